Background: an optimization exercise with open tools, aiming at small area, a short achievable clock period and few clock cycles. Do not read the settings as production practice. In this exercise RTL edits were held to simulation tests only and were not proved equivalent to the original. Runs are listed by start time; runs that overlapped did not see each other's results, and the first one shown may already differ from the original design. Some runs may be left out. An edit can pass the tests and still lose a function that they never use. Power figures rest on the tool's default switching activity, not on a simulated workload.

==> flow/design.v <==
`timescale 1ns / 1ps
module adder(
    input [31:0] A,
    input [31:0] B,
    input cin,
    output ZF,
    output CF,
    output OF,
    output NF,
    output [31:0] S
);
wire [32:0] M;
assign M = {1'b0,A} + {1'b0,B} + cin;
assign ZF = M[31:0] == 32'd0;
assign CF = M[32];
assign OF = A[31]==B[31] && A[31]!=M[31];
assign NF = M[31];
assign S = M[31:0];
endmodule
`timescale 1ns / 1ps
module leadingz(
input [31:0] A,
output [4:0] res
);
wire [15:0] val16;
wire [7:0] val8;
wire [3:0] val4;
wire [1:0] val2;
assign res[4] = A[31:16] == 16'd0;
assign val16 = res[4] ? A[15:0] : A[31:16];
assign res[3] = val16[15:8] == 8'd0;
assign val8 = res[3] ? val16[7:0] : val16[15:8];
assign res[2] = val8[7:4] == 4'd0;
assign val4 = res[2] ? val8[3:0] : val8[7:4];
assign res[1] = val4[3:2] == 2'd0;
assign val2 = res[1] ? val4[1:0] : val4[3:2];
assign res[0] = val2[1] == 1'd0;
endmodule
`timescale 1ns / 1ps
module alu(
input [31:0] A,
input [31:0] B,
input [3:0] op,
output [31:0] alu_out,
output ZF_out,OF_out,LF_out
);
wire [2:0] ctrl;
wire [31:0] and32 = A & B;
wire [31:0] or32 = A | B;
wire [31:0] xor32 = A ^ B;
wire [31:0] nor32 = ~or32;
wire [31:0] A_xor_op0 = A ^{32{op[0]}};  
wire [31:0] B_xor_op0 = B ^{32{op[0]}};  
wire [31:0] se = op[0] ? {{16{B[15]}},B[15:0]}: {{24{B[7]}},B[7:0]} ;  
wire [31:0] slt;  
wire [31:0] prefix0;  
wire less_sel = !op[3] && op[2] && op[1] &&op[0];  
wire [4:0] mediate_leadingz;  
wire                                    CF;
wire                                    NF;
wire                                    OF;
wire [31:0]                             S;
wire                                    ZF;
assign ctrl[2] = !op[3]&&!op[1] || !op[3]&&op[2]&&op[0] || op[3]&&op[1];
assign ctrl[1] = !op[3]&&!op[2]&&!op[1] || op[3]&&!op[2]&&!op[0] ||
    op[2]&&op[1]&&!op[0] || op[3]&&op[1];
assign ctrl[0] = !op[2]&&!op[1] || !op[3]&&op[2]&&op[0] || op[3]&&op[2]&&op[1];
adder adder( 
    .A                          (A[31:0]                        ),
    .B                          (B_xor_op0                        ),
    .cin                        (op[0]                            ),
    .ZF                         (ZF                             ),
    .CF                         (CF                             ),
    .OF                         (OF                             ),
    .NF                         (NF                             ),
    .S                          (S[31:0]                        )
);
leadingz leadingz( 
    .A                          (A_xor_op0[31:0]                        ),
    .res                        (mediate_leadingz[4:0]                      )
);
assign LF_out = less_sel ? !CF : NF^OF;  
assign ZF_out = ZF;
assign OF_out = OF && op[3] && op[2] && op[1]; 
assign prefix0[5:0] = A_xor_op0 == 32'd0 ? 6'b100000 : {1'b0,mediate_leadingz[4:0]} ;
assign prefix0[31:6] = 26'd0;
assign slt = LF_out ? 32'd1 : 32'd0;
assign alu_out = ctrl==3'b000 ? prefix0 :
    (ctrl==3'b001 ? xor32 :
    (ctrl==3'b010 ? or32 :
    (ctrl==3'b011 ? nor32 :
    (ctrl==3'b100 ? and32 :
    (ctrl==3'b101 ? slt :
    (ctrl==3'b110 ? se : S
))))));
endmodule
`timescale 1ns / 1ps
module barrel_shifter
#(parameter lo_l = 0 , parameter lo_r = 1 , parameter al_r = 2 , parameter ci_r = 3)
(
	input [31:0] Shift_in,
	input [4:0] Shift_amount,
	input [1:0] Shift_op,
	output reg [31:0] Shift_out	
);
	reg [31:0] inter1;
	reg [31:0] inter2;
    	always@(*)
    	begin
    	   inter1 = 32'h0;
    	   inter2 = 32'h0;
    		Shift_out = Shift_in;
		case(Shift_op)
	 	lo_l: Shift_out = Shift_in << Shift_amount;
		lo_r: Shift_out = Shift_in >> Shift_amount;
		al_r: Shift_out = $signed(Shift_in) >>> Shift_amount;
		ci_r: begin 
			if(Shift_amount[4] == 1'b1) Shift_out = {Shift_out[15:0] , Shift_out[31:16]};
			if(Shift_amount[3] == 1'b1) Shift_out = {Shift_out[7:0] , Shift_out[31:8]};
			if(Shift_amount[2] == 1'b1) Shift_out = {Shift_out[3:0] , Shift_out[31:4]};
			if(Shift_amount[1] == 1'b1) Shift_out = {Shift_out[1:0] , Shift_out[31:2]};
			if(Shift_amount[0] == 1'b1) Shift_out = {Shift_out[0] , Shift_out[31:1]};
			end
		endcase
	end
endmodule
`timescale 1ns / 1ps
module control_unit(
    input clk,
    input reset,
    input mem_stall,
    input [4 :0] ifid_rs_addr,
    input [4 : 0] real_rt_addr,
    input [4 : 0] idex_rd_addr,
    input idex_mem_read,
    input [31:0] predicted_idex_pc,
    input [31:0] predicted_ifid_pc,   
    input [31:0] target_exmem_pc,
    input [31:0] mem_pc,
    input cp0_intr,
    input id_jump,
    input mem_jmp,
    input exmem_eret,
    input exmem_syscall,
    input mem_nop,
    input ex_nop,
    output reg [3 : 0]cu_pc_src,
    output reg cu_pc_stall,
    output reg cu_ifid_stall,
    output reg cu_idex_stall,
    output reg cu_exmem_stall,
    output reg cu_ifid_flush,
    output reg cu_idex_flush,
    output reg cu_exmem_flush,
    output reg cu_cp0_w_en,
    output reg [4 : 0] cu_exec_code,
    output reg [31 : 0] cu_epc,
    output reg [31 :0] cu_vector,
    output reg bpu_write_en
);
    wire load_use_hazard = idex_mem_read & (idex_rd_addr == ifid_rs_addr | idex_rd_addr == real_rt_addr);
    wire classic_branch_hazard = !(ex_nop || mem_nop) && (predicted_idex_pc != target_exmem_pc);
    wire load_use_with_wrong_prediction_hazard = ex_nop && !mem_nop && !mem_jmp && (predicted_ifid_pc != target_exmem_pc);
    wire branch_hazard = classic_branch_hazard || load_use_with_wrong_prediction_hazard;
    reg [31:0] correct_pc;   
    reg [31:0] clock_cnt;    
    reg [31:0] instr_cnt;    
    always @(posedge clk or posedge reset) begin: update_status
        if (reset) begin
            correct_pc <= 32'h00000000;
            clock_cnt <= 32'd0;
            instr_cnt <= 32'd0;
        end
        else begin
            if ( !mem_nop && !mem_stall ) begin
                correct_pc <= mem_pc;
                instr_cnt <= instr_cnt + 1;
            end
            clock_cnt <= clock_cnt + 1;
        end
    end
    always @(*) begin
        cu_pc_src = 4'b0101;
        cu_pc_stall = 1'b0;
        cu_ifid_stall = 1'b0;
        cu_idex_stall = 1'b0;
        cu_exmem_stall = 1'b0;
        cu_ifid_flush = 1'b0;
        cu_idex_flush = 1'b0;
        cu_exmem_flush = 1'b0;
        cu_cp0_w_en = 1'b0;
        cu_exec_code = 5'b00000;
        cu_epc = 32'h00000000;
        cu_vector = 32'h80000180;
        bpu_write_en = 1'b0;
        if (~branch_hazard  & load_use_hazard) begin
            cu_pc_stall = 1'b1;
            cu_ifid_stall = 1'b1;
            cu_idex_flush = 1'b1;
        end
        if (branch_hazard) begin
            cu_ifid_flush = 1'b1;
            cu_idex_flush = 1'b1;
            cu_exmem_flush = 1'b1;
            if (~cp0_intr) begin 
                cu_pc_src = 4;
            end
            bpu_write_en = 1'b1;
        end
        if (~branch_hazard & id_jump) begin
            cu_pc_src = 4'b0000;
            cu_ifid_flush = 1;
        end
        if (exmem_syscall) begin
            cu_pc_src = 4'b0010;
            cu_cp0_w_en = 1'b1;
            cu_exec_code = 8;
            cu_epc = target_exmem_pc;
        end
        if (cp0_intr) begin
            cu_pc_src = 4'b0010;
            cu_cp0_w_en = 1'b1;
            cu_exec_code = 0;
            if ( !mem_nop ) begin
                cu_epc = target_exmem_pc;   
            end
            else begin
                cu_epc = correct_pc;
            end
        end
        if (exmem_eret) begin
            cu_ifid_flush = 1'b1;
            cu_idex_flush = 1'b1;
            cu_exmem_flush = 1'b1;
            cu_pc_src = 4'b0011;
        end
        if (mem_stall) begin
            cu_pc_stall = 1'b1;
            cu_ifid_stall = 1'b1;
            cu_idex_stall = 1'b1;
            cu_exmem_stall = 1'b1;
        end
    end
endmodule
`timescale 1ns / 1ps
module cp0
(
	input Wb_cp0_w_en,
	input Cu_cp0_w_en,
	input [31:0] Epc,
	input [4:0] Id_cp0_src_addr,
	input [4:0] Wb_cp0_dst_addr,
	input [31:0] Ex_data,
	input [4:0] Cu_exec_code,
	input [7:0] Interrupt,
	input Clk,
	input Reset,
	output [31:0] Cp0_data,
	output reg [31:0] Cp0_epc,
	output Cp0_intr
);
    	reg [31:0] cp0_data_reg;
	reg cp0_intr;
	reg [31:0] status;
	reg [31:0] cause;
	reg [31:0] count;
	reg [7:0] interrupt_detect;
	integer i;
	always @(*) 
	begin
		interrupt_detect[7:0] = 8'h0;
		i = 0;
		if(status[0] == 1'b1)				 
        	begin
			interrupt_detect[7:0] = status[15:8] & cause[15:8];
			i = (interrupt_detect[0] | interrupt_detect[1] | interrupt_detect[2] | interrupt_detect[3] | interrupt_detect[4] | interrupt_detect[5] | interrupt_detect[6] | interrupt_detect[7]);
			if(i == 1)				 
				cp0_intr = 1'b1;		 
			else
				cp0_intr = 1'b0;
		end
		else						 
				cp0_intr = 1'b0;
		if(Id_cp0_src_addr == 12)			 
			cp0_data_reg = status;
		else if(Id_cp0_src_addr == 13)
			cp0_data_reg = cause;
		else if(Id_cp0_src_addr == 14)
			cp0_data_reg = Cp0_epc;
		else if(Id_cp0_src_addr == 9)
			cp0_data_reg = count;
		else
			cp0_data_reg = 32'd0;
	end
	always@(posedge Clk)
	begin
		if (Reset) begin
			status <= 32'hff01;
			cause <= 32'h0;
			Cp0_epc <= 32'h0;
			count <= 32'h0;
		end
		else begin
		count <= count + 1;
		if(Cu_cp0_w_en == 1'b1)			 
		begin
			if(status[0] == 1'b1)
			begin
				cause[6:2] <= Cu_exec_code;	 
				status[0] <= 1'b0;		 
				Cp0_epc <= Epc;			 
			end
		end
		else 
		begin
			if(Wb_cp0_w_en == 1'b1) 	 
			begin  
				if(Wb_cp0_dst_addr == 13)   	 
					cause <= Ex_data;
				else if(Wb_cp0_dst_addr == 12)	 
					status <= Ex_data;
				else if(Wb_cp0_dst_addr == 14)	 
					Cp0_epc <= Ex_data;
				else if(Wb_cp0_dst_addr == 9)	 
					count <= Ex_data;
			end
            		else
				cause[15:8] <= Interrupt;	 
		end
		end
	end
	assign Cp0_data = cp0_data_reg;
	assign Cp0_intr = cp0_intr;
endmodule
`timescale 1ns / 1ps
module decoder(
    input   [31:0] ifid_instr, output  reg idex_mem_w,
    output  reg idex_mem_r,
    output  reg idex_reg_w,
    output  reg idex_branch,
    output  reg [2:0] idex_condition,
    output  reg idex_B_sel,
    output  reg [3:0] idex_ALU_op,
    output  [4:0] idex_shamt,
    output  reg idex_shamt_sel,
    output  reg [1:0] idex_shift_op,
    output  reg [2:0] idex_load_sel,
    output  reg [2:0] idex_store_sel,
    output  reg idex_of_w_disen,
    output  [4:0] idex_cp0_dest_addr,
    output  reg idex_cp0_w_en,
    output  reg idex_syscall,
    output  reg idex_eret,
    output  reg [1:0] id_imm_ext,
    output  reg id_jr,
    output  reg id_jump,
    output  reg [1:0] id_rd_addr_sel,
    output  reg id_rt_addr_sel,  
    output  reg id_rt_data_sel,  
    output  [4:0] id_cp0_src_addr,
    output  reg [2:0] idex_exres_sel,
    output  reg idex_movn,
    output  reg idex_movz,
	output  reg [3:0] idex_div_mul 
    );
    assign idex_shamt = ifid_instr[10:6];
    assign idex_rs_addr = ifid_instr[25:21];
    assign idex_rt_addr = ifid_instr[20:16];
    assign idex_cp0_dest_addr = ifid_instr[15:11];
    assign id_cp0_src_addr = ifid_instr[15:11];
    always@(*) begin
        if(ifid_instr == 0) begin
			idex_div_mul = 0;
            idex_movn = 0; idex_movz = 0;
            idex_mem_w = 0; idex_mem_r = 0; idex_reg_w = 0;
            idex_branch = 0; idex_condition = 0;
            idex_of_w_disen = 0; idex_exres_sel = 0;
            idex_ALU_op = 0;
            idex_shamt_sel = 0;
            idex_shift_op = 0;
            idex_cp0_w_en = 0;
            idex_load_sel = 0; idex_store_sel = 0;
            idex_B_sel = 0;
            idex_eret = 0; idex_syscall = 0;
            id_imm_ext = 0;
            id_rd_addr_sel = 0;
            id_rt_addr_sel = 0;
            id_rt_data_sel = 1;
            id_jr = 0; id_jump = 0;
        end
        else if(ifid_instr[31:26] == 0 && ifid_instr[5:4] == 2'b10) begin
			idex_div_mul = 0;
            idex_movn = 0; idex_movz = 0;
            idex_branch = 0; idex_condition = 0;     
            idex_load_sel = 0; idex_store_sel = 0;   
            idex_shamt_sel = 0; idex_shift_op = 0;   
            id_imm_ext = 0;  
            idex_mem_w = 0; idex_mem_r = 0; idex_reg_w = 1;
            idex_cp0_w_en = 0;
            idex_eret = 0;
            idex_syscall = 0;
            id_rt_addr_sel = 0;
            id_rt_data_sel = 1;
            id_rd_addr_sel = 1;
            idex_B_sel = 0;
            idex_exres_sel = 0;   
            id_jr = 0; id_jump = 0;
            case(ifid_instr[3:0])
            4'b0000: begin
                idex_of_w_disen = 1;
                idex_ALU_op = 4'b1110;
            end
            4'b0001: begin
                idex_of_w_disen = 0;
                idex_ALU_op = 4'b0000;
            end
            4'b0010: begin
                idex_ALU_op = 4'b1111;
                idex_of_w_disen = 1;
            end
            4'b0011: begin
                idex_ALU_op = 4'b0001;
                idex_of_w_disen = 0;
            end
            4'b0100: begin
                idex_ALU_op = 4'b0100;
                idex_of_w_disen = 0;
            end
            4'b0101: begin
                idex_ALU_op = 4'b0110;
                idex_of_w_disen = 0;
            end
            4'b0110: begin
                idex_ALU_op = 4'b1001;
                idex_of_w_disen = 0;
            end
            4'b0111: begin
                idex_ALU_op = 4'b1000;
                idex_of_w_disen = 0;
            end
            4'b1010: begin
                idex_ALU_op = 4'b0101;
                idex_of_w_disen = 0;
            end
            4'b1011: begin
                idex_ALU_op = 4'b0111;
                idex_of_w_disen = 0;
            end
            default: begin
                idex_ALU_op = 4'b0111;
                idex_of_w_disen = 0;
            end
            endcase
        end
        else if(ifid_instr[31:26] == 0 && ifid_instr[5:3] == 3'b000) begin
			idex_div_mul = 0;
            idex_movn = 0; idex_movz = 0;
            idex_mem_w = 0; idex_mem_r = 0; idex_reg_w = 1;
            idex_branch = 0; idex_condition = 0;  
            idex_load_sel = 0; idex_store_sel = 0;  
            idex_ALU_op = 0; idex_B_sel = 0;  
            idex_eret = 0; idex_syscall = 0;
            idex_of_w_disen = 0;
            idex_exres_sel = 1;
            idex_cp0_w_en = 0;
            id_imm_ext = 0;  
            id_rd_addr_sel = 1;
            id_rt_addr_sel = 0;
            id_rt_data_sel = 1;
            id_jr = 0; id_jump = 0;
            case(ifid_instr[2:0])
            3'b000:
            begin
                idex_shamt_sel = 0;
                idex_shift_op = 2'b00;
            end
            3'b100:
            begin
                idex_shamt_sel = 1;
                idex_shift_op = 2'b00;
            end
            3'b011:
            begin
                idex_shamt_sel = 0;
                idex_shift_op = 2'b10;
            end
            3'b111:
            begin
                idex_shamt_sel = 1;
                idex_shift_op = 2'b10;
            end
            3'b010:
            begin
                idex_shamt_sel = 0;
                idex_shift_op = 2'b01;
            end
            3'b110:
            begin
                idex_shamt_sel = 1;
                idex_shift_op = 2'b01;
            end
            default:
			begin
                idex_shamt_sel = 1;
				idex_shift_op = 2'b01;
            end
            endcase
        end
        else if(ifid_instr[31:26] == 0 && ifid_instr[5:3] == 3'b001) begin
			idex_div_mul = 0;
            idex_mem_w = 0; idex_mem_r = 0;
            idex_condition = 0;
            idex_of_w_disen = 0;
            idex_exres_sel = 0;
            idex_ALU_op = 0;
            idex_shamt_sel = 0; idex_shift_op = 0;
            idex_cp0_w_en = 0;
            idex_load_sel = 0; idex_store_sel = 0;
            idex_B_sel = 0;
            idex_eret = 0;
            id_imm_ext = 0;
            id_rd_addr_sel = 1;
            id_rt_addr_sel = 0;
            id_rt_data_sel = 1;
            case(ifid_instr[2:0])
            3'b100:
            begin
                idex_branch = 0;
                id_jump = 1;
                idex_syscall = 1;
                id_jr = 0;
                idex_reg_w = 0;
                idex_movn = 0;
                idex_movz = 0;
            end
            3'b000:
            begin
                idex_branch = 1;
                id_jump = 0;
                idex_syscall = 0;
                id_jr = 1;
                idex_reg_w = 0;
                idex_movn = 0;
                idex_movz = 0;
            end
            3'b011:
            begin
                idex_branch = 0;
                id_jump = 0;
                idex_syscall = 0;
                id_jr = 0;
                idex_reg_w = 1;
                idex_movn = 1;
                idex_movz = 0;
            end
            3'b010:
            begin
                idex_branch = 0;
                id_jump = 0;
                idex_syscall = 0;
                id_jr = 0;
                idex_reg_w = 1;
                idex_movn = 0;
                idex_movz = 1;
            end
            default:
			begin
                idex_branch = 0;
                id_jump = 0;
                idex_syscall = 0;
                id_jr = 0;
				idex_reg_w = 0;
                idex_movn = 0;
                idex_movz = 0;
            end
            endcase
        end
		else if(ifid_instr[31:26] == 0 && ifid_instr[5:3] == 3'b010) begin
			 idex_mem_w = 0; idex_mem_r = 0;
			 idex_branch = 0; idex_condition = 0;  
			 idex_of_w_disen = 0;
			 idex_exres_sel = 3'b100;  
			 idex_ALU_op = 0;  
			 idex_shamt_sel = 0; idex_shift_op = 0;  
			 idex_cp0_w_en = 0;
			 idex_load_sel = 0; idex_store_sel = 0;
			 idex_B_sel = 0;
			 idex_eret = 0; idex_syscall = 0;
			 idex_movn = 0; idex_movz = 0;
			 id_imm_ext = 0;  
			 id_rd_addr_sel = 1;  
			 id_rt_addr_sel = 0;
			 id_rt_data_sel = 1;
			 id_jr = 0; id_jump = 0;
			 case(ifid_instr[1:0])
				 2'b00:
				 begin
					 idex_reg_w = 1;
					 idex_div_mul = 4'b0011;
				 end
				 2'b10:
				 begin
					 idex_reg_w = 1;
					 idex_div_mul = 4'b0100;
				 end
				 2'b01:
				 begin
					 idex_reg_w = 0;
					 idex_div_mul = 4'b0101;
				 end
				 2'b11:
				 begin
					 idex_reg_w = 0;
					 idex_div_mul = 4'b0110;
				 end 
				 default:
				 begin
					 idex_reg_w = 0;
					 idex_div_mul = 0;
				 end
			 endcase
		end
		else if(ifid_instr[31:26] == 0 && ifid_instr[5:3] == 3'b011) begin
			idex_mem_w = 0;
			idex_mem_r = 0;
			idex_reg_w = 0;
			idex_branch = 0; idex_condition = 0;  
			idex_of_w_disen = 0;
			idex_exres_sel = 3'b100;  
			idex_ALU_op = 0;  
			idex_shamt_sel = 0; idex_shift_op = 0;  
			idex_cp0_w_en = 0;
			idex_load_sel = 0; idex_store_sel = 0;  
			idex_B_sel = 0;
			idex_eret = 0; idex_syscall = 0;
			idex_movn = 0;
			idex_movz = 0;
			id_imm_ext = 0;  
			id_rd_addr_sel = 0;  
			id_rt_addr_sel = 0;
			id_rt_data_sel = 1;
			id_jr = 0;
			id_jump = 0;
			case(ifid_instr[1:0])
				2'b10:
					idex_div_mul = 4'b0001;
				2'b11:
					idex_div_mul = 4'b0010;
				2'b00:
					idex_div_mul = 4'b1000;
				2'b01:
					idex_div_mul = 4'b1001;
				default:
					idex_div_mul = 4'b0000;
			endcase
		end
        else if(ifid_instr[31:26] == 1) begin
			idex_div_mul = 0;
            idex_movn = 0; idex_movz = 0;
            idex_mem_w = 0; idex_mem_r = 0; idex_reg_w = 0;
            idex_branch = 1;
            idex_of_w_disen = 0;
            idex_exres_sel = 0;
            idex_ALU_op = 4'b0001;
            idex_shamt_sel = 0;
            idex_shift_op = 0;
            idex_cp0_w_en = 0;
            idex_load_sel = 0;
            idex_store_sel = 0;
            idex_B_sel = 0;
            idex_eret = 0;
            idex_syscall = 0;
            id_imm_ext = 1;
            id_rd_addr_sel = 0;  
            id_rt_addr_sel = 1;
            id_rt_data_sel = 1;
            id_jr = 0;
            id_jump = 0;
            case(ifid_instr[16])
            1'b1: idex_condition = 3'b011;  
            1'b0: idex_condition = 3'b110;  
            default:  idex_condition = 3'b000;
            endcase
        end
        else if(ifid_instr[31:26] == 6'b011100 && ifid_instr[5] == 1) begin
			idex_div_mul = 0;
            idex_movn = 0; idex_movz = 0;
            idex_mem_w = 0; idex_mem_r = 0; idex_reg_w = 1;
            idex_branch = 0; idex_condition = 0;
            idex_of_w_disen = 0;
            idex_exres_sel = 0;
            idex_shamt_sel = 0; idex_shift_op = 0;
            idex_cp0_w_en = 0;
            idex_load_sel = 0; idex_store_sel = 0;
            idex_B_sel = 0;
            idex_eret = 0;
            idex_syscall = 0;
            id_imm_ext = 0;
            id_rd_addr_sel = 1;
            id_rt_addr_sel = 0;
            id_rt_data_sel = 1;
            id_jr = 0;
            id_jump = 0;
            case(ifid_instr[0])
            1'b1: idex_ALU_op = 4'b0011;  
            1'b0: idex_ALU_op = 4'b0010;  
            default: idex_ALU_op = 4'b0010;
            endcase
        end
		else if(ifid_instr[31:26] == 6'b011100 && ifid_instr[5] == 0) begin
			idex_mem_w = 0; idex_mem_r = 0;
			idex_reg_w = 1;
			idex_branch = 0; idex_condition = 0;
			idex_of_w_disen = 0;
			idex_exres_sel = 3'b100;
			idex_ALU_op = 0;
			idex_shamt_sel = 0; idex_shift_op = 0;
			idex_cp0_w_en = 0;
			idex_load_sel = 0;
			idex_store_sel = 0;
			idex_B_sel = 0;
			idex_eret = 0;
			idex_syscall = 0;
			idex_movn = 0;
			idex_movz = 0;
			idex_div_mul = 4'b0111;
			id_imm_ext = 0;
			id_rd_addr_sel = 1; 
			id_rt_addr_sel = 0;
			id_rt_data_sel = 1;
			id_jr = 0;
			id_jump = 0;
		end
        else if(ifid_instr[31:26] == 6'b010000) begin
			idex_div_mul = 0;
            idex_movn = 0; idex_movz = 0;
            idex_mem_w = 0; idex_mem_r = 0;
            idex_branch = 0; idex_condition = 0;
            idex_of_w_disen = 0;
            idex_exres_sel = 0;
            idex_ALU_op = 0;
            idex_shamt_sel = 0; idex_shift_op = 0;
            idex_load_sel = 0; idex_store_sel = 0;
            idex_B_sel = 0;
            idex_syscall = 0;
            id_imm_ext = 0;
            id_rd_addr_sel = 0;
            id_rt_addr_sel = 0;
            id_jr = 0; id_jump = 0;
            case(ifid_instr[25:23])
            3'b100: begin
                idex_reg_w = 0;
                idex_cp0_w_en = 0;
                idex_eret = 1;
                id_rt_data_sel = 1;
            end
            3'b000: begin
                idex_reg_w = 1;
                idex_cp0_w_en = 0;
                idex_eret = 0;
                id_rt_data_sel = 0;
            end
            3'b001: begin
                idex_reg_w = 0;
                idex_cp0_w_en = 1;
                idex_eret = 0;
                id_rt_data_sel = 1;
            end
            default: begin
                idex_reg_w = 0;
                idex_cp0_w_en = 0;
                idex_eret = 0;
                id_rt_data_sel = 0;
            end
            endcase
        end
        else if(ifid_instr[31:29] == 3'b100) begin
			idex_div_mul = 0;
            idex_movn = 0; idex_movz = 0;
            idex_mem_w = 0;
            idex_mem_r = 1;
            idex_reg_w = 1;
            idex_branch = 0; idex_condition = 0;
            idex_exres_sel = 0;
            idex_ALU_op = 0;
            idex_of_w_disen = 0;
            idex_shamt_sel = 0; idex_shift_op = 0;
            idex_cp0_w_en = 0;
            idex_store_sel = 0;
            idex_B_sel = 1;
            idex_eret = 0;
            idex_syscall = 0;
            id_imm_ext = 1;
            id_rd_addr_sel = 0;
            id_rt_addr_sel = 0;
            id_rt_data_sel = 1;
            id_jr = 0;
            id_jump = 0;
            case(ifid_instr[28:26])
            3'b000: idex_load_sel = 3'b000;  
            3'b100: idex_load_sel = 3'b001;  
            3'b001: idex_load_sel = 3'b010;  
            3'b101: idex_load_sel = 3'b011;  
            3'b011: idex_load_sel = 3'b100;  
            3'b010: idex_load_sel = 3'b101;  
            3'b110: idex_load_sel = 3'b110;  
            default:  idex_load_sel = 3'b000;
            endcase
        end
        else if(ifid_instr[31:29] == 3'b101)
        begin
			idex_div_mul = 0;
            idex_movn = 0; idex_movz = 0;
            idex_mem_w = 1; idex_mem_r = 0; idex_reg_w = 0;
            idex_branch = 0; idex_condition = 0;
            idex_of_w_disen = 0;
            idex_exres_sel = 0;
            idex_ALU_op = 0;
            idex_shamt_sel = 0;
            idex_shift_op = 0;
            idex_cp0_w_en = 0;
            idex_load_sel = 0;
            idex_B_sel = 1;
            idex_eret = 0;
            idex_syscall = 0;
            id_imm_ext = 1;
            id_rd_addr_sel  = 0;
            id_rt_addr_sel = 0;
            id_rt_data_sel = 1;
            id_jr = 0; id_jump = 0;
            case(ifid_instr[28:26])
            3'b000: idex_store_sel = 3'b000;  
            3'b001: idex_store_sel = 3'b001;  
            3'b011: idex_store_sel = 3'b010;  
            3'b010: idex_store_sel = 3'b011;  
            3'b110: idex_store_sel = 3'b100;  
            default:  idex_store_sel = 3'b000;
            endcase
        end
        else if(ifid_instr[31:29] == 3'b001)
        begin
			idex_div_mul = 0;
            idex_movn = 0; idex_movz = 0;
            idex_mem_w = 0; idex_mem_r = 0; idex_reg_w = 1;
            idex_branch = 0; idex_condition = 0;
            idex_exres_sel = 0;
            idex_shamt_sel = 0; idex_shift_op = 0;
            idex_cp0_w_en = 0;
            idex_load_sel = 0; idex_store_sel = 0;
            idex_B_sel = 1;
            idex_eret = 0; idex_syscall = 0;
            id_rd_addr_sel = 0;  
            id_rt_addr_sel = 0;
            id_rt_data_sel = 1;
            id_jr = 0; id_jump = 0;
            case(ifid_instr[28:26])
            3'b000: begin
                idex_of_w_disen = 1;
                idex_ALU_op = 4'b1110;
                id_imm_ext = 1;
            end
            3'b001: begin
                idex_of_w_disen = 0;
                idex_ALU_op = 4'b0000;
                id_imm_ext = 1;
            end
            3'b100: begin
                idex_of_w_disen = 0;
                idex_ALU_op = 4'b0100;
                id_imm_ext = 0;
            end
            3'b101: begin
                idex_of_w_disen = 0;
                idex_ALU_op = 4'b0110;
                id_imm_ext = 0;
            end
            3'b010: begin
                idex_of_w_disen = 0;
                idex_ALU_op = 4'b0101;
                id_imm_ext = 1;
            end
            3'b011: begin
                idex_of_w_disen = 0;
                idex_ALU_op = 4'b0111;
                id_imm_ext = 1;
            end
            3'b110: begin
                idex_of_w_disen = 0;
                idex_ALU_op = 4'b1001;
                id_imm_ext = 0;
            end
            3'b111: begin
                idex_of_w_disen = 0;
                idex_ALU_op = 4'b0000;
                id_imm_ext = 2'b10;
            end
            default: begin
                idex_of_w_disen = 1;
                idex_ALU_op = 4'b1110;
                id_imm_ext = 1;
            end
            endcase
        end
        else if(ifid_instr[31:26] == 6'b000100 || ifid_instr[31:26] == 6'b010100) begin
			idex_div_mul = 0;
            idex_movn = 0; idex_movz = 0;
            idex_mem_w = 0; idex_mem_r = 0; idex_reg_w = 0;
            idex_branch = 1; idex_condition = 3'b001;
            idex_of_w_disen = 0;
            idex_exres_sel = 0;
            idex_ALU_op = 4'b0001;
            idex_shamt_sel = 0;
            idex_shift_op = 0;
            idex_cp0_w_en = 0;
            idex_load_sel = 0;
            idex_store_sel = 0;
            idex_B_sel = 0;
            idex_eret = 0;
            idex_syscall = 0;
            id_imm_ext = 1;
            id_rd_addr_sel = 0;
            id_rt_addr_sel = 0;
            id_rt_data_sel = 1;
            id_jr = 0;
            id_jump = 0;
        end
        else if(ifid_instr[31:26] == 6'b000111) begin
			idex_div_mul = 0;
            idex_movn = 0; idex_movz = 0;
            idex_mem_w = 0; idex_mem_r = 0; idex_reg_w = 0;
            idex_branch = 1; idex_condition = 3'b100;
            idex_of_w_disen = 0;
            idex_exres_sel = 0;
            idex_ALU_op = 4'b0001;
            idex_shamt_sel = 0;
            idex_shift_op = 0;
            idex_cp0_w_en = 0;
            idex_load_sel = 0;
            idex_store_sel = 0;
            idex_B_sel = 0;
            idex_eret = 0;
            idex_syscall = 0;
            id_imm_ext = 1;
            id_rd_addr_sel = 0;
            id_rt_addr_sel = 1;
            id_rt_data_sel = 1;
            id_jr = 0;
            id_jump = 0;
        end
        else if(ifid_instr[31:26] == 6'b000110) begin
			idex_div_mul = 0;
            idex_movn = 0; idex_movz = 0;
            idex_mem_w = 0; idex_mem_r = 0; idex_reg_w = 0;
            idex_branch = 1; idex_condition = 3'b101;
            idex_of_w_disen = 0;
            idex_exres_sel = 0;
            idex_ALU_op = 4'b0001;
            idex_shamt_sel = 0;
            idex_shift_op = 0;
            idex_cp0_w_en = 0;
            idex_load_sel = 0;
            idex_store_sel = 0;
            idex_B_sel = 0;
            idex_eret = 0;
            idex_syscall = 0;
            id_imm_ext = 1;
            id_rd_addr_sel = 0;
            id_rt_addr_sel = 1;
            id_rt_data_sel = 1;
            id_jr = 0;
            id_jump = 0;
        end
        else if(ifid_instr[31:26] == 6'b000101) begin
			idex_div_mul = 0;
            idex_movn = 0; idex_movz = 0;
            idex_mem_w = 0; idex_mem_r = 0; idex_reg_w = 0;
            idex_branch = 1; idex_condition = 3'b010;
            idex_of_w_disen = 0;
            idex_exres_sel = 0;
            idex_ALU_op = 4'b0001;
            idex_shamt_sel = 0;
            idex_shift_op = 0;
            idex_cp0_w_en = 0;
            idex_load_sel = 0;
            idex_store_sel = 0;
            idex_B_sel = 0;
            idex_eret = 0;
            idex_syscall = 0;
            id_imm_ext = 1;
            id_rd_addr_sel = 0;
            id_rt_addr_sel = 0;
            id_rt_data_sel = 1;
            id_jr = 0;
            id_jump = 0;
        end
        else if(ifid_instr[31:26] == 6'b000010) begin
			idex_div_mul = 0;
            idex_movn = 0; idex_movz = 0;
            idex_mem_w = 0; idex_mem_r = 0; idex_reg_w = 0;
            idex_branch = 0; idex_condition = 0;
            idex_of_w_disen = 0;
            idex_exres_sel = 0;
            idex_ALU_op = 4'b0000;
            idex_shamt_sel = 0;
            idex_shift_op = 0;
            idex_cp0_w_en = 0;
            idex_load_sel = 0;
            idex_store_sel = 0;
            idex_B_sel = 0;
            idex_eret = 0;
            idex_syscall = 0;
            id_imm_ext = 1;
            id_rd_addr_sel = 0;
            id_rt_addr_sel = 0;
            id_rt_data_sel = 1;
            id_jr = 0;
            id_jump = 1;
        end
        else if(ifid_instr[31:26] == 6'b000011) begin
			idex_div_mul = 0;
            idex_movn = 0; idex_movz = 0;
            idex_mem_w = 0; idex_mem_r = 0; idex_reg_w = 1;
            idex_branch = 0; idex_condition = 0;
            idex_of_w_disen = 0;
            idex_exres_sel = 3'b010;
            idex_ALU_op = 4'b0000;
            idex_shamt_sel = 0;
            idex_shift_op = 0;
            idex_cp0_w_en = 0;
            idex_load_sel = 0;
            idex_store_sel = 0;
            idex_B_sel = 0;
            idex_eret = 0;
            idex_syscall = 0;
            id_imm_ext = 2'b11;
            id_rd_addr_sel = 2'b10;
            id_rt_addr_sel = 0;
            id_rt_data_sel = 1;
            id_jr = 0;
            id_jump = 1;
        end
        else begin
			idex_div_mul = 0;
            idex_movn = 0; idex_movz = 0;
            idex_mem_w = 0; idex_mem_r = 0; idex_reg_w = 0;
            idex_branch = 0; idex_condition = 0;
            idex_of_w_disen = 0; idex_exres_sel = 0;
            idex_ALU_op = 0;
            idex_shamt_sel = 0;
            idex_shift_op = 0;
            idex_cp0_w_en = 0;
            idex_load_sel = 0; idex_store_sel = 0;
            idex_B_sel = 0;
            idex_eret = 0; idex_syscall = 0;
            id_imm_ext = 0;
            id_rd_addr_sel = 0;
            id_rt_addr_sel = 0;
            id_rt_data_sel = 1;
            id_jr = 0; id_jump = 0;
        end
   end
endmodule
`timescale 1ns / 1ps
module exmem_reg(
    input clk,
    input reset,
    input cu_stall,
    input cu_flush,
    input ex_nop,
    input ex_jmp,
    input idex_mem_w,
    input idex_mem_r,
    input idex_reg_w,
    input idex_branch,
    input [2:0] idex_condition,
    input [31:0] addr_target,
    input alu_lf,
    input alu_zf,
    input alu_of,
    input [31:0] ex_res,
    input [4:0] real_rd_addr,
    input [2:0] idex_load_sel,
    input [3:0] reg_byte_w_en_in,
    input [3:0] mem_byte_w_en_in,
    input [31:0] idex_pc,
    input [31:0] idex_pc_4,
    input [31:0] aligned_rt_data,
    input [4:0] idex_cp0_dst_addr,
    input cp0_w_en_in,
    input syscall_in,
    input idex_eret,
    output reg mem_nop,
    output reg mem_jmp,
    output reg [31:0] exmem_pc,
    output reg exmem_mem_w,
    output reg exmem_mem_r,
    output reg exmem_reg_w,
    output reg [3:0] reg_byte_w_en_out,
    output reg [4:0] exmem_rd_addr,
    output reg [3:0] mem_byte_w_en_out,
    output reg [31:0] exmem_alu_res,
    output reg [31:0] exmem_aligned_rt_data,
    output reg exmem_branch,
    output reg [2:0] exmem_condition,
    output reg [31:0] exmem_target,
    output reg [31:0] exmem_pc_4,
    output reg exmem_lf,
    output reg exmem_zf,
    output reg [2:0] exmem_load_sel,
    output reg [4:0] exmem_cp0_dst_addr,
    output reg cp0_w_en_out,
    output reg syscall_out,
    output reg exmem_eret
    );
    always@(posedge clk) begin
        if (reset || (!cu_stall && cu_flush)) begin
            exmem_pc        <= 0;
            exmem_mem_w     <= 0;
            exmem_mem_r     <= 0;
            exmem_reg_w     <= 0;
            reg_byte_w_en_out   <= 0;
            exmem_rd_addr   <= 0;
            mem_byte_w_en_out   <= 0;
            exmem_alu_res   <= 0;
            exmem_aligned_rt_data   <= 0;
            exmem_branch    <= 0;
            exmem_condition <= 0;
            exmem_target    <= 0;
            exmem_pc_4      <= 0;
            exmem_lf        <= 0;
            exmem_zf        <= 0;
            exmem_load_sel  <= 0;
            exmem_cp0_dst_addr <= 0;
            cp0_w_en_out    <= 0;
            syscall_out     <= 0;
            exmem_eret      <= 0;
            mem_nop         <= 1;
            mem_jmp         <= 0;
        end
        else if (!cu_stall) begin
            exmem_pc        <= idex_pc;
            exmem_mem_w     <= idex_mem_w;
            exmem_mem_r     <= idex_mem_r;
            exmem_reg_w     <= idex_reg_w;
            reg_byte_w_en_out   <= reg_byte_w_en_in;
            exmem_rd_addr   <= real_rd_addr;
            mem_byte_w_en_out   <= mem_byte_w_en_in;
            exmem_alu_res   <= ex_res;
            exmem_aligned_rt_data   <= aligned_rt_data;
            exmem_branch    <= idex_branch;
            exmem_condition <= idex_condition;
            exmem_target    <= addr_target;
            exmem_pc_4      <= idex_pc_4;
            exmem_lf        <= alu_lf;
            exmem_zf        <= alu_zf;
            exmem_load_sel  <= idex_load_sel;
            exmem_cp0_dst_addr <= idex_cp0_dst_addr;
            cp0_w_en_out        <= cp0_w_en_in;
            syscall_out         <= syscall_in;
            exmem_eret      <= idex_eret;
            mem_nop         <= ex_nop;
            mem_jmp         <= ex_jmp;
        end
    end
endmodule
`timescale 1ns / 1ps
module extension(
    input [(16 - 1):0] ifid_imm,
    input [1:0] id_imm_ext,
    output reg [31:0] imm_ext
    );
    parameter UNSIGN_EXT = 0;
    parameter SIGN_EXT   = 1;
    parameter LUI        = 2;
    parameter CONST_4    = 3;
    always @(*) begin
        case (id_imm_ext)
        SIGN_EXT: imm_ext = { {16{ifid_imm[16 - 1]}}, ifid_imm};
        UNSIGN_EXT: imm_ext = { {16{1'b0}}, ifid_imm };
        LUI: imm_ext = { ifid_imm, 16'd0 };
        CONST_4: imm_ext = 32'd1;   
        endcase
    end
endmodule
`timescale 1ns / 1ps
module final_target(
	input Exmem_branch,
	input [2:0] Exmem_condition,
	input [31:0] Exmem_target,
	input [31:0] Exmem_pc_4,
	input Exmem_lf,
	input Exmem_zf,
	output reg [31:0] Final_target
);
	always@(*)
	begin
		if(Exmem_branch == 1'b0)
			Final_target = Exmem_pc_4;
		else if(Exmem_condition == 3'b000)
			Final_target = Exmem_target;
		else if((Exmem_condition == 3'b001) && (Exmem_zf == 1'b1))
			Final_target = Exmem_target;
		else if((Exmem_condition == 3'b010) && (Exmem_zf == 1'b0))
			Final_target = Exmem_target;
		else if((Exmem_condition == 3'b011) && (Exmem_lf == 1'b0))
			Final_target = Exmem_target;
		else if((Exmem_condition == 3'b100) && (Exmem_zf == 1'b0) && (Exmem_lf == 1'b0))
			Final_target = Exmem_target;
		else if((Exmem_condition == 3'b101) && ((Exmem_zf == 1'b1) || (Exmem_lf == 1'b1)))
			Final_target = Exmem_target;
		else if((Exmem_condition == 3'b110) && (Exmem_lf == 1'b1))
			Final_target = Exmem_target;
		else if(Exmem_condition == 3'b111)
			Final_target = Exmem_pc_4 + 4;
		else
			Final_target = Exmem_pc_4 + 4;
	end
endmodule
`timescale 1ns / 1ps
module ForwardUnit #(parameter DATA_WIDTH = 32,parameter ADDR_WIDTH = 5)(
    input [(DATA_WIDTH-1):0] rs_data,rt_data,memwb_data,
    input [(ADDR_WIDTH-1):0] rs_addr,rt_addr,exmem_rd_addr,memwb_rd_addr,
    input [3:0] exmem_byte_en,memwb_byte_en,
    input exmem_w_en,memwb_w_en,
    output reg [(DATA_WIDTH-1):0] input_A,input_B,
    output reg [1:0] A_sel,B_sel
    );
    always @ (*) begin
        input_A = rs_data;
        if(memwb_byte_en[3] == 1'b1) input_A[31:24] = memwb_data[31:24];
        if(memwb_byte_en[2] == 1'b1) input_A[23:16] = memwb_data[23:16];
        if(memwb_byte_en[1] == 1'b1) input_A[15:8] = memwb_data[15:8];
        if(memwb_byte_en[0] == 1'b1) input_A[7:0] = memwb_data[7:0];
    end
    always @ (*) begin
        input_B = rt_data;
        if(memwb_byte_en[3] == 1'b1) input_B[31:24] = memwb_data[31:24];
        if(memwb_byte_en[2] == 1'b1) input_B[23:16] = memwb_data[23:16];
        if(memwb_byte_en[1] == 1'b1) input_B[15:8] = memwb_data[15:8];
        if(memwb_byte_en[0] == 1'b1) input_B[7:0] = memwb_data[7:0];
    end
    wire is_exmem_rd_zero = (exmem_rd_addr == 0);
    wire is_memwb_rd_zero = (memwb_rd_addr == 0);
    always @ (*) begin
        if(exmem_rd_addr == rs_addr && exmem_byte_en == 4'b1111 &&
            exmem_w_en && !is_exmem_rd_zero)
            A_sel = 2'b01;
        else if(memwb_rd_addr == rs_addr && memwb_byte_en != 4'b0000 &&
            memwb_w_en && !is_memwb_rd_zero)
            A_sel = 2'b10;
        else
            A_sel = 2'b00;
    end
    always @ (*) begin
        if(exmem_rd_addr == rt_addr && exmem_byte_en == 4'b1111 &&
            exmem_w_en && !is_exmem_rd_zero)
            B_sel = 2'b01;
        else if(memwb_rd_addr == rt_addr && memwb_byte_en != 4'b0000 &&
            memwb_w_en && !is_memwb_rd_zero)
            B_sel = 2'b10;
        else
            B_sel = 2'b00;
    end
endmodule
`timescale 1ns / 1ps
module GPR
#(parameter ADDR_WIDTH=5, DATA_WIDTH=32)
(
    input clk,
    input reset,
    input write,
    input [(ADDR_WIDTH-1):0] Rs_addr, Rt_addr, Rd_addr,
    input [(DATA_WIDTH-1):0] Rd_in,
    input [3:0] Rd_Byte_w_en,
    output [(DATA_WIDTH-1):0] Rs_out, Rt_out
);
    reg [DATA_WIDTH-1:0] register[2**ADDR_WIDTH-1:1];
    integer i;
    always @(posedge clk or posedge reset) begin
        if (reset) begin
            for (i = 1; i < 2**ADDR_WIDTH; i = i + 1)
                register[i] <= 0;
        end
        else if (Rd_addr != 0 && write) begin
            if (Rd_Byte_w_en[0] == 1)
                register[Rd_addr][7:0] <= Rd_in[7:0];
            if (Rd_Byte_w_en[1] == 1)
                register[Rd_addr][15:8] <= Rd_in[15:8];
            if (Rd_Byte_w_en[2] == 1)
                register[Rd_addr][23:16] <= Rd_in[23:16];
            if (Rd_Byte_w_en[3] == 1)
                register[Rd_addr][31:24] <= Rd_in[31:24];
        end
    end
    function [DATA_WIDTH-1:0] rd;
        input [ADDR_WIDTH-1:0] a;
        reg [DATA_WIDTH-1:0] v;
        begin
            v = (a == 0) ? {DATA_WIDTH{1'b0}} : register[a];
            if (write && a != 0 && a == Rd_addr) begin
                if (Rd_Byte_w_en[0]) v[7:0]   = Rd_in[7:0];
                if (Rd_Byte_w_en[1]) v[15:8]  = Rd_in[15:8];
                if (Rd_Byte_w_en[2]) v[23:16] = Rd_in[23:16];
                if (Rd_Byte_w_en[3]) v[31:24] = Rd_in[31:24];
            end
            rd = v;
        end
    endfunction
    assign Rs_out = rd(Rs_addr);
    assign Rt_out = rd(Rt_addr);
endmodule
`timescale 1ns / 1ps
module idex_reg( 
    input clk,
    input reset,
    input cu_stall,
    input cu_flush,
    input id_nop,
    input id_jmp,
    input id_jr,
    input [4:0] id_rd_addr,
    input idex_mem_w_in,
    input idex_mem_r_in,
    input idex_reg_w_in,
    input idex_branch_in,
    input [2:0] idex_condition_in,
    input idex_of_w_disen_in,
    input [2:0] idex_exres_sel_in,
    input idex_B_sel_in,
    input [3:0] idex_ALU_op_in,
    input idex_shamt_sel_in,
    input [4:0] idex_shamt_in,
    input [1:0] idex_shift_op_in,
    input [31:0] idex_imm_ext_in,
    input [4:0] idex_rd_addr_in,
    input [31:0] idex_pc_in,
    input [31:0] idex_pc_4_in,
    input [2:0] idex_load_sel_in,
    input [2:0] idex_store_sel_in,
    input [31:0] idex_op_A_in,
    input [31:0] idex_op_B_in,
    input [4:0] idex_rs_addr_in,
    input [4:0] idex_rt_addr_in,
    input [4:0] idex_cp0_dst_addr_in,
    input idex_cp0_w_en_in,
    input idex_syscall_in,
    input idex_eret_in,
    input id_movz,
    input id_movn,
    input [3:0]id_md_op,
    output reg ex_nop,
    output reg ex_jmp,
    output reg ex_jr,
    output reg idex_mem_w,
    output reg idex_mem_r,
    output reg idex_reg_w,
    output reg idex_branch,
    output reg [2:0] idex_condition,
    output reg idex_of_w_disen,
    output reg [2:0] idex_exres_sel,
    output reg idex_B_sel,
    output reg [3:0] idex_ALU_op,
    output reg idex_shamt_sel,
    output reg [4:0] idex_shamt,
    output reg [1:0] idex_shift_op,
    output reg [31:0] idex_imm_ext,
    output reg [4:0] idex_rd_addr,
    output reg [31:0] idex_pc,
    output reg [31:0] idex_pc_4,
    output reg [2:0] idex_load_sel,
    output reg [2:0] idex_store_sel,
    output reg [31:0] idex_op_A,
    output reg [31:0] idex_op_B,
    output reg [4:0] idex_rs_addr,
    output reg [4:0] idex_rt_addr,
    output reg [4:0] idex_cp0_dst_addr,
    output reg idex_movz,
    output reg idex_movn,
    output reg idex_cp0_w_en,
    output reg idex_syscall,
    output reg idex_eret,
    output reg [3:0] idex_md_op
    );
    always @(posedge clk) begin
        if(reset || (cu_flush && !cu_stall)) begin
            idex_md_op <= 4'd0;
            idex_mem_w <= 1'd0;
            idex_mem_r <= 1'd0;
            idex_reg_w <= 1'd0;
            idex_branch <= 1'd0;
            idex_condition <= 3'd0;
            idex_of_w_disen <= 1'd0;
            idex_exres_sel <= 3'd0;
            idex_B_sel <= 1'd0;
            idex_ALU_op <= 4'd0;
            idex_shamt_sel <= 1'd0;
            idex_shamt <= 5'd0;
            idex_shift_op <= 2'd0;
            idex_imm_ext <= 32'd0;
            idex_rd_addr <= 5'd0;
            idex_pc <= 32'd0;
            idex_pc_4 <= 32'd0;
            idex_load_sel <= 3'd0;
            idex_store_sel <= 3'd0;
            idex_op_A <= 32'd0;
            idex_op_B <= 32'd0;
            idex_rs_addr <= 5'd0;
            idex_rt_addr <= 5'd0;
            idex_cp0_dst_addr <= 5'd0;
            idex_cp0_w_en <= 1'd0;
            idex_syscall <= 1'd0;
            idex_eret <= 1'd0;
            idex_movz <= 1'b0;
            idex_movn <= 1'b0;
            ex_nop <= 1'b1;
            ex_jmp <= 1'b0;
            ex_jr  <= 1'b0;
        end
        else if(!cu_stall) begin
            idex_md_op <= id_md_op;
            idex_mem_w<= idex_mem_w_in;
            idex_mem_r<= idex_mem_r_in;
            idex_reg_w<=idex_reg_w_in;
            idex_branch<=idex_branch_in;
            idex_condition<=idex_condition_in;
            idex_of_w_disen<= idex_of_w_disen_in;
            idex_exres_sel<=idex_exres_sel_in;
            idex_B_sel<= idex_B_sel_in;
            idex_ALU_op<=idex_ALU_op_in;
            idex_shamt_sel<= idex_shamt_sel_in;
            idex_shamt<=idex_shamt_in;
            idex_shift_op<=idex_shift_op_in;
            idex_imm_ext<=idex_imm_ext_in;
            idex_rd_addr<= idex_rd_addr_in;
            idex_pc<= idex_pc_in;
            idex_pc_4<=idex_pc_4_in;
            idex_load_sel<= idex_load_sel_in;
            idex_store_sel<=idex_store_sel_in;
            idex_op_A<=idex_op_A_in;
            idex_op_B<=idex_op_B_in;
            idex_rs_addr<= idex_rs_addr_in;
            idex_rt_addr<= idex_rt_addr_in;
            idex_cp0_dst_addr<= idex_cp0_dst_addr_in;
            idex_cp0_w_en<=idex_cp0_w_en_in;
            idex_syscall<=idex_syscall_in;
            idex_eret<=idex_eret_in;
            idex_movz <= id_movz;
            idex_movn <= id_movn;
            ex_nop <= id_nop;
            ex_jmp <= id_jmp;
            ex_jr  <= id_jr;
        end
    end
endmodule
`timescale 1ns / 1ps
module ifid_reg(
    input clk,
    input reset,
    input cu_stall,
    input cu_flush,
    input [31:0] pc,
    input [31:0] pc_4,
    input [31:0] instr,
    output reg id_nop,
    output reg [31:0] ifid_pc,
    output reg [31:0] ifid_pc_4,
    output reg [31:0] ifid_instr,
    output [31:0] ifid_jump_addr,
    output [4:0] ifid_rs_addr,
    output [4:0] ifid_rt_addr,
    output [4:0] ifid_rd_addr,
    output [(16 - 1):0] ifid_imm
    );
    assign ifid_jump_addr = { ifid_pc[31:28], ifid_instr[25:0], 2'b0 };
    assign ifid_rs_addr   = ifid_instr[25:21];
    assign ifid_rt_addr   = ifid_instr[20:16];
    assign ifid_rd_addr   = ifid_instr[15:11];
    assign ifid_imm       = ifid_instr[15:0];
    always @(posedge clk) begin
        if (reset || (!cu_stall && cu_flush)) begin
            ifid_pc    <= 32'd0;
            ifid_pc_4  <= 32'd4;
            ifid_instr <= 32'd0;
            id_nop     <= 1'b1;
        end
        else if (cu_stall) begin
            ifid_pc    <= ifid_pc;
            ifid_pc_4  <= ifid_pc_4;
            ifid_instr <= ifid_instr;
            id_nop     <= id_nop;
        end
        else begin
            ifid_pc    <= pc;
            ifid_pc_4  <= pc_4;
            ifid_instr <= instr;
            id_nop     <= 1'b0;
        end
    end
endmodule
`timescale 1ns / 1ps
module load_b_w_e_gen(
	input [1:0]addr,
	input [2:0]load_sel,
	output [3:0]b_w_en
);
reg [3:0] b_w_en_reg;
always@(*) begin
	case(load_sel)
		3'd5:
			case(addr)
				2'd0: b_w_en_reg=4'b1111;
				2'd1: b_w_en_reg=4'b1110;
				2'd2: b_w_en_reg=4'b1100;
				2'd3: b_w_en_reg=4'b1000;
			endcase
		3'd6:
			case(addr)
				2'd0: b_w_en_reg=4'b0001;
				2'd1: b_w_en_reg=4'b0011;
				2'd2: b_w_en_reg=4'b0111;
				2'd3: b_w_en_reg=4'b1111;
			endcase
        default: 
            b_w_en_reg = 4'b1111;
    endcase
end
assign b_w_en = b_w_en_reg;
endmodule
`timescale 1ns / 1ps
module load_shifter(
	input [1:0]addr,
	input [2:0]load_sel,
	input [31:0]mem_data,
	output [31:0]data_to_reg
);
reg [31:0] dout;
reg [31:0] shift_mid;
reg [4:0] shamt;
always@(*) begin
    case(load_sel)
        3'd0:begin
            shamt = addr<<3;
            shift_mid = mem_data>>shamt;
            dout = {{24{shift_mid[7]}},shift_mid[7:0]};
        end
        3'd1:begin
            shamt = addr<<3;
            shift_mid = mem_data>>shamt;
            dout = {24'd0,shift_mid[7:0]};
        end
        3'd2:begin
            shamt = addr[1]<<4;
            shift_mid = mem_data>>shamt;
            dout = {{16{shift_mid[15]}},shift_mid[15:0]};
        end
        3'd3:begin
            shamt = addr[1]<<4;
            shift_mid = mem_data>>shamt;
            dout = {16'd0,shift_mid[15:0]};
        end
        3'd4:begin
            shift_mid = 32'd0;
            shamt = 5'd0;
            dout = mem_data;
        end
        3'd5:begin
            shift_mid = 32'd0;
            shamt = addr<<3;
            dout = mem_data<<shamt;
        end
        default:begin  
            shift_mid = 32'd0;
            shamt = (~addr)<<3;
            dout = mem_data>>shamt;
        end
    endcase
end
assign data_to_reg = dout;
endmodule
`timescale 1ns / 1ps
module memwb_reg(
    input clk,
    input reset,
    input mem_stall,
    input exmem_mem_r,
    input exmem_reg_w,
    input [3:0] reg_byte_w_en_in,
    input [4:0] exmem_rd_addr,
    input [31:0] mem_data,
    input [31:0] ex_data,
    input [4:0] exmem_cp0_dst_addr,
    input exmem_cp0_w_en,
    output reg memwb_mem_r,
    output reg memwb_reg_w,
    output reg [3:0] reg_byte_w_en_out,
    output reg [4:0] memwb_rd_addr,
    output reg [31:0] memwb_memdata,
    output reg [31:0] memwb_exdata,
    output reg [4:0] memwb_cp0_dst_addr,
    output reg memwb_cp0_w_en
    );
    always@(posedge clk) begin
        if (reset) begin
            memwb_mem_r         <= 0;
            memwb_reg_w         <= 0;
            reg_byte_w_en_out   <= 0;
            memwb_rd_addr       <= 0;
            memwb_memdata       <= 0;
            memwb_exdata        <= 0;
            memwb_cp0_dst_addr  <= 0;
            memwb_cp0_w_en      <= 0;
        end
        else if ( !mem_stall ) begin
            memwb_mem_r         <= exmem_mem_r;
            memwb_reg_w         <= exmem_reg_w;
            reg_byte_w_en_out   <= reg_byte_w_en_in;
            memwb_rd_addr       <= exmem_rd_addr;
            memwb_memdata       <= mem_data;
            memwb_exdata        <= ex_data;
            memwb_cp0_dst_addr  <= exmem_cp0_dst_addr;
            memwb_cp0_w_en      <= exmem_cp0_w_en;
        end
    end
endmodule
`timescale 1ns / 1ps
module muldiv
(
	input [3:0] Md_op,
	input [31:0] Rs_in,
	input [31:0] Rt_in,
	input Clk,
	output [31:0] Res_out,
	output Md_stall
);
assign Res_out = 32'd0;
assign Md_stall = 0;
endmodule
`timescale 1ns / 1ps
module PC(
    input clk,
    input reset,
    input stall,
    input [31:0] pc_in,
    output reg [31:0] pc_out
);
always @(posedge clk) begin
    if (reset) pc_out <= 32'hf0000000;  
    else if (~stall) pc_out <= pc_in;
end
endmodule
`timescale 1ns / 1ps
module reg_w_gen(
	input of,
	input zf,
	input idex_movz,
	input idex_movnz,
	input idex_reg_w,
	input idex_of_w_disen,
	output reg new_reg_w
);
	always@(*) 
	begin
	if((idex_movnz && zf) || (idex_movz && ~zf) || (idex_of_w_disen && of) == 1)
		new_reg_w = 1'b0;
	else
		new_reg_w = idex_reg_w;
	end
endmodule
`timescale 1ns / 1ps
module store_b_w_e_gen(
	input [1:0]addr,
	input [2:0]store_sel,
	output [3:0]b_w_en
);
reg [3:0] b_w_en_reg;
always@(*) begin
	case(store_sel)
		3'd0:
			case(addr)
				2'd0:b_w_en_reg = 4'b1000;
				2'd1:b_w_en_reg = 4'b0100;
				2'd2:b_w_en_reg = 4'b0010;
				2'd3:b_w_en_reg = 4'b0001;
			endcase
		3'd1:
			case(addr[1])
				1'b0:b_w_en_reg = 4'b1100;
				1'b1:b_w_en_reg = 4'b0011;
			endcase
		3'd2: b_w_en_reg = 4'b1111;
		3'd3:
			case(addr)
				2'd0:b_w_en_reg = 4'b1111;
				2'd1:b_w_en_reg = 4'b0111;
				2'd2:b_w_en_reg = 4'b0011;
				2'd3:b_w_en_reg = 4'b0001;
			endcase
		default:
			case(addr)
				2'd0:b_w_en_reg = 4'b1000;
				2'd1:b_w_en_reg = 4'b1100;
				2'd2:b_w_en_reg = 4'b1110;
				2'd3:b_w_en_reg = 4'b1111;
			endcase
	endcase
end
assign b_w_en = b_w_en_reg;
endmodule
`timescale 1ns / 1ps
module store_shifter(
	input [1:0]addr,
	input [2:0]store_sel,
	input [31:0]rt_data,
	output [31:0]real_rt_data
);
reg [4:0] shamt;
reg [31:0] shift_mid;
reg [31:0] dout;
always @(*) begin
    shamt = 5'd0;
    case(store_sel)
        3'd0:begin
            shamt = addr << 3;
            dout = rt_data << shamt;
        end
        3'd1:begin
            shamt = addr[1] << 4;
            dout = rt_data << shamt;
        end
        3'd2:begin
            dout = rt_data ;
        end
        3'd3:begin
            shamt = addr << 3;
            dout = rt_data >> shamt;
        end
        default:begin
            shamt = (~addr) << 3;
            dout = rt_data << shamt;
        end
    endcase
end
assign real_rt_data = dout;
endmodule
`timescale 1ns / 1ps
module mips_core (
    input clk,                      
    input reset,                    
    output [29:0] imem_addr,
    input  [31:0] imem_rdata,
    output        dmem_re,          
    output        dmem_we,          
    output [29:0] dmem_addr,        
    output [31:0] dmem_wdata,
    output [3:0]  dmem_be,          
    input  [31:0] dmem_rdata,       
    input         dmem_stall        
);
parameter DATA_WIDTH = 32;
wire [DATA_WIDTH - 1 : 0] predicted_pc;
wire bpu_w_en;                         
wire [DATA_WIDTH - 1 : 0] jmp;         
wire [DATA_WIDTH - 1 : 0] jr;          
wire [DATA_WIDTH - 1 : 0] cu_vector;   
wire [DATA_WIDTH - 1 : 0] epc;         
wire [DATA_WIDTH - 1 : 0] target;      
reg [DATA_WIDTH - 1 : 0] pc_in;        
wire [DATA_WIDTH - 1 : 0] pc_out;   
wire [DATA_WIDTH - 1 : 0] ic_data_out;
wire [DATA_WIDTH - 1 : 0] ifid_pc, ifid_pc_4;
wire [DATA_WIDTH - 1 : 0] ifid_jump_addr;
wire [DATA_WIDTH - 1 : 0] ifid_instr;
wire [4:0] ifid_rs_addr, ifid_rt_addr, ifid_rd_addr;
wire [(16 - 1):0] ifid_imm;
wire id_jr;
wire id_jump;
wire idex_syscall;
wire idex_eret;
wire [1:0] id_imm_ext;
wire idex_mem_w;
wire idex_mem_r;
wire idex_reg_w;
wire idex_branch;
wire [2:0] idex_condition;
wire idex_B_sel;
wire [3:0] idex_ALU_op;
wire [4:0] idex_shamt;
wire idex_shamt_sel;
wire [1:0] idex_shift_op;
wire [2:0] idex_load_sel;
wire [2:0] idex_store_sel;
wire [1:0] id_rd_addr_sel;
wire [4:0] idex_cp0_dest_addr;
wire id_rt_addr_sel;
wire id_rt_data_sel;
wire [4:0] id_cp0_src_addr;
wire [2:0] idex_exres_sel;
wire idex_movn;
wire idex_movz;
reg [4:0] id_rt_addr;
wire [DATA_WIDTH - 1 : 0] wb_data_in;
wire [DATA_WIDTH - 1 : 0] id_rs_out;
wire [DATA_WIDTH - 1 : 0] id_rt_out;
reg [4:0] id_rd_addr;
wire [DATA_WIDTH - 1 : 0] id_gpr_rs = id_rs_out;   
reg [DATA_WIDTH - 1 : 0] id_gpr_rt;
wire [DATA_WIDTH - 1 : 0] cp0_data;
wire ex_movz;
wire ex_movn;
wire ex_mem_w;
wire ex_mem_r;
wire ex_reg_w;
wire ex_branch;
wire [2:0] ex_condition;
wire ex_of_w_disen;
wire [2:0] ex_exres_sel;
wire ex_B_sel;
wire [3:0] ex_ALU_op;
wire ex_shamt_sel;
wire [4:0] ex_shamt;
wire [1:0] ex_shift_op;
wire [31:0] ex_imm_ext;
wire [31:0] ex_pc;
wire [31:0] ex_pc_4;
wire [4:0] ex_rd_addr;
wire [2:0] ex_load_sel;
wire [2:0] ex_store_sel;
wire [31:0] ex_op_A;
wire [31:0] ex_op_B;
wire [4:0] ex_rs_addr;
wire [4:0] ex_rt_addr;
wire [4:0] ex_cp0_dst_addr;
wire ex_cp0_w_en;
wire ex_syscall;
wire ex_eret;
wire [DATA_WIDTH - 1 : 0] imm_ext;
reg [31:0] operand_A_after_forwarding;
reg [31:0] operand_A_after_selection;
reg [31:0] operand_B_after_forwarding;
reg [31:0] operand_B_after_selection;
reg [31:0] exec_result;
reg [4:0] shamt_after_sel;
wire [31:0] alu_out;
wire [31:0] shifter_out;
wire ex_jr;   
wire [31:0] branch_addr = (ex_jr == 1) ? alu_out : ex_pc_4 + (ex_imm_ext<<2);
wire [1:0] A_sel;
wire [1:0] B_sel;
wire [31:0] input_A;
wire [31:0] input_B;
wire ex_less;       
wire ex_overflow;   
wire ex_zero;       
wire [3:0] ex_reg_byte_w_en;
wire [3:0] ex_mem_byte_w_en;
wire [31:0] ex_aligned_rt_data;
wire [31:0] mem_pc;
wire [31:0] mem_pc_4;
wire mem_mem_w;
wire mem_mem_r;
wire mem_reg_w;
wire [3:0] mem_reg_byte_w_en;
wire [3:0] mem_mem_byte_w_en;
wire [4:0] mem_rd_addr;
wire [31:0] mem_alu_res;
wire [4:0] mem_cp0_dst_addr;
wire [31:0] mem_aligned_rt_data;
wire [31:0] mem_aligned_mem_data ;
wire mem_branch;
wire mem_lf;
wire mem_zf;
wire [2:0] mem_load_sel;
wire [2:0] mem_condition;
wire [31:0] mem_target;
wire mem_cp0_w_en;
wire mem_syscall;
wire mem_eret;
wire wb_mem_r;                     
wire wb_reg_w;                     
wire [3:0] wb_reg_byte_w_en;       
wire [31:0] wb_ex_data;       
wire [31:0] wb_mem_data;      
wire [4:0] wb_rd_addr;   
wire [4:0] wb_cp0_dst_addr;
wire wb_cp0_w_en;
wire [31:0] memwb_data = (wb_mem_r) ? wb_mem_data : wb_ex_data;
wire [31:0] mem_final_target;   
wire [31:0] mem_data;   
wire [3:0] id_md_op;
wire [3:0] ex_md_op;
wire [31:0] muldiv_out;
wire md_stall;
wire [31:0] if_pc_4;
assign predicted_pc = if_pc_4;
wire [3:0] cu_pc_src;   
always @(*) begin
    case (cu_pc_src)
    3'd0: pc_in = jmp;
    3'd1: pc_in = jr;
    3'd2: pc_in = cu_vector;
    3'd3: pc_in = epc;
    3'd4: pc_in = target;
    3'd5: pc_in = predicted_pc;
    default: pc_in = 0;
    endcase
end
assign target = mem_final_target;
wire cu_pc_stall;
PC PC (
    .clk    ( clk         ),
    .reset  ( reset       ),
    .stall  ( cu_pc_stall ),
    .pc_in  ( pc_in       ),
    .pc_out ( pc_out      )
);
assign jmp = ifid_jump_addr;
assign jr = id_rs_out;
assign if_pc_4 = (reset) ? 0 : pc_out + 4;   
wire id_nop;   
wire cu_ifid_stall;
wire cu_ifid_flush;
ifid_reg ifid (
    .clk            ( clk            ),
    .reset          ( reset          ),
    .cu_stall       ( cu_ifid_stall  ),
    .cu_flush       ( cu_ifid_flush  ),
    .pc             ( pc_out         ),
    .pc_4           ( if_pc_4        ),
    .instr          ( ic_data_out    ),
    .id_nop         ( id_nop         ),
    .ifid_pc        ( ifid_pc        ),
    .ifid_pc_4      ( ifid_pc_4      ),
    .ifid_instr     ( ifid_instr     ),
    .ifid_jump_addr ( ifid_jump_addr ),
    .ifid_rs_addr   ( ifid_rs_addr   ),
    .ifid_rt_addr   ( ifid_rt_addr   ),
    .ifid_rd_addr   ( ifid_rd_addr   ),
    .ifid_imm       ( ifid_imm       )
);
wire idex_of_w_disen;
wire idex_cp0_w_en;
decoder decoder(
    .ifid_instr         ( ifid_instr         ),
    .idex_mem_w         ( idex_mem_w         ),
    .idex_mem_r         ( idex_mem_r         ),
    .idex_reg_w         ( idex_reg_w         ),
    .idex_branch        ( idex_branch        ),
    .idex_condition     ( idex_condition     ),
    .idex_B_sel         ( idex_B_sel         ),
    .idex_ALU_op        ( idex_ALU_op        ),
    .idex_shamt         ( idex_shamt         ),
    .idex_shamt_sel     ( idex_shamt_sel     ),
    .idex_shift_op      ( idex_shift_op      ),
    .idex_load_sel      ( idex_load_sel      ),
    .idex_store_sel     ( idex_store_sel     ),
    .idex_of_w_disen    ( idex_of_w_disen    ),
    .idex_cp0_dest_addr ( idex_cp0_dest_addr ),
    .idex_cp0_w_en      ( idex_cp0_w_en      ),
    .idex_syscall       ( idex_syscall       ),
    .idex_eret          ( idex_eret          ),
    .id_imm_ext         ( id_imm_ext         ),
    .id_jr              ( id_jr              ),
    .id_jump            ( id_jump            ),
    .id_rd_addr_sel     ( id_rd_addr_sel     ),
    .id_rt_addr_sel     ( id_rt_addr_sel     ),
    .id_rt_data_sel     ( id_rt_data_sel     ),
    .id_cp0_src_addr    ( id_cp0_src_addr    ),
    .idex_exres_sel     ( idex_exres_sel     ),
    .idex_movn          ( idex_movn          ),
    .idex_movz          ( idex_movz          ),
    .idex_div_mul       ( id_md_op           )
);
always @(*) begin
    case (id_rt_addr_sel)
    1'b0: id_rt_addr = ifid_rt_addr;
    1'b1: id_rt_addr = 5'd0;
    endcase
end
GPR gpr (
    .clk          ( clk              ),  
    .reset        ( reset            ),
    .write        ( wb_reg_w         ),
    .Rs_addr      ( ifid_rs_addr     ),
    .Rt_addr      ( id_rt_addr       ),
    .Rd_addr      ( wb_rd_addr       ),
    .Rd_in        ( wb_data_in       ),
    .Rd_Byte_w_en ( wb_reg_byte_w_en ),
    .Rs_out       ( id_rs_out        ),
    .Rt_out       ( id_rt_out        )
);
extension ext (
    .ifid_imm   ( ifid_imm   ),
    .id_imm_ext ( id_imm_ext ),
    .imm_ext    ( imm_ext    )
);
always @(*) begin
    case (id_rd_addr_sel)
    2'd0: id_rd_addr = ifid_rt_addr;
    2'd1: id_rd_addr = ifid_rd_addr;
    2'd2: id_rd_addr = 5'b11111;
    default: id_rd_addr = 5'b00000;
    endcase
end
always @(*) begin
    case (id_rt_data_sel)
    1'b0: id_gpr_rt = cp0_data;
    1'b1: id_gpr_rt = id_rt_out;
    endcase
end
wire ex_nop;   
wire ex_jmp;   
wire cu_idex_stall;
wire cu_idex_flush;
idex_reg idex_reg (
    .clk                  ( clk             ),
    .reset                ( reset           ),
    .id_md_op             ( id_md_op        ),
    .id_nop               ( id_nop          ),
    .id_jmp               ( id_jump         ),
    .id_jr                ( id_jr           ),
    .cu_stall             ( cu_idex_stall   ),
    .cu_flush             ( cu_idex_flush   ),
    .id_rd_addr           ( id_rd_addr      ),
    .idex_mem_r_in        ( idex_mem_r      ),
    .idex_mem_w_in        ( idex_mem_w      ),
    .idex_reg_w_in        ( idex_reg_w      ),
    .idex_branch_in       ( idex_branch     ),
    .idex_condition_in    ( idex_condition  ),
    .idex_of_w_disen_in   ( idex_of_w_disen ),
    .idex_exres_sel_in    ( idex_exres_sel  ),
    .idex_B_sel_in        ( idex_B_sel      ),
    .idex_ALU_op_in       ( idex_ALU_op     ),
    .idex_shamt_sel_in    ( idex_shamt_sel  ),
    .idex_shamt_in        ( idex_shamt      ),
    .idex_shift_op_in     ( idex_shift_op   ),
    .idex_imm_ext_in      ( imm_ext         ),
    .idex_rd_addr_in      ( id_rd_addr      ),
    .idex_pc_in           ( ifid_pc         ),
    .idex_pc_4_in         ( ifid_pc_4       ),
    .idex_load_sel_in     ( idex_load_sel   ),
    .idex_store_sel_in    ( idex_store_sel  ),
    .idex_op_A_in         ( id_gpr_rs       ),
    .idex_op_B_in         ( id_gpr_rt       ),
    .idex_rs_addr_in      ( ifid_rs_addr    ),
    .idex_rt_addr_in      ( id_rt_addr      ),
    .idex_cp0_dst_addr_in ( ifid_rd_addr    ),
    .idex_cp0_w_en_in     ( idex_cp0_w_en   ),
    .idex_syscall_in      ( idex_syscall    ),
    .idex_eret_in         ( idex_eret       ),
    .id_movz              ( idex_movz       ),
    .id_movn              ( idex_movn       ),
    .idex_md_op           ( ex_md_op        ),
    .ex_nop               ( ex_nop          ),
    .ex_jmp               ( ex_jmp          ),
    .ex_jr                ( ex_jr           ),
    .idex_mem_w           ( ex_mem_w        ),
    .idex_mem_r           ( ex_mem_r        ),
    .idex_reg_w           ( ex_reg_w        ),
    .idex_branch          ( ex_branch       ),
    .idex_condition       ( ex_condition    ),
    .idex_of_w_disen      ( ex_of_w_disen   ),
    .idex_exres_sel       ( ex_exres_sel    ),
    .idex_B_sel           ( ex_B_sel        ),
    .idex_ALU_op          ( ex_ALU_op       ),
    .idex_shamt_sel       ( ex_shamt_sel    ),
    .idex_shamt           ( ex_shamt        ),
    .idex_shift_op        ( ex_shift_op     ),
    .idex_imm_ext         ( ex_imm_ext      ),
    .idex_rd_addr         ( ex_rd_addr      ),
    .idex_pc              ( ex_pc           ),
    .idex_pc_4            ( ex_pc_4         ),
    .idex_load_sel        ( ex_load_sel     ),
    .idex_store_sel       ( ex_store_sel    ),
    .idex_op_A            ( ex_op_A         ),
    .idex_op_B            ( ex_op_B         ),
    .idex_rs_addr         ( ex_rs_addr      ),
    .idex_rt_addr         ( ex_rt_addr      ),
    .idex_cp0_dst_addr    ( ex_cp0_dst_addr ),
    .idex_movz            ( ex_movz         ),
    .idex_movn            ( ex_movn         ),
    .idex_cp0_w_en        ( ex_cp0_w_en     ),
    .idex_syscall         ( ex_syscall      ),
    .idex_eret            ( ex_eret         )
);
always @(*) begin
    case (ex_movz || ex_movn)
    1'b0: operand_A_after_selection = operand_A_after_forwarding;
    1'b1: operand_A_after_selection = 32'd0;
    endcase
end
always @(*) begin
    case (ex_B_sel)
    1'b0: operand_B_after_selection = operand_B_after_forwarding;
    1'b1: operand_B_after_selection = ex_imm_ext;
    endcase
end
always @(*) begin
    case (ex_shamt_sel)
    1'b0: shamt_after_sel = ex_shamt;
    1'b1: shamt_after_sel = operand_A_after_forwarding[4:0];
    endcase
end
always @(*) begin
    case (A_sel)
    2'd0: operand_A_after_forwarding = ex_op_A;
    2'd1: operand_A_after_forwarding = mem_alu_res;
    2'd2: operand_A_after_forwarding = input_A;
    2'd3: operand_A_after_forwarding = 32'dx;
    endcase
end
always @(*) begin
    case (B_sel)
    2'd0: operand_B_after_forwarding = ex_op_B;
    2'd1: operand_B_after_forwarding = mem_alu_res;
    2'd2: operand_B_after_forwarding = input_B;
    2'd3: operand_B_after_forwarding = 32'dx;
    endcase
end
always @(*) begin
    case (ex_exres_sel)
    3'd0: exec_result = alu_out;
    3'd1: exec_result = shifter_out;
    3'd2: exec_result = branch_addr;
    3'd3: exec_result = operand_A_after_forwarding;
    3'd4: exec_result = muldiv_out;
    default: exec_result = 32'dx;
    endcase
end
alu alu (
    .A       ( operand_A_after_selection ),
    .B       ( operand_B_after_selection ),
    .op      ( ex_ALU_op                 ),
    .LF_out  ( ex_less                   ),
    .OF_out  ( ex_overflow               ),
    .ZF_out  ( ex_zero                   ),
    .alu_out ( alu_out                   )
);
barrel_shifter shifter (
    .Shift_in     ( operand_B_after_forwarding ),
    .Shift_amount ( shamt_after_sel            ),
    .Shift_op     ( ex_shift_op                ),
    .Shift_out    ( shifter_out                )
);
muldiv mul_div (
	.Md_op      ( ex_md_op                  ),
	.Rs_in      ( operand_A_after_selection ),
	.Rt_in      ( operand_B_after_selection ),
	.Clk        ( clk                       ),
	.Res_out    ( muldiv_out                ),
	.Md_stall ( md_stall                )
);
wire ex_reg_w_gened;   
reg_w_gen reg_w_gen (
    .of              ( ex_overflow    ),
    .zf              ( ex_zero        ),
    .idex_movz       ( ex_movz        ),
    .idex_movnz      ( ex_movn        ),
    .idex_reg_w      ( ex_reg_w       ),
    .idex_of_w_disen ( ex_of_w_disen  ),
    .new_reg_w       ( ex_reg_w_gened )
);
load_b_w_e_gen inst_load_b_w_e_gen (
    .addr     ( alu_out[1:0]     ),
    .load_sel ( ex_load_sel      ),
    .b_w_en   ( ex_reg_byte_w_en )
);
store_b_w_e_gen  inst_store_b_w_e_gen (
    .addr      ( alu_out[1:0]     ),
    .store_sel ( ex_store_sel     ),
    .b_w_en    ( ex_mem_byte_w_en )
);
store_shifter  inst_store_shifter (
    .addr         ( alu_out[1:0]               ),
    .store_sel    ( ex_store_sel               ),
    .rt_data      ( operand_B_after_forwarding ),
    .real_rt_data ( ex_aligned_rt_data         )
);
ForwardUnit FU (
    .rs_data       ( ex_op_A           ),
    .rt_data       ( ex_op_B           ),
    .rs_addr       ( ex_rs_addr        ),
    .rt_addr       ( ex_rt_addr        ),
    .exmem_rd_addr ( mem_rd_addr       ),
    .exmem_byte_en ( mem_reg_byte_w_en ),
    .exmem_w_en    ( mem_reg_w         ),
    .memwb_data    ( memwb_data        ),
    .memwb_rd_addr ( wb_rd_addr        ),
    .memwb_byte_en ( wb_reg_byte_w_en  ),
    .memwb_w_en    ( wb_reg_w          ),
    .input_A       ( input_A           ),
    .input_B       ( input_B           ),
    .A_sel         ( A_sel             ),
    .B_sel         ( B_sel             )
);
wire cu_exmem_stall;
wire cu_exmem_flush;
wire mem_nop;   
wire mem_jmp;   
exmem_reg  inst_exmem_reg (
    .clk                   ( clk                 ),
    .reset                 ( reset               ),
    .cu_stall              ( cu_exmem_stall      ),
    .cu_flush              ( cu_exmem_flush      ),
    .ex_nop                ( ex_nop              ),
    .ex_jmp                ( ex_jmp              ),
    .idex_mem_w            ( ex_mem_w            ),
    .idex_mem_r            ( ex_mem_r            ),
    .idex_reg_w            ( ex_reg_w_gened      ),
    .idex_branch           ( ex_branch           ),
    .idex_condition        ( ex_condition        ),
    .addr_target           ( branch_addr         ),
    .alu_lf                ( ex_less             ),
    .alu_zf                ( ex_zero             ),
    .alu_of                ( ex_overflow         ),
    .ex_res                ( exec_result         ),
    .real_rd_addr          ( ex_rd_addr          ),
    .idex_load_sel         ( ex_load_sel         ),
    .reg_byte_w_en_in      ( ex_reg_byte_w_en    ),
    .mem_byte_w_en_in      ( ex_mem_byte_w_en    ),
    .idex_pc               ( ex_pc               ),
    .idex_pc_4             ( ex_pc_4             ),
    .aligned_rt_data       ( ex_aligned_rt_data  ),
    .idex_cp0_dst_addr     ( ex_cp0_dst_addr     ),
    .cp0_w_en_in           ( ex_cp0_w_en         ),
    .syscall_in            ( ex_syscall          ),
    .idex_eret             ( ex_eret             ),
    .mem_nop               ( mem_nop             ),
    .mem_jmp               ( mem_jmp             ),
    .exmem_pc              ( mem_pc              ),
    .exmem_pc_4            ( mem_pc_4            ),
    .exmem_mem_w           ( mem_mem_w           ),
    .exmem_mem_r           ( mem_mem_r           ),
    .exmem_reg_w           ( mem_reg_w           ),
    .reg_byte_w_en_out     ( mem_reg_byte_w_en   ),
    .exmem_rd_addr         ( mem_rd_addr         ),
    .mem_byte_w_en_out     ( mem_mem_byte_w_en   ),
    .exmem_alu_res         ( mem_alu_res         ),
    .exmem_aligned_rt_data ( mem_aligned_rt_data ),
    .exmem_branch          ( mem_branch          ),
    .exmem_condition       ( mem_condition       ),
    .exmem_target          ( mem_target          ),
    .exmem_lf              ( mem_lf              ),
    .exmem_zf              ( mem_zf              ),
    .exmem_load_sel        ( mem_load_sel        ),
    .exmem_cp0_dst_addr    ( mem_cp0_dst_addr    ),
    .cp0_w_en_out          ( mem_cp0_w_en        ),
    .syscall_out           ( mem_syscall         ),
    .exmem_eret            ( mem_eret            )
);
final_target  inst_final_target (
    .Exmem_branch    ( mem_branch       ),
    .Exmem_condition ( mem_condition    ),
    .Exmem_target    ( mem_target       ),
    .Exmem_pc_4      ( mem_pc_4         ),
    .Exmem_lf        ( mem_lf           ),
    .Exmem_zf        ( mem_zf           ),
    .Final_target    ( mem_final_target )
);
load_shifter  inst_load_shifter (
   .addr        ( mem_alu_res[1:0]     ),
   .load_sel    ( mem_load_sel         ),
   .mem_data    ( mem_data             ),
   .data_to_reg ( mem_aligned_mem_data )
);
wire [31:0] wb_aligned_rt_data;
memwb_reg  inst_memwb_reg (
    .clk                 ( clk                  ),
    .reset               ( reset                ),
    .mem_stall           ( mem_stall            ),
    .exmem_mem_r         ( mem_mem_r            ),
    .exmem_reg_w         ( mem_reg_w            ),
    .reg_byte_w_en_in    ( mem_reg_byte_w_en    ),
    .exmem_rd_addr       ( mem_rd_addr          ),
    .mem_data            ( mem_aligned_mem_data ),
    .ex_data             ( mem_alu_res          ),
    .exmem_cp0_dst_addr  ( mem_cp0_dst_addr     ),
    .exmem_cp0_w_en      ( mem_cp0_w_en         ),
    .memwb_mem_r         ( wb_mem_r             ),
    .memwb_reg_w         ( wb_reg_w             ),
    .reg_byte_w_en_out   ( wb_reg_byte_w_en     ),
    .memwb_rd_addr       ( wb_rd_addr           ),
    .memwb_memdata       ( wb_mem_data          ),
    .memwb_exdata        ( wb_ex_data           ),
    .memwb_cp0_dst_addr  ( wb_cp0_dst_addr      ),
    .memwb_cp0_w_en      ( wb_cp0_w_en          )
);
assign wb_data_in = (wb_mem_r) ? wb_mem_data : wb_ex_data;
wire cp0_intr;
wire cu_cp0_w_en;
wire [4:0] cu_exec_code;
wire [31:0] cu_epc;
control_unit  inst_control_unit (
    .clk               ( clk                    ),
    .reset             ( reset                  ),
    .mem_stall         ( mem_stall | md_stall ),
    .mem_nop           ( mem_nop                ),
    .ex_nop            ( ex_nop                 ),
    .mem_jmp           ( mem_jmp                ),
    .ifid_rs_addr      ( ifid_rs_addr           ),
    .real_rt_addr      ( id_rt_addr             ),
    .idex_rd_addr      ( ex_rd_addr             ),
    .idex_mem_read     ( ex_mem_r               ),
    .predicted_idex_pc ( ex_pc                  ),
    .predicted_ifid_pc ( ifid_pc                ),
    .target_exmem_pc   ( mem_final_target       ),
    .mem_pc            ( mem_pc                 ),
    .cp0_intr          ( cp0_intr               ),
    .id_jump           ( id_jump                ),
    .exmem_eret        ( mem_eret               ),
    .exmem_syscall     ( mem_syscall            ),
    .cu_pc_src         ( cu_pc_src              ),
    .cu_pc_stall       ( cu_pc_stall            ),
    .cu_ifid_stall     ( cu_ifid_stall          ),
    .cu_idex_stall     ( cu_idex_stall          ),
    .cu_exmem_stall    ( cu_exmem_stall         ),
    .cu_ifid_flush     ( cu_ifid_flush          ),
    .cu_idex_flush     ( cu_idex_flush          ),
    .cu_exmem_flush    ( cu_exmem_flush         ),
    .cu_cp0_w_en       ( cu_cp0_w_en            ),
    .cu_exec_code      ( cu_exec_code           ),
    .cu_epc            ( cu_epc                 ),
    .cu_vector         ( cu_vector              ),
    .bpu_write_en      ( bpu_w_en               )
);
cp0 inst_cp0 (
    .Wb_cp0_w_en     ( wb_cp0_w_en     ),
    .Cu_cp0_w_en     ( cu_cp0_w_en     ),
    .Epc             ( cu_epc          ),
    .Id_cp0_src_addr ( id_cp0_src_addr ),
    .Wb_cp0_dst_addr ( wb_cp0_dst_addr ),
    .Ex_data         ( wb_ex_data      ),
    .Cu_exec_code    ( cu_exec_code    ),
    .Interrupt       ( 8'd0            ),
    .Clk             ( clk             ),
    .Reset           ( reset           ),
    .Cp0_data        ( cp0_data        ),
    .Cp0_epc         ( epc             ),
    .Cp0_intr        ( cp0_intr        )
);
wire mem_stall = dmem_stall;
assign mem_data = dmem_rdata;
assign ic_data_out = imem_rdata;
assign imem_addr  = pc_out[31:2];
assign dmem_re    = mem_mem_r;
assign dmem_we    = mem_mem_w;
assign dmem_addr  = mem_alu_res[31:2];
assign dmem_wdata = mem_aligned_rt_data;
assign dmem_be    = {mem_mem_byte_w_en[0], mem_mem_byte_w_en[1],
                     mem_mem_byte_w_en[2], mem_mem_byte_w_en[3]};
endmodule
==> flow/run.sh <==
#!/bin/bash
# synth_recipe.tcl (not shown) runs the flow's synth.tcl, then flattens the netlist and writes it again
# the make line also repeats each setting of config.mk as NAME=value (left out here)
make -C /OpenROAD-flow-scripts/flow DESIGN_CONFIG=/design/flow/config.mk WORK_HOME=/design/flow/orfs CLKGATE_MAP_FILE= SYNTH_SCRIPT=/design/flow/synth_recipe.tcl finish
==> flow/config.mk <==
export PLATFORM = sky130hd
export DESIGN_NAME = mips_core
export DESIGN_NICKNAME = mips_core
export VERILOG_FILES = /design/flow/design.v
export SDC_FILE = /design/flow/constraint.sdc
export NUM_CORES = 4
export LEC_CHECK = 0
export CAP_MARGIN = 20
export CORE_MARGIN = 2
export CORE_UTILIZATION = 30
export PLACE_DENSITY = 0.5
export SLEW_MARGIN = 20
==> flow/constraint.sdc <==
create_clock -name core_clock -period 10.0 [get_ports {clk}]
set_input_delay 2.0000 -clock core_clock [delete_from_list [all_inputs] [get_ports {clk}]]
set_output_delay 2.0000 -clock core_clock [all_outputs]
set_load 0.01 [all_outputs]
==> flow_summary.yaml, run 1 <==
job:
  cap_violations: 0
detailed_routing:
  vias: 105000
  wl_mm: 590
  dr.pass1.iters: 13
  vias_per_cell: 6.37
  dr.first_iter.drc_count: 17900
  drc_errors: 0
  wl_per_cell_um: 35.6
  ant_nets: 0
sta:
  report.final.slew_viol_count: 0
  period_share_pct: 97.5
  worst_slew_pin_slew_ns: 1.27
  hold_viol: 0
  rsz0062_at_grt: "no"
  finClkSkew_ns: 0.0825
  slew_headroom_pct: 14.5
  min_period_ns: 9.75
  setup_tns_ns: 0
  whs_ns: 0.451
  fmax_mhz: 103
  finalSetupViolCount: 0
clock_network:
  clk_path_buf_depth: 4
  clk_pin_slew_worst_paths_ns: 0.06
  clockRootBuffer: "clkbuf_16"
  cts.sink_count: 1787
  cts_tree: "yes"
  cts_setup_buffers: 0
  hold_buffers: 0
  numCtsBuffers: 205
  clk_latency_ns: 0.92
  cts-resized-gates: 0
  htreeDepth: 4
synth:
  async_reset_ff_share_pct: 57.3
  synthTopCellsByCount: "nand2_1 (1962), o21ai_0 (1360), nor2_1 (1090)"
  synth_edf_count: 0
  yosysTopAreaCellShare_pct: 25.4
  ys_ff_latch: 1787
  synth_cells: 12300
  synth.most_common_cell: "nand2_1"
  yosys_warnings: 22
  syn_area_mm2: 0.101
  syn_avg_cell_area_um2: 8.22
  synth-compound-area-share_pct: 26.8
  syn-num-nets: 12500
  yosysTopAreaCell: "dfrtp_1"
  muxShareOfSynthArea_pct: 6.64
  synth-adder-area-share_pct: 1.67
  synth_top_family_by_area: "compound AO/OA/AOI/OAI gates"
  synthFlopType: "dfrtp_1"
  ys_types: 99
  synthSimpleGateAreaFrac_pct: 17.2
  ys_seq_area_share_pct: 40.5
  synth_area_leaders: "dfrtp_1 (25%), dfxtp_1 (15%), nand2_1 (7.3%), o21ai_0 (6.7%), mux2i_1 (5.2%)"
  synth_xor_area_share_pct: 2.05
floorplan:
  dieArea_mm2: 0.341
  die_y_um: 584
  die_w_um: 584
  rows: 213
  io_pins: 165
  initial_core_util_pct: 30.1
  core-area_mm2: 0.336
global_route:
  grt_pass1_vias: 96200
  antenna_found_initial: 74
  grt_max_degree: 172
  grt_pass1_wl_mm: 806
  overflow: 0
  grt_use_total_pct: 33.3
power_and_ir_drop:
  p_leak_nw: 45.6
  peakVddDrop_mv: 0.136
  powerDensity_mw_per_mm2: 162
placed_design:
  place_area_mm2: 0.108
  portBuffers: 164
  routabilityCongestion: 1.05
  dp_hpwl_mm: 403
worst_hold_path:
  worstHoldPathCells: 2
  hold_class: "register to register"
setup_path:
  crit_type: "register to register"
  cp-start-kind: "register"
  arrival_ns: 10.48
  r2r.worst_path.cells: 24
  worstSetupEndpointType: "register"
  cp_data_required_time_ns: 10.73
  crit_fanout: 19
finish:
  top_register: "gpr.register"
  final_area_mm2: 0.115
  syn2layout_area_growth_pct: 13.8
  drive_gt1_share_pct: 8.81
  nets: 12100
  largest_reg_flops: 992
  n_fill_cell: 35400
run_status:
  status: "timing/DRC/antenna clean"
[cell usage in the layout (no fill, tap or decap), types with 105 or more instances in the layout]
cell type / Yosys / layout
a221oi_1: 342 / 341
clkdlybuf4s50_1: 0 / 162
inv_1: 194 / 194
nor2_1: 1090 / 1031
dfxtp_1: 763 / 754
xnor2_1: 134 / 134
dfrtp_1: 1024 / 1024
a21oi_1: 743 / 741
buf_4: 64 / 374
o21ai_0: 1360 / 1349
nand4_1: 190 / 190
ha_1: 128 / 128
nand2_1: 1962 / 1960
a211oi_1: 125 / 124
mux2_2: 123 / 123
clkbuf_16: 0 / 211
a222oi_1: 105 / 105
a22oi_1: 477 / 477
nand3_1: 252 / 252
mux2i_1: 521 / 484
nor3_1: 199 / 176
a22o_1: 241 / 241
[per-stage QoR]
step                      instances  utilization [%]  worst slack [ns]  total power [mW]
after CTS                     16500             34.2             0.515              18.5
after detailed placement      16100             32.1             0.687              10.7
after global placement        16100             32.1             0.627              10.7
after global routing          16500             34.2             0.109              19.0
after floorplan               12300                -              1.55              9.24
final                         16600             34.2             0.251              18.7
[worst max-delay path, cell delays in order (launching register included)]
cell	delay, ns
dfxtp_1	0.81
xor2_1	0.23
nor4_2	0.43
nand3_1	0.51
mux2i_1	0.26
o21ai_0	0.70
mux2i_1	0.34
xnor2_1	0.21
ha_1	0.38
o21a_1	0.14
o31a_1	0.19
o211ai_1	0.19
a211oi_1	0.55
o211ai_1	0.24
nor4bb_1	0.22
or4_1	0.57
and3_1	0.25
a21oi_2	0.18
a21oi_1	0.12
o41ai_2	0.90
o211ai_2	0.35
mux2i_2	0.82
and2_1	0.46
a221oi_1	0.15
a221oi_1	0.35
[routing by layer]
| layer | vias up | share of wire [%] | global-route usage [%] |
|---|---|---|---|
| li1 | 44200 | - | - |
| met1 | 51600 | 39 | 43.2 |
| met2 | 7519 | 40 | 47.1 |
| met3 | 1965 | 12 | 10.3 |
| met4 | 56 | 8.1 | 22.5 |
| met5 | - | 0.064 | 0 |
[logic make-up (layout without fill, tap and decap cells)]
group                    count (synthesis)  count (layout)
other                                    0              39
XOR/XNOR                               236             236
multiplexers                           651             651
adder cells (fa/ha/maj)                134             134
flip-flops                            1787            1787
buffers and inverters                 1300            1119
AO/OA/AOI/OAI                         4112            4112
AND/OR/NAND/NOR                       4066            4066
[final cells by class]
| class | instances | area (um^2) | share of cell area, % |
|---|---|---|---|
| Clock buffer | 304 | 6140 | 5.34 |
| Inverter | 202 | 768 | 0.669 |
| Sequential cell | 1787 | 40900 | 35.6 |
| Timing Repair Buffer | 552 | 4760 | 4.14 |
| Antenna cell | 39 | 97.6 | 0.0849 |
| Multi-Input combinational cell | 9199 | 56000 | 48.8 |
| Tap cell | 4407 | 5510 | 4.80 |
| Clock inverter | 61 | 691 | 0.601 |
[final timing paths]
check	startpoint	endpoint	slack [ns]
worst max-delay path	inst_memwb_reg.memwb_rd_addr[3]$_SDFFE_PP0N_	inst_exmem_reg.exmem_aligned_rt_data[31]$_SDFFE_PP0N_	0.25
worst max register to register	inst_memwb_reg.memwb_rd_addr[3]$_SDFFE_PP0N_	inst_exmem_reg.exmem_aligned_rt_data[31]$_SDFFE_PP0N_	0.25
max in group asynchronous	reset	gpr.register[4][13]$_DFFE_PP0P_	5.30
worst min register to register	ifid.ifid_pc_4[1]$_SDFFE_PP0N_	ifid.ifid_pc_4[1]$_SDFFE_PP0N_	0.45
min in group asynchronous	reset	inst_control_unit.correct_pc[17]$_DFFE_PP0P_	1.67
worst min-delay path	ifid.ifid_pc_4[1]$_SDFFE_PP0N_	ifid.ifid_pc_4[1]$_SDFFE_PP0N_	0.45
[where the power goes]
group | internal (mW) | switching [mW]
combinational | 0.877 | 2.26
sequential | 7.30 | 0.292
clock | 4.56 | 3.35
Testbench counts, summed over its fixed seeds: cycles 96,163.
==> run 2, diff against run 1 <==
==> flow/design.v (replaced) <==
`timescale 1ns / 1ps
module mips_core (
    input clk,                      
    input reset,                    
    output [29:0] imem_addr,
    input  [31:0] imem_rdata,
    output        dmem_re,          
    output        dmem_we,          
    output [29:0] dmem_addr,        
    output [31:0] dmem_wdata,
    output [3:0]  dmem_be,          
    input  [31:0] dmem_rdata,       
    input         dmem_stall        
);
wire stall = dmem_stall;
localparam OP_ADD  = 4'd0,
           OP_SUB  = 4'd1,
           OP_AND  = 4'd2,
           OP_OR   = 4'd3,
           OP_XOR  = 4'd4,
           OP_NOR  = 4'd5,
           OP_SLT  = 4'd6,
           OP_SLTU = 4'd7,
           OP_SLL  = 4'd8,
           OP_SRL  = 4'd9,
           OP_SRA  = 4'd10,
           OP_CLZ  = 4'd11,
           OP_CLO  = 4'd12;
localparam B_REG = 2'd0, B_SEXT = 2'd1, B_ZEXT = 2'd2, B_LUI = 2'd3;
reg  [31:0] pc;
reg  [31:0] d_ins;       
reg  [31:0] d_pc4;
reg  [31:0] e_a, e_b;    
reg  [15:0] e_imm;
reg  [1:0]  e_bsel;
reg  [3:0]  e_op;
reg         e_shvar;
reg         e_ovf, e_movn, e_movz;
reg         e_we, e_load, e_store;
reg  [2:0]  e_mtype;
reg  [4:0]  e_rd;
reg         e_fa, e_fb;
reg  [31:0] m_res;       
reg  [31:0] m_sd;
reg  [3:0]  m_be;
reg  [4:0]  m_rd;
reg         m_we, m_load, m_store;
reg  [2:0]  m_ltype;
wire [1:0] ma = m_res[1:0];
reg  [31:0] ld;
reg  [3:0]  lbe;         
reg  [7:0]  lbyte;
reg  [15:0] lhalf;
always @(*) begin
    case (ma)
    2'd0: lbyte = dmem_rdata[7:0];
    2'd1: lbyte = dmem_rdata[15:8];
    2'd2: lbyte = dmem_rdata[23:16];
    default: lbyte = dmem_rdata[31:24];
    endcase
    lhalf = ma[1] ? dmem_rdata[31:16] : dmem_rdata[15:0];
    lbe = 4'b1111;
    case (m_ltype)
    3'd0: ld = {{24{lbyte[7]}}, lbyte};
    3'd1: ld = {24'd0, lbyte};
    3'd2: ld = {{16{lhalf[15]}}, lhalf};
    3'd3: ld = {16'd0, lhalf};
    3'd4: ld = dmem_rdata;
    3'd5: begin    
        ld = dmem_rdata << {ma, 3'b000};
        lbe = 4'b1111 << ma;
    end
    default: begin    
        ld = dmem_rdata >> {~ma, 3'b000};
        lbe = 4'b1111 >> ~ma;
    end
    endcase
end
wire [3:0]  wbe = m_load ? lbe : 4'b1111;
wire [31:0] wd  = m_load ? ld : m_res;
wire        wen = m_we & ~stall;
reg  [31:1] rv;
wire [32*32-1:0] rflat;
assign rflat[31:0] = 32'd0;
genvar gi;
generate
for (gi = 1; gi < 32; gi = gi + 1) begin : R
    reg [31:0] r;
    wire sel = wen & (m_rd == gi);
    wire keep = rv[gi];
    always @(posedge clk) begin
        if (sel & (wbe[0] | ~keep)) r[7:0]   <= wbe[0] ? wd[7:0]   : 8'd0;
        if (sel & (wbe[1] | ~keep)) r[15:8]  <= wbe[1] ? wd[15:8]  : 8'd0;
        if (sel & (wbe[2] | ~keep)) r[23:16] <= wbe[2] ? wd[23:16] : 8'd0;
        if (sel & (wbe[3] | ~keep)) r[31:24] <= wbe[3] ? wd[31:24] : 8'd0;
    end
    assign rflat[gi*32 +: 32] = r;
end
endgenerate
always @(posedge clk) begin
    if (reset) rv <= 31'd0;
    else if (wen) rv[m_rd] <= 1'b1;
end
function [31:0] rdport;
    input [4:0] a;
    input [32*32-1:0] rf;
    input [31:1] v;
    integer k;
    begin
        rdport = 32'd0;
        for (k = 1; k < 32; k = k + 1)
            rdport = rdport | ({32{(a == k) & v[k]}} & rf[k*32 +: 32]);
    end
endfunction
wire [31:0] pc4 = pc + 32'd4;
wire [31:0] pc8 = pc + 32'd8;
wire [5:0]  fop = imem_rdata[31:26];
wire f_j  = (fop == 6'h02) | (fop == 6'h03);
wire f_br = (fop == 6'h01) | (fop == 6'h04) | (fop == 6'h05) | (fop == 6'h06) |
            (fop == 6'h07) | (fop == 6'h14);
wire [31:0] f_jt = {pc[31:28], imem_rdata[25:0], 2'b00};
wire [5:0] op = d_ins[31:26];
wire [5:0] fn = d_ins[5:0];
wire [4:0] rs = d_ins[25:21];
wire [4:0] rt = d_ins[20:16];
wire [4:0] rdf = d_ins[15:11];
reg        i_we;         
reg  [1:0] i_dst;        
reg        i_use_rs, i_use_rt;
reg  [3:0] i_op;
reg  [1:0] i_bsel;
reg        i_shvar;
reg        i_ovf, i_movn, i_movz;
reg        i_load, i_store;
reg  [2:0] i_mtype;
reg        i_zero;       
reg        i_jal;
reg        i_br;         
reg  [2:0] i_cond;       
reg        i_jr;
always @(*) begin
    i_we = 1'b0; i_dst = 2'd1; i_use_rs = 1'b0; i_use_rt = 1'b0;
    i_op = OP_ADD; i_bsel = B_REG; i_shvar = 1'b0;
    i_ovf = 1'b0; i_movn = 1'b0; i_movz = 1'b0;
    i_load = 1'b0; i_store = 1'b0; i_mtype = 3'd0;
    i_zero = 1'b0; i_jal = 1'b0; i_br = 1'b0; i_cond = 3'd0; i_jr = 1'b0;
    if (op == 6'h00) begin
        if (fn[5:4] == 2'b10) begin
            i_we = 1'b1; i_use_rs = 1'b1; i_use_rt = 1'b1;
            case (fn[3:0])
            4'h0: begin i_op = OP_ADD; i_ovf = 1'b1; end
            4'h1: i_op = OP_ADD;
            4'h2: begin i_op = OP_SUB; i_ovf = 1'b1; end
            4'h3: i_op = OP_SUB;
            4'h4: i_op = OP_AND;
            4'h5: i_op = OP_OR;
            4'h6: i_op = OP_XOR;
            4'h7: i_op = OP_NOR;
            4'ha: i_op = OP_SLT;
            default: i_op = OP_SLTU;
            endcase
        end
        else if (fn[5:3] == 3'b000) begin
            i_we = (d_ins != 32'd0);
            i_use_rt = 1'b1;
            i_shvar = fn[2] | (fn[0] & ~fn[1]);
            i_use_rs = i_shvar;
            i_op = (fn[1:0] == 2'b00) ? OP_SLL : (fn[1:0] == 2'b11) ? OP_SRA : OP_SRL;
        end
        else if (fn[5:3] == 3'b001) begin
            case (fn[2:0])
            3'b000: begin i_jr = 1'b1; i_use_rs = 1'b1; end
            3'b011: begin i_we = 1'b1; i_movn = 1'b1; i_use_rt = 1'b1; end
            3'b010: begin i_we = 1'b1; i_movz = 1'b1; i_use_rt = 1'b1; end
            default: ;
            endcase
        end
        else if (fn[5:3] == 3'b010) begin
            i_we = ~fn[0]; i_zero = 1'b1;
        end
    end
    else if (op == 6'h01) begin
        i_br = 1'b1; i_use_rs = 1'b1;
        i_cond = d_ins[16] ? 3'd2 : 3'd3;
    end
    else if (op == 6'h1c) begin
        i_we = 1'b1;
        if (fn[5]) begin
            i_use_rs = 1'b1;
            i_op = fn[0] ? OP_CLO : OP_CLZ;
        end
        else i_zero = 1'b1;    
    end
    else if (op[5:3] == 3'b100) begin
        i_we = 1'b1; i_dst = 2'd0; i_use_rs = 1'b1; i_load = 1'b1; i_bsel = B_SEXT;
        case (op[2:0])
        3'b100: i_mtype = 3'd1;
        3'b001: i_mtype = 3'd2;
        3'b101: i_mtype = 3'd3;
        3'b011: i_mtype = 3'd4;
        3'b010: i_mtype = 3'd5;
        3'b110: i_mtype = 3'd6;
        default: i_mtype = 3'd0;
        endcase
    end
    else if (op[5:3] == 3'b101) begin
        i_use_rs = 1'b1; i_use_rt = 1'b1; i_store = 1'b1; i_bsel = B_SEXT;
        case (op[2:0])
        3'b001: i_mtype = 3'd1;
        3'b011: i_mtype = 3'd2;
        3'b010: i_mtype = 3'd3;
        3'b110: i_mtype = 3'd4;
        default: i_mtype = 3'd0;
        endcase
    end
    else if (op[5:3] == 3'b001) begin
        i_we = 1'b1; i_dst = 2'd0; i_use_rs = 1'b1;
        case (op[2:0])
        3'b000: begin i_op = OP_ADD;  i_bsel = B_SEXT; i_ovf = 1'b1; end
        3'b001: begin i_op = OP_ADD;  i_bsel = B_SEXT; end
        3'b010: begin i_op = OP_SLT;  i_bsel = B_SEXT; end
        3'b011: begin i_op = OP_SLTU; i_bsel = B_SEXT; end
        3'b100: begin i_op = OP_AND;  i_bsel = B_ZEXT; end
        3'b101: begin i_op = OP_OR;   i_bsel = B_ZEXT; end
        3'b110: begin i_op = OP_XOR;  i_bsel = B_ZEXT; end
        default: begin i_op = OP_ADD; i_bsel = B_LUI; end    
        endcase
    end
    else if (op == 6'h04 || op == 6'h14) begin
        i_br = 1'b1; i_use_rs = 1'b1; i_use_rt = 1'b1; i_cond = 3'd0;
    end
    else if (op == 6'h05) begin
        i_br = 1'b1; i_use_rs = 1'b1; i_use_rt = 1'b1; i_cond = 3'd1;
    end
    else if (op == 6'h07) begin
        i_br = 1'b1; i_use_rs = 1'b1; i_cond = 3'd4;
    end
    else if (op == 6'h06) begin
        i_br = 1'b1; i_use_rs = 1'b1; i_cond = 3'd5;
    end
    else if (op == 6'h03) begin
        i_we = 1'b1; i_dst = 2'd2; i_jal = 1'b1; i_bsel = B_ZEXT;
    end
end
wire [4:0] i_rd = (i_dst == 2'd0) ? rt : (i_dst == 2'd1) ? rdf : 5'd31;
wire       i_wr = i_we & (i_rd != 5'd0);
wire [31:0] g_rs = rdport(rs, rflat, rv);
wire [31:0] g_rt = rdport(rt, rflat, rv);
function [31:0] merge;
    input [31:0] old;
    input [31:0] nw;
    input [3:0]  be;
    begin
        merge[7:0]   = be[0] ? nw[7:0]   : old[7:0];
        merge[15:8]  = be[1] ? nw[15:8]  : old[15:8];
        merge[23:16] = be[2] ? nw[23:16] : old[23:16];
        merge[31:24] = be[3] ? nw[31:24] : old[31:24];
    end
endfunction
wire [31:0] v_rs = (m_we & (m_rd == rs)) ? merge(g_rs, wd, wbe) : g_rs;
wire [31:0] v_rt = (m_we & (m_rd == rt)) ? merge(g_rt, wd, wbe) : g_rt;
wire [31:0] b_rs = (m_we & ~m_load & (m_rd == rs)) ? m_res : g_rs;
wire [31:0] b_rt = (m_we & ~m_load & (m_rd == rt)) ? m_res : g_rt;
wire rs_eq_rt = (b_rs == b_rt);
wire rs_zero  = (b_rs == 32'd0);
wire rs_neg   = b_rs[31];
reg  br_taken;
always @(*) begin
    case (i_cond)
    3'd0: br_taken = rs_eq_rt;
    3'd1: br_taken = ~rs_eq_rt;
    3'd2: br_taken = ~rs_neg;
    3'd3: br_taken = rs_neg;
    3'd4: br_taken = ~rs_neg & ~rs_zero;
    default: br_taken = rs_neg | rs_zero;
    endcase
end
wire [31:0] br_target = d_pc4 + {{14{d_ins[15]}}, d_ins[15:0], 2'b00};
wire ex_rs = e_we & (e_rd == rs);
wire ex_rt = e_we & (e_rd == rt);
wire mem_ld_rs = m_we & m_load & (m_rd == rs);
wire mem_ld_rt = m_we & m_load & (m_rd == rt);
wire hz_load = e_load & ((i_use_rs & ex_rs) | (i_use_rt & ex_rt));
wire hz_br   = (i_br | i_jr) & ((i_use_rs & (ex_rs | mem_ld_rs)) | (i_use_rt & (ex_rt | mem_ld_rt)));
wire hz = hz_load | hz_br;
wire redirect = ~hz & (i_jr | (i_br & br_taken));
wire [31:0] target = i_jr ? b_rs : br_target;
wire fa = e_we & ~e_load & (e_rd == rs) & i_use_rs & ~i_jal & ~i_zero;
wire fb = e_we & ~e_load & (e_rd == rt) & i_use_rt & ~i_zero;
wire [31:0] xa = (e_fa & m_we) ? m_res : e_a;
wire [31:0] xr = (e_fb & m_we) ? m_res : e_b;    
reg  [31:0] xb;
always @(*) begin
    case (e_bsel)
    B_REG:  xb = xr;
    B_SEXT: xb = {{16{e_imm[15]}}, e_imm};
    B_ZEXT: xb = {16'd0, e_imm};
    default: xb = {e_imm, 16'd0};
    endcase
end
wire        x_sub = (e_op == OP_SUB) | (e_op == OP_SLT) | (e_op == OP_SLTU);
wire [31:0] xb2 = x_sub ? ~xb : xb;
wire [32:0] xsum = {1'b0, xa} + {1'b0, xb2} + {32'd0, x_sub};
wire        x_of = (xa[31] == xb2[31]) & (xa[31] != xsum[31]);
wire        x_lt = (e_op == OP_SLTU) ? ~xsum[32] : (xsum[31] ^ x_of);
wire [4:0]  x_sh = e_shvar ? xa[4:0] : e_imm[10:6];
wire [31:0] x_clzin = (e_op == OP_CLO) ? ~xa : xa;
reg  [5:0]  x_clz;
integer ci;
always @(*) begin
    x_clz = 6'd32;
    for (ci = 0; ci < 32; ci = ci + 1)
        if (x_clzin[ci]) x_clz = 6'd31 - ci[5:0];
end
reg [31:0] x_res;
always @(*) begin
    case (e_op)
    OP_AND:  x_res = xa & xb;
    OP_OR:   x_res = xa | xb;
    OP_XOR:  x_res = xa ^ xb;
    OP_NOR:  x_res = ~(xa | xb);
    OP_SLT, OP_SLTU: x_res = {31'd0, x_lt};
    OP_SLL:  x_res = xr << x_sh;
    OP_SRL:  x_res = xr >> x_sh;
    OP_SRA:  x_res = $signed(xr) >>> x_sh;
    OP_CLZ, OP_CLO: x_res = {26'd0, x_clz};
    default: x_res = xsum[31:0];
    endcase
end
wire x_rz = (xr == 32'd0);
wire x_we = e_we & ~(e_ovf & x_of) & ~(e_movn & x_rz) & ~(e_movz & ~x_rz);
wire [1:0] xa2 = xsum[1:0];
reg [31:0] x_sd;
reg [3:0]  x_be;    
always @(*) begin
    case (e_mtype)
    3'd0: begin x_sd = xr << {xa2, 3'b000};        x_be = 4'b0001 << xa2; end       
    3'd1: begin x_sd = xr << {xa2[1], 4'b0000};    x_be = xa2[1] ? 4'b1100 : 4'b0011; end   
    3'd2: begin x_sd = xr;                         x_be = 4'b1111; end              
    3'd3: begin x_sd = xr >> {xa2, 3'b000};        x_be = 4'b1111 << xa2; end       
    default: begin x_sd = xr << {~xa2, 3'b000};    x_be = 4'b1111 >> ~xa2; end      
    endcase
end
always @(posedge clk) begin
    if (reset) pc <= 32'hf0000000;
    else if (~stall) begin
        if (redirect) pc <= target;
        else if (~hz) pc <= f_j ? f_jt : f_br ? pc8 : pc4;
    end
end
always @(posedge clk) begin
    if (reset) d_ins <= 32'd0;
    else if (~stall) begin
        if (redirect) d_ins <= 32'd0;
        else if (~hz) d_ins <= imem_rdata;
    end
end
always @(posedge clk) begin
    if (~stall & ~hz) d_pc4 <= pc4;
end
always @(posedge clk) begin
    if (reset) begin
        e_we <= 1'b0; e_load <= 1'b0; e_store <= 1'b0;
        e_fa <= 1'b0; e_fb <= 1'b0;
    end
    else if (~stall) begin
        e_we    <= i_wr & ~hz;
        e_load  <= i_load & ~hz;
        e_store <= i_store & ~hz;
        e_fa    <= fa;
        e_fb    <= fb;
    end
end
always @(posedge clk) begin
    if (~stall) begin
        e_a     <= i_jal ? d_pc4 : (i_zero | i_movn | i_movz) ? 32'd0 : v_rs;
        e_b     <= i_zero ? 32'd0 : v_rt;
        e_imm   <= i_jal ? 16'd4 : d_ins[15:0];
        e_bsel  <= i_bsel;
        e_op    <= i_op;
        e_shvar <= i_shvar;
        e_ovf   <= i_ovf;
        e_movn  <= i_movn;
        e_movz  <= i_movz;
        e_mtype <= i_mtype;
        e_rd    <= i_rd;
    end
end
always @(posedge clk) begin
    if (reset) begin
        m_we <= 1'b0; m_load <= 1'b0; m_store <= 1'b0;
    end
    else if (~stall) begin
        m_we    <= x_we;
        m_load  <= e_load;
        m_store <= e_store;
    end
end
always @(posedge clk) begin
    if (~stall) begin
        m_res   <= x_res;
        m_sd    <= x_sd;
        m_be    <= x_be;
        m_rd    <= e_rd;
        m_ltype <= e_mtype;
    end
end
assign imem_addr  = pc[31:2];
assign dmem_re    = m_load;
assign dmem_we    = m_store;
assign dmem_addr  = m_res[31:2];
assign dmem_wdata = m_sd;
assign dmem_be    = m_be;
endmodule
==> flow_summary.yaml, run 2 <==
synth:
  yosysTopAreaCellShare_pct: 45.7
  synth_cells: 8335
  yosys_warnings: 1
  async_reset_ff_share_pct: 0
  yosysTopAreaCell: "edfxtp_1"
  ys_types: 107
  synthFlopType: "edfxtp_1"
  syn_area_mm2: 0.0787
  syn-num-nets: 8548
  synth_area_leaders: "edfxtp_1 (46%), nand2_1 (6.4%), nand4_1 (4.0%), o22ai_1 (3.2%), a21oi_1 (3.1%)"
  synth_edf_count: 1198
  synthTopCellsByCount: "nand2_1 (1346), edfxtp_1 (1198), nor2_1 (538)"
  ys_seq_area_share_pct: 48.5
  syn_avg_cell_area_um2: 9.44
  ys_ff_latch: 1305
  synth.most_common_cell: "nand2_1"
worst_hold_path:
  hp-start: "pc[1]$_SDFFE_PP0P_"
  hold_class: "register to register"
setup_path:
  cp_data_required_time_ns: 10.77
  arrival_ns: 9.94
  crit_chain: "and3b_1, buf_4, nand2_1, buf_4, o22ai_1, or4_1, o41ai_2, xor2_1, a2111oi_0, nand4_1, nand4b_1, o21a_1, o21bai_2, and2_1, buf_4, nor2_1, a22o_1"
  cp_num_buf_inv: 3
  crit_fanout: 23
  reg2reg_from: "d_ins[24]$_SDFFE_PP0P_"
  cp-start-kind: "register"
  path_delay_family: "simple AND/OR/NAND/NOR gates"
  cp_slowest_cell: "o41ai_2"
  cp-startpoint: "d_ins[24]$_SDFFE_PP0P_"
  worstSetupEndpointType: "register"
  crit_top_cell: "buf_4"
  crit_path_max_incr_delay_ns: 1.11
  crit_type: "register to register"
detailed_routing:
  vias_per_cell: 7.14
  wl_per_cell_um: 53.5
  ant_nets: 0
  dr.first_iter.drc_count: 15600
  wl_mm: 647
  dr.pass1.iters: 8
  vias: 86400
  drc_errors: 0
floorplan:
  core-area_mm2: 0.260
  initial_core_util_pct: 30.2
  die_y_um: 516
  io_pins: 165
  rows: 187
  dieArea_mm2: 0.266
  die_w_um: 516
clock_network:
  hold_buffers: 0
  htreeDepth: 4
  clockRootBuffer: "clkbuf_16"
  clk_latency_ns: 0.93
  cts_setup_buffers: 0
  numCtsBuffers: 172
  cts-resized-gates: 0
  clk_path_buf_depth: 4
  cts_tree: "yes"
  clk_pin_slew_worst_paths_ns: 0.06
  cts.sink_count: 1305
power_and_ir_drop:
  intPower_mw: 10.8
  comb_power_share_pct: 19.5
  total_power_mw: 16.2
  netSwitchingFraction_pct: 33.0
  clkPwrFrac_pct: 40.2
  p_leak_nw: 29.7
  powerDensity_mw_per_mm2: 174
  seqPwrFrac_pct: 40.3
  p_sw_mw: 5.33
  peakVddDrop_mv: 0.146
job:
  cap_violations: 0
global_route:
  grt_use_total_pct: 47.0
  antenna_found_initial: 105
  grt_pass1_vias: 78700
  grt_max_degree: 66
  overflow: 0
  grt_pass1_wl_mm: 821
sta:
  finClkSkew_ns: 0.100
  slew_headroom_pct: 9.64
  setup_ws_ns: 0.828
  hold_viol: 0
  worst_slew_pin_slew_ns: 1.34
  report.final.slew_viol_count: 0
  finalSetupViolCount: 0
  fmax_mhz: 109
  whs_ns: 0.473
  min_period_ns: 9.17
  period_share_pct: 91.7
  rsz0062_at_grt: "no"
finish:
  largest_reg_flops: 992
  regArea_mm2: 0.0382
  drive_gt1_share_pct: 13.9
  syn2layout_area_growth_pct: 18.0
  instances_no_fill: 12100
  final_common_cell: "nand2_1"
  layout_common_cells: "nand2_1 (1315), edfxtp_1 (1198), nor2_1 (528), nand4_1 (507), buf_4 (491)"
  n_fill_cell: 26500
  nets: 8626
  multiInputGateArea_mm2: 0.0381
  top_register: "R.r"
placed_design:
  place_inst: 11700
  portBuffers: 164
  dp_hpwl_mm: 460
  routabilityCongestion: 1.09
  pre_cts_slack_ns: 1.48
run_status:
  status: "timing/DRC/antenna clean"
## run 2: cell count changes after synthesis, sizes merged, moves of 551 or more
| cell | before | now |
|---|---|---|
| dfrtp | 1024 | 0 |
| dfxtp | 763 | 107 |
| edfxtp | 0 | 1198 |
| nand2 | 1962 | 1351 |
| nor2 | 1090 | 539 |
| o21ai | 1376 | 314 |
## run 2: area by class of cell
class                           count  area share (%)
Clock inverter                     91            1.05
Timing Repair Buffer              685            6.38
Inverter                          116           0.480
Clock buffer                      212            5.02
Tap cell                         3496            4.71
Antenna cell                       68           0.183
Sequential cell                  1305            41.1
Multi-Input combinational cell   6133            41.1
## run 2: kinds of logic (layout without fill, tap and decap cells)
kind of cell / after synthesis / in the layout / share of synthesized area, %
xor+xnor: 196 / 196 / 2.18
flops: 1305 / 1305 / 48.5
simple gates: 3544 / 3544 / 22.1
buf+inv: 897 / 1104 / 5.00
fa+ha+maj: 146 / 146 / 2.34
compound gates: 2072 / 2072 / 17.6
other cells: 0 / 68 / 0
mux: 175 / 175 / 2.32
## run 2: per-stage QoR
| step | TNS [ns] | utilization, % | area (um^2) |
|---|---|---|---|
| 3_5_place_dp | 0 | 33.4 | 87000 |
| 4_1_cts | 0 | 35.6 | 92600 |
| 2_1_floorplan | 0 | - | 78700 |
| 3_3_place_gp | -16.71 | 33.3 | 86600 |
| 5_1_grt | 0 | 35.6 | 92700 |
| 6_report | 0 | 35.7 | 92800 |
## run 2: final timing paths
path	endpoint	slack [ns]	cells past startpoint
setup / recovery	pc[1]$_SDFFE_PP0P_	0.83	17
hold / removal	d_pc4[1]$_DFFE_PP_	0.47	0
setup reg to reg	pc[1]$_SDFFE_PP0P_	0.83	17
hold reg to reg	d_pc4[1]$_DFFE_PP_	0.47	0
## run 2: power groups by stage
stage	Clock (mW)	Sequential [mW]	Combinational, mW
detailed placement	0	6.61	3.00
global route	6.69	6.51	3.21
finish	6.51	6.51	3.15
floorplan	0	6.47	1.57
global placement	0	6.61	3.00
CTS	6.51	6.50	3.01
## run 2: metal layers
metal	routed length (um)	vias up	global-route usage, %
met5	1090	-	0
met4	66700	62	39.4
met3	81100	2606	17.1
met2	264000	8089	67.2
met1	234000	43400	56.1
li1	-	32200	-
Testbench counts for the RTL of run 2, summed over its fixed seeds: cycles 76,420.
==> run 3, diff against run 2 <==
--- a/flow/config.mk
+++ b/flow/config.mk
@@ -6,7 +6,9 @@
 export NUM_CORES = 4
 export LEC_CHECK = 0
+export ABC_CLOCK_PERIOD_IN_PS = 3000
 export CAP_MARGIN = 20
 export CORE_MARGIN = 2
 export CORE_UTILIZATION = 30
 export PLACE_DENSITY = 0.5
+export SETUP_SLACK_MARGIN = 5
 export SLEW_MARGIN = 20
==> flow_summary.yaml, run 3 <==
run_status:
  status: "timing/DRC/antenna clean"
sta:
  finClkSkew_ns: 0.0524
  report.final.slew_viol_count: 0
  finalSetupViolCount: 0
  hold_viol: 0
  rsz0062_at_grt: "yes"
  worst_slew_pin_slew_ns: 1.32
  period_share_pct: 53.9
  fmax_mhz: 186
  min_period_ns: 5.39
  slew_headroom_pct: 11.7
  setup_tns_ns: 0
job:
  cap_violations: 0
setup_path:
  crit_type: "register to register"
  cp-start-kind: "register"
  rrSetupSlack_ns: 4.61
  cp_data_required_time_ns: 10.72
  arrival_ns: 6.11
  worstSetupEndpointType: "register"
  crit_fanout: 12
synth:
  yosys_warnings: 1
  synth_cells: 8335
  synth_edf_count: 1198
  synthFlopType: "edfxtp_1"
  synth.most_common_cell: "nand2_1"
  syn-num-nets: 8548
  ys_ff_latch: 1305
  ys_seq_area_share_pct: 48.5
  async_reset_ff_share_pct: 0
  syn_area_mm2: 0.0787
  yosysTopAreaCell: "edfxtp_1"
  synthTopCellsByCount: "nand2_1 (1346), edfxtp_1 (1198), nor2_1 (538)"
  synth_area_leaders: "edfxtp_1 (46%), nand2_1 (6.4%), nand4_1 (4.0%), o22ai_1 (3.2%), a21oi_1 (3.1%)"
  syn_avg_cell_area_um2: 9.44
  yosysTopAreaCellShare_pct: 45.7
  ys_types: 107
power_and_ir_drop:
  comb_power_share_pct: 22.5
  total_power_mw: 16.6
  peakVddDrop_mv: 0.192
  clkPwrFrac_pct: 38.3
  intPower_mw: 10.9
  powerDensity_mw_per_mm2: 164
  seqPwrFrac_pct: 39.2
  p_sw_mw: 5.66
  netSwitchingFraction_pct: 34.2
  p_leak_nw: 33.4
placed_design:
  place_area_mm2: 0.0872
  routabilityCongestion: 1.06
  portBuffers: 164
  dp_hpwl_mm: 461
finish:
  nets: 9032
  final_common_cell: "nand2_1"
  final_area_mm2: 0.101
  n_fill_cell: 26000
  drive_gt1_share_pct: 21.1
  largest_reg_flops: 992
  layout_common_cells: "nand2_1 (1292), edfxtp_1 (1198), buf_4 (627), nor2_1 (510), nand4_1 (507)"
  postLayoutCoreUtil_pct: 38.9
  syn2layout_area_growth_pct: 28.6
  top_register: "R.r"
global_route:
  grt_use_total_pct: 48.7
  grt_pass1_vias: 80700
  grt_max_degree: 131
  grt_pass1_wl_mm: 849
  overflow: 0
  antenna_found_initial: 98
floorplan:
  rows: 187
  die_w_um: 516
  io_pins: 165
  dieArea_mm2: 0.266
  die_y_um: 516
  initial_core_util_pct: 30.2
  core-area_mm2: 0.260
detailed_routing:
  dr.first_iter.drc_count: 15500
  drc_errors: 0
  vias_per_cell: 7.07
  dr.pass1.iters: 8
  wl_mm: 672
  vias: 88500
  ant_nets: 0
  wl_per_cell_um: 53.6
clock_network:
  cts_tree: "yes"
  hold_buffers: 0
  clk_latency_ns: 0.88
  clockRootBuffer: "clkbuf_16"
  clk_path_buf_depth: 3
  numCtsBuffers: 166
  clk_pin_slew_worst_paths_ns: 0.06
  cts.sink_count: 1305
  htreeDepth: 4
worst_hold_path:
  hold_class: "register to register"
## run 3: cell types whose count changed in the layout (fill, tap and decap cells not counted), sizes merged, moves of 3 or more
cell and delta:
buf +382, clkinv +18, bufbuf +14, clkbuf -8
bufinv -5, clkinvlp -3, diode +3, inv +3
mux2 +3
## run 3: cell families (layout without fill, tap and decap cells)
| group | count (synthesis) | in the layout | synth area share (%) |
|---|---|---|---|
| XOR/XNOR | 196 | 196 | 2.18 |
| adder cells (fa/ha/maj) | 146 | 146 | 2.34 |
| AND/OR/NAND/NOR | 3544 | 3553 | 22.1 |
| AO/OA/AOI/OAI | 2072 | 2072 | 17.6 |
| flip-flops | 1305 | 1305 | 48.5 |
| other | 0 | 71 | 0 |
| buffers and inverters | 897 | 1505 | 5.00 |
| multiplexers | 175 | 178 | 2.32 |
## run 3: repair_timing
item	4_1_cts	5_1_grt
buffers inserted	328	50
resized for setup	736	117
pin swaps	106	53
endpoints found under the setup margin	298	87
cloned	27	7
## run 3: power by group through the flow
stage / registers (mW) / logic (mW) / clock network (mW)
6_report: 6.48 / 3.73 / 6.35
5_1_grt: 6.48 / 3.76 / 6.53
4_1_cts: 6.48 / 3.46 / 6.35
3_5_place_dp: 6.62 / 3.02 / 0
3_3_place_gp: 6.62 / 3.03 / 0
2_1_floorplan: 6.47 / 1.60 / 0
## run 3: layout make-up
cell class,instances,area [um^2],share of cell area [%]
Inverter,116,453,0.448
Tap cell,3496,4370,4.33
Timing Repair Buffer,1085,11600,11.5
Antenna cell,71,178,0.176
Clock buffer,200,4430,4.38
Clock inverter,104,1110,1.10
Multi-Input combinational cell,6145,40700,40.3
Sequential cell,1305,38200,37.8
## run 3: worst paths after layout
check                                             from             endpoint  cells past startpoint
worst min-delay path                pc[0]$_SDFFE_PP0P_   d_pc4[0]$_DFFE_PP_                      0
worst max-delay path            d_ins[19]$_SDFFE_PP0P_  pc[17]$_SDFFE_PP0P_                     18
worst max register to register  d_ins[19]$_SDFFE_PP0P_  pc[17]$_SDFFE_PP0P_                     18
worst min register to register      pc[0]$_SDFFE_PP0P_   d_pc4[0]$_DFFE_PP_                      0
## run 3: metrics by stage
| step | setup slack [ns] | hold slack, ns | std cells |
|---|---|---|---|
| after floorplan | 4.47 | 0.409 | 8335 |
| after global placement | 0.682 | 0.426 | 11700 |
| after detailed placement | 1.70 | 0.437 | 11700 |
| after CTS | 4.96 | 0.441 | 12400 |
| after global routing | 4.72 | 0.464 | 12500 |
| final | 4.61 | 0.448 | 12500 |
## run 3: worst max-delay path, stage by stage (launching register included)
cell and delay, ns:
dfxtp_4 0.52, nor3b_4 0.61, buf_4 0.23, nand2_1 0.10, buf_8 0.22, o2111ai_1 0.55, or4_4 0.30, nor3_4 0.07
or3_4 0.37, a2111oi_4 0.51, nand4_1 0.13, nand4b_1 0.21, buf_6 0.18, o21a_4 0.23, o21a_4 0.26, nor2_4 0.23
clkbuf_16 0.20, mux2i_1 0.17, o22ai_1 0.09
## run 3: routing by layer
layer	GRT usage (%)	part of all wire, %
met1	57.6	36
met2	69.0	40
met3	19.5	13
met4	40.6	11
met5	0.505	0.037
==> run 4, diff against run 3 <==
--- a/flow/config.mk
+++ b/flow/config.mk
@@ -6,9 +6,9 @@
 export NUM_CORES = 4
 export LEC_CHECK = 0
-export ABC_CLOCK_PERIOD_IN_PS = 3000
+export ABC_CLOCK_PERIOD_IN_PS = 4000
 export CAP_MARGIN = 20
 export CORE_MARGIN = 2
 export CORE_UTILIZATION = 30
 export PLACE_DENSITY = 0.5
-export SETUP_SLACK_MARGIN = 5
+export SETUP_SLACK_MARGIN = 4
 export SLEW_MARGIN = 20
==> flow_summary.yaml, run 4 <==
placed_design:
  pre_cts_slack_ns: 1.66
  routabilityCongestion: 1.06
  portBuffers: 164
  dp_hpwl_mm: 457
  place_area_mm2: 0.0871
sta:
  report.final.slew_viol_count: 0
  rsz0062_at_grt: "yes"
  hold_viol: 0
  period_share_pct: 61.4
  slew_headroom_pct: 10.7
  finClkSkew_ns: 0.0547
  finalSetupViolCount: 0
  min_period_ns: 6.14
  worst_slew_pin_slew_ns: 1.33
  fmax_mhz: 163
  setup_ws_ns: 3.86
detailed_routing:
  ant_nets: 0
  dr.pass1.iters: 9
  drc_errors: 0
  wl_per_cell_um: 53.7
  vias: 86600
  dr.first_iter.drc_count: 15500
  wl_mm: 655
  vias_per_cell: 7.10
clock_network:
  clockRootBuffer: "clkbuf_16"
  htreeDepth: 4
  numCtsBuffers: 165
  hold_buffers: 0
  clk_path_buf_depth: 3
  cts_tree: "yes"
  clk_pin_slew_worst_paths_ns: 0.07
  clk_latency_ns: 0.90
  cts.sink_count: 1305
setup_path:
  worstSetupEndpointType: "register"
  cp-startpoint: "d_ins[16]$_SDFFE_PP0P_"
  cp_slowest_cell: "and2_4"
  worstReg2RegEnd: "pc[18]$_SDFFE_PP0P_"
  crit_path_max_incr_delay_ns: 0.62
  r2r.worst_path.cells: 18
  reg2reg_from: "d_ins[16]$_SDFFE_PP0P_"
  cp_data_required_time_ns: 10.79
  endpoint: "pc[18]$_SDFFE_PP0P_"
  crit_fanout: 29
  cp-start-kind: "register"
  arrival_ns: 6.94
  crit_type: "register to register"
  crit_chain: "buf_4, and2_4, buf_6, buf_4, nand4_1, o2111ai_1, or4_4, o41ai_2, xnor2_1, or4_4, a2111oi_4, nand3b_1, o21a_1, o21a_4, nor2_8, buf_12, mux2_4, o22ai_1"
  rrSetupSlack_ns: 3.86
global_route:
  grt_pass1_wl_mm: 830
  grt_use_total_pct: 47.6
  grt_max_degree: 72
  grt_pass1_vias: 78700
  antenna_found_initial: 83
  overflow: 0
power_and_ir_drop:
  powerDensity_mw_per_mm2: 170
  total_power_mw: 16.1
  p_leak_nw: 30.7
  peakVddDrop_mv: 0.201
synth:
  yosysTopAreaCellShare_pct: 45.7
  synth_edf_count: 1198
  syn_area_mm2: 0.0787
  ys_ff_latch: 1305
  synth_cells: 8335
  synth_area_leaders: "edfxtp_1 (46%), nand2_1 (6.4%), nand4_1 (4.0%), o22ai_1 (3.2%), a21oi_1 (3.1%)"
  ys_types: 107
  synthTopCellsByCount: "nand2_1 (1346), edfxtp_1 (1198), nor2_1 (538)"
  yosys_warnings: 1
  syn_avg_cell_area_um2: 9.44
  syn-num-nets: 8548
  ys_seq_area_share_pct: 48.5
  async_reset_ff_share_pct: 0
  yosysTopAreaCell: "edfxtp_1"
  synthFlopType: "edfxtp_1"
  synth.most_common_cell: "nand2_1"
floorplan:
  io_pins: 165
  dieArea_mm2: 0.266
  die_y_um: 516
  rows: 187
  die_w_um: 516
  initial_core_util_pct: 30.2
  core-area_mm2: 0.260
worst_hold_path:
  hp-start: "pc[0]$_SDFFE_PP0P_"
  hold_class: "register to register"
finish:
  top_register: "R.r"
  nets: 8722
  postLayoutCoreUtil_pct: 36.3
  layout_common_cells: "nand2_1 (1301), edfxtp_1 (1198), nor2_1 (529), buf_4 (522), nand4_1 (507)"
  final_common_cell: "nand2_1"
  largest_reg_flops: 992
  syn2layout_area_growth_pct: 20.1
  final_area_mm2: 0.0945
  drive_gt1_share_pct: 15.5
job:
  cap_violations: 0
run_status:
  status: "timing/DRC/antenna clean"
[run 4: cell counts after synthesis]
Identical to the previous run, type by type.
[run 4: final cells by class]
| type | instances | area (um^2) |
|---|---|---|
| fillers | 26400 | 166000 |
| multi-input cells | 6138 | 38800 |
| flip-flops and latches | 1305 | 38200 |
| repair buffers | 783 | 7120 |
| clock inverters | 110 | 1170 |
| well taps | 3496 | 4370 |
| inverters | 116 | 443 |
| diodes | 53 | 133 |
| clock buffers | 195 | 4270 |
[run 4: what timing repair did]
item | 4_1_cts | 5_1_grt
gates cloned | 5 | 0
resized for setup | 134 | 81
pin swaps | 21 | 12
endpoints found under the setup margin | 75 | 72
setup buffers | 41 | 35
[run 4: how the worst min path moves through the flow]
stage                              end  slack, ns  cells after the start
finish              d_pc4[0]$_DFFE_PP_       0.45                      0
global route        d_pc4[0]$_DFFE_PP_       0.47                      0
CTS                 d_pc4[0]$_DFFE_PP_       0.46                      0
detailed placement  d_pc4[0]$_DFFE_PP_       0.43                      0
global placement    d_pc4[0]$_DFFE_PP_       0.43                      0
floorplan           d_pc4[0]$_DFFE_PP_       0.41                      0
[run 4: metrics by stage]
| stage | TNS (ns) | instances | hold slack, ns |
|---|---|---|---|
| global placement | -25.20 | 11800 | 0.433 |
| global route | 0 | 12100 | 0.473 |
| CTS | 0 | 12100 | 0.455 |
| floorplan | 0 | 8335 | 0.409 |
| finish | 0 | 12200 | 0.447 |
| detailed placement | 0 | 11800 | 0.426 |
[run 4: cell families after synthesis]
family | synth area share (%)
AOI/OAI and AO/OA | 17.6
adders and majority gates | 2.34
muxes | 2.32
buffers and inverters | 5.00
xor gates and xnor gates | 2.18
and+or+nand+nor | 22.1
DFF | 48.5
[run 4: layer usage]
layer / up-vias / global-route usage (%) / part of all wire, %
li1: 32400 / - / -
met1: 43500 / 56.2 / 36
met2: 8179 / 68.9 / 41
met3: 2507 / 17.9 / 13
met4: 26 / 38.5 / 10
met5: - / 0.0541 / 0.087
[run 4: report_power, final]
group	switching (mW)	leakage (nW)	internal (mW)
combinational	2.47	16.2	0.887
sequential	0.203	11.9	6.27
clock	2.84	2.61	3.42
total	5.52	30.7	10.6
[run 4: critical path: cells and delay by family, from the launching register on]
kind / cells / cell delay, ns
and+or+nand+nor: 6 / 2.09
xor gates and xnor gates: 1 / 0.16
AOI/OAI and AO/OA: 6 / 1.46
buffers and inverters: 4 / 1.62
DFF: 1 / 0.31
muxes: 1 / 0.30
==> run 5, diff against run 4 <==
--- a/flow/design.v
+++ b/flow/design.v
@@ -31,4 +31,6 @@
 reg  [31:0] d_ins;       
 reg  [31:0] d_pc4;
+reg  [31:1] d_rs_oh;     
+reg  [31:1] d_rt_oh;
 reg  [31:0] e_a, e_b;    
 reg  [15:0] e_imm;
@@ -79,5 +81,5 @@
 wire [3:0]  wbe = m_load ? lbe : 4'b1111;
 wire [31:0] wd  = m_load ? ld : m_res;
-wire        wen = m_we & ~stall;
+wire        wen = m_we;
 reg  [31:1] rv;
 wire [32*32-1:0] rflat;
@@ -103,5 +105,5 @@
 end
 function [31:0] rdport;
-    input [4:0] a;
+    input [31:1] a;      
     input [32*32-1:0] rf;
     input [31:1] v;
@@ -110,5 +112,5 @@
         rdport = 32'd0;
         for (k = 1; k < 32; k = k + 1)
-            rdport = rdport | ({32{(a == k) & v[k]}} & rf[k*32 +: 32]);
+            rdport = rdport | ({32{a[k] & v[k]}} & rf[k*32 +: 32]);
     end
 endfunction
@@ -120,4 +122,11 @@
             (fop == 6'h07) | (fop == 6'h14);
 wire [31:0] f_jt = {pc[31:28], imem_rdata[25:0], 2'b00};
+wire [31:1] f_rs_oh, f_rt_oh;
+generate
+for (gi = 1; gi < 32; gi = gi + 1) begin : DEC
+    assign f_rs_oh[gi] = (imem_rdata[25:21] == gi);
+    assign f_rt_oh[gi] = (imem_rdata[20:16] == gi);
+end
+endgenerate
 wire [5:0] op = d_ins[31:26];
 wire [5:0] fn = d_ins[5:0];
@@ -245,6 +254,6 @@
 wire [4:0] i_rd = (i_dst == 2'd0) ? rt : (i_dst == 2'd1) ? rdf : 5'd31;
 wire       i_wr = i_we & (i_rd != 5'd0);
-wire [31:0] g_rs = rdport(rs, rflat, rv);
-wire [31:0] g_rt = rdport(rt, rflat, rv);
+wire [31:0] g_rs = rdport(d_rs_oh, rflat, rv);
+wire [31:0] g_rt = rdport(d_rt_oh, rflat, rv);
 function [31:0] merge;
     input [31:0] old;
@@ -305,4 +314,20 @@
 wire        x_lt = (e_op == OP_SLTU) ? ~xsum[32] : (xsum[31] ^ x_of);
 wire [4:0]  x_sh = e_shvar ? xa[4:0] : e_imm[10:6];
+function [31:0] rev32;
+    input [31:0] v;
+    integer i;
+    begin
+        for (i = 0; i < 32; i = i + 1) rev32[i] = v[31 - i];
+    end
+endfunction
+wire        x_left = (e_op == OP_SLL);
+wire        x_fill = (e_op == OP_SRA) & xr[31];
+wire [31:0] x_s0 = x_left ? rev32(xr) : xr;
+wire [31:0] x_s1 = x_sh[0] ? {x_fill, x_s0[31:1]} : x_s0;
+wire [31:0] x_s2 = x_sh[1] ? {{2{x_fill}}, x_s1[31:2]} : x_s1;
+wire [31:0] x_s3 = x_sh[2] ? {{4{x_fill}}, x_s2[31:4]} : x_s2;
+wire [31:0] x_s4 = x_sh[3] ? {{8{x_fill}}, x_s3[31:8]} : x_s3;
+wire [31:0] x_s5 = x_sh[4] ? {{16{x_fill}}, x_s4[31:16]} : x_s4;
+wire [31:0] x_shout = x_left ? rev32(x_s5) : x_s5;
 wire [31:0] x_clzin = (e_op == OP_CLO) ? ~xa : xa;
 reg  [5:0]  x_clz;
@@ -321,7 +346,5 @@
     OP_NOR:  x_res = ~(xa | xb);
     OP_SLT, OP_SLTU: x_res = {31'd0, x_lt};
-    OP_SLL:  x_res = xr << x_sh;
-    OP_SRL:  x_res = xr >> x_sh;
-    OP_SRA:  x_res = $signed(xr) >>> x_sh;
+    OP_SLL, OP_SRL, OP_SRA: x_res = x_shout;
     OP_CLZ, OP_CLO: x_res = {26'd0, x_clz};
     default: x_res = xsum[31:0];
@@ -350,8 +373,14 @@
 end
 always @(posedge clk) begin
-    if (reset) d_ins <= 32'd0;
+    if (reset) begin
+        d_ins <= 32'd0; d_rs_oh <= 31'd0; d_rt_oh <= 31'd0;
+    end
     else if (~stall) begin
-        if (redirect) d_ins <= 32'd0;
-        else if (~hz) d_ins <= imem_rdata;
+        if (redirect) begin
+            d_ins <= 32'd0; d_rs_oh <= 31'd0; d_rt_oh <= 31'd0;
+        end
+        else if (~hz) begin
+            d_ins <= imem_rdata; d_rs_oh <= f_rs_oh; d_rt_oh <= f_rt_oh;
+        end
     end
 end
--- a/flow/config.mk
+++ b/flow/config.mk
@@ -6,9 +6,9 @@
 export NUM_CORES = 4
 export LEC_CHECK = 0
-export ABC_CLOCK_PERIOD_IN_PS = 4000
+export ABC_CLOCK_PERIOD_IN_PS = 3000
 export CAP_MARGIN = 20
 export CORE_MARGIN = 2
 export CORE_UTILIZATION = 30
 export PLACE_DENSITY = 0.5
-export SETUP_SLACK_MARGIN = 4
+export SETUP_SLACK_MARGIN = 5
 export SLEW_MARGIN = 20
==> flow_summary.yaml, run 5 <==
synth:
  yosysTopAreaCell: "edfxtp_1"
  synth_cells: 8155
  yosys_warnings: 1
  yosysTopAreaCellShare_pct: 46.1
  ys_ff_latch: 1367
  ys_types: 92
  synth_edf_count: 1198
  async_reset_ff_share_pct: 0
  synthTopCellsByCount: "nand3_1 (2059), edfxtp_1 (1198), clkbuf_1 (591)"
  syn_area_mm2: 0.0780
  ys_seq_area_share_pct: 50.5
  synth_area_leaders: "edfxtp_1 (46%), nand3_1 (13%), dfxtp_1 (4.3%), nand4_1 (3.9%), mux2i_1 (3.0%)"
  synth.most_common_cell: "nand3_1"
  synthFlopType: "edfxtp_1"
  syn-num-nets: 8367
  syn_avg_cell_area_um2: 9.56
sta:
  report.final.slew_viol_count: 0
  fmax_mhz: 193
  slew_headroom_pct: 10.8
  finalSetupViolCount: 0
  min_period_ns: 5.19
  setup_tns_ns: 0
  worst_slew_pin_slew_ns: 1.34
  rsz0062_at_grt: "no"
  period_share_pct: 51.9
  finClkSkew_ns: 0.0843
  hold_viol: 0
detailed_routing:
  dr.pass1.iters: 11
  wl_mm: 510
  dr.first_iter.drc_count: 16100
  wl_per_cell_um: 43.6
  vias_per_cell: 6.97
  drc_errors: 0
  vias: 81400
  ant_nets: 0
clock_network:
  clk_path_buf_depth: 3
  hold_buffers: 0
  numCtsBuffers: 165
  clockRootBuffer: "clkbuf_16"
  clk_pin_slew_worst_paths_ns: 0.06
  htreeDepth: 4
  clk_latency_ns: 0.91
  cts.sink_count: 1367
  cts_tree: "yes"
finish:
  largest_reg_flops: 992
  drive_gt1_share_pct: 14.0
  top_register: "R.r"
  nets: 8312
  final_common_cell: "nand3_1"
  postLayoutCoreUtil_pct: 35.6
  syn2layout_area_growth_pct: 18.3
  layout_common_cells: "nand3_1 (2059), edfxtp_1 (1198), nand4_1 (491), nand2_1 (473), buf_4 (372)"
placed_design:
  dp_hpwl_mm: 338
  routabilityCongestion: 1.06
  portBuffers: 164
power_and_ir_drop:
  powerDensity_mw_per_mm2: 170
  p_leak_nw: 31.6
  peakVddDrop_mv: 0.211
floorplan:
  dieArea_mm2: 0.264
  die_w_um: 514
  core-area_mm2: 0.259
  io_pins: 165
  initial_core_util_pct: 30.1
  rows: 187
  die_y_um: 514
setup_path:
  worstSetupEndpointType: "register"
  r2r.worst_path.cells: 15
  arrival_ns: 5.96
  crit_type: "register to register"
  cp-start-kind: "register"
  crit_fanout: 14
  cp_data_required_time_ns: 10.77
global_route:
  grt_max_degree: 130
  antenna_found_initial: 45
  grt_pass1_wl_mm: 665
  overflow: 0
  grt_pass1_vias: 74100
  grt_use_total_pct: 36.9
run_status:
  status: "timing/DRC/antenna clean"
worst_hold_path:
  worstHoldPathCells: 0
  hold_class: "register to register"
job:
  cap_violations: 0
-- run 5: final cells by class --
class / count / area [um^2]
tap: 3402 / 4260
sequential: 1367 / 39600
clock buffer: 201 / 4290
inverter: 137 / 518
fill: 25900 / 167000
clock inverter: 107 / 1080
antenna: 41 / 103
multi-input combinational: 5829 / 37000
timing repair buffer: 600 / 5440
-- run 5: metal layers --
| layer | track usage, % | part of all wire [%] | vias to the layer above | wire length, um |
|---|---|---|---|---|
| li1 | - | - | 31200 | - |
| met1 | 43.6 | 35 | 39900 | 178000 |
| met2 | 52.4 | 40 | 7978 | 204000 |
| met3 | 17.1 | 15 | 2359 | 77900 |
| met4 | 26.5 | 9.5 | 36 | 48200 |
| met5 | 1.41 | 0.17 | - | 855 |
-- run 5: repair_timing --
action / 4_1_cts / 5_1_grt
hold endpoints to repair: 0 / 0
endpoints found under the setup margin: 215 / 158
pin swaps: 13 / 25
gates cloned: 2 / 0
setup buffers: 21 / 45
resized for setup: 153 / 60
-- run 5: cell families (layout without fill, tap and decap cells) --
family | count (synthesis) | count (layout) | share of synthesized area [%]
simple gates | 3920 | 3921 | 25.5
flops | 1367 | 1367 | 50.5
compound gates | 1299 | 1300 | 10.8
buf+inv | 961 | 1045 | 5.12
mux | 269 | 269 | 3.54
xor+xnor | 194 | 194 | 2.19
fa+ha+maj | 145 | 145 | 2.35
other cells | 0 | 41 | 0
-- run 5: where the power goes --
group,switching [mW],total (mW),internal [mW],leakage (nW)
registers,0.290,6.85,6.56,12.5
logic,1.87,2.69,0.825,16.6
clock network,2.81,6.14,3.33,2.55
-- run 5: critical path: stages, from the launching register on --
cell and delay [ns]:
dfxtp_2 0.88, buf_4 0.51, nand3_1 0.31, nand4_1 0.23
nor4_2 0.06, buf_4 0.21, a31oi_2 0.31, xnor2_2 0.20
nand4_1 0.29, nor4_4 0.39, nand4_1 0.21, a31o_4 0.37
nor2_4 0.24, buf_4 0.29, a22oi_1 0.17, a31o_2 0.29
-- run 5: final timing paths --
path,to,slack (ns),start
worst max register to register,register,4.81,d_rt_oh[12]$_SDFFE_PP0P_
worst min-delay path,d_pc4[0]$_DFFE_PP_,0.41,pc[0]$_SDFFE_PP0P_
worst min register to register,d_pc4[0]$_DFFE_PP_,0.41,pc[0]$_SDFFE_PP0P_
worst max-delay path,register,4.81,d_rt_oh[12]$_SDFFE_PP0P_
-- run 5: metrics by stage --
stage          power, mW  hold WS, ns  area (um^2)  worst slack, ns  cells
4_1_cts             15.5        0.425        91200             4.90  11600
3_3_place_gp        9.48        0.415        84400             3.22  11300
6_report            15.7        0.412        92200             4.81  11700
5_1_grt             16.0        0.430        92100             4.96  11700
2_1_floorplan       8.34        0.408        78000             4.87   8155
3_5_place_dp        9.48        0.425        84600             3.17  11300
Testbench counts for the RTL of run 5, summed over its fixed seeds: cycles 76,420.
==> run 6, diff against run 5 <==
--- a/flow/design.v
+++ b/flow/design.v
@@ -31,4 +31,5 @@
 reg  [31:0] d_ins;       
 reg  [31:0] d_pc4;
+reg         d_pt;        
 reg  [31:1] d_rs_oh;     
 reg  [31:1] d_rt_oh;
@@ -122,4 +123,6 @@
             (fop == 6'h07) | (fop == 6'h14);
 wire [31:0] f_jt = {pc[31:28], imem_rdata[25:0], 2'b00};
+wire f_pt = f_br & ((fop == 6'h05) | (fop == 6'h07) | ((fop == 6'h01) & imem_rdata[16]) | imem_rdata[15]);
+wire [31:0] f_bt = pc4 + {{14{imem_rdata[15]}}, imem_rdata[15:0], 2'b00};
 wire [31:1] f_rs_oh, f_rt_oh;
 generate
@@ -293,6 +296,6 @@
 wire hz_br   = (i_br | i_jr) & ((i_use_rs & (ex_rs | mem_ld_rs)) | (i_use_rt & (ex_rt | mem_ld_rt)));
 wire hz = hz_load | hz_br;
-wire redirect = ~hz & (i_jr | (i_br & br_taken));
-wire [31:0] target = i_jr ? b_rs : br_target;
+wire redirect = ~hz & (i_jr | (i_br & (br_taken != d_pt)));
+wire [31:0] target = i_jr ? b_rs : d_pt ? d_pc4 + 32'd4 : br_target;
 wire fa = e_we & ~e_load & (e_rd == rs) & i_use_rs & ~i_jal & ~i_zero;
 wire fb = e_we & ~e_load & (e_rd == rt) & i_use_rt & ~i_zero;
@@ -369,5 +372,5 @@
     else if (~stall) begin
         if (redirect) pc <= target;
-        else if (~hz) pc <= f_j ? f_jt : f_br ? pc8 : pc4;
+        else if (~hz) pc <= f_j ? f_jt : f_pt ? f_bt : f_br ? pc8 : pc4;
     end
 end
@@ -389,4 +392,11 @@
 end
 always @(posedge clk) begin
+    if (reset) d_pt <= 1'b0;
+    else if (~stall) begin
+        if (redirect) d_pt <= 1'b0;
+        else if (~hz) d_pt <= f_pt;
+    end
+end
+always @(posedge clk) begin
     if (reset) begin
         e_we <= 1'b0; e_load <= 1'b0; e_store <= 1'b0;
==> flow_summary.yaml, run 6 <==
global_route:
  antenna_found_initial: 75
  grt_use_total_pct: 37.4
  overflow: 0
  grt_pass1_wl_mm: 657
  grt_pass1_vias: 72200
  grt_max_degree: 91
finish:
  largest_reg_flops: 992
  postLayoutCoreUtil_pct: 38.3
  drive_gt1_share_pct: 21.5
  n_fill_cell: 24600
  nets: 8078
  top_register: "R.r"
  layout_common_cells: "edfxtp_1 (1198), a22oi_1 (563), nand2_1 (532), buf_4 (486), nor2_1 (464)"
  syn2layout_area_growth_pct: 27.1
  final_common_cell: "edfxtp_1"
setup_path:
  arrival_ns: 6.23
  rrSetupSlack_ns: 4.58
  cp_slowest_cell: "or4_4"
  r2r.worst_path.cells: 20
  reg2reg_from: "d_rs_oh[8]$_SDFFE_PP0P_"
  crit_chain: "buf_4, and2_4, buf_6, a22oi_1, nand4_1, or4_4, o22ai_2, nor2_1, o21ai_1, nand4_1, a2111o_1, nor4_4, mux2_4, a31o_4, or2_4, nor2_8, buf_12, buf_8, nand4b_1, o21ai_1"
  cp_data_required_time_ns: 10.81
  crit_fanout: 13
  worstSetupEndpointType: "register"
  cp-start-kind: "register"
  worstReg2RegEnd: "d_rt_oh[13]$_SDFFE_PP0P_"
  crit_path_max_incr_delay_ns: 0.68
  crit_type: "register to register"
sta:
  finalSetupViolCount: 0
  fmax_mhz: 185
  slew_headroom_pct: 8.76
  setup_tns_ns: 0
  finClkSkew_ns: 0.130
  hold_viol: 0
  rsz0062_at_grt: "yes"
  period_share_pct: 54.2
  worst_slew_pin_slew_ns: 1.37
  whs_ns: 0.451
  report.final.slew_viol_count: 0
  min_period_ns: 5.42
  setup_ws_ns: 4.58
floorplan:
  core-area_mm2: 0.254
  die_y_um: 510
  die_w_um: 510
  io_pins: 165
  initial_core_util_pct: 30.2
  rows: 185
  dieArea_mm2: 0.260
clock_network:
  htreeDepth: 4
  clk_pin_slew_worst_paths_ns: 0.06
  clockRootBuffer: "clkbuf_16"
  clk_path_buf_depth: 3
  hold_buffers: 0
  numCtsBuffers: 155
  cts_tree: "yes"
  clk_latency_ns: 0.91
  cts.sink_count: 1368
placed_design:
  dp_hpwl_mm: 319
  portBuffers: 164
  pre_cts_slack_ns: 2.73
  routabilityCongestion: 1.12
synth:
  syn_area_mm2: 0.0767
  synth.most_common_cell: "edfxtp_1"
  syn_avg_cell_area_um2: 10.4
  synthTopCellsByCount: "edfxtp_1 (1198), a22oi_1 (580), nand2_1 (544)"
  synth_area_leaders: "edfxtp_1 (47%), a22oi_1 (5.7%), dfxtp_1 (4.4%), a21oi_1 (3.5%), ha_1 (2.8%)"
  ys_types: 90
  async_reset_ff_share_pct: 0
  yosysTopAreaCellShare_pct: 46.9
  synthFlopType: "edfxtp_1"
  synth_cells: 7387
  synth_edf_count: 1198
  syn-num-nets: 7630
  yosys_warnings: 1
  ys_ff_latch: 1368
  yosysTopAreaCell: "edfxtp_1"
  ys_seq_area_share_pct: 51.4
power_and_ir_drop:
  peakVddDrop_mv: 0.203
  netSwitchingFraction_pct: 31.0
  comb_power_share_pct: 19.6
  seqPwrFrac_pct: 42.5
  p_leak_nw: 35.4
  intPower_mw: 10.9
  powerDensity_mw_per_mm2: 163
  clkPwrFrac_pct: 37.9
  p_sw_mw: 4.92
detailed_routing:
  vias_per_cell: 7.00
  vias: 79800
  wl_per_cell_um: 43.9
  dr.first_iter.drc_count: 17000
  ant_nets: 0
  drc_errors: 0
  dr.pass1.iters: 17
  wl_mm: 501
worst_hold_path:
  hp-start: "pc[1]$_SDFFE_PP0P_"
  hold_class: "register to register"
  worstHoldPathCells: 0
  whs_endpoint: "d_pc4[1]$_DFFE_PP_"
run_status:
  status: "timing/DRC/antenna clean"
job:
  cap_violations: 0
[run 6: power by group through the flow]
| stage | logic, mW | registers [mW] | clock network, mW |
|---|---|---|---|
| after floorplan | 1.59 | 6.78 | 0 |
| after global placement | 2.61 | 6.87 | 0 |
| after detailed placement | 2.63 | 6.87 | 0 |
| after CTS | 2.85 | 6.74 | 5.97 |
| after global routing | 3.25 | 6.75 | 6.19 |
| final | 3.11 | 6.74 | 6.01 |
[run 6: stage by stage]
stage	instance area, um^2	cells	total power, mW
finish	97500	11400	15.9
global route	97300	11400	16.2
CTS	95600	11300	15.6
detailed placement	83300	10600	9.50
global placement	83200	10600	9.48
floorplan	76900	7387	8.37
[run 6: kinds of logic after synthesis]
family,synth area share (%)
mux,3.32
flops,51.4
compound gates,20.5
xor+xnor,2.42
simple gates,15.6
buf+inv,3.94
fa+ha+maj,2.90
[run 6: worst max path at each step]
stage | cells past startpoint | end | slack (ns) | from
after floorplan | 7 | d_rt_oh[29]$_SDFFE_PP0P_ | 4.50 | dmem_stall
after global placement | 18 | d_rs_oh[12]$_SDFFE_PP0P_ | 2.68 | rv[15]$_SDFFE_PP0P_
after detailed placement | 18 | d_rs_oh[14]$_SDFFE_PP0P_ | 2.73 | rv[15]$_SDFFE_PP0P_
after CTS | 22 | d_rt_oh[13]$_SDFFE_PP0P_ | 4.91 | rv[18]$_SDFFE_PP0P_
after global routing | 22 | pc[24]$_SDFFE_PP0P_ | 4.59 | rv[31]$_SDFFE_PP0P_
final | 20 | d_rt_oh[13]$_SDFFE_PP0P_ | 4.58 | d_rs_oh[8]$_SDFFE_PP0P_
[run 6: per-layer routing]
metal | vias up | global-route usage [%] | share of wire [%] | wire length (um)
met5 | - | 5.21 | 0.49 | 2440
met1 | 38700 | 41.9 | 34 | 169000
li1 | 29900 | - | - | -
met2 | 8274 | 51.7 | 39 | 198000
met3 | 2839 | 20.9 | 16 | 78200
met4 | 77 | 28.7 | 11 | 53100
[run 6: final cells by class]
cell class,count,area [um^2],share of cell area (%)
diodes,76,190,0.195
clock buffers,195,4190,4.30
clock inverters,91,1050,1.07
inverters,124,470,0.483
multi-input cells,5283,37900,38.9
flip-flops and latches,1368,39500,40.5
well taps,3366,4210,4.32
repair buffers,903,9880,10.1
[run 6: timing repair]
action,in CTS,in global routing
cloned,35,7
setup buffers,329,53
pin swaps,200,81
setup endpoints to repair,187,170
resized for setup,829,189
[run 6: critical path, delay by kind of cell, from the launching register on]
kind | cells | cell delay, ns
buffers and inverters | 4 | 0.77
AND/OR/NAND/NOR | 9 | 2.47
AO/OA/AOI/OAI | 6 | 1.35
flip-flops | 1 | 0.29
multiplexers | 1 | 0.38
Testbench counts for the RTL of run 6, summed over its fixed seeds: cycles 74,029.
==> run 7, diff against run 6 <==
--- a/flow/design.v
+++ b/flow/design.v
@@ -32,4 +32,5 @@
 reg  [31:0] d_pc4;
 reg         d_pt;        
+reg         d_v;         
 reg  [31:1] d_rs_oh;     
 reg  [31:1] d_rt_oh;
@@ -293,8 +294,8 @@
 wire mem_ld_rs = m_we & m_load & (m_rd == rs);
 wire mem_ld_rt = m_we & m_load & (m_rd == rt);
-wire hz_load = e_load & ((i_use_rs & ex_rs) | (i_use_rt & ex_rt));
-wire hz_br   = (i_br | i_jr) & ((i_use_rs & (ex_rs | mem_ld_rs)) | (i_use_rt & (ex_rt | mem_ld_rt)));
+wire hz_load = d_v & e_load & ((i_use_rs & ex_rs) | (i_use_rt & ex_rt));
+wire hz_br   = d_v & (i_br | i_jr) & ((i_use_rs & (ex_rs | mem_ld_rs)) | (i_use_rt & (ex_rt | mem_ld_rt)));
 wire hz = hz_load | hz_br;
-wire redirect = ~hz & (i_jr | (i_br & (br_taken != d_pt)));
+wire redirect = d_v & ~hz & (i_jr | (i_br & (br_taken != d_pt)));
 wire [31:0] target = i_jr ? b_rs : d_pt ? d_pc4 + 32'd4 : br_target;
 wire fa = e_we & ~e_load & (e_rd == rs) & i_use_rs & ~i_jal & ~i_zero;
@@ -376,25 +377,17 @@
 end
 always @(posedge clk) begin
-    if (reset) begin
-        d_ins <= 32'd0; d_rs_oh <= 31'd0; d_rt_oh <= 31'd0;
-    end
+    if (reset) d_v <= 1'b0;
     else if (~stall) begin
-        if (redirect) begin
-            d_ins <= 32'd0; d_rs_oh <= 31'd0; d_rt_oh <= 31'd0;
-        end
-        else if (~hz) begin
-            d_ins <= imem_rdata; d_rs_oh <= f_rs_oh; d_rt_oh <= f_rt_oh;
-        end
+        if (redirect) d_v <= 1'b0;
+        else if (~hz) d_v <= 1'b1;
     end
 end
 always @(posedge clk) begin
-    if (~stall & ~hz) d_pc4 <= pc4;
+    if (~stall & ~hz) begin
+        d_ins <= imem_rdata; d_rs_oh <= f_rs_oh; d_rt_oh <= f_rt_oh; d_pt <= f_pt;
+    end
 end
 always @(posedge clk) begin
-    if (reset) d_pt <= 1'b0;
-    else if (~stall) begin
-        if (redirect) d_pt <= 1'b0;
-        else if (~hz) d_pt <= f_pt;
-    end
+    if (~stall & ~hz) d_pc4 <= pc4;
 end
 always @(posedge clk) begin
@@ -404,7 +397,7 @@
     end
     else if (~stall) begin
-        e_we    <= i_wr & ~hz;
-        e_load  <= i_load & ~hz;
-        e_store <= i_store & ~hz;
+        e_we    <= d_v & i_wr & ~hz;
+        e_load  <= d_v & i_load & ~hz;
+        e_store <= d_v & i_store & ~hz;
         e_fa    <= fa;
         e_fb    <= fb;
==> flow_summary.yaml, run 7 <==
run_status:
  status: "timing/DRC/antenna clean"
placed_design:
  place_area_mm2: 0.0847
  portBuffers: 164
  routabilityCongestion: 1.10
  place_inst: 10800
  dp_hpwl_mm: 357
synth:
  synthTopCellsByCount: "edfxtp_1 (1293), nand3_1 (558), clkbuf_1 (502)"
  synth_cells: 7420
  syn-num-nets: 7662
  ys_ff_latch: 1369
  ys_types: 91
  yosysTopAreaCellShare_pct: 50.2
  synth_area_leaders: "edfxtp_1 (50%), a22oi_1 (4.8%), nand3_1 (3.6%), and3_1 (3.3%), a21oi_1 (3.0%)"
  syn_area_mm2: 0.0774
  syn_avg_cell_area_um2: 10.4
  yosys_warnings: 1
  synth_edf_count: 1293
  ys_seq_area_share_pct: 52.2
  synth.most_common_cell: "edfxtp_1"
  async_reset_ff_share_pct: 0
  yosysTopAreaCell: "edfxtp_1"
  synthFlopType: "edfxtp_1"
global_route:
  grt_use_total_pct: 38.2
  grt_pass1_vias: 70900
  grt_max_degree: 118
  overflow: 0
  grt_pass1_wl_mm: 675
  antenna_found_initial: 80
detailed_routing:
  vias_per_cell: 6.89
  wl_mm: 521
  ant_nets: 0
  dr.first_iter.drc_count: 15400
  vias: 78200
  wl_per_cell_um: 45.9
  dr.pass1.iters: 14
  drc_errors: 0
setup_path:
  endpoint: "pc[21]$_SDFFE_PP0P_"
  cp.depth: 20
  crit_type: "register to register"
  r2r.worst_path.cells: 20
  cp-startpoint: "d_rt_oh[23]$_DFFE_PP_"
  reg2reg_from: "d_rt_oh[23]$_DFFE_PP_"
  cp-start-kind: "register"
  arrival_ns: 6.39
  cp_num_buf_inv: 6
  crit_chain: "buf_4, and2_2, a222oi_1, nor4bb_4, a31oi_1, xnor2_1, nand4_1, or4_4, nor3_2, nand4_1, buf_6, buf_6, nor4_4, nor3b_4, buf_6, buf_4, a211o_4, buf_4, nand2_1, a31oi_1"
  rrSetupSlack_ns: 4.32
  cp_slowest_cell: "a222oi_1"
  crit_path_max_incr_delay_ns: 0.98
  worstSetupEndpointType: "register"
  worstReg2RegEnd: "pc[21]$_SDFFE_PP0P_"
  crit_fanout: 13
  cp_data_required_time_ns: 10.71
  path_delay_family: "simple AND/OR/NAND/NOR gates"
clock_network:
  htreeDepth: 4
  clockRootBuffer: "clkbuf_16"
  cts_tree: "yes"
  hold_buffers: 0
  numCtsBuffers: 164
  clk_path_buf_depth: 3
  clk_pin_slew_worst_paths_ns: 0.06
  clk_latency_ns: 0.91
  cts.sink_count: 1369
sta:
  rsz0062_at_grt: "yes"
  setup_tns_ns: 0
  fmax_mhz: 176
  slew_headroom_pct: 9.02
  hold_viol: 0
  period_share_pct: 56.8
  finalSetupViolCount: 0
  worst_slew_pin_slew_ns: 1.36
  finClkSkew_ns: 0.114
  min_period_ns: 5.68
  report.final.slew_viol_count: 0
floorplan:
  rows: 186
  die_y_um: 512
  core-area_mm2: 0.257
  initial_core_util_pct: 30.1
  die_w_um: 512
  dieArea_mm2: 0.262
  io_pins: 165
finish:
  multiInputGateArea_mm2: 0.0368
  drive_gt1_share_pct: 17.5
  n_fill_cell: 25200
  final_area_mm2: 0.0950
  instances_no_fill: 11400
  syn2layout_area_growth_pct: 22.8
  nets: 7988
  layout_common_cells: "edfxtp_1 (1293), nand3_1 (555), nand2_1 (494), a22oi_1 (485), buf_4 (475)"
  top_register: "R.r"
  final_common_cell: "edfxtp_1"
  regArea_mm2: 0.0404
  largest_reg_flops: 992
power_and_ir_drop:
  peakVddDrop_mv: 0.205
  clkPwrFrac_pct: 40.9
  p_leak_nw: 34.6
  comb_power_share_pct: 15.8
  intPower_mw: 10.8
  seqPwrFrac_pct: 43.3
  powerDensity_mw_per_mm2: 163
  p_sw_mw: 4.60
  netSwitchingFraction_pct: 29.8
job:
  cap_violations: 0
worst_hold_path:
  hold_class: "register to register"
==> run 7: changes by cell type after synthesis, moves of 78 or more <==
cell	previous run	this run
nand3_1	316	558
and3_1	295	406
edfxtp_1	1198	1293
dfxtp_1	170	76
a22oi_1	580	499
a22o_1	111	33
==> run 7: timing repair <==
action	4_1_cts	5_1_grt
gates resized for setup	499	128
pin swaps	68	69
cloned	10	2
buffers inserted	122	78
setup endpoints to repair	172	98
==> run 7: kinds of logic (layout without fill, tap and decap cells) <==
group,Yosys count,in the layout,share of synthesized area [%]
AO/OA/AOI/OAI,2000,2003,17.8
multiplexers,252,252,3.40
XOR/XNOR,208,208,2.37
flip-flops,1369,1369,52.2
AND/OR/NAND/NOR,2659,2662,17.5
buffers and inverters,757,1213,3.92
adder cells (fa/ha/maj),175,175,2.86
other,0,84,0
==> run 7: area by class of cell <==
class / instances / share of cell area, %
antenna: 84 / 0.221
clock buffer: 199 / 4.55
clock inverter: 103 / 1.25
inverter: 139 / 0.557
multi-input combinational: 5300 / 38.7
sequential: 1369 / 42.5
tap: 3384 / 4.46
timing repair buffer: 771 / 7.74
timing repair inverter: 1 / 0.00527
==> run 7: worst reg2reg max path: stages (launching register included) <==
cell and delay (ns):
edfxtp_1 0.36, buf_4 0.27, and2_2 0.43, a222oi_1 0.99
nor4bb_4 0.48, a31oi_1 0.16, xnor2_1 0.18, nand4_1 0.14
or4_4 0.59, nor3_2 0.18, nand4_1 0.12, buf_6 0.18
buf_6 0.14, nor4_4 0.26, nor3b_4 0.09, buf_6 0.14
buf_4 0.15, a211o_4 0.33, buf_4 0.16, nand2_1 0.08
a31oi_1 0.09
==> run 7: per-layer routing <==
metal / track usage [%] / vias to the layer above / routed length [um]
met1: 44.9 / 38400 / 183000
met5: 1.74 / - / 805
met4: 31.1 / 26 / 52600
li1: - / 29800 / -
met3: 16.0 / 2354 / 71400
met2: 54.1 / 7618 / 213000
==> run 7: how the worst min path moves through the flow <==
| stage | slack, ns | to | cells after the start | start |
|---|---|---|---|---|
| floorplan | 0.41 | d_pc4[0]$_DFFE_PP_ | 0 | pc[0]$_SDFFE_PP0P_ |
| global placement | 0.45 | d_pc4[1]$_DFFE_PP_ | 0 | pc[1]$_SDFFE_PP0P_ |
| detailed placement | 0.46 | d_pc4[1]$_DFFE_PP_ | 0 | pc[1]$_SDFFE_PP0P_ |
| CTS | 0.49 | d_pc4[1]$_DFFE_PP_ | 0 | pc[1]$_SDFFE_PP0P_ |
| global route | 0.50 | d_pc4[0]$_DFFE_PP_ | 0 | pc[0]$_SDFFE_PP0P_ |
| finish | 0.49 | d_pc4[0]$_DFFE_PP_ | 0 | pc[0]$_SDFFE_PP0P_ |
==> run 7: power groups by stage <==
stage,clock network (mW),logic [mW],registers (mW)
after floorplan,0,1.17,6.74
after global placement,0,2.15,6.82
after detailed placement,0,2.16,6.82
after CTS,6.31,2.27,6.68
after global routing,6.53,2.51,6.69
final,6.32,2.44,6.68
==> run 7: metrics by stage <==
step / total power, mW / utilization [%] / setup WS [ns] / hold WS [ns]
final: 15.4 / 37.0 / 4.32 / 0.492
after global routing: 15.7 / 36.9 / 4.48 / 0.501
after CTS: 15.3 / 36.4 / 4.70 / 0.490
after detailed placement: 8.98 / 33.0 / 3.02 / 0.456
after global placement: 8.97 / 32.9 / 2.92 / 0.450
after floorplan: 7.91 / - / 4.91 / 0.408
Testbench counts for the RTL of run 7, summed over its fixed seeds: cycles 74,029.
==> run 8, diff against run 7 <==
--- a/flow/design.v
+++ b/flow/design.v
@@ -31,5 +31,4 @@
 reg  [31:0] d_ins;       
 reg  [31:0] d_pc4;
-reg         d_pt;        
 reg         d_v;         
 reg  [31:1] d_rs_oh;     
@@ -124,6 +123,4 @@
             (fop == 6'h07) | (fop == 6'h14);
 wire [31:0] f_jt = {pc[31:28], imem_rdata[25:0], 2'b00};
-wire f_pt = f_br & ((fop == 6'h05) | (fop == 6'h07) | ((fop == 6'h01) & imem_rdata[16]) | imem_rdata[15]);
-wire [31:0] f_bt = pc4 + {{14{imem_rdata[15]}}, imem_rdata[15:0], 2'b00};
 wire [31:1] f_rs_oh, f_rt_oh;
 generate
@@ -297,6 +294,6 @@
 wire hz_br   = d_v & (i_br | i_jr) & ((i_use_rs & (ex_rs | mem_ld_rs)) | (i_use_rt & (ex_rt | mem_ld_rt)));
 wire hz = hz_load | hz_br;
-wire redirect = d_v & ~hz & (i_jr | (i_br & (br_taken != d_pt)));
-wire [31:0] target = i_jr ? b_rs : d_pt ? d_pc4 + 32'd4 : br_target;
+wire redirect = d_v & ~hz & (i_jr | (i_br & br_taken));
+wire [31:0] target = i_jr ? b_rs : br_target;
 wire fa = e_we & ~e_load & (e_rd == rs) & i_use_rs & ~i_jal & ~i_zero;
 wire fb = e_we & ~e_load & (e_rd == rt) & i_use_rt & ~i_zero;
@@ -373,5 +370,5 @@
     else if (~stall) begin
         if (redirect) pc <= target;
-        else if (~hz) pc <= f_j ? f_jt : f_pt ? f_bt : f_br ? pc8 : pc4;
+        else if (~hz) pc <= f_j ? f_jt : f_br ? pc8 : pc4;
     end
 end
@@ -385,5 +382,5 @@
 always @(posedge clk) begin
     if (~stall & ~hz) begin
-        d_ins <= imem_rdata; d_rs_oh <= f_rs_oh; d_rt_oh <= f_rt_oh; d_pt <= f_pt;
+        d_ins <= imem_rdata; d_rs_oh <= f_rs_oh; d_rt_oh <= f_rt_oh;
     end
 end
==> flow_summary.yaml, run 8 <==
detailed_routing:
  vias: 79400
  dr.pass1.iters: 13
  vias_per_cell: 6.87
  wl_per_cell_um: 42.2
  wl_met3_mm: 75.6
  wl_mm: 488
  maxUsedRoutingLayer: "met5"
  wirelength_met1_mm: 170
  drc_errors: 0
  met2WireLength_mm: 194
  ant_nets: 0
  dr.first_iter.drc_count: 15300
synth:
  synth_edf_count: 1292
  yosysTopAreaCellShare_pct: 49.8
  ys_types: 95
  synth_cells: 7949
  synthFlopType: "edfxtp_1"
  syn-num-nets: 8161
  synth.most_common_cell: "nand3_1"
  syn_avg_cell_area_um2: 9.80
  ys_ff_latch: 1368
  syn_area_mm2: 0.0779
  yosys_warnings: 1
  async_reset_ff_share_pct: 0
  ys_seq_area_share_pct: 51.8
  synthTopCellsByCount: "nand3_1 (2005), edfxtp_1 (1292), clkbuf_1 (570)"
  synth_area_leaders: "edfxtp_1 (50%), nand3_1 (13%), nand4_1 (3.8%), mux2i_1 (2.8%), clkbuf_1 (2.7%)"
  yosysTopAreaCell: "edfxtp_1"
sta:
  report.final.slew_viol_count: 0
  setup_tns_ns: 0
  rsz0062_at_grt: "no"
  worst_slew_pin_slew_ns: 1.36
  setup_ws_ns: 4.87
  period_share_pct: 51.3
  finClkSkew_ns: 0.0908
  finalSetupViolCount: 0
  min_period_ns: 5.13
  fmax_mhz: 195
  slew_headroom_pct: 9.19
  hold_viol: 0
setup_path:
  crit_top_cell: "buf_4"
  crit_type: "register to register"
  crit_chain: "buf_4, nand3_1, nand4_1, nor4_2, buf_4, a31o_2, xnor2_1, nor4_2, nand4_1, buf_4, a2bb2oi_1, o21ai_2, nand3_1, o2bb2ai_4, a2111o_1"
  cp_slowest_cell: "buf_4"
  cp_data_required_time_ns: 10.70
  cp_num_buf_inv: 3
  crit_path_max_incr_delay_ns: 0.80
  cp-start-kind: "register"
  crit_fanout: 26
  arrival_ns: 5.84
  rrSetupSlack_ns: 4.87
  worstSetupEndpointType: "register"
  path_delay_family: "compound AO/OA/AOI/OAI gates"
run_status:
  status: "timing/DRC/antenna clean"
floorplan:
  dieArea_mm2: 0.264
  initial_core_util_pct: 30.1
  die_y_um: 513
  core-area_mm2: 0.259
  rows: 187
  die_w_um: 513
  io_pins: 165
power_and_ir_drop:
  powerDensity_mw_per_mm2: 165
  peakVddDrop_mv: 0.182
  p_leak_nw: 31.8
  total_power_mw: 15.2
placed_design:
  dp_hpwl_mm: 320
  routabilityCongestion: 1.02
  pre_cts_slack_ns: 3.42
  portBuffers: 164
  place_inst: 11200
finish:
  final_common_cell: "nand3_1"
  top_register: "R.r"
  layout_common_cells: "nand3_1 (2004), edfxtp_1 (1292), nand4_1 (477), buf_4 (416), nand2_1 (411)"
  n_fill_cell: 25900
  nets: 8200
  instances_no_fill: 11600
  largest_reg_flops: 992
  syn2layout_area_growth_pct: 18.7
  drive_gt1_share_pct: 14.1
global_route:
  antenna_found_initial: 45
  overflow: 0
  grt_max_degree: 127
  grt_pass1_wl_mm: 642
  grt_use_total_pct: 35.5
  grt_pass1_vias: 72900
clock_network:
  cts.sink_count: 1368
  cts_tree: "yes"
  clk_pin_slew_worst_paths_ns: 0.06
  htreeDepth: 4
  clk_latency_ns: 0.89
  clk_path_buf_depth: 3
  numCtsBuffers: 161
  clockRootBuffer: "clkbuf_16"
worst_hold_path:
  hold_class: "register to register"
job:
  cap_violations: 0
-- run 8: path summary, 6_finish.rpt --
| check | depth (start not counted) | start | to |
|---|---|---|---|
| worst min-delay path | 0 | pc[0]$_SDFFE_PP0P_ | d_pc4[0]$_DFFE_PP_ |
| worst max register to register | 15 | d_rs_oh[9]$_DFFE_PP_ | pc[30]$_SDFFE_PP1P_ |
| worst max-delay path | 15 | d_rs_oh[9]$_DFFE_PP_ | pc[30]$_SDFFE_PP1P_ |
| worst min register to register | 0 | pc[0]$_SDFFE_PP0P_ | d_pc4[0]$_DFFE_PP_ |
-- run 8: cells by family after synthesis --
kind of cell / count (synthesis) / synth area share [%]
xor+xnor: 194 / 2.20
compound gates: 1231 / 10.3
flops: 1368 / 51.8
simple gates: 3881 / 25.3
mux: 249 / 3.32
buf+inv: 881 / 4.67
fa+ha+maj: 145 / 2.35
-- run 8: report_power, final --
group / switching (mW) / total, mW / internal, mW
Clock: 2.73 / 6.11 / 3.38
Sequential: 0.169 / 6.69 / 6.52
Combinational: 1.77 / 2.42 / 0.644
Total: 4.68 / 15.2 / 10.5
-- run 8: per-stage QoR --
step	utilization [%]	area, um^2	hold WS [ns]
after floorplan	-	77900	0.409
after global placement	32.8	84800	0.432
after detailed placement	32.8	85000	0.432
after CTS	35.3	91400	0.445
after global routing	35.7	92400	0.463
final	35.7	92400	0.449
-- run 8: cell type report --
| cell class | instances | area [um^2] | area share [%] |
|---|---|---|---|
| antenna | 36 | 90.1 | 0.0975 |
| sequential | 1368 | 40400 | 43.8 |
| clock buffer | 200 | 4260 | 4.61 |
| timing repair buffer | 634 | 5600 | 6.06 |
| multi-input combinational | 5701 | 36200 | 39.2 |
| clock inverter | 96 | 1090 | 1.18 |
| tap | 3402 | 4260 | 4.61 |
| timing repair inverter | 1 | 7.51 | 0.00812 |
| inverter | 121 | 469 | 0.508 |
-- run 8: worst register-to-register path: stages (launching register included) --
cell	delay (ns)
edfxtp_1	0.71
buf_4	0.81
nand3_1	0.21
nand4_1	0.23
nor4_2	0.06
buf_4	0.20
a31o_2	0.35
xnor2_1	0.19
nor4_2	0.42
nand4_1	0.14
buf_4	0.21
a2bb2oi_1	0.16
o21ai_2	0.26
nand3_1	0.28
o2bb2ai_4	0.35
a2111o_1	0.40
-- run 8: timing repair --
item / in CTS / in global routing
endpoints found under the setup margin: 84 / 112
hold buffers: 0 / 0
buffers inserted: 20 / 38
pin swaps: 7 / 29
gates resized for setup: 144 / 81
endpoints found under the hold margin: 0 / 0
cloned: 1 / 3
-- run 8: per-layer routing --
layer | global-route usage [%] | up-vias
met4 | 27.8 | 36
li1 | - | 30700
met2 | 49.4 | 7509
met5 | 0.712 | -
met3 | 17.1 | 2379
met1 | 41.6 | 38700
Testbench counts for the RTL of run 8, summed over its fixed seeds: cycles 76,420.
==> run 9, diff against run 8 <==
--- a/flow/config.mk
+++ b/flow/config.mk
@@ -9,6 +9,6 @@
 export CAP_MARGIN = 20
 export CORE_MARGIN = 2
-export CORE_UTILIZATION = 30
-export PLACE_DENSITY = 0.5
+export CORE_UTILIZATION = 40
+export PLACE_DENSITY = 0.6
 export SETUP_SLACK_MARGIN = 5
 export SLEW_MARGIN = 20
==> flow_summary.yaml, run 9 <==
setup_path:
  cp-start-kind: "register"
  arrival_ns: 5.89
  reg2reg_from: "d_rt_oh[22]$_DFFE_PP_"
  worstSetupEndpointType: "register"
  cp_data_required_time_ns: 10.71
  crit_fanout: 28
  crit_type: "register to register"
  cp-startpoint: "d_rt_oh[22]$_DFFE_PP_"
sta:
  finalSetupViolCount: 0
  finClkSkew_ns: 0.0799
  hold_viol: 0
  setup_tns_ns: 0
  rsz0062_at_grt: "no"
  worst_slew_pin_slew_ns: 1.41
  min_period_ns: 5.17
  period_share_pct: 51.7
  report.final.slew_viol_count: 0
  fmax_mhz: 193
  slew_headroom_pct: 5.88
power_and_ir_drop:
  peakVddDrop_mv: 0.188
  powerDensity_mw_per_mm2: 167
  p_leak_nw: 31.8
detailed_routing:
  met2WireLength_mm: 186
  wl_mm: 481
  wl_met3_mm: 81.7
  wirelength_met1_mm: 158
  ant_nets: 0
  vias: 81200
  dr.pass1.iters: 11
  maxUsedRoutingLayer: "met5"
  vias_per_cell: 7.60
  wl_per_cell_um: 45.0
  drc_errors: 0
  dr.first_iter.drc_count: 16400
finish:
  drive_gt1_share_pct: 14.5
  final_common_cell: "nand3_1"
  n_fill_cell: 17900
  top_register: "R.r"
  layout_common_cells: "nand3_1 (2003), edfxtp_1 (1292), nand4_1 (477), buf_4 (418), nand2_1 (412)"
  nets: 8193
  syn2layout_area_growth_pct: 17.4
  largest_reg_flops: 992
  postLayoutCoreUtil_pct: 47.4
  regArea_mm2: 0.0404
  multiInputGateArea_mm2: 0.0363
clock_network:
  clk_path_buf_depth: 3
  htreeDepth: 4
  clk_pin_slew_worst_paths_ns: 0.06
  numCtsBuffers: 155
  hold_buffers: 0
  cts.sink_count: 1368
  cts_tree: "yes"
  clockRootBuffer: "clkbuf_16"
  clk_latency_ns: 0.89
synth:
  yosysTopAreaCell: "edfxtp_1"
  ys_ff_latch: 1368
  yosysTopAreaCellShare_pct: 49.8
  synthTopCellsByCount: "nand3_1 (2005), edfxtp_1 (1292), clkbuf_1 (570)"
  async_reset_ff_share_pct: 0
  synthFlopType: "edfxtp_1"
  synth_area_leaders: "edfxtp_1 (50%), nand3_1 (13%), nand4_1 (3.8%), mux2i_1 (2.8%), clkbuf_1 (2.7%)"
  syn_avg_cell_area_um2: 9.80
  ys_types: 95
  synth_edf_count: 1292
  syn_area_mm2: 0.0779
  ys_seq_area_share_pct: 51.8
  syn-num-nets: 8161
  synth.most_common_cell: "nand3_1"
  synth_cells: 7949
  yosys_warnings: 1
placed_design:
  routabilityCongestion: 1.12
  portBuffers: 164
  dp_hpwl_mm: 313
floorplan:
  io_pins: 165
  die_y_um: 445
  core-area_mm2: 0.193
  rows: 161
  dieArea_mm2: 0.198
  die_w_um: 445
  initial_core_util_pct: 40.3
global_route:
  grt_pass1_vias: 73100
  grt_pass1_wl_mm: 629
  grt_max_degree: 89
  grt_use_total_pct: 46.4
  overflow: 0
  antenna_found_initial: 35
worst_hold_path:
  hp-start: "e_store$_SDFFE_PP0N_"
  hold_class: "register to register"
run_status:
  status: "timing/DRC/antenna clean"
job:
  cap_violations: 0
-- run 9: worst paths after layout --
| kind | end | slack [ns] | depth (start not counted) |
|---|---|---|---|
| min reg2reg | e_store$_SDFFE_PP0N_ | 0.47 | 2 |
| min | e_store$_SDFFE_PP0N_ | 0.47 | 2 |
| max | pc[17]$_SDFFE_PP0P_ | 4.83 | 17 |
| max reg2reg | pc[17]$_SDFFE_PP0P_ | 4.83 | 17 |
-- run 9: cell families (layout without fill, tap and decap cells) --
group	after synthesis	after routing	synth area share (%)
AO/OA/AOI/OAI	1231	1231	10.3
XOR/XNOR	194	194	2.20
adder cells (fa/ha/maj)	145	145	2.35
buffers and inverters	881	1045	4.67
flip-flops	1368	1368	51.8
multiplexers	249	249	3.32
other	0	41	0
AND/OR/NAND/NOR	3881	3881	25.3
-- run 9: critical path, stage by stage (launching register included) --
cell       delay [ns]
edfxtp_1         0.36
buf_4            0.28
buf_4            0.43
nand3_1          0.21
nand4_1          0.17
nor4_4           0.77
a31oi_2          0.30
xor2_1           0.24
nor4_1           0.25
nand4_1          0.11
buf_4            0.19
buf_4            0.13
a2111oi_2        0.42
o21a_2           0.26
o31ai_4          0.11
buf_8            0.20
a211o_1          0.24
a32o_1           0.24
-- run 9: area by class of cell --
class	instances	area share (%)
Sequential cell	1368	44.2
Timing Repair Buffer	635	6.13
Multi-Input combinational cell	5700	39.8
Clock inverter	113	1.46
Clock buffer	176	4.35
Tap cell	2526	3.46
Antenna cell	41	0.112
Inverter	121	0.506
-- run 9: routing by layer --
layer  vias to the layer above  global-route usage (%)
met4                        56                    38.3
met1                     38800                    53.1
met3                      2951                    24.8
met5                         -                    4.81
met2                      8623                    62.9
li1                      30700                       -
-- run 9: what timing repair did --
item,4_1_cts,5_1_grt
setup buffers,30,33
gates resized for setup,136,104
gates cloned,0,2
endpoints found under the setup margin,118,59
pin swaps,8,31
hold endpoints to repair,0,0
-- run 9: power breakdown --
group          switching, mW  internal [mW]
registers              0.167           6.52
clock network           2.70           3.45
logic                   1.78          0.634
total                   4.64           10.6
-- run 9: per-stage QoR --
stage / setup WS, ns / power, mW / area, um^2 / std cells / hold WS (ns)
floorplan: 4.89 / 7.90 / 77900 / 7949 / 0.409
global placement: 2.91 / 9.00 / 83800 / 10300 / 0.457
detailed placement: 2.89 / 9.00 / 83900 / 10300 / 0.457
CTS: 4.99 / 15.0 / 90200 / 10600 / 0.465
global route: 4.96 / 15.4 / 91300 / 10600 / 0.476
finish: 4.83 / 15.2 / 91400 / 10700 / 0.466
==> run 10, diff against run 9 <==
--- a/flow/config.mk
+++ b/flow/config.mk
@@ -6,9 +6,10 @@
 export NUM_CORES = 4
 export LEC_CHECK = 0
+export ABC_AREA = 1
 export ABC_CLOCK_PERIOD_IN_PS = 3000
 export CAP_MARGIN = 20
 export CORE_MARGIN = 2
-export CORE_UTILIZATION = 40
-export PLACE_DENSITY = 0.6
+export CORE_UTILIZATION = 30
+export PLACE_DENSITY = 0.5
 export SETUP_SLACK_MARGIN = 5
 export SLEW_MARGIN = 20
==> flow_summary.yaml, run 10 <==
global_route:
  antenna_found_initial: 46
  grt_pass1_wl_mm: 620
  overflow: 0
  grt_max_degree: 92
  grt_use_total_pct: 35.4
  grt_pass1_vias: 68900
floorplan:
  dieArea_mm2: 0.259
  initial_core_util_pct: 30.1
  rows: 185
  io_pins: 165
  die_y_um: 509
  core-area_mm2: 0.254
  die_w_um: 509
worst_hold_path:
  worstHoldPathCells: 0
  hp-start: "pc[1]$_SDFFE_PP0P_"
  hold_class: "register to register"
sta:
  period_share_pct: 51.0
  min_period_ns: 5.10
  hold_viol: 0
  finClkSkew_ns: 0.0717
  fmax_mhz: 196
  report.final.slew_viol_count: 0
  setup_tns_ns: 0
  rsz0062_at_grt: "yes"
  worst_slew_pin_slew_ns: 1.34
  finalSetupViolCount: 0
  slew_headroom_pct: 10.0
detailed_routing:
  dr.first_iter.drc_count: 15300
  vias_per_cell: 6.10
  dr.pass1.iters: 9
  wl_mm: 473
  vias: 76600
  drc_errors: 0
  wl_per_cell_um: 37.7
  ant_nets: 0
placed_design:
  routabilityCongestion: 1.07
  dp_hpwl_mm: 328
  portBuffers: 164
synth:
  syn_area_mm2: 0.0765
  synthSimpleGateAreaFrac_pct: 18.1
  syn-num-nets: 9006
  synth_cells: 8794
  async_reset_ff_share_pct: 0
  synthFlopType: "edfxtp_1"
  yosysTopAreaCellShare_pct: 50.7
  syn_avg_cell_area_um2: 8.69
  synthTopCellsByCount: "nand2_1 (2072), edfxtp_1 (1292), inv_1 (1270)"
  ys_seq_area_share_pct: 52.7
  yosys_warnings: 1
  synth_top_family_by_area: "simple AND/OR/NAND/NOR gates"
  synth-adder-area-share_pct: 2.39
  ys_ff_latch: 1368
  muxShareOfSynthArea_pct: 0.183
  synth_edf_count: 1292
  synth_area_leaders: "edfxtp_1 (51%), nand2_1 (10%), inv_1 (6.2%), o21ai_0 (5.9%), nor2_1 (3.0%)"
  synth.most_common_cell: "nand2_1"
  synth_xor_area_share_pct: 2.06
  yosysTopAreaCell: "edfxtp_1"
  synth-compound-area-share_pct: 15.6
  ys_types: 63
power_and_ir_drop:
  p_leak_nw: 35.7
  peakVddDrop_mv: 0.199
  powerDensity_mw_per_mm2: 167
finish:
  regArea_mm2: 0.0403
  largest_reg_flops: 992
  top_register: "R.r"
  layout_common_cells: "nand2_1 (2044), edfxtp_1 (1292), inv_1 (1237), o21ai_0 (870), nor2_1 (587)"
  final_common_cell: "nand2_1"
  syn2layout_area_growth_pct: 17.7
  nets: 9208
  multiInputGateArea_mm2: 0.0303
  postLayoutCoreUtil_pct: 35.5
  n_fill_cell: 26100
  drive_gt1_share_pct: 8.91
clock_network:
  clk_pin_slew_worst_paths_ns: 0.06
  clk_path_buf_depth: 3
  cts.sink_count: 1368
  clockRootBuffer: "clkbuf_16"
  cts_tree: "yes"
  htreeDepth: 4
  numCtsBuffers: 164
  clk_latency_ns: 0.91
setup_path:
  endpoint: "pc[2]$_SDFFE_PP0P_"
  crit_fanout: 11
  crit_type: "register to register"
  cp_data_required_time_ns: 10.79
  reg2reg_from: "d_rt_oh[30]$_DFFE_PP_"
  cp-start-kind: "register"
  rrSetupSlack_ns: 4.90
  worstReg2RegEnd: "pc[2]$_SDFFE_PP0P_"
  arrival_ns: 5.89
  worstSetupEndpointType: "register"
  cp-startpoint: "d_rt_oh[30]$_DFFE_PP_"
  r2r.worst_path.cells: 26
job:
  cap_violations: 0
run_status:
  status: "timing/DRC/antenna clean"
run 10: layout make-up:
type                       count  area share [%]
multi-input combinational   5684            33.7
sequential                  1368            44.8
timing repair buffer         452            4.70
clock inverter               104            1.40
tap                         3366            4.68
antenna                       49           0.136
clock buffer                 202            4.90
inverter                    1326            5.64
run 10: what timing repair did:
action | in CTS | in global routing
setup buffers | 14 | 22
resized for setup | 176 | 141
endpoints found under the setup margin | 125 | 121
pin swaps | 13 | 10
hold buffers | 0 | 0
cloned | 0 | 2
run 10: cell families (layout without fill, tap and decap cells):
kind of cell | after synthesis | count (layout)
and+or+nand+nor | 3332 | 3334
AOI/OAI and AO/OA | 2011 | 2011
buffers and inverters | 1744 | 2084
DFF | 1368 | 1368
xor gates and xnor gates | 180 | 180
adders and majority gates | 145 | 145
muxes | 14 | 14
other | 0 | 49
run 10: layer usage:
layer	GRT usage (%)	vias up	wire length, um
met5	0	-	151
met2	49.0	6759	188000
met4	21.6	10	35200
met1	47.5	37500	185000
met3	11.5	1532	64900
li1	-	30800	-
run 10: worst min-delay path by stage:
stage	endpoint	slack, ns
6_report	d_pc4[1]$_DFFE_PP_	0.46
3_3_place_gp	d_pc4[1]$_DFFE_PP_	0.43
5_1_grt	d_pc4[1]$_DFFE_PP_	0.48
4_1_cts	d_pc4[1]$_DFFE_PP_	0.46
3_5_place_dp	d_pc4[1]$_DFFE_PP_	0.44
2_1_floorplan	d_pc4[0]$_DFFE_PP_	0.41
run 10: power by group:
part,internal [mW],switching (mW)
Combinational,0.525,1.34
Sequential,6.55,0.182
Clock,3.62,2.82
run 10: worst max-delay path, cell delays in order (launching register included):
cell	delay [ns]
edfxtp_1	0.38
nand2_1	0.11
buf_4	0.37
inv_2	0.31
buf_4	0.38
a211oi_1	0.53
nand4_1	0.17
nor2_2	0.46
a31oi_1	0.18
xor2_1	0.20
nand3_1	0.09
nor2_1	0.09
nand2_1	0.10
nor2_1	0.14
nand2_1	0.13
nand2_1	0.09
nand2_1	0.06
nand2_1	0.06
nand2_1	0.08
nand2_4	0.16
nand2_8	0.15
buf_4	0.25
nand2_1	0.06
nand3b_1	0.10
nand2_1	0.08
nand2_1	0.06
nor2_1	0.10
run 10: stage by stage:
| step | instances | area [um^2] | setup WS, ns | hold slack, ns | power [mW] |
|---|---|---|---|---|---|
| floorplan | 8794 | 76500 | 5.01 | 0.409 | 7.78 |
| global placement | 12200 | 82500 | 3.79 | 0.426 | 8.62 |
| detailed placement | 12200 | 82600 | 3.88 | 0.436 | 8.62 |
| CTS | 12500 | 89100 | 5.00 | 0.456 | 14.9 |
| global route | 12500 | 89900 | 4.89 | 0.475 | 15.4 |
| finish | 12600 | 90000 | 4.90 | 0.455 | 15.0 |
==> run 11, diff against run 10 <==
--- a/flow/design.v
+++ b/flow/design.v
@@ -32,6 +32,4 @@
 reg  [31:0] d_pc4;
 reg         d_v;         
-reg  [31:1] d_rs_oh;     
-reg  [31:1] d_rt_oh;
 reg  [31:0] e_a, e_b;    
 reg  [15:0] e_imm;
@@ -123,11 +121,4 @@
             (fop == 6'h07) | (fop == 6'h14);
 wire [31:0] f_jt = {pc[31:28], imem_rdata[25:0], 2'b00};
-wire [31:1] f_rs_oh, f_rt_oh;
-generate
-for (gi = 1; gi < 32; gi = gi + 1) begin : DEC
-    assign f_rs_oh[gi] = (imem_rdata[25:21] == gi);
-    assign f_rt_oh[gi] = (imem_rdata[20:16] == gi);
-end
-endgenerate
 wire [5:0] op = d_ins[31:26];
 wire [5:0] fn = d_ins[5:0];
@@ -255,6 +246,13 @@
 wire [4:0] i_rd = (i_dst == 2'd0) ? rt : (i_dst == 2'd1) ? rdf : 5'd31;
 wire       i_wr = i_we & (i_rd != 5'd0);
-wire [31:0] g_rs = rdport(d_rs_oh, rflat, rv);
-wire [31:0] g_rt = rdport(d_rt_oh, rflat, rv);
+wire [31:1] rs_oh, rt_oh;
+generate
+for (gi = 1; gi < 32; gi = gi + 1) begin : DEC
+    assign rs_oh[gi] = (rs == gi);
+    assign rt_oh[gi] = (rt == gi);
+end
+endgenerate
+wire [31:0] g_rs = rdport(rs_oh, rflat, rv);
+wire [31:0] g_rt = rdport(rt_oh, rflat, rv);
 function [31:0] merge;
     input [31:0] old;
@@ -382,5 +380,5 @@
 always @(posedge clk) begin
     if (~stall & ~hz) begin
-        d_ins <= imem_rdata; d_rs_oh <= f_rs_oh; d_rt_oh <= f_rt_oh;
+        d_ins <= imem_rdata;
     end
 end
==> flow_summary.yaml, run 11 <==
run_status:
  status: "timing/DRC/antenna clean"
placed_design:
  dp_hpwl_mm: 332
  place_area_mm2: 0.0825
  routabilityCongestion: 1.04
  portBuffers: 164
finish:
  largest_reg_flops: 992
  top_register: "R.r"
  drive_gt1_share_pct: 10.1
  final_common_cell: "nand2_1"
  postLayoutCoreUtil_pct: 36.2
  layout_common_cells: "nand2_1 (1693), inv_1 (1633), edfxtp_1 (1230), nor2_1 (976), o22ai_1 (827)"
  final_area_mm2: 0.0919
  nets: 9795
  syn2layout_area_growth_pct: 20.1
clock_network:
  clk_pin_slew_worst_paths_ns: 0.06
  clockRootBuffer: "clkbuf_16"
  clk_path_buf_depth: 3
  cts_tree: "yes"
  hold_buffers: 0
  cts.sink_count: 1306
  numCtsBuffers: 157
  htreeDepth: 4
  clk_latency_ns: 0.92
worst_hold_path:
  worstHoldPathCells: 0
  hold_class: "register to register"
setup_path:
  rrSetupSlack_ns: 4.94
  cp_slowest_cell: "nand3_1"
  worstSetupEndpointType: "register"
  crit_top_cell: "nand2_1"
  crit_path_max_incr_delay_ns: 0.50
  cp_data_required_time_ns: 10.65
  cp-start-kind: "register"
  arrival_ns: 5.71
  crit_fanout: 27
  crit_type: "register to register"
  r2r.worst_path.cells: 28
global_route:
  grt_use_total_pct: 35.6
  grt_pass1_wl_mm: 629
  antenna_found_initial: 45
  grt_max_degree: 75
  grt_pass1_vias: 71300
  overflow: 0
sta:
  slew_headroom_pct: 14.5
  report.final.slew_viol_count: 0
  worst_slew_pin_slew_ns: 1.27
  period_share_pct: 50.6
  hold_viol: 0
  fmax_mhz: 198
  whs_ns: 0.448
  finalSetupViolCount: 0
  finClkSkew_ns: 0.101
  min_period_ns: 5.06
  rsz0062_at_grt: "yes"
  setup_tns_ns: 0
detailed_routing:
  wirelength_met1_mm: 188
  wl_per_cell_um: 37.0
  maxUsedRoutingLayer: "met5"
  drc_errors: 0
  dr.first_iter.drc_count: 15000
  vias_per_cell: 6.05
  vias: 79400
  ant_nets: 0
  dr.pass1.iters: 9
  wl_met3_mm: 65.4
  wl_mm: 485
  met2WireLength_mm: 193
synth:
  ys_seq_area_share_pct: 50.2
  synth.most_common_cell: "nand2_1"
  synthTopCellsByCount: "nand2_1 (1765), inv_1 (1661), edfxtp_1 (1230)"
  ys_ff_latch: 1306
  synthFlopType: "edfxtp_1"
  synth_edf_count: 1230
  synth_area_leaders: "edfxtp_1 (48%), nand2_1 (8.7%), inv_1 (8.1%), o22ai_1 (6.8%), nor2_1 (5.2%)"
  yosysTopAreaCellShare_pct: 48.3
  yosys_warnings: 1
  syn_area_mm2: 0.0765
  yosysTopAreaCell: "edfxtp_1"
  syn-num-nets: 9509
  ys_types: 66
  syn_avg_cell_area_um2: 8.23
  async_reset_ff_share_pct: 0
  synth_cells: 9297
floorplan:
  die_w_um: 509
  initial_core_util_pct: 30.1
  rows: 185
  core-area_mm2: 0.254
  dieArea_mm2: 0.259
  io_pins: 165
  die_y_um: 509
power_and_ir_drop:
  p_leak_nw: 39.5
  powerDensity_mw_per_mm2: 160
  total_power_mw: 14.7
  peakVddDrop_mv: 0.182
job:
  cap_violations: 0
==> run 11: cell types whose count changed after synthesis, moves of 62 or more <==
cell | previous run | this run
a221oi_1 | 95 | 33
buf_2 | 53 | 141
edfxtp_1 | 1292 | 1230
inv_1 | 1270 | 1661
nand2_1 | 2072 | 1765
nand3_1 | 217 | 300
nand4_1 | 201 | 96
nor2_1 | 608 | 1064
nor4_1 | 92 | 25
o21ai_0 | 906 | 755
o22ai_1 | 342 | 831
==> run 11: where the power goes <==
| group | total (mW) | internal [mW] | switching, mW |
|---|---|---|---|
| Combinational | 2.00 | 0.576 | 1.43 |
| Clock | 6.26 | 3.54 | 2.71 |
| Sequential | 6.43 | 6.26 | 0.175 |
| Total | 14.7 | 10.4 | 4.31 |
==> run 11: path summary, 6_finish.rpt <==
path	start	to
min	pc[0]$_SDFFE_PP0P_	d_pc4[0]$_DFFE_PP_
max reg2reg	rv[15]$_SDFFE_PP0P_	pc[30]$_SDFFE_PP1P_
min reg2reg	pc[0]$_SDFFE_PP0P_	d_pc4[0]$_DFFE_PP_
max	rv[15]$_SDFFE_PP0P_	pc[30]$_SDFFE_PP1P_
==> run 11: what timing repair did <==
| item | CTS | global route |
|---|---|---|
| setup buffers | 71 | 77 |
| endpoints found under the setup margin | 61 | 47 |
| gates resized for setup | 316 | 212 |
| gates cloned | 7 | 14 |
| pin swaps | 15 | 21 |
==> run 11: kinds of logic after synthesis <==
group                      after synthesis  share of synthesized area, %
xor gates and xnor gates               150                          1.72
adders and majority gates              145                          2.39
buffers and inverters                 2146                          11.1
DFF                                   1306                          50.2
and+or+nand+nor                       3369                          17.8
AOI/OAI and AO/OA                     2174                          16.6
muxes                                    7                        0.0915
==> run 11: cell type report <==
type,instances,area (um^2)
well taps,3366,4210
repair buffers,562,6010
fillers,26100,162000
clock inverters,100,1360
clock buffers,187,4090
diodes,41,103
flip-flops and latches,1306,38500
multi-input cells,5852,31100
inverters,1704,6550
==> run 11: worst max-delay path, delay by kind of cell (launching register included) <==
kind	cells	cell delay (ns)
DFF	1	0.29
buffers and inverters	4	1.07
and+or+nand+nor	22	3.04
AOI/OAI and AO/OA	2	0.38
==> run 11: metrics by stage <==
step           worst slack (ns)  cells
2_1_floorplan              5.02   9297
5_1_grt                    4.97  13100
3_3_place_gp               3.36  12600
3_5_place_dp               3.40  12600
4_1_cts                    5.02  13000
6_report                   4.94  13100
==> run 11: layer usage <==
layer,vias to the layer above,GRT usage (%)
li1,32100,-
met1,38800,47.6
met2,6876,50.3
met3,1634,10.4
met4,12,21.9
met5,-,0
Testbench counts for the RTL of run 11, summed over its fixed seeds: cycles 76,420.

separate check: timing with driven ports:
The results above use ideal ports. As a check the final layouts listed here were re-extracted and re-timed, cells and wires unchanged. Step 1, drivers: a clkbuf_16 drives clk and a buf_2 each remaining input, both assumed. Step 2, shift: input delay + t, output delay - t, t = (earliest + latest rising clock arrival at the registers) / 2. This alone moves slack from input paths to output paths. Slacks: ideal ports / drivers / drivers and shift; pairs: ideal ports / drivers.
run	t (ns)	slack for setup (ns)	latest minus earliest clock arrival (ns)	worst data-port slew with drivers (ns)	cell pins on the clock port's net
run 1	0.996	0.251 / 0.251 / 0.251	0.083 / 0.083	0.30	1
run 2	0.990	0.828 / 0.828 / 0.828	0.101 / 0.101	0.16	1
run 3	0.954	4.610 / 4.610 / 3.983	0.066 / 0.066	0.15	1
run 4	0.974	3.856 / 3.856 / 3.173	0.059 / 0.059	0.11	1
run 5	0.987	4.813 / 4.813 / 4.011	0.087 / 0.087	0.16	1
run 6	0.948	4.584 / 4.584 / 4.061	0.130 / 0.130	0.14	1
run 7	0.946	4.321 / 4.321 / 3.864	0.115 / 0.114	0.12	1
run 8	0.940	4.867 / 4.867 / 4.125	0.093 / 0.092	0.15	1
run 9	0.947	4.827 / 4.827 / 4.189	0.080 / 0.080	0.13	1
run 10	0.988	4.901 / 4.901 / 4.170	0.071 / 0.072	0.06	1
run 11	0.976	4.943 / 4.943 / 4.304	0.101 / 0.101	0.08	1
After both steps every run listed still meets setup and hold. For run 5, which loses most, drivers alone change the setup slack by 0.000 ns; drivers and shift together by -0.802 ns.
